This design comes from an exercise in tuning for small area and a short achievable clock period on the open sky130 flow, not from production work. RTL that was checked went through simulation tests only; none was proved equivalent to the original. The runs stand in the order in which they began. Some may have run side by side, so a run need not build on the results above it, and the first need not be the original design. The series may have gaps, and a smaller design here may also do less where the tests do not look. Only the layout flow was run in run 12; the RTL was not checked for function there.

--- flow/run.sh ---
#!/bin/bash
# synth_recipe.tcl (not shown) runs the flow's synth.tcl, then flattens the netlist and writes it again
# the make line also repeats each setting of config.mk as NAME=value (left out here)
make -C /OpenROAD-flow-scripts/flow DESIGN_CONFIG=/design/flow/config.mk WORK_HOME=/design/flow/orfs CLKGATE_MAP_FILE= SYNTH_SCRIPT=/design/flow/synth_recipe.tcl finish
--- flow/config.mk ---
export PLATFORM = sky130hd
export DESIGN_NAME = CL_02
export DESIGN_NICKNAME = CL_02
export VERILOG_FILES = /design/flow/design.v
export SDC_FILE = /design/flow/constraint.sdc
export NUM_CORES = 4
export LEC_CHECK = 0
export CAP_MARGIN = 20
export CORE_MARGIN = 2
export CORE_UTILIZATION = 40
export SLEW_MARGIN = 20
--- flow/constraint.sdc ---
create_clock -name core_clock -period 11.0 [get_ports {clk}]
set_input_delay 2.2000 -clock core_clock [delete_from_list [all_inputs] [get_ports {clk}]]
set_output_delay 2.2000 -clock core_clock [all_outputs]
set_load 0.01 [all_outputs]
--- flow/design.v ---
module PC(PC_select, Jump_address, clk, rstn, instr_addr);
  input PC_select;  
  input rstn, clk;
  input [7:0] Jump_address;  
  output [7:0] instr_addr;  
  reg [7:0] instr_addr;
  always@(posedge clk or negedge rstn) 
  begin
    if (!rstn) 
      instr_addr <= 0;
    else   
    begin
      if(PC_select)       
        instr_addr <= Jump_address;
      else
        instr_addr <= instr_addr + 1;     
    end
  end
endmodule
module IR(in_instr, clk, rstn, out_instr);
  input [15:0] in_instr;  
  input clk, rstn;
  output [15:0] out_instr;  
  reg [15:0] out_instr;
  always @(posedge clk or negedge rstn)  
  begin
    if(!rstn)         
      out_instr <= 0;
    else
      out_instr <= in_instr;  
  end
endmodule
module Decode(instr, PC_select, source2_select, ALU_out_select, RegWrite_Flag, Rd_select, Mul_flag, jump_addr, immediate_addr, shift_amm, Rreg_sig1, Rreg_sig2, Wreg_sig, opcode);
  input [15:0] instr;  
  output PC_select;  
  output [1:0] source2_select;  
  output ALU_out_select;  
  output RegWrite_Flag;  
  output Rd_select;  
  output Mul_flag;  
  output [7:0] jump_addr;  
  output [5:0] immediate_addr;  
  output [2:0] shift_amm;  
  output [2:0] Rreg_sig1;  
  output [2:0] Rreg_sig2;  
  output [2:0] Wreg_sig;  
  output [3:0] opcode;  
  reg PC_select, ALU_out_select, RegWrite_Flag, Rd_select, Mul_flag;
  reg [1:0] source2_select;
  reg [7:0] jump_addr;
  reg [5:0] immediate_addr;
  always @(*)
  begin 
    jump_addr = instr[11:4];
    if(instr[3:0] == 4'b1001)  
      PC_select = 1;
    else
      PC_select = 0;
  end
  always @(*)
  begin 
    immediate_addr = instr[15:10];
    if(instr[3:0] >= 5 && instr[3:0] <= 8)  
      source2_select = 1;
    else if(instr[3:0] == 1 || instr[3:0] == 2)  
           source2_select = 2;
    else
      source2_select = 0;
  end
 always @(*)
  begin 
    if(instr[3:0] == 4'b0111)  
    begin
      ALU_out_select = 1;
    end
    else
      ALU_out_select = 0;
  end
 always @(*)
  begin 
    if(instr[3:0] == 4'b1000 || instr[3:0] == 4'b1001)  
    begin
      RegWrite_Flag = 0;
    end
    else
      RegWrite_Flag = 1;
  end
 always @(*)
  begin 
    if(instr[3:0] == 4'b0110)  
    begin
      Rd_select = 1;
    end
    else
      Rd_select = 0;
  end
 always @(*)
  begin 
    if(instr[3:0] == 4'b1010)  
      Mul_flag = 1;
    else
      Mul_flag = 0;
  end
  assign shift_amm = instr[15:13];  
  assign Rreg_sig1 = instr[9:7];  
  assign Rreg_sig2 = instr[12:10];  
  assign Wreg_sig = instr[6:4];  
  assign opcode = instr[3:0];  
endmodule
module ALU_CON(opcode, signal);
  input [3:0] opcode;  
  output [2:0] signal;  
  reg [2:0] signal;
  always @(*)
  begin
    if(opcode == 4'b0011)  
      signal = 3'b011;	
    else if(opcode == 4'b0100)  
      signal = 3'b010;	
    else if(opcode == 4'b1010)  
      signal = 3'b001;
    else if(opcode == 4'b0001)  
      signal = 3'b100;
    else if(opcode == 4'b0010)  
      signal = 3'b101;
    else   
      signal = 3'b000;	
  end
endmodule
module Control_logic_01(clk, rstn, imem_data, instr_addr, Instruction, PC_select, Source2_select, ALU_out_Select, RegWrite_Flag, Rd_select, Mul_flag, Jump_addr, Immediate_Addr, shift_amm, Rreg_Sig1, Rreg_Sig2, Wreg_Sig, OPCODE);
  input clk, rstn;  
  input [15:0] imem_data;  
  output [7:0] instr_addr;
  output [15:0] Instruction;
  output PC_select;
  output  [1:0] Source2_select;
  output ALU_out_Select, RegWrite_Flag, Rd_select, Mul_flag;
  output [7:0] Jump_addr;
  output [5:0] Immediate_Addr;
  output [2:0] shift_amm;
  output [2:0] Rreg_Sig1, Rreg_Sig2, Wreg_Sig;
  output [3:0] OPCODE;
  wire  pc_select;  
  wire [7:0] jump_addr;  
  wire [7:0] inst_address;  
  PC obj_PC(pc_select, jump_addr, clk, rstn, inst_address);
  wire [15:0] instruction;
  assign instruction = imem_data;  
  wire [15:0] instruction1;
  IR obj_IR(instruction, clk, rstn, instruction1);
  wire [1:0] source2_select;
  wire ALU_out_select, regwrite_flag, Rd_Select, mul_flag;
  wire [5:0] immediate_addr;
  wire [2:0] Shift_amm;
  wire [2:0] Rreg_sig1, Rreg_sig2, Wreg_sig;
  wire [3:0] opcode;
  Decode obj_Dec(instruction1, pc_select, source2_select, ALU_out_select, regwrite_flag, Rd_Select, mul_flag, jump_addr, immediate_addr, Shift_amm, Rreg_sig1, Rreg_sig2, Wreg_sig, opcode);
  assign instr_addr = inst_address;
  assign Instruction = instruction1;
  assign PC_select = pc_select;
  assign Source2_select = source2_select;
  assign ALU_out_Select = ALU_out_select;
  assign RegWrite_Flag = regwrite_flag;
  assign Rd_select = Rd_Select;
  assign Mul_flag = mul_flag;
  assign Jump_addr = jump_addr;
  assign Immediate_Addr = immediate_addr;
  assign shift_amm = Shift_amm;
  assign Rreg_Sig1 = Rreg_sig1;
  assign Rreg_Sig2 = Rreg_sig2;
  assign Wreg_Sig = Wreg_sig;
  assign OPCODE = opcode;
endmodule
module Bits_E(in, out);
  input [5:0] in;  
  output [15:0] out;  
  assign out = {10'd0 , in};  
endmodule
module RF(RegWrite_Flag, Rreg1, Rreg2, Wreg, Datain, clk, rstn, Dout1, Dout2, Dout3);
  input RegWrite_Flag;  
  input [2:0] Rreg1;  
  input [2:0] Rreg2;  
  input [2:0] Wreg;  
  input [15:0] Datain;  
  input clk, rstn;
  output [15:0] Dout1;  
  output [15:0] Dout2;  
  output [15:0] Dout3;  
  reg [15:0] RegMem[0:7];  
  integer i;
  always @(posedge clk or negedge rstn)
  begin
    if (!rstn)
      for(i = 0; i < 8; i = i + 1)
        RegMem[i] <= 0;
    else
      if(RegWrite_Flag)
        RegMem[Wreg] <= Datain;
  end
  assign Dout1 = RegMem[Rreg1];
  assign Dout2 = RegMem[Rreg2];
  assign Dout3 = RegMem[Wreg];
endmodule
module MUX_1(Source2_select, Dout2, Ext_Immed_Addr, shift_amm, out);
  input [1:0] Source2_select;  
  input [15:0] Dout2, Ext_Immed_Addr;
  input [2:0] shift_amm;  
  output [15:0] out;  
  reg [15:0] out;
  always @(*)
  begin
    case(Source2_select)
    2'b00: out = Dout2;  
    2'b01: out = Ext_Immed_Addr;  
    2'b10: out = shift_amm;  
    default: out = Dout2;
    endcase     
  end
endmodule
module ALU(in1, in2, con_sig, out);
  input [15:0] in1;
  input [15:0] in2;
  input [2:0] con_sig;  
  output [31:0] out;  
  reg [31:0] out;
  always @(*)
  begin
    case(con_sig)
    3'b000: out = in1 + in2;  
    3'b001: out = in1 * in2;  
    3'b010: out = in1 & in2;  
    3'b011: out = in1 | in2;  
    3'b100: out = in1 << in2;  
    3'b101: out = in1 >> in2;  
    default: out = in1 + in2;
    endcase
  end
endmodule
module SPR(clk, rstn, flag, ALU_res, SR, Lo, Hi);
  input clk, rstn;
  input flag;  
  input [31:0] ALU_res;  
  output [8:0] SR;
  output [15:0] Lo;
  output [15:0] Hi;
  reg [8:0] SR;
  reg [15:0] Lo;
  reg [15:0] Hi;
  always @(posedge clk or negedge rstn)
  begin
    if(!rstn)
    begin
       SR <= 0;
       Lo <= 0;
       Hi <= 0;
    end
    else if(flag)  
         begin
           Lo <= ALU_res[15:0];
           Hi <= ALU_res[31:16];
         end
  end
endmodule
module MUX_2(ALU_out_Select, ALU_res, Mem_Data, out);
  input ALU_out_Select;  
  input [15:0] ALU_res, Mem_Data;  
  output [15:0] out;  
  reg [15:0] out;
  always @(*)
  begin
    if(ALU_out_Select)   
      out = Mem_Data;  
    else
      out = ALU_res;  
  end
endmodule
module MUX_3(Rd_select, MUX_02_res, Ext_Immed_Addr, out);
  input Rd_select;  
  input [15:0] MUX_02_res, Ext_Immed_Addr;  
  output [15:0] out;  
  reg [15:0] out;
  always @(*)
  begin
    if(Rd_select)   
      out = Ext_Immed_Addr;  
    else
      out = MUX_02_res;  
  end
endmodule
module CL_02(clk, rstn, imem_addr, imem_data, dmem_addr, dmem_wdata, dmem_we, dmem_re, dmem_rdata, wb_en, wb_rd, wb_data);
  input clk, rstn;
  input [15:0] imem_data;    
  input [15:0] dmem_rdata;   
  output [7:0] imem_addr;    
  output [15:0] dmem_addr, dmem_wdata;
  output dmem_we, dmem_re;
  output wb_en;              
  output [2:0] wb_rd;
  output [15:0] wb_data;
  wire [7:0] instr_addr;
  wire [15:0] instruction;
  wire PC_select;
  wire [1:0] Source2_select;
  wire ALU_out_Select, RegWrite_Flag, Rd_Select, Mul_flag;
  wire [7:0] Jump_addr;
  wire [5:0] Immediate_Addr;
  wire [2:0] Shift_amm;
  wire [2:0] Rreg_Sig1, Rreg_Sig2, Wreg_Sig;
  wire [3:0] OPCODE;
  Control_logic_01 obj_CL_01(clk, rstn, imem_data, instr_addr, instruction, PC_select, Source2_select, ALU_out_Select, RegWrite_Flag, Rd_Select, Mul_flag, Jump_addr, Immediate_Addr, Shift_amm, Rreg_Sig1, Rreg_Sig2, Wreg_Sig, OPCODE);
  wire [2:0] ALU_signal; 
  ALU_CON obj_ALU_CON(OPCODE, ALU_signal);
  wire [15:0] Ext_Immed_Addr;
  Bits_E obj_BE(Immediate_Addr, Ext_Immed_Addr);
  wire [15:0] MUX_res3;
  wire [15:0] Dout1;
  wire [15:0] Dout2;
  wire [15:0] Dout3;   
  RF obj_RF(RegWrite_Flag, Rreg_Sig1, Rreg_Sig2, Wreg_Sig, MUX_res3, clk, rstn, Dout1, Dout2, Dout3);
  wire [15:0] res1;
  MUX_1 obj_M1(Source2_select, Dout2, Ext_Immed_Addr, Shift_amm, res1);
  wire [31:0] ALU_res;
  ALU obj_ALU(Dout1, res1, ALU_signal, ALU_res);
  wire [8:0] SR;
  wire [15:0] Lo;
  wire [15:0] Hi;
  SPR obj_SPR(clk, rstn, Mul_flag, ALU_res, SR, Lo, Hi);
  wire [15:0] Mem_Data;
  assign Mem_Data = dmem_rdata;
  wire [15:0] MUX_res2;
  MUX_2 obj_M2(ALU_out_Select, ALU_res[15:0], Mem_Data, MUX_res2);
  wire [15:0] MUX_res2b;
  assign MUX_res2b = (OPCODE == 4'b1011) ? Lo : (OPCODE == 4'b1100) ? Hi : MUX_res2;
  MUX_3 obj_M3(Rd_Select, MUX_res2b, Ext_Immed_Addr, MUX_res3);
  assign imem_addr = instr_addr;
  assign dmem_addr = ALU_res[15:0];
  assign dmem_wdata = Dout3;
  assign dmem_we = !RegWrite_Flag && !PC_select;
  assign dmem_re = ALU_out_Select;
  assign wb_en = RegWrite_Flag;
  assign wb_rd = Wreg_Sig;
  assign wb_data = MUX_res3;
endmodule
==> results.ini, run 1 <==
[setup_path]
regToRegSetupSlack_ps=2090
r2r-start=obj_CL_01.obj_IR.out_instr[8]
criticalPathCategory=flip-flop to output pin
crit_arrival_ps=8500
timing.rr.end=obj_SPR.Hi[15]
cp_top_family=adder cells
end_kind=output pin
cpMostUsedCell=fa_1
crit_buf_inv=6
cp_slowest_cell=dfrtp_4
reg2regPathDepth=24
required_ps=8800
cp_slowest_stage_delay_ps=570
start_kind=flip-flop
timing.critical_path.fanout_max=20

[hold_path]
min_to=obj_SPR.Lo[5]
hp-class=flip-flop to flip-flop
holdPathStages=1
hold_path_startpoint=obj_SPR.Lo[5]

[placed_design]
io_buffers=95
hpwl_um=71500
place.gp.congestion=1.08

[clocking]
cts.sinks=184
insertion_delay_ps=470
cts-buffers-inserted=17
postCtsHoldBufs=0
cts_max_path_buffers=2
tritoncts=built
cts-root-buf=clkbuf_16
htreeDepth=4
clkTransAtPathRegs_ps=70

[cells_and_area]
n_fill_cell=5463
area_growth_pct=12.9
multi_input_area_um2=15800
diodes=0
finalNetCount=3059
drive_gt1_share_pct=12.0
seqCellArea_um2=4620

[floorplan]
dieWidth_um=239
start_util_pct=40.3
io_pins=96
die_h_um=239
rows=86
die-area_um2=57200
core_area_um2=54900

[grt]
grt_remaining_overflow=0
grt_pass1_wl_um=137000
gr-usage-all-layers_pct=32.3
antenna_found_initial=1
grt_max_degree=71
first_global_vias=20719

[synthesis]
yosysSeqAreaShare_pct=20.8
yosysTopAreaCellShare_pct=20.8
synth_ff_type=dfrtp_1
ys_async_sr_fraction_pct=100
synth-seq-cells=184
yosys_warnings=11
avgSynthCellArea_um2=8.42
synth_area_leader_cell=dfrtp_1
synth_common_cells=inv_1 (295), nand2_1 (289), nor2_1 (277)
synth_most_common_cell=inv_1
syn_nets=2994
ys_types=91
yosys-top-cells-area=dfrtp_1 (21%), fa_1 (18%), ha_1 (7.7%)
synth-edff-count=0
synthCells=2628
syn_area_um2=22100

[sta]
skew_ps=11.4
final_max_slew_viol_count=0
fin_crit_sh_pct=97.3
fin_crit_ps=10700
fmax_mhz=93.4
tightest_slew_ps=1230
hold_viol=0
setup_tns_ps=0
finalSetupViolCount=0
rsz0062_at_grt=false
relSlewSlack_pct=18.0

[detailed_routing]
ant_nets=0
viasPerCell=6.26
drtPass1Iterations=6
num_vias=21356
wl_um=91000
wire_per_inst_um=26.7
drc_errors=0
drtIter0Drc=2572

[outcome]
status=complete, no violations

[job]
drv_cap=0

-- area by class of cell --
type,count,share of cell area [%]
clock inverter,14,0.536
inverter,308,4.69
timing repair buffer,228,7.92
multi-input combinational,1954,63.1
tap,704,3.52
clock buffer,18,1.72
sequential,184,18.5
-- how the worst max path moves through the flow --
| stage | start | to | slack, ps | cells past startpoint |
|---|---|---|---|---|
| after global placement | obj_CL_01.obj_IR.out_instr[3] | wb_data[9] | 230 | 30 |
| final | obj_CL_01.obj_IR.out_instr[8] | wb_data[15] | 300 | 25 |
| after detailed placement | obj_CL_01.obj_IR.out_instr[1] | wb_data[12] | 30 | 28 |
| after global routing | obj_CL_01.obj_IR.out_instr[1] | wb_data[9] | 50 | 30 |
| after CTS | obj_CL_01.obj_IR.out_instr[3] | wb_data[9] | 4 | 30 |
| after floorplan | obj_CL_01.obj_IR.out_instr[10] | wb_data[14] | 1060 | 29 |
-- stage by stage --
stage | setup slack, ps | utilization [%] | area [um2] | std cells | hold slack (ps)
after floorplan | 1060 | - | 22100 | 2628 | 441
after global placement | 228 | 44.0 | 24100 | 3365 | 456
after detailed placement | 32.4 | 44.0 | 24100 | 3365 | 464
after CTS | 3.73 | 45.1 | 24800 | 3397 | 485
after global routing | 46.9 | 45.5 | 25000 | 3410 | 507
final | 298 | 45.5 | 25000 | 3410 | 487
-- registers in the layout, indices dropped and copies added, names as in the netlist --
name,flops
obj_CL_01.obj_IR.out_instr,16
obj_CL_01.obj_PC.instr_addr,8
obj_RF.RegMem,128
obj_SPR.Hi,16
obj_SPR.Lo,16
-- per-layer routing --
layer	track usage [%]	vias up	part of all wire (%)
met2	46.8	1369	42
met3	7.41	210	11
li1	-	9167	-
met5	0	-	0.012
met1	47.1	10608	43
met4	11.5	2	4.1
-- what timing repair did --
item,4_1_cts,5_1_grt
buffers inserted,0,13
pin swaps,0,6
endpoints found under the setup margin,6,12
gates resized for setup,13,33
-- kinds of logic (layout without fill, tap and decap cells) --
family / count (synthesis) / count (layout) / synth area share, %
AO/OA/AOI/OAI: 654 / 654 / 20.1
AND/OR/NAND/NOR: 792 / 792 / 16.0
flip-flops: 184 / 184 / 20.8
XOR/XNOR: 41 / 41 / 1.62
multiplexers: 135 / 135 / 7.30
adder cells (fa/ha/maj): 332 / 332 / 25.4
buffers and inverters: 490 / 568 / 8.86
-- layout by cell type, fill, tap and decap left out, types with 25 or more instances in the layout --
master	synthesis	final
fa_1	195	195
a21o_1	26	26
ha_1	137	136
a31oi_1	45	45
mux2_2	56	56
buf_4	21	130
a211oi_1	38	37
nor2_1	277	271
nor2b_1	26	25
a221oi_1	26	25
a21oi_1	114	112
o22ai_1	26	26
nand3b_1	36	36
mux2i_1	58	58
nand3_1	49	49
dfrtp_1	184	178
o21ai_0	106	104
inv_1	295	292
o21ai_1	54	54
clkdlybuf4s50_1	0	92
o31ai_1	26	25
nand2b_1	31	31
xnor2_1	25	25
nand2_1	289	286
Power of run 1 is left out: the tool's default activity adds up to more than one toggle a clock period on the data nets, which glitch-free logic cannot reach.
==> run 2: changes to the inputs <==
==> flow/design.v (replaced) <==
module RF(clk, rstn, we, wa, wd, ra1, ra2, ra3, rd1, rd2, rd3);
  input clk, rstn;
  input we;
  input [2:0] wa;
  input [15:0] wd;
  input [2:0] ra1, ra2, ra3;
  output [15:0] rd1, rd2, rd3;
  reg [15:0] r [0:7];
  integer i;
  always @(posedge clk or negedge rstn) begin
    if (!rstn) begin
      for (i = 0; i < 8; i = i + 1)
        r[i] <= 16'd0;
    end else if (we) begin
      r[wa] <= wd;
    end
  end
  assign rd1 = r[ra1];
  assign rd2 = r[ra2];
  assign rd3 = r[ra3];
endmodule
module mul16(a, b, p);
  input [15:0] a, b;
  output [31:0] p;
  wire t1 = a[0] & b[0];
  wire t2 = a[0] & b[1];
  wire t3 = a[0] & b[2];
  wire t4 = a[0] & b[3];
  wire t5 = a[0] & b[4];
  wire t6 = a[0] & b[5];
  wire t7 = a[0] & b[6];
  wire t8 = a[0] & b[7];
  wire t9 = a[0] & b[8];
  wire t10 = a[0] & b[9];
  wire t11 = a[0] & b[10];
  wire t12 = a[0] & b[11];
  wire t13 = a[0] & b[12];
  wire t14 = a[0] & b[13];
  wire t15 = a[0] & b[14];
  wire t16 = a[0] & b[15];
  wire t17 = a[1] & b[0];
  wire t18 = a[1] & b[1];
  wire t19 = a[1] & b[2];
  wire t20 = a[1] & b[3];
  wire t21 = a[1] & b[4];
  wire t22 = a[1] & b[5];
  wire t23 = a[1] & b[6];
  wire t24 = a[1] & b[7];
  wire t25 = a[1] & b[8];
  wire t26 = a[1] & b[9];
  wire t27 = a[1] & b[10];
  wire t28 = a[1] & b[11];
  wire t29 = a[1] & b[12];
  wire t30 = a[1] & b[13];
  wire t31 = a[1] & b[14];
  wire t32 = a[1] & b[15];
  wire t33 = a[2] & b[0];
  wire t34 = a[2] & b[1];
  wire t35 = a[2] & b[2];
  wire t36 = a[2] & b[3];
  wire t37 = a[2] & b[4];
  wire t38 = a[2] & b[5];
  wire t39 = a[2] & b[6];
  wire t40 = a[2] & b[7];
  wire t41 = a[2] & b[8];
  wire t42 = a[2] & b[9];
  wire t43 = a[2] & b[10];
  wire t44 = a[2] & b[11];
  wire t45 = a[2] & b[12];
  wire t46 = a[2] & b[13];
  wire t47 = a[2] & b[14];
  wire t48 = a[2] & b[15];
  wire t49 = a[3] & b[0];
  wire t50 = a[3] & b[1];
  wire t51 = a[3] & b[2];
  wire t52 = a[3] & b[3];
  wire t53 = a[3] & b[4];
  wire t54 = a[3] & b[5];
  wire t55 = a[3] & b[6];
  wire t56 = a[3] & b[7];
  wire t57 = a[3] & b[8];
  wire t58 = a[3] & b[9];
  wire t59 = a[3] & b[10];
  wire t60 = a[3] & b[11];
  wire t61 = a[3] & b[12];
  wire t62 = a[3] & b[13];
  wire t63 = a[3] & b[14];
  wire t64 = a[3] & b[15];
  wire t65 = a[4] & b[0];
  wire t66 = a[4] & b[1];
  wire t67 = a[4] & b[2];
  wire t68 = a[4] & b[3];
  wire t69 = a[4] & b[4];
  wire t70 = a[4] & b[5];
  wire t71 = a[4] & b[6];
  wire t72 = a[4] & b[7];
  wire t73 = a[4] & b[8];
  wire t74 = a[4] & b[9];
  wire t75 = a[4] & b[10];
  wire t76 = a[4] & b[11];
  wire t77 = a[4] & b[12];
  wire t78 = a[4] & b[13];
  wire t79 = a[4] & b[14];
  wire t80 = a[4] & b[15];
  wire t81 = a[5] & b[0];
  wire t82 = a[5] & b[1];
  wire t83 = a[5] & b[2];
  wire t84 = a[5] & b[3];
  wire t85 = a[5] & b[4];
  wire t86 = a[5] & b[5];
  wire t87 = a[5] & b[6];
  wire t88 = a[5] & b[7];
  wire t89 = a[5] & b[8];
  wire t90 = a[5] & b[9];
  wire t91 = a[5] & b[10];
  wire t92 = a[5] & b[11];
  wire t93 = a[5] & b[12];
  wire t94 = a[5] & b[13];
  wire t95 = a[5] & b[14];
  wire t96 = a[5] & b[15];
  wire t97 = a[6] & b[0];
  wire t98 = a[6] & b[1];
  wire t99 = a[6] & b[2];
  wire t100 = a[6] & b[3];
  wire t101 = a[6] & b[4];
  wire t102 = a[6] & b[5];
  wire t103 = a[6] & b[6];
  wire t104 = a[6] & b[7];
  wire t105 = a[6] & b[8];
  wire t106 = a[6] & b[9];
  wire t107 = a[6] & b[10];
  wire t108 = a[6] & b[11];
  wire t109 = a[6] & b[12];
  wire t110 = a[6] & b[13];
  wire t111 = a[6] & b[14];
  wire t112 = a[6] & b[15];
  wire t113 = a[7] & b[0];
  wire t114 = a[7] & b[1];
  wire t115 = a[7] & b[2];
  wire t116 = a[7] & b[3];
  wire t117 = a[7] & b[4];
  wire t118 = a[7] & b[5];
  wire t119 = a[7] & b[6];
  wire t120 = a[7] & b[7];
  wire t121 = a[7] & b[8];
  wire t122 = a[7] & b[9];
  wire t123 = a[7] & b[10];
  wire t124 = a[7] & b[11];
  wire t125 = a[7] & b[12];
  wire t126 = a[7] & b[13];
  wire t127 = a[7] & b[14];
  wire t128 = a[7] & b[15];
  wire t129 = a[8] & b[0];
  wire t130 = a[8] & b[1];
  wire t131 = a[8] & b[2];
  wire t132 = a[8] & b[3];
  wire t133 = a[8] & b[4];
  wire t134 = a[8] & b[5];
  wire t135 = a[8] & b[6];
  wire t136 = a[8] & b[7];
  wire t137 = a[8] & b[8];
  wire t138 = a[8] & b[9];
  wire t139 = a[8] & b[10];
  wire t140 = a[8] & b[11];
  wire t141 = a[8] & b[12];
  wire t142 = a[8] & b[13];
  wire t143 = a[8] & b[14];
  wire t144 = a[8] & b[15];
  wire t145 = a[9] & b[0];
  wire t146 = a[9] & b[1];
  wire t147 = a[9] & b[2];
  wire t148 = a[9] & b[3];
  wire t149 = a[9] & b[4];
  wire t150 = a[9] & b[5];
  wire t151 = a[9] & b[6];
  wire t152 = a[9] & b[7];
  wire t153 = a[9] & b[8];
  wire t154 = a[9] & b[9];
  wire t155 = a[9] & b[10];
  wire t156 = a[9] & b[11];
  wire t157 = a[9] & b[12];
  wire t158 = a[9] & b[13];
  wire t159 = a[9] & b[14];
  wire t160 = a[9] & b[15];
  wire t161 = a[10] & b[0];
  wire t162 = a[10] & b[1];
  wire t163 = a[10] & b[2];
  wire t164 = a[10] & b[3];
  wire t165 = a[10] & b[4];
  wire t166 = a[10] & b[5];
  wire t167 = a[10] & b[6];
  wire t168 = a[10] & b[7];
  wire t169 = a[10] & b[8];
  wire t170 = a[10] & b[9];
  wire t171 = a[10] & b[10];
  wire t172 = a[10] & b[11];
  wire t173 = a[10] & b[12];
  wire t174 = a[10] & b[13];
  wire t175 = a[10] & b[14];
  wire t176 = a[10] & b[15];
  wire t177 = a[11] & b[0];
  wire t178 = a[11] & b[1];
  wire t179 = a[11] & b[2];
  wire t180 = a[11] & b[3];
  wire t181 = a[11] & b[4];
  wire t182 = a[11] & b[5];
  wire t183 = a[11] & b[6];
  wire t184 = a[11] & b[7];
  wire t185 = a[11] & b[8];
  wire t186 = a[11] & b[9];
  wire t187 = a[11] & b[10];
  wire t188 = a[11] & b[11];
  wire t189 = a[11] & b[12];
  wire t190 = a[11] & b[13];
  wire t191 = a[11] & b[14];
  wire t192 = a[11] & b[15];
  wire t193 = a[12] & b[0];
  wire t194 = a[12] & b[1];
  wire t195 = a[12] & b[2];
  wire t196 = a[12] & b[3];
  wire t197 = a[12] & b[4];
  wire t198 = a[12] & b[5];
  wire t199 = a[12] & b[6];
  wire t200 = a[12] & b[7];
  wire t201 = a[12] & b[8];
  wire t202 = a[12] & b[9];
  wire t203 = a[12] & b[10];
  wire t204 = a[12] & b[11];
  wire t205 = a[12] & b[12];
  wire t206 = a[12] & b[13];
  wire t207 = a[12] & b[14];
  wire t208 = a[12] & b[15];
  wire t209 = a[13] & b[0];
  wire t210 = a[13] & b[1];
  wire t211 = a[13] & b[2];
  wire t212 = a[13] & b[3];
  wire t213 = a[13] & b[4];
  wire t214 = a[13] & b[5];
  wire t215 = a[13] & b[6];
  wire t216 = a[13] & b[7];
  wire t217 = a[13] & b[8];
  wire t218 = a[13] & b[9];
  wire t219 = a[13] & b[10];
  wire t220 = a[13] & b[11];
  wire t221 = a[13] & b[12];
  wire t222 = a[13] & b[13];
  wire t223 = a[13] & b[14];
  wire t224 = a[13] & b[15];
  wire t225 = a[14] & b[0];
  wire t226 = a[14] & b[1];
  wire t227 = a[14] & b[2];
  wire t228 = a[14] & b[3];
  wire t229 = a[14] & b[4];
  wire t230 = a[14] & b[5];
  wire t231 = a[14] & b[6];
  wire t232 = a[14] & b[7];
  wire t233 = a[14] & b[8];
  wire t234 = a[14] & b[9];
  wire t235 = a[14] & b[10];
  wire t236 = a[14] & b[11];
  wire t237 = a[14] & b[12];
  wire t238 = a[14] & b[13];
  wire t239 = a[14] & b[14];
  wire t240 = a[14] & b[15];
  wire t241 = a[15] & b[0];
  wire t242 = a[15] & b[1];
  wire t243 = a[15] & b[2];
  wire t244 = a[15] & b[3];
  wire t245 = a[15] & b[4];
  wire t246 = a[15] & b[5];
  wire t247 = a[15] & b[6];
  wire t248 = a[15] & b[7];
  wire t249 = a[15] & b[8];
  wire t250 = a[15] & b[9];
  wire t251 = a[15] & b[10];
  wire t252 = a[15] & b[11];
  wire t253 = a[15] & b[12];
  wire t254 = a[15] & b[13];
  wire t255 = a[15] & b[14];
  wire t256 = a[15] & b[15];
  wire t257 = t14 ^ t29;
  wire t258 = t14 & t29;
  wire t259 = t15 ^ t30 ^ t45;
  wire t260 = (t15 & t30) | (t15 & t45) | (t30 & t45);
  wire t261 = t60 ^ t75;
  wire t262 = t60 & t75;
  wire t263 = t16 ^ t31 ^ t46;
  wire t264 = (t16 & t31) | (t16 & t46) | (t31 & t46);
  wire t265 = t61 ^ t76 ^ t91;
  wire t266 = (t61 & t76) | (t61 & t91) | (t76 & t91);
  wire t267 = t106 ^ t121;
  wire t268 = t106 & t121;
  wire t269 = t32 ^ t47 ^ t62;
  wire t270 = (t32 & t47) | (t32 & t62) | (t47 & t62);
  wire t271 = t77 ^ t92 ^ t107;
  wire t272 = (t77 & t92) | (t77 & t107) | (t92 & t107);
  wire t273 = t122 ^ t137;
  wire t274 = t122 & t137;
  wire t275 = t48 ^ t63 ^ t78;
  wire t276 = (t48 & t63) | (t48 & t78) | (t63 & t78);
  wire t277 = t93 ^ t108 ^ t123;
  wire t278 = (t93 & t108) | (t93 & t123) | (t108 & t123);
  wire t279 = t64 ^ t79 ^ t94;
  wire t280 = (t64 & t79) | (t64 & t94) | (t79 & t94);
  wire t281 = t10 ^ t25;
  wire t282 = t10 & t25;
  wire t283 = t11 ^ t26 ^ t41;
  wire t284 = (t11 & t26) | (t11 & t41) | (t26 & t41);
  wire t285 = t56 ^ t71;
  wire t286 = t56 & t71;
  wire t287 = t12 ^ t27 ^ t42;
  wire t288 = (t12 & t27) | (t12 & t42) | (t27 & t42);
  wire t289 = t57 ^ t72 ^ t87;
  wire t290 = (t57 & t72) | (t57 & t87) | (t72 & t87);
  wire t291 = t102 ^ t117;
  wire t292 = t102 & t117;
  wire t293 = t13 ^ t28 ^ t43;
  wire t294 = (t13 & t28) | (t13 & t43) | (t28 & t43);
  wire t295 = t58 ^ t73 ^ t88;
  wire t296 = (t58 & t73) | (t58 & t88) | (t73 & t88);
  wire t297 = t103 ^ t118 ^ t133;
  wire t298 = (t103 & t118) | (t103 & t133) | (t118 & t133);
  wire t299 = t148 ^ t163;
  wire t300 = t148 & t163;
  wire t301 = t257 ^ t44 ^ t59;
  wire t302 = (t257 & t44) | (t257 & t59) | (t44 & t59);
  wire t303 = t74 ^ t89 ^ t104;
  wire t304 = (t74 & t89) | (t74 & t104) | (t89 & t104);
  wire t305 = t119 ^ t134 ^ t149;
  wire t306 = (t119 & t134) | (t119 & t149) | (t134 & t149);
  wire t307 = t164 ^ t179 ^ t194;
  wire t308 = (t164 & t179) | (t164 & t194) | (t179 & t194);
  wire t309 = t258 ^ t259 ^ t261;
  wire t310 = (t258 & t259) | (t258 & t261) | (t259 & t261);
  wire t311 = t90 ^ t105 ^ t120;
  wire t312 = (t90 & t105) | (t90 & t120) | (t105 & t120);
  wire t313 = t135 ^ t150 ^ t165;
  wire t314 = (t135 & t150) | (t135 & t165) | (t150 & t165);
  wire t315 = t180 ^ t195 ^ t210;
  wire t316 = (t180 & t195) | (t180 & t210) | (t195 & t210);
  wire t317 = t260 ^ t262 ^ t263;
  wire t318 = (t260 & t262) | (t260 & t263) | (t262 & t263);
  wire t319 = t265 ^ t267 ^ t136;
  wire t320 = (t265 & t267) | (t265 & t136) | (t267 & t136);
  wire t321 = t151 ^ t166 ^ t181;
  wire t322 = (t151 & t166) | (t151 & t181) | (t166 & t181);
  wire t323 = t196 ^ t211 ^ t226;
  wire t324 = (t196 & t211) | (t196 & t226) | (t211 & t226);
  wire t325 = t264 ^ t266 ^ t268;
  wire t326 = (t264 & t266) | (t264 & t268) | (t266 & t268);
  wire t327 = t269 ^ t271 ^ t273;
  wire t328 = (t269 & t271) | (t269 & t273) | (t271 & t273);
  wire t329 = t152 ^ t167 ^ t182;
  wire t330 = (t152 & t167) | (t152 & t182) | (t167 & t182);
  wire t331 = t197 ^ t212 ^ t227;
  wire t332 = (t197 & t212) | (t197 & t227) | (t212 & t227);
  wire t333 = t270 ^ t272 ^ t274;
  wire t334 = (t270 & t272) | (t270 & t274) | (t272 & t274);
  wire t335 = t275 ^ t277 ^ t138;
  wire t336 = (t275 & t277) | (t275 & t138) | (t277 & t138);
  wire t337 = t153 ^ t168 ^ t183;
  wire t338 = (t153 & t168) | (t153 & t183) | (t168 & t183);
  wire t339 = t198 ^ t213 ^ t228;
  wire t340 = (t198 & t213) | (t198 & t228) | (t213 & t228);
  wire t341 = t276 ^ t278 ^ t279;
  wire t342 = (t276 & t278) | (t276 & t279) | (t278 & t279);
  wire t343 = t109 ^ t124 ^ t139;
  wire t344 = (t109 & t124) | (t109 & t139) | (t124 & t139);
  wire t345 = t154 ^ t169 ^ t184;
  wire t346 = (t154 & t169) | (t154 & t184) | (t169 & t184);
  wire t347 = t199 ^ t214 ^ t229;
  wire t348 = (t199 & t214) | (t199 & t229) | (t214 & t229);
  wire t349 = t280 ^ t80 ^ t95;
  wire t350 = (t280 & t80) | (t280 & t95) | (t80 & t95);
  wire t351 = t110 ^ t125 ^ t140;
  wire t352 = (t110 & t125) | (t110 & t140) | (t125 & t140);
  wire t353 = t155 ^ t170 ^ t185;
  wire t354 = (t155 & t170) | (t155 & t185) | (t170 & t185);
  wire t355 = t200 ^ t215 ^ t230;
  wire t356 = (t200 & t215) | (t200 & t230) | (t215 & t230);
  wire t357 = t96 ^ t111 ^ t126;
  wire t358 = (t96 & t111) | (t96 & t126) | (t111 & t126);
  wire t359 = t141 ^ t156 ^ t171;
  wire t360 = (t141 & t156) | (t141 & t171) | (t156 & t171);
  wire t361 = t186 ^ t201 ^ t216;
  wire t362 = (t186 & t201) | (t186 & t216) | (t201 & t216);
  wire t363 = t112 ^ t127 ^ t142;
  wire t364 = (t112 & t127) | (t112 & t142) | (t127 & t142);
  wire t365 = t157 ^ t172 ^ t187;
  wire t366 = (t157 & t172) | (t157 & t187) | (t172 & t187);
  wire t367 = t128 ^ t143 ^ t158;
  wire t368 = (t128 & t143) | (t128 & t158) | (t143 & t158);
  wire t369 = t7 ^ t22;
  wire t370 = t7 & t22;
  wire t371 = t8 ^ t23 ^ t38;
  wire t372 = (t8 & t23) | (t8 & t38) | (t23 & t38);
  wire t373 = t53 ^ t68;
  wire t374 = t53 & t68;
  wire t375 = t9 ^ t24 ^ t39;
  wire t376 = (t9 & t24) | (t9 & t39) | (t24 & t39);
  wire t377 = t54 ^ t69 ^ t84;
  wire t378 = (t54 & t69) | (t54 & t84) | (t69 & t84);
  wire t379 = t99 ^ t114;
  wire t380 = t99 & t114;
  wire t381 = t281 ^ t40 ^ t55;
  wire t382 = (t281 & t40) | (t281 & t55) | (t40 & t55);
  wire t383 = t70 ^ t85 ^ t100;
  wire t384 = (t70 & t85) | (t70 & t100) | (t85 & t100);
  wire t385 = t115 ^ t130 ^ t145;
  wire t386 = (t115 & t130) | (t115 & t145) | (t130 & t145);
  wire t387 = t282 ^ t283 ^ t285;
  wire t388 = (t282 & t283) | (t282 & t285) | (t283 & t285);
  wire t389 = t86 ^ t101 ^ t116;
  wire t390 = (t86 & t101) | (t86 & t116) | (t101 & t116);
  wire t391 = t131 ^ t146 ^ t161;
  wire t392 = (t131 & t146) | (t131 & t161) | (t146 & t161);
  wire t393 = t284 ^ t286 ^ t287;
  wire t394 = (t284 & t286) | (t284 & t287) | (t286 & t287);
  wire t395 = t289 ^ t291 ^ t132;
  wire t396 = (t289 & t291) | (t289 & t132) | (t291 & t132);
  wire t397 = t147 ^ t162 ^ t177;
  wire t398 = (t147 & t162) | (t147 & t177) | (t162 & t177);
  wire t399 = t288 ^ t290 ^ t292;
  wire t400 = (t288 & t290) | (t288 & t292) | (t290 & t292);
  wire t401 = t293 ^ t295 ^ t297;
  wire t402 = (t293 & t295) | (t293 & t297) | (t295 & t297);
  wire t403 = t299 ^ t178 ^ t193;
  wire t404 = (t299 & t178) | (t299 & t193) | (t178 & t193);
  wire t405 = t294 ^ t296 ^ t298;
  wire t406 = (t294 & t296) | (t294 & t298) | (t296 & t298);
  wire t407 = t300 ^ t301 ^ t303;
  wire t408 = (t300 & t301) | (t300 & t303) | (t301 & t303);
  wire t409 = t305 ^ t307 ^ t209;
  wire t410 = (t305 & t307) | (t305 & t209) | (t307 & t209);
  wire t411 = t302 ^ t304 ^ t306;
  wire t412 = (t302 & t304) | (t302 & t306) | (t304 & t306);
  wire t413 = t308 ^ t309 ^ t311;
  wire t414 = (t308 & t309) | (t308 & t311) | (t309 & t311);
  wire t415 = t313 ^ t315 ^ t225;
  wire t416 = (t313 & t315) | (t313 & t225) | (t315 & t225);
  wire t417 = t310 ^ t312 ^ t314;
  wire t418 = (t310 & t312) | (t310 & t314) | (t312 & t314);
  wire t419 = t316 ^ t317 ^ t319;
  wire t420 = (t316 & t317) | (t316 & t319) | (t317 & t319);
  wire t421 = t321 ^ t323 ^ t241;
  wire t422 = (t321 & t323) | (t321 & t241) | (t323 & t241);
  wire t423 = t318 ^ t320 ^ t322;
  wire t424 = (t318 & t320) | (t318 & t322) | (t320 & t322);
  wire t425 = t324 ^ t325 ^ t327;
  wire t426 = (t324 & t325) | (t324 & t327) | (t325 & t327);
  wire t427 = t329 ^ t331 ^ t242;
  wire t428 = (t329 & t331) | (t329 & t242) | (t331 & t242);
  wire t429 = t326 ^ t328 ^ t330;
  wire t430 = (t326 & t328) | (t326 & t330) | (t328 & t330);
  wire t431 = t332 ^ t333 ^ t335;
  wire t432 = (t332 & t333) | (t332 & t335) | (t333 & t335);
  wire t433 = t337 ^ t339 ^ t243;
  wire t434 = (t337 & t339) | (t337 & t243) | (t339 & t243);
  wire t435 = t334 ^ t336 ^ t338;
  wire t436 = (t334 & t336) | (t334 & t338) | (t336 & t338);
  wire t437 = t340 ^ t341 ^ t343;
  wire t438 = (t340 & t341) | (t340 & t343) | (t341 & t343);
  wire t439 = t345 ^ t347 ^ t244;
  wire t440 = (t345 & t347) | (t345 & t244) | (t347 & t244);
  wire t441 = t342 ^ t344 ^ t346;
  wire t442 = (t342 & t344) | (t342 & t346) | (t344 & t346);
  wire t443 = t348 ^ t349 ^ t351;
  wire t444 = (t348 & t349) | (t348 & t351) | (t349 & t351);
  wire t445 = t353 ^ t355 ^ t245;
  wire t446 = (t353 & t355) | (t353 & t245) | (t355 & t245);
  wire t447 = t350 ^ t352 ^ t354;
  wire t448 = (t350 & t352) | (t350 & t354) | (t352 & t354);
  wire t449 = t356 ^ t357 ^ t359;
  wire t450 = (t356 & t357) | (t356 & t359) | (t357 & t359);
  wire t451 = t361 ^ t231 ^ t246;
  wire t452 = (t361 & t231) | (t361 & t246) | (t231 & t246);
  wire t453 = t358 ^ t360 ^ t362;
  wire t454 = (t358 & t360) | (t358 & t362) | (t360 & t362);
  wire t455 = t363 ^ t365 ^ t202;
  wire t456 = (t363 & t365) | (t363 & t202) | (t365 & t202);
  wire t457 = t217 ^ t232 ^ t247;
  wire t458 = (t217 & t232) | (t217 & t247) | (t232 & t247);
  wire t459 = t364 ^ t366 ^ t367;
  wire t460 = (t364 & t366) | (t364 & t367) | (t366 & t367);
  wire t461 = t173 ^ t188 ^ t203;
  wire t462 = (t173 & t188) | (t173 & t203) | (t188 & t203);
  wire t463 = t218 ^ t233 ^ t248;
  wire t464 = (t218 & t233) | (t218 & t248) | (t233 & t248);
  wire t465 = t368 ^ t144 ^ t159;
  wire t466 = (t368 & t144) | (t368 & t159) | (t144 & t159);
  wire t467 = t174 ^ t189 ^ t204;
  wire t468 = (t174 & t189) | (t174 & t204) | (t189 & t204);
  wire t469 = t219 ^ t234 ^ t249;
  wire t470 = (t219 & t234) | (t219 & t249) | (t234 & t249);
  wire t471 = t160 ^ t175 ^ t190;
  wire t472 = (t160 & t175) | (t160 & t190) | (t175 & t190);
  wire t473 = t205 ^ t220 ^ t235;
  wire t474 = (t205 & t220) | (t205 & t235) | (t220 & t235);
  wire t475 = t176 ^ t191 ^ t206;
  wire t476 = (t176 & t191) | (t176 & t206) | (t191 & t206);
  wire t477 = t5 ^ t20;
  wire t478 = t5 & t20;
  wire t479 = t6 ^ t21 ^ t36;
  wire t480 = (t6 & t21) | (t6 & t36) | (t21 & t36);
  wire t481 = t51 ^ t66;
  wire t482 = t51 & t66;
  wire t483 = t369 ^ t37 ^ t52;
  wire t484 = (t369 & t37) | (t369 & t52) | (t37 & t52);
  wire t485 = t67 ^ t82 ^ t97;
  wire t486 = (t67 & t82) | (t67 & t97) | (t82 & t97);
  wire t487 = t370 ^ t371 ^ t373;
  wire t488 = (t370 & t371) | (t370 & t373) | (t371 & t373);
  wire t489 = t83 ^ t98 ^ t113;
  wire t490 = (t83 & t98) | (t83 & t113) | (t98 & t113);
  wire t491 = t372 ^ t374 ^ t375;
  wire t492 = (t372 & t374) | (t372 & t375) | (t374 & t375);
  wire t493 = t377 ^ t379 ^ t129;
  wire t494 = (t377 & t379) | (t377 & t129) | (t379 & t129);
  wire t495 = t376 ^ t378 ^ t380;
  wire t496 = (t376 & t378) | (t376 & t380) | (t378 & t380);
  wire t497 = t381 ^ t383 ^ t385;
  wire t498 = (t381 & t383) | (t381 & t385) | (t383 & t385);
  wire t499 = t382 ^ t384 ^ t386;
  wire t500 = (t382 & t384) | (t382 & t386) | (t384 & t386);
  wire t501 = t387 ^ t389 ^ t391;
  wire t502 = (t387 & t389) | (t387 & t391) | (t389 & t391);
  wire t503 = t388 ^ t390 ^ t392;
  wire t504 = (t388 & t390) | (t388 & t392) | (t390 & t392);
  wire t505 = t393 ^ t395 ^ t397;
  wire t506 = (t393 & t395) | (t393 & t397) | (t395 & t397);
  wire t507 = t394 ^ t396 ^ t398;
  wire t508 = (t394 & t396) | (t394 & t398) | (t396 & t398);
  wire t509 = t399 ^ t401 ^ t403;
  wire t510 = (t399 & t401) | (t399 & t403) | (t401 & t403);
  wire t511 = t400 ^ t402 ^ t404;
  wire t512 = (t400 & t402) | (t400 & t404) | (t402 & t404);
  wire t513 = t405 ^ t407 ^ t409;
  wire t514 = (t405 & t407) | (t405 & t409) | (t407 & t409);
  wire t515 = t406 ^ t408 ^ t410;
  wire t516 = (t406 & t408) | (t406 & t410) | (t408 & t410);
  wire t517 = t411 ^ t413 ^ t415;
  wire t518 = (t411 & t413) | (t411 & t415) | (t413 & t415);
  wire t519 = t412 ^ t414 ^ t416;
  wire t520 = (t412 & t414) | (t412 & t416) | (t414 & t416);
  wire t521 = t417 ^ t419 ^ t421;
  wire t522 = (t417 & t419) | (t417 & t421) | (t419 & t421);
  wire t523 = t418 ^ t420 ^ t422;
  wire t524 = (t418 & t420) | (t418 & t422) | (t420 & t422);
  wire t525 = t423 ^ t425 ^ t427;
  wire t526 = (t423 & t425) | (t423 & t427) | (t425 & t427);
  wire t527 = t424 ^ t426 ^ t428;
  wire t528 = (t424 & t426) | (t424 & t428) | (t426 & t428);
  wire t529 = t429 ^ t431 ^ t433;
  wire t530 = (t429 & t431) | (t429 & t433) | (t431 & t433);
  wire t531 = t430 ^ t432 ^ t434;
  wire t532 = (t430 & t432) | (t430 & t434) | (t432 & t434);
  wire t533 = t435 ^ t437 ^ t439;
  wire t534 = (t435 & t437) | (t435 & t439) | (t437 & t439);
  wire t535 = t436 ^ t438 ^ t440;
  wire t536 = (t436 & t438) | (t436 & t440) | (t438 & t440);
  wire t537 = t441 ^ t443 ^ t445;
  wire t538 = (t441 & t443) | (t441 & t445) | (t443 & t445);
  wire t539 = t442 ^ t444 ^ t446;
  wire t540 = (t442 & t444) | (t442 & t446) | (t444 & t446);
  wire t541 = t447 ^ t449 ^ t451;
  wire t542 = (t447 & t449) | (t447 & t451) | (t449 & t451);
  wire t543 = t448 ^ t450 ^ t452;
  wire t544 = (t448 & t450) | (t448 & t452) | (t450 & t452);
  wire t545 = t453 ^ t455 ^ t457;
  wire t546 = (t453 & t455) | (t453 & t457) | (t455 & t457);
  wire t547 = t454 ^ t456 ^ t458;
  wire t548 = (t454 & t456) | (t454 & t458) | (t456 & t458);
  wire t549 = t459 ^ t461 ^ t463;
  wire t550 = (t459 & t461) | (t459 & t463) | (t461 & t463);
  wire t551 = t460 ^ t462 ^ t464;
  wire t552 = (t460 & t462) | (t460 & t464) | (t462 & t464);
  wire t553 = t465 ^ t467 ^ t469;
  wire t554 = (t465 & t467) | (t465 & t469) | (t467 & t469);
  wire t555 = t466 ^ t468 ^ t470;
  wire t556 = (t466 & t468) | (t466 & t470) | (t468 & t470);
  wire t557 = t471 ^ t473 ^ t250;
  wire t558 = (t471 & t473) | (t471 & t250) | (t473 & t250);
  wire t559 = t472 ^ t474 ^ t475;
  wire t560 = (t472 & t474) | (t472 & t475) | (t474 & t475);
  wire t561 = t221 ^ t236 ^ t251;
  wire t562 = (t221 & t236) | (t221 & t251) | (t236 & t251);
  wire t563 = t476 ^ t192 ^ t207;
  wire t564 = (t476 & t192) | (t476 & t207) | (t192 & t207);
  wire t565 = t222 ^ t237 ^ t252;
  wire t566 = (t222 & t237) | (t222 & t252) | (t237 & t252);
  wire t567 = t208 ^ t223 ^ t238;
  wire t568 = (t208 & t223) | (t208 & t238) | (t223 & t238);
  wire t569 = t4 ^ t19;
  wire t570 = t4 & t19;
  wire t571 = t477 ^ t35 ^ t50;
  wire t572 = (t477 & t35) | (t477 & t50) | (t35 & t50);
  wire t573 = t478 ^ t479 ^ t481;
  wire t574 = (t478 & t479) | (t478 & t481) | (t479 & t481);
  wire t575 = t480 ^ t482 ^ t483;
  wire t576 = (t480 & t482) | (t480 & t483) | (t482 & t483);
  wire t577 = t484 ^ t486 ^ t487;
  wire t578 = (t484 & t486) | (t484 & t487) | (t486 & t487);
  wire t579 = t488 ^ t490 ^ t491;
  wire t580 = (t488 & t490) | (t488 & t491) | (t490 & t491);
  wire t581 = t492 ^ t494 ^ t495;
  wire t582 = (t492 & t494) | (t492 & t495) | (t494 & t495);
  wire t583 = t496 ^ t498 ^ t499;
  wire t584 = (t496 & t498) | (t496 & t499) | (t498 & t499);
  wire t585 = t500 ^ t502 ^ t503;
  wire t586 = (t500 & t502) | (t500 & t503) | (t502 & t503);
  wire t587 = t504 ^ t506 ^ t507;
  wire t588 = (t504 & t506) | (t504 & t507) | (t506 & t507);
  wire t589 = t508 ^ t510 ^ t511;
  wire t590 = (t508 & t510) | (t508 & t511) | (t510 & t511);
  wire t591 = t512 ^ t514 ^ t515;
  wire t592 = (t512 & t514) | (t512 & t515) | (t514 & t515);
  wire t593 = t516 ^ t518 ^ t519;
  wire t594 = (t516 & t518) | (t516 & t519) | (t518 & t519);
  wire t595 = t520 ^ t522 ^ t523;
  wire t596 = (t520 & t522) | (t520 & t523) | (t522 & t523);
  wire t597 = t524 ^ t526 ^ t527;
  wire t598 = (t524 & t526) | (t524 & t527) | (t526 & t527);
  wire t599 = t528 ^ t530 ^ t531;
  wire t600 = (t528 & t530) | (t528 & t531) | (t530 & t531);
  wire t601 = t532 ^ t534 ^ t535;
  wire t602 = (t532 & t534) | (t532 & t535) | (t534 & t535);
  wire t603 = t536 ^ t538 ^ t539;
  wire t604 = (t536 & t538) | (t536 & t539) | (t538 & t539);
  wire t605 = t540 ^ t542 ^ t543;
  wire t606 = (t540 & t542) | (t540 & t543) | (t542 & t543);
  wire t607 = t544 ^ t546 ^ t547;
  wire t608 = (t544 & t546) | (t544 & t547) | (t546 & t547);
  wire t609 = t548 ^ t550 ^ t551;
  wire t610 = (t548 & t550) | (t548 & t551) | (t550 & t551);
  wire t611 = t552 ^ t554 ^ t555;
  wire t612 = (t552 & t554) | (t552 & t555) | (t554 & t555);
  wire t613 = t556 ^ t558 ^ t559;
  wire t614 = (t556 & t558) | (t556 & t559) | (t558 & t559);
  wire t615 = t560 ^ t562 ^ t563;
  wire t616 = (t560 & t562) | (t560 & t563) | (t562 & t563);
  wire t617 = t564 ^ t566 ^ t567;
  wire t618 = (t564 & t566) | (t564 & t567) | (t566 & t567);
  wire t619 = t568 ^ t224 ^ t239;
  wire t620 = (t568 & t224) | (t568 & t239) | (t224 & t239);
  wire t621 = t3 ^ t18;
  wire t622 = t3 & t18;
  wire t623 = t569 ^ t34 ^ t49;
  wire t624 = (t569 & t34) | (t569 & t49) | (t34 & t49);
  wire t625 = t570 ^ t571 ^ t65;
  wire t626 = (t570 & t571) | (t570 & t65) | (t571 & t65);
  wire t627 = t572 ^ t573 ^ t81;
  wire t628 = (t572 & t573) | (t572 & t81) | (t573 & t81);
  wire t629 = t574 ^ t575 ^ t485;
  wire t630 = (t574 & t575) | (t574 & t485) | (t575 & t485);
  wire t631 = t576 ^ t577 ^ t489;
  wire t632 = (t576 & t577) | (t576 & t489) | (t577 & t489);
  wire t633 = t578 ^ t579 ^ t493;
  wire t634 = (t578 & t579) | (t578 & t493) | (t579 & t493);
  wire t635 = t580 ^ t581 ^ t497;
  wire t636 = (t580 & t581) | (t580 & t497) | (t581 & t497);
  wire t637 = t582 ^ t583 ^ t501;
  wire t638 = (t582 & t583) | (t582 & t501) | (t583 & t501);
  wire t639 = t584 ^ t585 ^ t505;
  wire t640 = (t584 & t585) | (t584 & t505) | (t585 & t505);
  wire t641 = t586 ^ t587 ^ t509;
  wire t642 = (t586 & t587) | (t586 & t509) | (t587 & t509);
  wire t643 = t588 ^ t589 ^ t513;
  wire t644 = (t588 & t589) | (t588 & t513) | (t589 & t513);
  wire t645 = t590 ^ t591 ^ t517;
  wire t646 = (t590 & t591) | (t590 & t517) | (t591 & t517);
  wire t647 = t592 ^ t593 ^ t521;
  wire t648 = (t592 & t593) | (t592 & t521) | (t593 & t521);
  wire t649 = t594 ^ t595 ^ t525;
  wire t650 = (t594 & t595) | (t594 & t525) | (t595 & t525);
  wire t651 = t596 ^ t597 ^ t529;
  wire t652 = (t596 & t597) | (t596 & t529) | (t597 & t529);
  wire t653 = t598 ^ t599 ^ t533;
  wire t654 = (t598 & t599) | (t598 & t533) | (t599 & t533);
  wire t655 = t600 ^ t601 ^ t537;
  wire t656 = (t600 & t601) | (t600 & t537) | (t601 & t537);
  wire t657 = t602 ^ t603 ^ t541;
  wire t658 = (t602 & t603) | (t602 & t541) | (t603 & t541);
  wire t659 = t604 ^ t605 ^ t545;
  wire t660 = (t604 & t605) | (t604 & t545) | (t605 & t545);
  wire t661 = t606 ^ t607 ^ t549;
  wire t662 = (t606 & t607) | (t606 & t549) | (t607 & t549);
  wire t663 = t608 ^ t609 ^ t553;
  wire t664 = (t608 & t609) | (t608 & t553) | (t609 & t553);
  wire t665 = t610 ^ t611 ^ t557;
  wire t666 = (t610 & t611) | (t610 & t557) | (t611 & t557);
  wire t667 = t612 ^ t613 ^ t561;
  wire t668 = (t612 & t613) | (t612 & t561) | (t613 & t561);
  wire t669 = t614 ^ t615 ^ t565;
  wire t670 = (t614 & t615) | (t614 & t565) | (t615 & t565);
  wire t671 = t616 ^ t617 ^ t253;
  wire t672 = (t616 & t617) | (t616 & t253) | (t617 & t253);
  wire t673 = t618 ^ t619 ^ t254;
  wire t674 = (t618 & t619) | (t618 & t254) | (t619 & t254);
  wire t675 = t620 ^ t240 ^ t255;
  wire t676 = (t620 & t240) | (t620 & t255) | (t240 & t255);
  wire [31:0] x = {1'b0, t676, t674, t672, t670, t668, t666, t664, t662, t660, t658, t656, t654, t652, t650, t648, t646, t644, t642, t640, t638, t636, t634, t632, t630, t628, t626, t624, t622, t621, t2, t1};
  wire [31:0] y = {1'b0, t256, t675, t673, t671, t669, t667, t665, t663, t661, t659, t657, t655, t653, t651, t649, t647, t645, t643, t641, t639, t637, t635, t633, t631, t629, t627, t625, t623, t33, t17, 1'b0};
  assign p = x + y;
endmodule
module CL_02(clk, rstn, imem_addr, imem_data, dmem_addr, dmem_wdata, dmem_we, dmem_re, dmem_rdata, wb_en, wb_rd, wb_data);
  input clk, rstn;
  input [15:0] imem_data;
  input [15:0] dmem_rdata;
  output [7:0] imem_addr;
  output [15:0] dmem_addr, dmem_wdata;
  output dmem_we, dmem_re;
  output wb_en;
  output [2:0] wb_rd;
  output [15:0] wb_data;
  reg [7:0]  pc;
  reg [15:0] ir;
  reg [15:0] opa, opb;    
  reg [15:0] lo, hi;
  wire [3:0] op = ir[3:0];
  wire [2:0] rd = ir[6:4];
  wire is_lw   = (op == 4'b0111);
  wire is_sw   = (op == 4'b1000);
  wire is_b    = (op == 4'b1001);
  wire is_mul  = (op == 4'b1010);
  wire [15:0] sum = opa + opb;
  wire [31:0] prod;
  mul16 u_mul(.a(opa), .b(opb), .p(prod));
  reg [15:0] res;
  always @(*) begin
    case (op)
      4'b0001: res = opa << opb[2:0];
      4'b0010: res = opa >> opb[2:0];
      4'b0011: res = opa | opb;
      4'b0100: res = opa & opb;
      4'b0110: res = {10'd0, ir[15:10]};
      4'b0111: res = dmem_rdata;
      4'b1010: res = prod[15:0];
      4'b1011: res = lo;
      4'b1100: res = hi;
      default: res = sum;
    endcase
  end
  assign wb_en      = !(is_sw || is_b);
  assign wb_rd      = rd;
  assign wb_data    = res;
  assign dmem_addr  = sum;
  assign dmem_we    = is_sw;
  assign dmem_re    = is_lw;
  assign imem_addr  = pc;
  wire [15:0] rf_d1, rf_d2, rf_d3;
  RF u_rf(.clk(clk), .rstn(rstn), .we(wb_en), .wa(rd), .wd(res),
          .ra1(imem_data[9:7]), .ra2(imem_data[12:10]), .ra3(rd),
          .rd1(rf_d1), .rd2(rf_d2), .rd3(rf_d3));
  assign dmem_wdata = rf_d3;
  wire [3:0] nop = imem_data[3:0];
  wire fwd1 = wb_en && (rd == imem_data[9:7]);
  wire fwd2 = wb_en && (rd == imem_data[12:10]);
  wire [15:0] a_next = fwd1 ? res : rf_d1;
  wire [15:0] r2     = fwd2 ? res : rf_d2;
  wire n_imm = (nop == 4'b0101) || (nop == 4'b0110) || (nop == 4'b0111) || (nop == 4'b1000);
  wire n_sh  = (nop == 4'b0001) || (nop == 4'b0010);
  wire [15:0] b_next = n_imm ? {10'd0, imem_data[15:10]} :
                       n_sh  ? {13'd0, imem_data[15:13]} : r2;
  always @(posedge clk or negedge rstn) begin
    if (!rstn) begin
      pc  <= 8'd0;
      ir  <= 16'd0;
      opa <= 16'd0;
      opb <= 16'd0;
    end else begin
      pc  <= is_b ? ir[11:4] : pc + 8'd1;
      ir  <= imem_data;
      opa <= a_next;
      opb <= b_next;
    end
  end
  always @(posedge clk or negedge rstn) begin
    if (!rstn) begin
      lo <= 16'd0;
      hi <= 16'd0;
    end else if (is_mul) begin
      lo <= prod[15:0];
      hi <= prod[31:16];
    end
  end
endmodule
==> run 2 against run 1 <==
Effect of this change: synthesized cell count decreased by 1.9%; non-clock buffer count decreased by 87; routed wire length decreased by 0.61%; register-to-register slack improved by 1600 ps; first-iteration DRC count decreased by 22%; core utilization decreased by 0.89 points.
==> results.ini, run 2 <==
[grt]
first_global_vias=20063
use_met1_pct=41.3
grt_max_degree=90
gr-usage-all-layers_pct=32.0
antenna_found_initial=0
grt_remaining_overflow=0
grt-busiest-layer=met2
grt_pass1_wl_um=134000
met3_usage_pct=3.26
grt.met2_usage_pct=53.5

[cells_and_area]
final_common_cell=nand2_1
largest_register_ffs=128
drive_gt1_share_pct=8.86
area_growth_pct=10.3
seqCellArea_um2=5410
finalNetCount=2881
regMostFlops=u_rf.r
mostFrequentLayoutCells=nand2_1 (366), inv_1 (301), nor2_1 (291)
final_area_um2=24100
n_fill_cell=5321
final_cells=3282
multi_input_area_um2=14500

[placed_design]
post_dp_cell_area_um2=23200
place.gp.congestion=0.995
hpwl_um=68600
io_buffers=95
placed_cells=3239

[clocking]
clkTransAtPathRegs_ps=60
postCtsHoldBufs=0
cts_setup_buffers=0
cts_resized=0
tritoncts=built
insertion_delay_ps=590
cts-root-buf=clkbuf_16
cts-buffers-inserted=26
cts.sinks=216
cts_max_path_buffers=3
htreeDepth=1

[floorplan]
rows=85
die_h_um=238
start_util_pct=40.5
io_pins=96
core_area_um2=53900
die-area_um2=56500
dieWidth_um=238

[synthesis]
yosysTopAreaCellShare_pct=24.8
synth-edff-count=0
synth_common_cells=nand2_1 (367), inv_1 (301), nor2_1 (292)
synth-seq-cells=216
synth_ff_type=dfrtp_1
yosys_warnings=3
synth_area_leader_cell=dfrtp_1
ys_types=93
syn_area_um2=21800
synthCells=2577
yosys-top-cells-area=dfrtp_1 (25%), fa_1 (18%), nand2_1 (6.3%)
syn_nets=2887
synth_most_common_cell=nand2_1
yosysSeqAreaShare_pct=24.8
ys_async_sr_fraction_pct=100
avgSynthCellArea_um2=8.47

[setup_path]
regToRegSetupSlack_ps=3690
timing.critical_path.fanout_max=15
crit_buf_inv=7
cpMostUsedCell=inv_1
crit_chain=clkinv_1 > nor2_1 > ha_1 > fa_1 > inv_1 > fa_1 > inv_1 > fa_1 > inv_1 > fa_1 > inv_1 > ha_1 > a21oi_1 > o21ai_0 > a21oi_2 > o21ai_1 > and2_1 > o31a_1 > a311oi_1 > nand2_1 > inv_1 > clkdlybuf4s50_1
start_kind=flip-flop
crit_arrival_ps=7090
cp_top_family=adder cells
required_ps=8800
end_kind=output pin
cp_slowest_stage_delay_ps=700
cp_slowest_cell=dfrtp_1
criticalPathCategory=flip-flop to output pin

[sta]
setup_tns_ps=0
rsz0062_at_grt=false
tightest_slew_ps=1220
fin_crit_sh_pct=84.4
skew_ps=32.1
fin_crit_ps=9290
finalSetupViolCount=0
final_max_slew_viol_count=0
hold_viol=0
relSlewSlack_pct=18.1
fmax_mhz=108
hold_ws_ps=459

[detailed_routing]
drtIter0Drc=2010
drtPass1Iterations=6
drc_errors=0
wl_um=90400
ant_nets=0
viasPerCell=6.07
num_vias=19916
wire_per_inst_um=27.6

[outcome]
status=complete, no violations

[job]
drv_cap=0

[hold_path]
hp-class=flip-flop to flip-flop

-- run 2: layout make-up --
cell class                      instances  area share, %
Multi-Input combinational cell       1869           60.1
Sequential cell                       216           22.5
Timing Repair Buffer                  141           5.30
Inverter                              317           4.94
Tap cell                              696           3.62
Clock buffer                           36           3.07
Clock inverter                          6          0.452
Antenna cell                            1         0.0104
-- run 2: worst paths after layout --
| path | depth (start not counted) | to | start |
|---|---|---|---|
| worst min register to register | 2 | pc[4] | ir[8] |
| max in group asynchronous | 2 | hi[7] | rstn |
| worst max-delay path | 22 | wb_data[14] | opa[4] |
| worst max register to register | 21 | hi[7] | opb[13] |
| worst min-delay path | 2 | pc[4] | ir[8] |
| min in group asynchronous | 1 | u_rf.r[2][12] | rstn |
-- run 2: routing by layer --
layer	vias up	part of all wire [%]
li1	8614	-
met1	9973	40
met2	1097	47
met3	232	7.1
met4	0	6.2
met5	-	0
-- run 2: logic make-up (layout without fill, tap and decap cells) --
family / Yosys count / after routing / synth area share [%]
and+or+nand+nor: 810 / 810 / 15.7
AOI/OAI and AO/OA: 599 / 599 / 18.1
buffers and inverters: 492 / 500 / 9.09
adders and majority gates: 276 / 276 / 22.6
DFF: 216 / 216 / 24.8
muxes: 139 / 139 / 8.03
xor gates and xnor gates: 45 / 45 / 1.81
other: 0 / 1 / 0
-- run 2: metrics by stage --
stage	utilization, %	setup WS, ps
after floorplan	-	3490
after global placement	43.1	2470
after detailed placement	43.1	2410
after CTS	44.6	1810
after global routing	44.6	1360
final	44.6	1710
-- run 2: worst reg2reg max path, cell delays in order, from the launching register on --
cell and delay [ps]:
dfrtp_1 600, clkinv_1 480, nor2_1 300, fa_1 470, fa_1 550, inv_1 50
fa_1 490, inv_1 50, fa_1 400, inv_1 90, fa_1 440, fa_1 520
inv_1 60, ha_1 410, a21oi_1 180, o21ai_0 130, a311oi_1 660, o21ai_1 340
a21o_1 260, a21oi_1 170, xor2_1 410, o21ai_1 100
Power of run 2 is left out for the same reason.
==> run 3: changes to the inputs <==
--- a/flow/config.mk
+++ b/flow/config.mk
@@ -10,2 +10,3 @@
 export CORE_UTILIZATION = 40
+export SETUP_SLACK_MARGIN = 3
 export SLEW_MARGIN = 20
==> run 3 against run 2 <==
Effect of this change: non-clock buffer count increased by 92; worst setup slack improved by 1300 ps; worst hold slack got worse by 0.97 ps; cell count increased by 2.8%; core utilization increased by 2.3 points; sequential cell count unchanged; clock skew increased by 3.9 ps; register-to-register slack improved by 360 ps; global-route usage increased by 0.77 points.
==> results.ini, run 3 <==
[outcome]
status=complete, no violations

[cells_and_area]
area_growth_pct=15.9
final_area_um2=25300
largest_register_ffs=128
final_cells=3374
finalNetCount=2973
final_common_cell=nand2_1
drive_gt1_share_pct=15.4
mostFrequentLayoutCells=nand2_1 (360), nor2_1 (286), inv_1 (284)
regMostFlops=u_rf.r
n_fill_cell=5251

[placed_design]
placed_cells=3239
post_dp_cell_area_um2=23200
io_buffers=95
place.gp.congestion=0.995
hpwl_um=68600

[setup_path]
timing.critical_path.fanout_max=6
end_kind=output pin
required_ps=8800
regToRegSetupSlack_ps=4050
crit_start=opa[1]
r2r-start=opa[5]
timing.rr.end=hi[7]
start_kind=flip-flop
criticalPathCategory=flip-flop to output pin
crit_arrival_ps=5750
crit_end=wb_data[15]
reg2regPathDepth=22

[synthesis]
yosysSeqAreaShare_pct=24.8
synth_ff_type=dfrtp_1
yosys-top-cells-area=dfrtp_1 (25%), fa_1 (18%), nand2_1 (6.3%)
synthCells=2577
synth-edff-count=0
ys_types=93
synth-seq-cells=216
ys_async_sr_fraction_pct=100
avgSynthCellArea_um2=8.47
syn_area_um2=21800
yosysTopAreaCellShare_pct=24.8
synth_common_cells=nand2_1 (367), inv_1 (301), nor2_1 (292)
syn_nets=2887
yosys_warnings=3
synth_most_common_cell=nand2_1
synth_area_leader_cell=dfrtp_1

[grt]
antenna_found_initial=1
grt_max_degree=90
met3_usage_pct=3.90
first_global_vias=20392
grt.met2_usage_pct=54.3
use_met1_pct=41.9
gr-usage-all-layers_pct=32.8
grt-busiest-layer=met2
grt_pass1_wl_um=137000
grt_remaining_overflow=0

[sta]
relSlewSlack_pct=16.3
hold_viol=0
finalSetupViolCount=0
fin_crit_sh_pct=72.3
rsz0062_at_grt=true
tightest_slew_ps=1250
fin_crit_ps=7950
final_max_slew_viol_count=0
fmax_mhz=126
setup_tns_ps=0
skew_ps=36.1

[detailed_routing]
ant_nets=0
wl_um=92600
drc_errors=0
drtPass1Iterations=5
num_vias=20464
viasPerCell=6.07
wire_per_inst_um=27.5
drtIter0Drc=2262

[hold_path]
hp-class=flip-flop to flip-flop

[floorplan]
core_area_um2=53900
die_h_um=238
die-area_um2=56500
start_util_pct=40.5
rows=85
dieWidth_um=238
io_pins=96

[clocking]
insertion_delay_ps=590
cts-root-buf=clkbuf_16
cts_max_path_buffers=3
postCtsHoldBufs=0
htreeDepth=1
cts-buffers-inserted=26
clkTransAtPathRegs_ps=60
tritoncts=built
cts.sinks=216

[job]
drv_cap=0

## run 3: cell types whose count changed in the layout (fill, tap and decap cells not counted), moves of 11 or more
| cell | before | now |
|---|---|---|
| inv_1 | 301 | 284 |
| dfrtp_2 | 3 | 24 |
| dfrtp_1 | 213 | 190 |
| ha_1 | 79 | 68 |
| clkinvlp_4 | 0 | 14 |
| buf_4 | 46 | 123 |
## run 3: per-stage QoR
stage,util [%],setup slack [ps],hold slack (ps)
final,46.9,3050,458
after floorplan,-,3490,426
after global placement,43.1,2470,436
after detailed placement,43.1,2410,444
after global routing,46.9,2840,479
after CTS,46.3,2890,460
## run 3: what timing repair did
| action | CTS | global route |
|---|---|---|
| gates resized for setup | 102 | 49 |
| pin swaps | 11 | 19 |
| endpoints found under the setup margin | 10 | 9 |
| gates cloned | 0 | 1 |
| setup buffers | 76 | 15 |
## run 3: worst min-delay path by stage
| stage | start | endpoint | slack [ps] | cells past startpoint |
|---|---|---|---|---|
| 4_1_cts | ir[8] | pc[4] | 460 | 2 |
| 3_5_place_dp | ir[8] | pc[4] | 440 | 2 |
| 3_3_place_gp | ir[7] | pc[3] | 440 | 2 |
| 2_1_floorplan | ir[7] | pc[3] | 430 | 2 |
| 6_report | ir[8] | pc[4] | 460 | 2 |
| 5_1_grt | ir[8] | pc[4] | 480 | 2 |
## run 3: cells by family (layout without fill, tap and decap cells)
family / Yosys count / after routing / share of synthesized area (%)
AO/OA/AOI/OAI: 599 / 599 / 18.1
XOR/XNOR: 45 / 45 / 1.81
adder cells (fa/ha/maj): 276 / 276 / 22.6
buffers and inverters: 492 / 592 / 9.09
flip-flops: 216 / 216 / 24.8
multiplexers: 139 / 139 / 8.03
other: 0 / 1 / 0
AND/OR/NAND/NOR: 810 / 810 / 15.7
## run 3: routing by layer
layer  wire length, um  vias up
li1                  -     8802
met1             35900    10195
met2             43800     1207
met3              7010      260
met4              5980        0
met5                 0        -
## run 3: cell type report
| type | count | area [um2] | area share, % |
|---|---|---|---|
| inverters | 317 | 1270 | 5.04 |
| clock buffers | 36 | 738 | 2.92 |
| well taps | 696 | 871 | 3.44 |
| repair buffers | 233 | 2090 | 8.25 |
| multi-input cells | 1869 | 14800 | 58.4 |
| diodes | 1 | 2.50 | 0.00989 |
| clock inverters | 6 | 109 | 0.430 |
| flip-flops and latches | 216 | 5440 | 21.5 |
## run 3: critical path, stage by stage, from the launching register on
cell and delay [ps]:
dfrtp_2 430, buf_4 140, buf_4 110, nand2_1 70, fa_1 620, inv_1 90, fa_1 520, fa_1 600
fa_1 450, ha_1 430, and4_1 240, nand2_1 90, nor3_4 200, buf_4 160, o211ai_1 120, buf_4 170
nor2_1 80, o21ai_1 80, a2bb2oi_2 170, buf_6 160, clkdlybuf4s15_2 230
Power of run 3 is left out for the same reason.
==> run 4: changes to the inputs <==
--- a/flow/design.v
+++ b/flow/design.v
@@ -1,2 +1,2 @@
-module RF(clk, rstn, we, wa, wd, ra1, ra2, ra3, rd1, rd2, rd3);
+module RF(clk, rstn, we, wa, wd, ra1, ra2, rd1, rd2);
   input clk, rstn;
@@ -5,17 +5,30 @@
   input [15:0] wd;
-  input [2:0] ra1, ra2, ra3;
-  output [15:0] rd1, rd2, rd3;
+  input [2:0] ra1, ra2;
+  output [15:0] rd1, rd2;
   reg [15:0] r [0:7];
-  integer i;
-  always @(posedge clk or negedge rstn) begin
-    if (!rstn) begin
-      for (i = 0; i < 8; i = i + 1)
-        r[i] <= 16'd0;
-    end else if (we) begin
+  reg [7:0] v;
+  always @(posedge clk) begin
+    if (we)
       r[wa] <= wd;
+  end
+  always @(posedge clk or negedge rstn) begin
+    if (!rstn)
+      v <= 8'd0;
+    else if (we)
+      v[wa] <= 1'b1;
+  end
+  wire [7:0] s1 = (8'd1 << ra1) & v;
+  wire [7:0] s2 = (8'd1 << ra2) & v;
+  reg [15:0] o1, o2;
+  integer i;
+  always @(*) begin
+    o1 = 16'd0;
+    o2 = 16'd0;
+    for (i = 0; i < 8; i = i + 1) begin
+      o1 = o1 | (r[i] & {16{s1[i]}});
+      o2 = o2 | (r[i] & {16{s2[i]}});
     end
   end
-  assign rd1 = r[ra1];
-  assign rd2 = r[ra2];
-  assign rd3 = r[ra3];
+  assign rd1 = o1;
+  assign rd2 = o2;
 endmodule
@@ -283,3 +296,3 @@
   wire t259 = t15 ^ t30 ^ t45;
-  wire t260 = (t15 & t30) | (t15 & t45) | (t30 & t45);
+  wire t260 = ((t15 ^ t30) ? t45 : t15);
   wire t261 = t60 ^ t75;
@@ -287,5 +300,5 @@
   wire t263 = t16 ^ t31 ^ t46;
-  wire t264 = (t16 & t31) | (t16 & t46) | (t31 & t46);
+  wire t264 = ((t16 ^ t31) ? t46 : t16);
   wire t265 = t61 ^ t76 ^ t91;
-  wire t266 = (t61 & t76) | (t61 & t91) | (t76 & t91);
+  wire t266 = ((t61 ^ t76) ? t91 : t61);
   wire t267 = t106 ^ t121;
@@ -307,3 +320,3 @@
   wire t283 = t11 ^ t26 ^ t41;
-  wire t284 = (t11 & t26) | (t11 & t41) | (t26 & t41);
+  wire t284 = ((t11 ^ t26) ? t41 : t11);
   wire t285 = t56 ^ t71;
@@ -311,5 +324,5 @@
   wire t287 = t12 ^ t27 ^ t42;
-  wire t288 = (t12 & t27) | (t12 & t42) | (t27 & t42);
+  wire t288 = ((t12 ^ t27) ? t42 : t12);
   wire t289 = t57 ^ t72 ^ t87;
-  wire t290 = (t57 & t72) | (t57 & t87) | (t72 & t87);
+  wire t290 = ((t57 ^ t72) ? t87 : t57);
   wire t291 = t102 ^ t117;
@@ -317,7 +330,7 @@
   wire t293 = t13 ^ t28 ^ t43;
-  wire t294 = (t13 & t28) | (t13 & t43) | (t28 & t43);
+  wire t294 = ((t13 ^ t28) ? t43 : t13);
   wire t295 = t58 ^ t73 ^ t88;
-  wire t296 = (t58 & t73) | (t58 & t88) | (t73 & t88);
+  wire t296 = ((t58 ^ t73) ? t88 : t58);
   wire t297 = t103 ^ t118 ^ t133;
-  wire t298 = (t103 & t118) | (t103 & t133) | (t118 & t133);
+  wire t298 = ((t103 ^ t118) ? t133 : t103);
   wire t299 = t148 ^ t163;
@@ -325,25 +338,25 @@
   wire t301 = t257 ^ t44 ^ t59;
-  wire t302 = (t257 & t44) | (t257 & t59) | (t44 & t59);
+  wire t302 = ((t257 ^ t44) ? t59 : t257);
   wire t303 = t74 ^ t89 ^ t104;
-  wire t304 = (t74 & t89) | (t74 & t104) | (t89 & t104);
+  wire t304 = ((t74 ^ t89) ? t104 : t74);
   wire t305 = t119 ^ t134 ^ t149;
-  wire t306 = (t119 & t134) | (t119 & t149) | (t134 & t149);
+  wire t306 = ((t119 ^ t134) ? t149 : t119);
   wire t307 = t164 ^ t179 ^ t194;
-  wire t308 = (t164 & t179) | (t164 & t194) | (t179 & t194);
+  wire t308 = ((t164 ^ t179) ? t194 : t164);
   wire t309 = t258 ^ t259 ^ t261;
-  wire t310 = (t258 & t259) | (t258 & t261) | (t259 & t261);
+  wire t310 = ((t258 ^ t259) ? t261 : t258);
   wire t311 = t90 ^ t105 ^ t120;
-  wire t312 = (t90 & t105) | (t90 & t120) | (t105 & t120);
+  wire t312 = ((t90 ^ t105) ? t120 : t90);
   wire t313 = t135 ^ t150 ^ t165;
-  wire t314 = (t135 & t150) | (t135 & t165) | (t150 & t165);
+  wire t314 = ((t135 ^ t150) ? t165 : t135);
   wire t315 = t180 ^ t195 ^ t210;
-  wire t316 = (t180 & t195) | (t180 & t210) | (t195 & t210);
+  wire t316 = ((t180 ^ t195) ? t210 : t180);
   wire t317 = t260 ^ t262 ^ t263;
-  wire t318 = (t260 & t262) | (t260 & t263) | (t262 & t263);
+  wire t318 = ((t260 ^ t262) ? t263 : t260);
   wire t319 = t265 ^ t267 ^ t136;
-  wire t320 = (t265 & t267) | (t265 & t136) | (t267 & t136);
+  wire t320 = ((t265 ^ t267) ? t136 : t265);
   wire t321 = t151 ^ t166 ^ t181;
-  wire t322 = (t151 & t166) | (t151 & t181) | (t166 & t181);
+  wire t322 = ((t151 ^ t166) ? t181 : t151);
   wire t323 = t196 ^ t211 ^ t226;
-  wire t324 = (t196 & t211) | (t196 & t226) | (t211 & t226);
+  wire t324 = ((t196 ^ t211) ? t226 : t196);
   wire t325 = t264 ^ t266 ^ t268;
@@ -395,3 +408,3 @@
   wire t371 = t8 ^ t23 ^ t38;
-  wire t372 = (t8 & t23) | (t8 & t38) | (t23 & t38);
+  wire t372 = ((t8 ^ t23) ? t38 : t8);
   wire t373 = t53 ^ t68;
@@ -399,5 +412,5 @@
   wire t375 = t9 ^ t24 ^ t39;
-  wire t376 = (t9 & t24) | (t9 & t39) | (t24 & t39);
+  wire t376 = ((t9 ^ t24) ? t39 : t9);
   wire t377 = t54 ^ t69 ^ t84;
-  wire t378 = (t54 & t69) | (t54 & t84) | (t69 & t84);
+  wire t378 = ((t54 ^ t69) ? t84 : t54);
   wire t379 = t99 ^ t114;
@@ -405,43 +418,43 @@
   wire t381 = t281 ^ t40 ^ t55;
-  wire t382 = (t281 & t40) | (t281 & t55) | (t40 & t55);
+  wire t382 = ((t281 ^ t40) ? t55 : t281);
   wire t383 = t70 ^ t85 ^ t100;
-  wire t384 = (t70 & t85) | (t70 & t100) | (t85 & t100);
+  wire t384 = ((t70 ^ t85) ? t100 : t70);
   wire t385 = t115 ^ t130 ^ t145;
-  wire t386 = (t115 & t130) | (t115 & t145) | (t130 & t145);
+  wire t386 = ((t115 ^ t130) ? t145 : t115);
   wire t387 = t282 ^ t283 ^ t285;
-  wire t388 = (t282 & t283) | (t282 & t285) | (t283 & t285);
+  wire t388 = ((t282 ^ t283) ? t285 : t282);
   wire t389 = t86 ^ t101 ^ t116;
-  wire t390 = (t86 & t101) | (t86 & t116) | (t101 & t116);
+  wire t390 = ((t86 ^ t101) ? t116 : t86);
   wire t391 = t131 ^ t146 ^ t161;
-  wire t392 = (t131 & t146) | (t131 & t161) | (t146 & t161);
+  wire t392 = ((t131 ^ t146) ? t161 : t131);
   wire t393 = t284 ^ t286 ^ t287;
-  wire t394 = (t284 & t286) | (t284 & t287) | (t286 & t287);
+  wire t394 = ((t284 ^ t286) ? t287 : t284);
   wire t395 = t289 ^ t291 ^ t132;
-  wire t396 = (t289 & t291) | (t289 & t132) | (t291 & t132);
+  wire t396 = ((t289 ^ t291) ? t132 : t289);
   wire t397 = t147 ^ t162 ^ t177;
-  wire t398 = (t147 & t162) | (t147 & t177) | (t162 & t177);
+  wire t398 = ((t147 ^ t162) ? t177 : t147);
   wire t399 = t288 ^ t290 ^ t292;
-  wire t400 = (t288 & t290) | (t288 & t292) | (t290 & t292);
+  wire t400 = ((t288 ^ t290) ? t292 : t288);
   wire t401 = t293 ^ t295 ^ t297;
-  wire t402 = (t293 & t295) | (t293 & t297) | (t295 & t297);
+  wire t402 = ((t293 ^ t295) ? t297 : t293);
   wire t403 = t299 ^ t178 ^ t193;
-  wire t404 = (t299 & t178) | (t299 & t193) | (t178 & t193);
+  wire t404 = ((t299 ^ t178) ? t193 : t299);
   wire t405 = t294 ^ t296 ^ t298;
-  wire t406 = (t294 & t296) | (t294 & t298) | (t296 & t298);
+  wire t406 = ((t294 ^ t296) ? t298 : t294);
   wire t407 = t300 ^ t301 ^ t303;
-  wire t408 = (t300 & t301) | (t300 & t303) | (t301 & t303);
+  wire t408 = ((t300 ^ t301) ? t303 : t300);
   wire t409 = t305 ^ t307 ^ t209;
-  wire t410 = (t305 & t307) | (t305 & t209) | (t307 & t209);
+  wire t410 = ((t305 ^ t307) ? t209 : t305);
   wire t411 = t302 ^ t304 ^ t306;
-  wire t412 = (t302 & t304) | (t302 & t306) | (t304 & t306);
+  wire t412 = ((t302 ^ t304) ? t306 : t302);
   wire t413 = t308 ^ t309 ^ t311;
-  wire t414 = (t308 & t309) | (t308 & t311) | (t309 & t311);
+  wire t414 = ((t308 ^ t309) ? t311 : t308);
   wire t415 = t313 ^ t315 ^ t225;
-  wire t416 = (t313 & t315) | (t313 & t225) | (t315 & t225);
+  wire t416 = ((t313 ^ t315) ? t225 : t313);
   wire t417 = t310 ^ t312 ^ t314;
-  wire t418 = (t310 & t312) | (t310 & t314) | (t312 & t314);
+  wire t418 = ((t310 ^ t312) ? t314 : t310);
   wire t419 = t316 ^ t317 ^ t319;
-  wire t420 = (t316 & t317) | (t316 & t319) | (t317 & t319);
+  wire t420 = ((t316 ^ t317) ? t319 : t316);
   wire t421 = t321 ^ t323 ^ t241;
-  wire t422 = (t321 & t323) | (t321 & t241) | (t323 & t241);
+  wire t422 = ((t321 ^ t323) ? t241 : t321);
   wire t423 = t318 ^ t320 ^ t322;
@@ -503,3 +516,3 @@
   wire t479 = t6 ^ t21 ^ t36;
-  wire t480 = (t6 & t21) | (t6 & t36) | (t21 & t36);
+  wire t480 = ((t6 ^ t21) ? t36 : t6);
   wire t481 = t51 ^ t66;
@@ -507,41 +520,41 @@
   wire t483 = t369 ^ t37 ^ t52;
-  wire t484 = (t369 & t37) | (t369 & t52) | (t37 & t52);
+  wire t484 = ((t369 ^ t37) ? t52 : t369);
   wire t485 = t67 ^ t82 ^ t97;
-  wire t486 = (t67 & t82) | (t67 & t97) | (t82 & t97);
+  wire t486 = ((t67 ^ t82) ? t97 : t67);
   wire t487 = t370 ^ t371 ^ t373;
-  wire t488 = (t370 & t371) | (t370 & t373) | (t371 & t373);
+  wire t488 = ((t370 ^ t371) ? t373 : t370);
   wire t489 = t83 ^ t98 ^ t113;
-  wire t490 = (t83 & t98) | (t83 & t113) | (t98 & t113);
+  wire t490 = ((t83 ^ t98) ? t113 : t83);
   wire t491 = t372 ^ t374 ^ t375;
-  wire t492 = (t372 & t374) | (t372 & t375) | (t374 & t375);
+  wire t492 = ((t372 ^ t374) ? t375 : t372);
   wire t493 = t377 ^ t379 ^ t129;
-  wire t494 = (t377 & t379) | (t377 & t129) | (t379 & t129);
+  wire t494 = ((t377 ^ t379) ? t129 : t377);
   wire t495 = t376 ^ t378 ^ t380;
-  wire t496 = (t376 & t378) | (t376 & t380) | (t378 & t380);
+  wire t496 = ((t376 ^ t378) ? t380 : t376);
   wire t497 = t381 ^ t383 ^ t385;
-  wire t498 = (t381 & t383) | (t381 & t385) | (t383 & t385);
+  wire t498 = ((t381 ^ t383) ? t385 : t381);
   wire t499 = t382 ^ t384 ^ t386;
-  wire t500 = (t382 & t384) | (t382 & t386) | (t384 & t386);
+  wire t500 = ((t382 ^ t384) ? t386 : t382);
   wire t501 = t387 ^ t389 ^ t391;
-  wire t502 = (t387 & t389) | (t387 & t391) | (t389 & t391);
+  wire t502 = ((t387 ^ t389) ? t391 : t387);
   wire t503 = t388 ^ t390 ^ t392;
-  wire t504 = (t388 & t390) | (t388 & t392) | (t390 & t392);
+  wire t504 = ((t388 ^ t390) ? t392 : t388);
   wire t505 = t393 ^ t395 ^ t397;
-  wire t506 = (t393 & t395) | (t393 & t397) | (t395 & t397);
+  wire t506 = ((t393 ^ t395) ? t397 : t393);
   wire t507 = t394 ^ t396 ^ t398;
-  wire t508 = (t394 & t396) | (t394 & t398) | (t396 & t398);
+  wire t508 = ((t394 ^ t396) ? t398 : t394);
   wire t509 = t399 ^ t401 ^ t403;
-  wire t510 = (t399 & t401) | (t399 & t403) | (t401 & t403);
+  wire t510 = ((t399 ^ t401) ? t403 : t399);
   wire t511 = t400 ^ t402 ^ t404;
-  wire t512 = (t400 & t402) | (t400 & t404) | (t402 & t404);
+  wire t512 = ((t400 ^ t402) ? t404 : t400);
   wire t513 = t405 ^ t407 ^ t409;
-  wire t514 = (t405 & t407) | (t405 & t409) | (t407 & t409);
+  wire t514 = ((t405 ^ t407) ? t409 : t405);
   wire t515 = t406 ^ t408 ^ t410;
-  wire t516 = (t406 & t408) | (t406 & t410) | (t408 & t410);
+  wire t516 = ((t406 ^ t408) ? t410 : t406);
   wire t517 = t411 ^ t413 ^ t415;
-  wire t518 = (t411 & t413) | (t411 & t415) | (t413 & t415);
+  wire t518 = ((t411 ^ t413) ? t415 : t411);
   wire t519 = t412 ^ t414 ^ t416;
-  wire t520 = (t412 & t414) | (t412 & t416) | (t414 & t416);
+  wire t520 = ((t412 ^ t414) ? t416 : t412);
   wire t521 = t417 ^ t419 ^ t421;
-  wire t522 = (t417 & t419) | (t417 & t421) | (t419 & t421);
+  wire t522 = ((t417 ^ t419) ? t421 : t417);
   wire t523 = t418 ^ t420 ^ t422;
@@ -595,25 +608,25 @@
   wire t571 = t477 ^ t35 ^ t50;
-  wire t572 = (t477 & t35) | (t477 & t50) | (t35 & t50);
+  wire t572 = ((t477 ^ t35) ? t50 : t477);
   wire t573 = t478 ^ t479 ^ t481;
-  wire t574 = (t478 & t479) | (t478 & t481) | (t479 & t481);
+  wire t574 = ((t478 ^ t479) ? t481 : t478);
   wire t575 = t480 ^ t482 ^ t483;
-  wire t576 = (t480 & t482) | (t480 & t483) | (t482 & t483);
+  wire t576 = ((t480 ^ t482) ? t483 : t480);
   wire t577 = t484 ^ t486 ^ t487;
-  wire t578 = (t484 & t486) | (t484 & t487) | (t486 & t487);
+  wire t578 = ((t484 ^ t486) ? t487 : t484);
   wire t579 = t488 ^ t490 ^ t491;
-  wire t580 = (t488 & t490) | (t488 & t491) | (t490 & t491);
+  wire t580 = ((t488 ^ t490) ? t491 : t488);
   wire t581 = t492 ^ t494 ^ t495;
-  wire t582 = (t492 & t494) | (t492 & t495) | (t494 & t495);
+  wire t582 = ((t492 ^ t494) ? t495 : t492);
   wire t583 = t496 ^ t498 ^ t499;
-  wire t584 = (t496 & t498) | (t496 & t499) | (t498 & t499);
+  wire t584 = ((t496 ^ t498) ? t499 : t496);
   wire t585 = t500 ^ t502 ^ t503;
-  wire t586 = (t500 & t502) | (t500 & t503) | (t502 & t503);
+  wire t586 = ((t500 ^ t502) ? t503 : t500);
   wire t587 = t504 ^ t506 ^ t507;
-  wire t588 = (t504 & t506) | (t504 & t507) | (t506 & t507);
+  wire t588 = ((t504 ^ t506) ? t507 : t504);
   wire t589 = t508 ^ t510 ^ t511;
-  wire t590 = (t508 & t510) | (t508 & t511) | (t510 & t511);
+  wire t590 = ((t508 ^ t510) ? t511 : t508);
   wire t591 = t512 ^ t514 ^ t515;
-  wire t592 = (t512 & t514) | (t512 & t515) | (t514 & t515);
+  wire t592 = ((t512 ^ t514) ? t515 : t512);
   wire t593 = t516 ^ t518 ^ t519;
-  wire t594 = (t516 & t518) | (t516 & t519) | (t518 & t519);
+  wire t594 = ((t516 ^ t518) ? t519 : t516);
   wire t595 = t520 ^ t522 ^ t523;
@@ -647,27 +660,27 @@
   wire t623 = t569 ^ t34 ^ t49;
-  wire t624 = (t569 & t34) | (t569 & t49) | (t34 & t49);
+  wire t624 = ((t569 ^ t34) ? t49 : t569);
   wire t625 = t570 ^ t571 ^ t65;
-  wire t626 = (t570 & t571) | (t570 & t65) | (t571 & t65);
+  wire t626 = ((t570 ^ t571) ? t65 : t570);
   wire t627 = t572 ^ t573 ^ t81;
-  wire t628 = (t572 & t573) | (t572 & t81) | (t573 & t81);
+  wire t628 = ((t572 ^ t573) ? t81 : t572);
   wire t629 = t574 ^ t575 ^ t485;
-  wire t630 = (t574 & t575) | (t574 & t485) | (t575 & t485);
+  wire t630 = ((t574 ^ t575) ? t485 : t574);
   wire t631 = t576 ^ t577 ^ t489;
-  wire t632 = (t576 & t577) | (t576 & t489) | (t577 & t489);
+  wire t632 = ((t576 ^ t577) ? t489 : t576);
   wire t633 = t578 ^ t579 ^ t493;
-  wire t634 = (t578 & t579) | (t578 & t493) | (t579 & t493);
+  wire t634 = ((t578 ^ t579) ? t493 : t578);
   wire t635 = t580 ^ t581 ^ t497;
-  wire t636 = (t580 & t581) | (t580 & t497) | (t581 & t497);
+  wire t636 = ((t580 ^ t581) ? t497 : t580);
   wire t637 = t582 ^ t583 ^ t501;
-  wire t638 = (t582 & t583) | (t582 & t501) | (t583 & t501);
+  wire t638 = ((t582 ^ t583) ? t501 : t582);
   wire t639 = t584 ^ t585 ^ t505;
-  wire t640 = (t584 & t585) | (t584 & t505) | (t585 & t505);
+  wire t640 = ((t584 ^ t585) ? t505 : t584);
   wire t641 = t586 ^ t587 ^ t509;
-  wire t642 = (t586 & t587) | (t586 & t509) | (t587 & t509);
+  wire t642 = ((t586 ^ t587) ? t509 : t586);
   wire t643 = t588 ^ t589 ^ t513;
-  wire t644 = (t588 & t589) | (t588 & t513) | (t589 & t513);
+  wire t644 = ((t588 ^ t589) ? t513 : t588);
   wire t645 = t590 ^ t591 ^ t517;
-  wire t646 = (t590 & t591) | (t590 & t517) | (t591 & t517);
+  wire t646 = ((t590 ^ t591) ? t517 : t590);
   wire t647 = t592 ^ t593 ^ t521;
-  wire t648 = (t592 & t593) | (t592 & t521) | (t593 & t521);
+  wire t648 = ((t592 ^ t593) ? t521 : t592);
   wire t649 = t594 ^ t595 ^ t525;
@@ -716,6 +729,9 @@
   reg [15:0] ir;
-  reg [15:0] opa, opb;    
+  reg [15:0] opa, opb;
   reg [15:0] lo, hi;
+  reg        hl_v;
   wire [3:0] op = ir[3:0];
   wire [2:0] rd = ir[6:4];
+  wire [5:0] imm = ir[15:10];
+  wire [2:0] sh = ir[15:13];
   wire is_lw   = (op == 4'b0111);
@@ -724,3 +740,5 @@
   wire is_mul  = (op == 4'b1010);
-  wire [15:0] sum = opa + opb;
+  wire use_imm = (op == 4'b0101) || is_lw || is_sw;
+  wire [15:0] addb = use_imm ? {10'd0, imm} : opb;
+  wire [15:0] sum = opa + addb;
   wire [31:0] prod;
@@ -730,11 +748,11 @@
     case (op)
-      4'b0001: res = opa << opb[2:0];
-      4'b0010: res = opa >> opb[2:0];
+      4'b0001: res = opa << sh;
+      4'b0010: res = opa >> sh;
       4'b0011: res = opa | opb;
       4'b0100: res = opa & opb;
-      4'b0110: res = {10'd0, ir[15:10]};
+      4'b0110: res = {10'd0, imm};
       4'b0111: res = dmem_rdata;
       4'b1010: res = prod[15:0];
-      4'b1011: res = lo;
-      4'b1100: res = hi;
+      4'b1011: res = lo & {16{hl_v}};
+      4'b1100: res = hi & {16{hl_v}};
       default: res = sum;
@@ -746,2 +764,3 @@
   assign dmem_addr  = sum;
+  assign dmem_wdata = opb;
   assign dmem_we    = is_sw;
@@ -749,34 +768,32 @@
   assign imem_addr  = pc;
-  wire [15:0] rf_d1, rf_d2, rf_d3;
+  wire n_sw = (imem_data[3:0] == 4'b1000);
+  wire [2:0] ra1 = imem_data[9:7];
+  wire [2:0] ra2 = n_sw ? imem_data[6:4] : imem_data[12:10];
+  wire [15:0] rf_d1, rf_d2;
   RF u_rf(.clk(clk), .rstn(rstn), .we(wb_en), .wa(rd), .wd(res),
-          .ra1(imem_data[9:7]), .ra2(imem_data[12:10]), .ra3(rd),
-          .rd1(rf_d1), .rd2(rf_d2), .rd3(rf_d3));
-  assign dmem_wdata = rf_d3;
-  wire [3:0] nop = imem_data[3:0];
-  wire fwd1 = wb_en && (rd == imem_data[9:7]);
-  wire fwd2 = wb_en && (rd == imem_data[12:10]);
+          .ra1(ra1), .ra2(ra2), .rd1(rf_d1), .rd2(rf_d2));
+  wire fwd1 = wb_en && (rd == ra1);
+  wire fwd2 = wb_en && (rd == ra2);
   wire [15:0] a_next = fwd1 ? res : rf_d1;
-  wire [15:0] r2     = fwd2 ? res : rf_d2;
-  wire n_imm = (nop == 4'b0101) || (nop == 4'b0110) || (nop == 4'b0111) || (nop == 4'b1000);
-  wire n_sh  = (nop == 4'b0001) || (nop == 4'b0010);
-  wire [15:0] b_next = n_imm ? {10'd0, imem_data[15:10]} :
-                       n_sh  ? {13'd0, imem_data[15:13]} : r2;
+  wire [15:0] b_next = fwd2 ? res : rf_d2;
   always @(posedge clk or negedge rstn) begin
     if (!rstn) begin
-      pc  <= 8'd0;
-      ir  <= 16'd0;
-      opa <= 16'd0;
-      opb <= 16'd0;
+      pc         <= 8'd0;
+      ir[3:0]    <= 4'b0110;
+      ir[6:4]    <= 3'd0;
+      ir[15:10]  <= 6'd0;
     end else begin
-      pc  <= is_b ? ir[11:4] : pc + 8'd1;
-      ir  <= imem_data;
-      opa <= a_next;
-      opb <= b_next;
+      pc         <= is_b ? ir[11:4] : pc + 8'd1;
+      ir[3:0]    <= imem_data[3:0];
+      ir[6:4]    <= imem_data[6:4];
+      ir[15:10]  <= imem_data[15:10];
     end
   end
-  always @(posedge clk or negedge rstn) begin
-    if (!rstn) begin
-      lo <= 16'd0;
-      hi <= 16'd0;
-    end else if (is_mul) begin
+  always @(posedge clk) begin
+    ir[9:7] <= imem_data[9:7];
+    opa     <= a_next;
+    opb     <= b_next;
+  end
+  always @(posedge clk) begin
+    if (is_mul) begin
       lo <= prod[15:0];
@@ -785,2 +802,8 @@
   end
+  always @(posedge clk or negedge rstn) begin
+    if (!rstn)
+      hl_v <= 1'b0;
+    else if (is_mul)
+      hl_v <= 1'b1;
+  end
 endmodule
--- a/flow/config.mk
+++ b/flow/config.mk
@@ -10,3 +10,3 @@
 export CORE_UTILIZATION = 40
-export SETUP_SLACK_MARGIN = 3
+export SETUP_SLACK_MARGIN = 4
 export SLEW_MARGIN = 20
==> run 4 against run 3 <==
Effect of this change: sequential share of layout area grew 5.0 points; register-to-register slack gained 760 ps; cell count shrank 15%; via count shrank 17%; first-iteration DRC count shrank 9.2%; global-route usage shrank 7.1 points; critical path type unchanged; worst setup slack gained 980 ps; core utilization grew 2.1 points; clock skew shrank 22 ps; sequential cell count grew 9; highest routed layer unchanged; maximum frequency grew 14%; routed wire length shrank 26%.
==> results.ini, run 4 <==
[synthesis]
synth-compound-area-share_pct=15.6
synth_area_leader_cell=edfxtp_1
yosys_warnings=2
synthAdderAreaFrac_pct=18.4
synth_most_common_cell=nand2_1
synth-seq-cells=225
muxShareOfSynthArea_pct=2.67
synth_common_cells=nand2_1 (263), edfxtp_1 (160), xnor2_1 (153)
synth-simple-area-share_pct=15.1
ys_async_sr_fraction_pct=13.3
yosys-top-cells-area=edfxtp_1 (24%), fa_1 (11%), xnor2_1 (6.8%)
syn_nets=2304
synth_top_family_by_area=adder cells
synth-edff-count=160
ys_types=82
synthXorXnorAreaFrac_pct=10.6
yosysTopAreaCellShare_pct=24.5
avgSynthCellArea_um2=9.34
yosysSeqAreaShare_pct=31.9
synth_ff_type=edfxtp_1
synthCells=2100
syn_area_um2=19600

[clocking]
cts-root-buf=clkbuf_16
postCtsHoldBufs=0
htreeDepth=1
cts.sinks=225
tritoncts=built
clkTransAtPathRegs_ps=60
cts_max_path_buffers=3
insertion_delay_ps=550
cts-buffers-inserted=25

[grt]
grt_pass1_wl_um=99500
grt_remaining_overflow=0
grt_max_degree=39
antenna_found_initial=3
first_global_vias=16617
gr-usage-all-layers_pct=25.7

[detailed_routing]
viasPerCell=5.92
drtIter0Drc=2055
ant_nets=0
drtPass1Iterations=6
wire_per_inst_um=24.0
drc_errors=0
wl_um=68300
num_vias=16894

[floorplan]
die_h_um=225
dieWidth_um=225
start_util_pct=40.3
die-area_um2=50800
rows=81
io_pins=96
core_area_um2=48600

[cells_and_area]
mostFrequentLayoutCells=nand2_1 (257), edfxtp_1 (160), inv_1 (134)
largest_register_ffs=128
n_fill_cell=4485
regMostFlops=u_rf.r
diodes=0
final_common_cell=nand2_1
area_growth_pct=21.6
finalNetCount=2416
drive_gt1_share_pct=16.1

[sta]
tightest_slew_ps=1200
skew_ps=14.2
finalSetupViolCount=0
rsz0062_at_grt=true
hold_viol=0
setup_tns_ps=0
final_max_slew_viol_count=0
fin_crit_sh_pct=63.4
relSlewSlack_pct=19.4
fmax_mhz=143
fin_crit_ps=6970

[setup_path]
required_ps=8800
timing.critical_path.fanout_max=11
crit_arrival_ps=4770
cpMostUsedCell=a21o_1
crit_chain=buf_12 > and2_1 > ha_4 > xnor2_2 > xnor2_1 > maj3_2 > maj3_1 > ha_1 > a21o_1 > a21o_1 > a21oi_2 > inv_1 > a211oi_2 > o211ai_1 > o41a_1 > o2111ai_2 > o21ai_2 > inv_2 > buf_6
start_kind=flip-flop
criticalPathCategory=flip-flop to output pin
end_kind=output pin
cp_slowest_stage_delay_ps=410
cp_slowest_cell=dfxtp_4

[placed_design]
io_buffers=95
place.gp.congestion=0.945
hpwl_um=45200

[job]
drv_cap=0

[hold_path]
hp-class=flip-flop to flip-flop

[outcome]
status=complete, no violations

==> run 4: cell types whose count changed in the layout (fill, tap and decap cells not counted), moves of 48 or more <==
cell      before  now
maj3_1         0   49
a22oi_1       19   83
edfxtp_1       0  160
nand2_1      360  257
inv_1        284  134
dfrtp_1      190   26
mux2_2        69   16
nor2_1       286   93
xor2_1        18   66
xnor2_1       27  122
and2_1         5  104
o21ai_0      173   55
fa_1         195  106
==> run 4: path summary, 6_finish.rpt <==
| kind | start | end | slack [ps] | depth (start not counted) |
|---|---|---|---|---|
| worst max register to register | opa[2] | hi[14] | 4810 | 23 |
| worst min register to register | ir[7] | pc[3] | 430 | 2 |
| max in group asynchronous | rstn | ir[2] | 8630 | 2 |
| min in group asynchronous | rstn | pc[0] | 2050 | 2 |
| worst min-delay path | ir[7] | pc[3] | 430 | 2 |
| worst max-delay path | opb[4] | wb_data[15] | 4030 | 19 |
==> run 4: cell type report <==
cell class	count	area, um2	area share [%]
Clock buffer	27	633	2.66
Inverter	147	552	2.31
Timing Repair Buffer	224	2370	9.92
Sequential cell	225	6310	26.5
Tap cell	622	778	3.26
Multi-Input combinational cell	1589	13000	54.5
Clock inverter	18	218	0.913
==> run 4: critical path, delay by kind of cell, from the launching register on <==
kind | cells | cell delay [ps]
AO/OA/AOI/OAI | 8 | 1570
XOR/XNOR | 2 | 310
adder cells (fa/ha/maj) | 4 | 1260
buffers and inverters | 4 | 500
flip-flops | 1 | 410
AND/OR/NAND/NOR | 1 | 170
==> run 4: repair_timing <==
item / CTS / global route
setup buffers: 17 / 36
setup endpoints to repair: 12 / 22
endpoints found under the hold margin: 0 / 0
resized for setup: 91 / 162
pin swaps: 14 / 44
cloned: 1 / 9
==> run 4: routing by layer <==
metal  track usage [%]  routed length (um)  up-vias
li1                  -                   -     7582
met1              32.7               26700     8286
met2              43.9               32800      840
met3              4.43                6260      186
met4              9.16                2550        0
met5                 0                   0        -
==> run 4: metrics by stage <==
| stage | instance area (um2) | util (%) | instances | hold WS (ps) | setup slack (ps) |
|---|---|---|---|---|---|
| after floorplan | 19600 | - | 2100 | 410 | 4400 |
| after global placement | 21400 | 43.9 | 2742 | 417 | 2950 |
| after detailed placement | 21400 | 44.0 | 2743 | 418 | 3260 |
| after CTS | 22700 | 46.6 | 2806 | 437 | 3820 |
| after global routing | 23800 | 49.0 | 2852 | 462 | 3890 |
| final | 23800 | 49.0 | 2852 | 434 | 4030 |
==> run 4: cells by family after synthesis <==
| logic type | after synthesis |
|---|---|
| simple gates | 619 |
| xor+xnor | 230 |
| mux | 49 |
| compound gates | 453 |
| fa+ha+maj | 238 |
| buf+inv | 286 |
| flops | 225 |
Power of run 4 is not shown: the default activity estimate is doubtful for this run.
==> run 5: changes to the inputs <==
--- a/flow/config.mk
+++ b/flow/config.mk
@@ -10,3 +10,3 @@
 export CORE_UTILIZATION = 40
-export SETUP_SLACK_MARGIN = 4
+export SETUP_SLACK_MARGIN = 5
 export SLEW_MARGIN = 20
==> run 5 against run 4 <==
Effect of this change: still clean; non-clock buffer count up 53; maximum frequency grew 2.2%; core utilization up 2.0 points; worst hold slack gained 7.5 ps; cell area is 4.1% higher; area after synthesis did not move; first-iteration DRC count fell by 6.5%; die area stayed put; sequential share of layout area shrank 0.97 points; critical path type unchanged; critical endpoint is now wb_data[13]; largest cell class unchanged.
==> results.ini, run 5 <==
[grt]
antenna_found_initial=2
grt_remaining_overflow=0
grt_max_degree=45
grt_pass1_wl_um=104000
gr-usage-all-layers_pct=26.9
first_global_vias=17413

[clocking]
htreeDepth=1
clkTransAtPathRegs_ps=70
postCtsHoldBufs=0
cts-buffers-inserted=25
cts_max_path_buffers=3
cts-root-buf=clkbuf_16
insertion_delay_ps=530
tritoncts=built
cts.sinks=225

[sta]
rsz0062_at_grt=true
relSlewSlack_pct=20.7
tightest_slew_ps=1180
skew_ps=13.9
finalSetupViolCount=0
setup_tns_ps=0
fin_crit_ps=6820
hold_viol=0
fin_crit_sh_pct=62.0
final_max_slew_viol_count=0
fmax_mhz=147

[setup_path]
reg2regPathDepth=23
crit_arrival_ps=4620
start_kind=flip-flop
criticalPathCategory=flip-flop to output pin
regToRegSetupSlack_ps=5060
r2r-start=opa[3]
timing.critical_path.fanout_max=5
end_kind=output pin
timing.rr.end=hi[12]
required_ps=8800

[placed_design]
place.gp.congestion=0.932
hpwl_um=44700
io_buffers=95

[cells_and_area]
area_growth_pct=26.6
final_common_cell=nand2_1
largest_register_ffs=128
mostFrequentLayoutCells=nand2_1 (258), edfxtp_1 (160), buf_4 (140)
regMostFlops=u_rf.r
finalNetCount=2469
multi_input_area_um2=13500
diodes=0
postLayoutCoreUtil_pct=51.0
seqCellArea_um2=6330
n_fill_cell=4378
drive_gt1_share_pct=21.9

[floorplan]
start_util_pct=40.3
rows=81
die-area_um2=50800
die_h_um=225
dieWidth_um=225
core_area_um2=48600
io_pins=96

[synthesis]
ys_types=82
synth_most_common_cell=nand2_1
syn_nets=2304
yosysTopAreaCellShare_pct=24.5
yosys_warnings=2
ys_async_sr_fraction_pct=13.3
synth-edff-count=160
avgSynthCellArea_um2=9.34
syn_area_um2=19600
synthCells=2100
synth-seq-cells=225
yosys-top-cells-area=edfxtp_1 (24%), fa_1 (11%), xnor2_1 (6.8%)
yosysSeqAreaShare_pct=31.9
synth_ff_type=edfxtp_1
synth_common_cells=nand2_1 (263), edfxtp_1 (160), xnor2_1 (153)
synth_area_leader_cell=edfxtp_1

[detailed_routing]
wl_um=70400
ant_nets=0
drtIter0Drc=1922
drtPass1Iterations=8
drc_errors=0
num_vias=17319
viasPerCell=5.96
wire_per_inst_um=24.2

[hold_path]
holdPathStages=2
min_to=pc[4]
hp-class=flip-flop to flip-flop
hold_path_startpoint=ir[8]

[job]
drv_cap=0

[outcome]
status=complete, no violations

-- run 5: changes by cell type in the layout (fill, tap and decap cells not counted), moves of 8 or more --
cell	delta
ha_1	-12
xnor2_2	+9
ha_4	+12
xnor2_1	-8
o21ai_0	-8
a21oi_1	-14
clkdlybuf4s50_1	-15
buf_6	+11
buf_4	+49
a21oi_2	+9
-- run 5: area by class of cell --
| cell class | count | share of cell area (%) |
|---|---|---|
| clock buffer | 32 | 2.84 |
| timing repair buffer | 277 | 11.5 |
| tap | 622 | 3.13 |
| multi-input combinational | 1589 | 54.4 |
| clock inverter | 13 | 0.413 |
| sequential | 225 | 25.5 |
| inverter | 147 | 2.26 |
-- run 5: worst max-delay path by stage --
stage                       start          end  slack [ps]
after floorplan            opa[1]  wb_data[15]        4980
after global placement     opb[5]  wb_data[13]        3400
final                      opa[1]  wb_data[13]        4180
after global routing       opb[5]  wb_data[15]        4030
after CTS                 opb[12]  wb_data[15]        4270
after detailed placement   opb[5]  wb_data[13]        3350
-- run 5: timing repair --
action / CTS / global route
buffers inserted: 77 / 35
endpoints found under the setup margin: 35 / 31
resized for setup: 318 / 94
cloned: 9 / 1
pin swaps: 80 / 60
-- run 5: critical path: stages (launching register included) --
cell and delay, ps:
dfxtp_4 390, buf_6 160, and2_4 160, ha_4 250, inv_2 40, maj3_2 370, maj3_2 370, nor2_4 120
nand2b_4 150, xnor2_4 90, maj3_1 420, ha_4 330, inv_1 90, o21ba_2 240, xnor2_2 220, a21o_1 170
o21ai_2 130, inv_2 130, clkdlybuf4s15_1 240
-- run 5: per-stage QoR --
stage	hold slack, ps	cells	instance area, um2	setup WS, ps
finish	442	2905	24800	4180
global route	463	2905	24800	4030
CTS	441	2869	24100	4270
detailed placement	426	2738	21400	3350
global placement	419	2738	21400	3400
floorplan	410	2100	19800	4980
-- run 5: cells by family (layout without fill, tap and decap cells) --
kind of cell | Yosys count | in the layout | synth area share, %
DFF | 225 | 225 | 31.9
xor gates and xnor gates | 230 | 230 | 10.6
and+or+nand+nor | 619 | 619 | 15.1
buffers and inverters | 286 | 469 | 5.72
muxes | 49 | 49 | 2.67
AOI/OAI and AO/OA | 453 | 453 | 15.6
adders and majority gates | 238 | 238 | 18.4
-- run 5: metal layers --
| layer | up-vias | global-route usage (%) | wire (um) |
|---|---|---|---|
| li1 | 7677 | - | - |
| met5 | - | 0 | 0 |
| met2 | 858 | 45.2 | 33100 |
| met4 | 0 | 11.9 | 3710 |
| met3 | 221 | 4.80 | 6150 |
| met1 | 8563 | 34.0 | 27500 |
Power of run 5 is not shown: the default activity estimate is doubtful for this run.
==> run 6: changes to the inputs <==
==> flow/flow/run.sh (new file) <==
#!/bin/bash
# The standard layout (standard.sh: ORFS synthesis through finish), with
# the input and output ports buffered by buf_1 cells instead of the default
# delay buffers.  The ORFS logs stay under orfs/logs; make's own output goes
# to standard.log.
set -o pipefail
bash standard.sh finish BUFFER_PORTS_ARGS="-buffer_cell sky130_fd_sc_hd__buf_1" > standard.log 2>&1
==> flow/standard.sh (new file) <==
#!/bin/bash
# synth_recipe.tcl (not shown) runs the flow's synth.tcl, then flattens the netlist and writes it again
# the make line also repeats each setting of config.mk as NAME=value (left out here)
make -C /OpenROAD-flow-scripts/flow DESIGN_CONFIG=/design/flow/config.mk WORK_HOME=/design/flow/orfs CLKGATE_MAP_FILE= SYNTH_SCRIPT=/design/flow/synth_recipe.tcl "${@:-finish}"
--- a/flow/config.mk
+++ b/flow/config.mk
@@ -10,3 +10,3 @@
 export CORE_UTILIZATION = 40
-export SETUP_SLACK_MARGIN = 5
+export SETUP_SLACK_MARGIN = 4
 export SLEW_MARGIN = 20
removed: flow/run.sh
==> run 6 against run 5 <==
Effect of this change: still clean on timing, DRC and antenna; critical endpoint is now wb_data[15]; global-route usage is 1.4 points lower; register-to-register slack worse by 440 ps; routed wire length is 6.4% lower.
==> results.ini, run 6 <==
[synthesis]
yosys_warnings=2
yosysSeqAreaShare_pct=31.9
syn_area_um2=19600
synth-seq-cells=225
avgSynthCellArea_um2=9.34
synth_most_common_cell=nand2_1
ys_types=82
synth_ff_type=edfxtp_1
yosysTopAreaCellShare_pct=24.5
ys_async_sr_fraction_pct=13.3
synthCells=2100
synth_common_cells=nand2_1 (263), edfxtp_1 (160), xnor2_1 (153)
yosys-top-cells-area=edfxtp_1 (24%), fa_1 (11%), xnor2_1 (6.8%)
synth_area_leader_cell=edfxtp_1
synth-edff-count=160
syn_nets=2304

[hold_path]
hp-class=flip-flop to flip-flop

[floorplan]
die-area_um2=50800
start_util_pct=40.3
core_area_um2=48600
rows=81
die_h_um=225
io_pins=96
dieWidth_um=225

[clocking]
tritoncts=built
insertion_delay_ps=550
cts-root-buf=clkbuf_16
cts_max_path_buffers=3
htreeDepth=1
clkTransAtPathRegs_ps=70
cts-buffers-inserted=25
postCtsHoldBufs=0
cts.sinks=225

[grt]
grt_remaining_overflow=0
grt_max_degree=39
first_global_vias=16942
antenna_found_initial=3
gr-usage-all-layers_pct=25.6
grt_pass1_wl_um=99400

[placed_design]
post_dp_cell_area_um2=20800
place.gp.congestion=0.935
hpwl_um=44900
io_buffers=95

[setup_path]
cp_top_family=adder cells
required_ps=8800
end_kind=output pin
cpMostUsedCell=inv_2
crit_chain=buf_12 > and2_1 > ha_1 > inv_1 > maj3_2 > maj3_1 > nor2_1 > nand2b_4 > xnor2_2 > xnor2_1 > ha_2 > nand4_1 > inv_2 > a211oi_2 > buf_4 > o41a_1 > o2111ai_4 > o21ai_4 > inv_2 > buf_2
timing.critical_path.fanout_max=11
cp_slowest_stage_delay_ps=400
criticalPathCategory=flip-flop to output pin
cp_slowest_cell=ha_2
regToRegSetupSlack_ps=4620
crit_arrival_ps=4880
crit_buf_inv=6
start_kind=flip-flop

[cells_and_area]
finalNetCount=2375
final_area_um2=22300
mostFrequentLayoutCells=nand2_1 (263), edfxtp_1 (160), xnor2_1 (138)
drive_gt1_share_pct=11.2
final_common_cell=nand2_1
largest_register_ffs=128
area_growth_pct=13.7
n_fill_cell=4599
regMostFlops=u_rf.r

[detailed_routing]
ant_nets=0
viasPerCell=5.97
drc_errors=0
drtIter0Drc=1722
wire_per_inst_um=23.5
drtPass1Iterations=8
num_vias=16765
wl_um=65900

[sta]
skew_ps=14.8
fmax_mhz=141
hold_viol=0
finalSetupViolCount=0
final_max_slew_viol_count=0
fin_crit_sh_pct=64.3
rsz0062_at_grt=true
relSlewSlack_pct=19.4
fin_crit_ps=7080
setup_tns_ps=0
tightest_slew_ps=1200

[outcome]
status=complete, no violations

[job]
drv_cap=0

## run 6: cell counts after synthesis
No cell type changed its count.
## run 6: logic make-up (layout without fill, tap and decap cells)
group	Yosys count	count (layout)	share of synthesized area, %
AO/OA/AOI/OAI	453	453	15.6
XOR/XNOR	230	230	10.6
adder cells (fa/ha/maj)	238	238	18.4
buffers and inverters	286	373	5.72
flip-flops	225	225	31.9
multiplexers	49	49	2.67
other	0	1	0
AND/OR/NAND/NOR	619	619	15.1
## run 6: final timing paths
check,endpoint,start,cells after the start
setup / recovery,wb_data[15],opa[1],20
hold / removal,pc[3],ir[7],2
min in group asynchronous,u_rf.v[7],rstn,1
setup reg to reg,hi[14],opb[14],24
hold reg to reg,pc[3],ir[7],2
max in group asynchronous,ir[3],rstn,1
## run 6: worst reg2reg max path: stages, from the launching register on
cell and delay (ps):
dfxtp_1 510, buf_4 340, nand2_1 130, fa_1 510, inv_1 50, fa_1 590
fa_1 190, inv_1 50, fa_1 500, inv_1 60, fa_1 530, inv_1 60
fa_1 500, inv_1 40, ha_1 380, nand2_1 140, o21ai_0 180, a21oi_1 90
o21ai_0 170, a21oi_1 90, nor2b_1 180, nor4_1 70, a21oi_1 420, a2111o_1 220
nand3_1 100
## run 6: stage by stage
step                      util [%]  setup slack, ps  hold slack [ps]  cells
after floorplan                  -             4400              410   2100
after global placement        42.7             3490              419   2740
after detailed placement      42.7             3460              424   2740
after CTS                     44.9             3860              442   2793
after global routing          45.9             3730              452   2809
final                         45.9             3920              441   2810
## run 6: repair_timing
action | 4_1_cts | 5_1_grt
cloned | 1 | 2
pin swaps | 2 | 22
resized for setup | 57 | 77
setup buffers | 9 | 14
endpoints found under the hold margin | 0 | 0
setup endpoints to repair | 13 | 12
## run 6: metal layers
layer / GRT usage [%] / up-vias / wire (um)
met2: 43.6 / 887 / 31400
met3: 4.04 / 206 / 5690
li1: - / 7492 / -
met4: 10.9 / 2 / 3010
met1: 32.2 / 8178 / 25700
met5: 0 / - / 13
## run 6: final cells by class
class / instances / area [um2] / share of cell area, %
sequential: 225 / 6280 / 28.2
clock buffer: 37 / 702 / 3.15
timing repair buffer: 183 / 1270 / 5.68
clock inverter: 6 / 68.8 / 0.308
inverter: 147 / 552 / 2.47
antenna: 1 / 2.50 / 0.0112
multi-input combinational: 1589 / 12700 / 56.7
tap: 622 / 778 / 3.49
Power of run 6 is not shown: the default activity estimate is doubtful for this run.
==> run 7: changes to the inputs <==
--- a/flow/design.v
+++ b/flow/design.v
@@ -34,5 +34,5 @@
 endmodule
-module mul16(a, b, p);
+module mul16(a, b, x, y);
   input [15:0] a, b;
-  output [31:0] p;
+  output [31:0] x, y;
   wire t1 = a[0] & b[0];
@@ -713,5 +713,4 @@
   wire t676 = (t620 & t240) | (t620 & t255) | (t240 & t255);
-  wire [31:0] x = {1'b0, t676, t674, t672, t670, t668, t666, t664, t662, t660, t658, t656, t654, t652, t650, t648, t646, t644, t642, t640, t638, t636, t634, t632, t630, t628, t626, t624, t622, t621, t2, t1};
-  wire [31:0] y = {1'b0, t256, t675, t673, t671, t669, t667, t665, t663, t661, t659, t657, t655, t653, t651, t649, t647, t645, t643, t641, t639, t637, t635, t633, t631, t629, t627, t625, t623, t33, t17, 1'b0};
-  assign p = x + y;
+  assign x = {1'b0, t676, t674, t672, t670, t668, t666, t664, t662, t660, t658, t656, t654, t652, t650, t648, t646, t644, t642, t640, t638, t636, t634, t632, t630, t628, t626, t624, t622, t621, t2, t1};
+  assign y = {1'b0, t256, t675, t673, t671, t669, t667, t665, t663, t661, t659, t657, t655, t653, t651, t649, t647, t645, t643, t641, t639, t637, t635, t633, t631, t629, t627, t625, t623, t33, t17, 1'b0};
 endmodule
@@ -741,6 +740,12 @@
   wire use_imm = (op == 4'b0101) || is_lw || is_sw;
+  wire use_mul = is_mul || (op == 4'b0001);
   wire [15:0] addb = use_imm ? {10'd0, imm} : opb;
-  wire [15:0] sum = opa + addb;
-  wire [31:0] prod;
-  mul16 u_mul(.a(opa), .b(opb), .p(prod));
+  wire [31:0] mx, my;
+  mul16 u_mul(.a(opa), .b(opb), .x(mx), .y(my));
+  wire [15:0] ca = use_mul ? mx[15:0] : opa;
+  wire [15:0] cb = use_mul ? my[15:0] : addb;
+  wire [16:0] cs = ca + cb;
+  wire [15:0] sum = cs[15:0];
+  wire [16:0] ph = {mx[31:16], 1'b1} + {my[31:16], cs[16]};
+  wire [15:0] prod_hi = ph[16:1];
   reg [15:0] res;
@@ -748,3 +753,2 @@
     case (op)
-      4'b0001: res = opa << sh;
       4'b0010: res = opa >> sh;
@@ -754,3 +758,2 @@
       4'b0111: res = dmem_rdata;
-      4'b1010: res = prod[15:0];
       4'b1011: res = lo & {16{hl_v}};
@@ -777,3 +780,4 @@
   wire [15:0] a_next = fwd1 ? res : rf_d1;
-  wire [15:0] b_next = fwd2 ? res : rf_d2;
+  wire n_sll = (imem_data[3:0] == 4'b0001);
+  wire [15:0] b_next = n_sll ? (16'd1 << imem_data[15:13]) : fwd2 ? res : rf_d2;
   always @(posedge clk or negedge rstn) begin
@@ -798,4 +802,4 @@
     if (is_mul) begin
-      lo <= prod[15:0];
-      hi <= prod[31:16];
+      lo <= sum;
+      hi <= prod_hi;
     end
==> flow/run.sh (new file) <==
#!/bin/bash
# synth_recipe.tcl (not shown) runs the flow's synth.tcl, then flattens the netlist and writes it again
# the make line also repeats each setting of config.mk as NAME=value (left out here)
make -C /OpenROAD-flow-scripts/flow DESIGN_CONFIG=/design/flow/config.mk WORK_HOME=/design/flow/orfs CLKGATE_MAP_FILE= SYNTH_SCRIPT=/design/flow/synth_recipe.tcl finish
removed: flow/flow/run.sh
removed: flow/standard.sh
==> run 7 against run 6 <==
Effect of this change: clock skew is 2.9 ps higher; cell count is 4.0% lower; largest cell class unchanged; still clean on timing, DRC and antenna; critical endpoint unchanged; highest routed layer unchanged; critical path type unchanged; synthesized cell count fell by 6.5%.
==> results.ini, run 7 <==
[outcome]
status=complete, no violations

[synthesis]
synth-edff-count=160
synth_area_leader_cell=edfxtp_1
yosys-top-cells-area=edfxtp_1 (25%), fa_1 (11%), xnor2_1 (6.5%)
yosys_warnings=2
synth_common_cells=nand2_1 (245), edfxtp_1 (160), xnor2_1 (140)
yosysTopAreaCellShare_pct=25.4
synth-seq-cells=225
synthCells=1964
ys_async_sr_fraction_pct=13.3
ys_types=80
syn_area_um2=18900
synth_ff_type=edfxtp_1
syn_nets=2154
yosysSeqAreaShare_pct=33.1
avgSynthCellArea_um2=9.63
synth_most_common_cell=nand2_1

[grt]
grt_max_degree=53
grt_pass1_wl_um=100000
antenna_found_initial=1
gr-usage-all-layers_pct=26.9
grt_remaining_overflow=0
first_global_vias=16137

[sta]
rsz0062_at_grt=true
final_max_slew_viol_count=0
setup_tns_ps=0
hold_viol=0
skew_ps=17.7
fin_crit_sh_pct=63.9
tightest_slew_ps=1140
hold_ws_ps=445
fmax_mhz=142
fin_crit_ps=7030
finalSetupViolCount=0
relSlewSlack_pct=24.0

[setup_path]
crit_buf_inv=6
reg2regPathDepth=23
crit_chain=buf_12 > and2_1 > ha_4 > xnor2_2 > xnor2_1 > inv_1 > maj3_1 > maj3_1 > o21ai_0 > ha_2 > o31ai_2 > o21bai_2 > buf_4 > o31ai_4 > mux2i_2 > buf_4 > nor2_2 > inv_2 > buf_2
timing.critical_path.fanout_max=10
required_ps=8800
end_kind=output pin
cp_top_family=adder cells
criticalPathCategory=flip-flop to output pin
crit_cells=19
crit_arrival_ps=4830
cp_slowest_cell=maj3_1
start_kind=flip-flop
regToRegSetupSlack_ps=4270
cp_slowest_stage_delay_ps=400

[hold_path]
hp-class=flip-flop to flip-flop
holdPathStages=2

[clocking]
clkTransAtPathRegs_ps=60
htreeDepth=1
cts-buffers-inserted=23
cts-root-buf=clkbuf_16
cts_max_path_buffers=3
insertion_delay_ps=540
cts.sinks=225
postCtsHoldBufs=0
tritoncts=built

[detailed_routing]
drtPass1Iterations=6
drc_errors=0
num_vias=16188
wl_um=67500
wire_per_inst_um=25.0
drtIter0Drc=1586
ant_nets=0
viasPerCell=6.00

[floorplan]
die_h_um=221
dieWidth_um=221
core_area_um2=46700
start_util_pct=40.5
rows=79
io_pins=96
die-area_um2=49000

[placed_design]
place.gp.congestion=0.945
io_buffers=95
hpwl_um=43300

[cells_and_area]
finalNetCount=2264
regMostFlops=u_rf.r
final_common_cell=nand2_1
area_growth_pct=21.3
drive_gt1_share_pct=16.9
largest_register_ffs=128
mostFrequentLayoutCells=nand2_1 (245), edfxtp_1 (160), inv_1 (133)
diodes=0
n_fill_cell=4282

[job]
drv_cap=0

==> run 7: cell count changes after synthesis, sizes merged, moves of 10 or more <==
| cell | delta |
|---|---|
| nand2 | -14 |
| a22oi | -26 |
| a22o | +11 |
| ha | -14 |
| xor2 | -16 |
| a21oi | -29 |
| o21ai | +15 |
| and2 | -15 |
| a31oi | +16 |
| mux2i | +10 |
| nand3 | -26 |
| nor3 | -20 |
==> run 7: timing repair <==
| item | 4_1_cts | 5_1_grt |
|---|---|---|
| gates cloned | 9 | 0 |
| endpoints found under the setup margin | 27 | 20 |
| resized for setup | 180 | 56 |
| pin swaps | 44 | 20 |
| setup buffers | 55 | 11 |
==> run 7: path summary, 6_finish.rpt <==
check	startpoint	end
setup / recovery	opb[4]	wb_data[15]
hold / removal	ir[9]	pc[5]
setup reg to reg	opa[2]	hi[15]
hold reg to reg	ir[9]	pc[5]
max in group asynchronous	rstn	ir[2]
min in group asynchronous	rstn	ir[6]
==> run 7: worst min-delay path: cells and delay by family (launching register included) <==
family | cells | cell delay, ps
DFF | 1 | 310
and+or+nand+nor | 1 | 40
AOI/OAI and AO/OA | 1 | 60
==> run 7: layout make-up <==
class                   count  area, um2  share of cell area [%]
clock buffers              29        608                    2.65
clock inverters            12        134                   0.583
inverters                 142        541                    2.36
multi-input cells        1454      12200                    53.2
flip-flops and latches    225       6330                    27.6
well taps                 607        759                    3.31
repair buffers            227       2370                    10.3
repair inverters            1       5.00                  0.0218
==> run 7: cell families after synthesis <==
| kind of cell | synth area share [%] |
|---|---|
| AND/OR/NAND/NOR | 13.4 |
| AO/OA/AOI/OAI | 15.7 |
| buffers and inverters | 6.05 |
| flip-flops | 33.1 |
| adder cells (fa/ha/maj) | 17.8 |
| XOR/XNOR | 10.7 |
| multiplexers | 3.35 |
==> run 7: routing by layer <==
layer,track usage [%],vias up,wire length [um]
li1,-,7072,-
met1,32.1,8097,25400
met2,46.3,813,32900
met3,3.53,204,4920
met4,16.6,2,4300
met5,0,-,13
==> run 7: stage by stage <==
step	cell area, um2	util, %	cells	setup WS (ps)
6_report	22900	49.2	2697	3970
5_1_grt	22900	49.2	2697	3810
3_3_place_gp	20500	44.0	2581	3080
2_1_floorplan	18900	-	1964	4440
3_5_place_dp	20600	44.1	2581	3020
4_1_cts	22600	48.5	2686	3920
Power of run 7 is not shown: the default activity estimate is doubtful for this run.
==> run 8: changes to the inputs <==
==> flow/flow/run.sh (new file) <==
#!/bin/bash
# The standard layout (standard.sh: ORFS synthesis through finish), with
# the input and output ports buffered by buf_1 cells instead of the default
# delay buffers.  The ORFS logs stay under orfs/logs; make's own output goes
# to standard.log.
set -o pipefail
bash standard.sh finish BUFFER_PORTS_ARGS="-buffer_cell sky130_fd_sc_hd__buf_1" > standard.log 2>&1
==> flow/standard.sh (new file) <==
#!/bin/bash
# synth_recipe.tcl (not shown) runs the flow's synth.tcl, then flattens the netlist and writes it again
# the make line also repeats each setting of config.mk as NAME=value (left out here)
make -C /OpenROAD-flow-scripts/flow DESIGN_CONFIG=/design/flow/config.mk WORK_HOME=/design/flow/orfs CLKGATE_MAP_FILE= SYNTH_SCRIPT=/design/flow/synth_recipe.tcl "${@:-finish}"
removed: flow/run.sh
==> run 8 against run 7 <==
Effect of this change: area after synthesis did not move; highest routed layer unchanged; critical path type unchanged; critical endpoint unchanged; sequential share of layout area up 1.2 points; routed wire length fell by 3.0%; cell area decreased by 4.1%; sequential cell count unchanged; synthesized cell count is the same; cell count down 1.6%; largest cell class unchanged; die area stayed put.
==> results.ini, run 8 <==
[floorplan]
core_area_um2=46700
io_pins=96
rows=79
die_h_um=221
dieWidth_um=221
die-area_um2=49000
start_util_pct=40.5

[cells_and_area]
diodes=0
largest_register_ffs=128
area_growth_pct=16.3
final_common_cell=nand2_1
mostFrequentLayoutCells=nand2_1 (243), edfxtp_1 (160), inv_1 (134)
drive_gt1_share_pct=15.2
finalNetCount=2224
n_fill_cell=4398
regMostFlops=u_rf.r

[synthesis]
synth_area_leader_cell=edfxtp_1
synthCells=1964
synth_common_cells=nand2_1 (245), edfxtp_1 (160), xnor2_1 (140)
yosysSeqAreaShare_pct=33.1
yosys_warnings=2
ys_async_sr_fraction_pct=13.3
ys_types=80
synth_most_common_cell=nand2_1
synth-edff-count=160
syn_area_um2=18900
synth-seq-cells=225
syn_nets=2154
yosysTopAreaCellShare_pct=25.4
yosys-top-cells-area=edfxtp_1 (25%), fa_1 (11%), xnor2_1 (6.5%)
avgSynthCellArea_um2=9.63
synth_ff_type=edfxtp_1

[grt]
grt-busiest-layer=met2
first_global_vias=15950
gr-usage-all-layers_pct=26.1
grt_pass1_wl_um=97700
antenna_found_initial=4
use_met1_pct=31.0
grt_remaining_overflow=0
met3_usage_pct=3.63
grt.met2_usage_pct=45.1
grt_max_degree=53

[setup_path]
reg2regPathDepth=23
regToRegSetupSlack_ps=4320
r2r-start=opa[3]
timing.rr.end=hi[15]
required_ps=8800
timing.critical_path.fanout_max=10
cp_slowest_cell=dfxtp_4
end_kind=output pin
crit_chain=buf_12 > and2_1 > ha_1 > xnor2_2 > xnor2_2 > inv_1 > maj3_1 > xnor3_1 > a21o_1 > ha_4 > and3_1 > a211oi_2 > o21bai_2 > buf_4 > o31ai_4 > mux2i_4 > nor2_2 > inv_2 > buf_2
cpMostUsedCell=xnor2_2
crit_buf_inv=5
start_kind=flip-flop
crit_arrival_ps=4760
crit_end=wb_data[15]
cp_top_family=compound AO/OA/AOI/OAI gates
crit_cells=19
criticalPathCategory=flip-flop to output pin
cp_slowest_stage_delay_ps=380
crit_start=opa[1]

[detailed_routing]
ant_nets=0
drc_errors=0
drtIter0Drc=1691
drtPass1Iterations=6
wl_um=65500
num_vias=15927
viasPerCell=6.00
wire_per_inst_um=24.7

[clocking]
cts-buffers-inserted=21
insertion_delay_ps=530
tritoncts=built
cts-root-buf=clkbuf_16
cts.sinks=225
htreeDepth=1
postCtsHoldBufs=0
cts_max_path_buffers=3
clkTransAtPathRegs_ps=70

[sta]
finalSetupViolCount=0
relSlewSlack_pct=27.9
fin_crit_ps=6960
final_max_slew_viol_count=0
hold_viol=0
tightest_slew_ps=1080
fin_crit_sh_pct=63.3
skew_ps=34.7
fmax_mhz=144
rsz0062_at_grt=true
setup_tns_ps=0

[job]
drv_cap=0

[outcome]
status=complete, no violations

[placed_design]
place.gp.congestion=0.950
hpwl_um=42300
io_buffers=95

[hold_path]
hp-class=flip-flop to flip-flop
hold_path_startpoint=ir[7]
holdPathStages=2

## run 8: cell counts after synthesis
Identical to the previous run, type by type.
## run 8: through the flow
step | instance area, um2 | util (%) | std cells | setup slack (ps) | hold WS, ps
3_5_place_dp | 19900 | 42.7 | 2578 | 3390 | 441
3_3_place_gp | 19900 | 42.7 | 2578 | 3460 | 419
6_report | 22000 | 47.2 | 2655 | 4040 | 447
2_1_floorplan | 18900 | - | 1964 | 4440 | 410
5_1_grt | 22000 | 47.2 | 2655 | 3920 | 482
4_1_cts | 21600 | 46.3 | 2646 | 3980 | 455
## run 8: final cells by class
| type | count | area, um2 | area share [%] |
|---|---|---|---|
| multi-input combinational | 1454 | 12200 | 55.2 |
| sequential | 225 | 6330 | 28.8 |
| timing repair buffer | 190 | 1570 | 7.15 |
| tap | 607 | 759 | 3.45 |
| clock buffer | 27 | 568 | 2.58 |
| inverter | 142 | 543 | 2.47 |
| clock inverter | 10 | 80.1 | 0.364 |
## run 8: timing repair
item                       in CTS  in global routing
buffers inserted               19                  9
cloned                         12                  0
pin swaps                      21                 28
resized for setup             134                 74
setup endpoints to repair      20                 14
## run 8: layer usage
layer	vias up	wire length (um)	part of all wire [%]
li1	7000	-	-
met1	7892	24300	37
met2	803	32000	49
met3	226	4880	7.5
met4	6	4230	6.5
met5	-	36	0.055
## run 8: kinds of logic (layout without fill, tap and decap cells)
family                     count (synthesis)  count (layout)  synth area share, %
AOI/OAI and AO/OA                        433             433                 15.7
xor gates and xnor gates                 212             212                 10.7
adders and majority gates                216             216                 17.8
buffers and inverters                    285             369                 6.05
DFF                                      225             225                 33.1
muxes                                     59              59                 3.35
and+or+nand+nor                          534             534                 13.4
## run 8: worst min-delay path by stage
stage | slack (ps) | to
floorplan | 410 | pc[3]
finish | 450 | pc[3]
detailed placement | 440 | pc[3]
global placement | 420 | pc[5]
global route | 480 | pc[5]
CTS | 450 | pc[3]
## run 8: worst register-to-register path: stages, from the launching register on
cell	delay (ps)
dfxtp_4	370
bufbuf_16	290
and2_1	180
fa_1	540
inv_1	50
fa_1	480
inv_1	60
fa_1	530
inv_1	50
fa_1	410
fa_1	510
inv_1	50
fa_1	540
ha_1	390
nor2b_1	150
o21ai_0	190
a21boi_0	150
o21ai_0	220
a21boi_0	160
o21ai_1	190
a21boi_0	170
o211a_1	280
o41ai_2	300
o21ai_0	170
Power of run 8 is not shown: the default activity estimate is doubtful for this run.
==> run 9: changes to the inputs <==
--- a/flow/config.mk
+++ b/flow/config.mk
@@ -10,2 +10,4 @@
 export CORE_UTILIZATION = 40
+export CTS_CLUSTER_DIAMETER = 100
+export CTS_CLUSTER_SIZE = 22
 export SETUP_SLACK_MARGIN = 4
==> run 9 against run 8 <==
Effect of this change: sequential share of layout area up 0.51 points; first-iteration DRC count shrank 3.2%; critical path depth shrank 1; maximum frequency is 0.24% lower; cell count fell by 0.53%; synthesized cell count unchanged; global-route usage shrank 0.16 points; critical endpoint unchanged; worst setup slack worse by 17 ps; non-clock buffer count decreased by 1; count of clock-buffer cells in the layout is 4 lower; sequential cell count stayed put; die area unchanged.
==> results.ini, run 9 <==
[outcome]
status=complete, no violations

[grt]
antenna_found_initial=5
grt_max_degree=53
gr-usage-all-layers_pct=25.9
first_global_vias=15868
grt_pass1_wl_um=97400
grt_remaining_overflow=0

[setup_path]
crit_arrival_ps=4780
required_ps=8800
criticalPathCategory=flip-flop to output pin
cp_slowest_cell=maj3_1
timing.critical_path.fanout_max=10
end_kind=output pin
start_kind=flip-flop
cp_slowest_stage_delay_ps=420
crit_chain=buf_12 > nand2_1 > xor2_1 > xnor2_1 > maj3_1 > xor2_1 > and2_1 > o31ai_1 > ha_1 > and3_1 > a211oi_2 > o21bai_2 > buf_4 > o31ai_4 > mux2i_4 > nor2_2 > inv_2 > buf_4

[sta]
rsz0062_at_grt=true
final_max_slew_viol_count=0
fmax_mhz=143
skew_ps=26.8
tightest_slew_ps=1100
hold_viol=0
fin_crit_ps=6980
fin_crit_sh_pct=63.4
relSlewSlack_pct=26.4
setup_tns_ps=0
finalSetupViolCount=0

[synthesis]
synthCells=1964
avgSynthCellArea_um2=9.63
synth_common_cells=nand2_1 (245), edfxtp_1 (160), xnor2_1 (140)
synth-edff-count=160
yosys_warnings=2
synth_ff_type=edfxtp_1
synth-seq-cells=225
yosysSeqAreaShare_pct=33.1
ys_types=80
ys_async_sr_fraction_pct=13.3
syn_nets=2154
synth_area_leader_cell=edfxtp_1
yosys-top-cells-area=edfxtp_1 (25%), fa_1 (11%), xnor2_1 (6.5%)
synth_most_common_cell=nand2_1
syn_area_um2=18900
yosysTopAreaCellShare_pct=25.4

[detailed_routing]
wire_per_inst_um=24.7
drtIter0Drc=1637
viasPerCell=6.05
drtPass1Iterations=8
drc_errors=0
num_vias=15967
ant_nets=0
wl_um=65200

[placed_design]
place.gp.congestion=0.950
hpwl_um=42300
io_buffers=95

[clocking]
clkTransAtPathRegs_ps=90
insertion_delay_ps=490
htreeDepth=1
cts_max_path_buffers=3
cts-root-buf=clkbuf_16
cts-buffers-inserted=14
postCtsHoldBufs=0
tritoncts=built
cts.sinks=225

[cells_and_area]
drive_gt1_share_pct=13.6
final_common_cell=nand2_1
n_fill_cell=4427
area_growth_pct=14.3
regMostFlops=u_rf.r
largest_register_ffs=128
finalNetCount=2216
diodes=0
mostFrequentLayoutCells=nand2_1 (245), edfxtp_1 (160), inv_1 (134)

[floorplan]
start_util_pct=40.5
rows=79
die_h_um=221
core_area_um2=46700
die-area_um2=49000
dieWidth_um=221
io_pins=96

[job]
drv_cap=0

[hold_path]
hp-class=flip-flop to flip-flop

run 9: cell counts after synthesis:
Identical to the previous run, type by type.
run 9: kinds of logic (layout without fill, tap and decap cells):
kind of cell	count (synthesis)	in the layout	share of synthesized area, %
simple gates	534	534	13.4
fa+ha+maj	216	216	17.8
mux	59	59	3.35
flops	225	225	33.1
compound gates	433	433	15.7
buf+inv	285	355	6.05
xor+xnor	212	212	10.7
run 9: final timing paths:
check                      startpoint  slack, ps  cells past startpoint     endpoint
min                             ir[7]        450                      2        pc[3]
max in group asynchronous        rstn       8610                      1        ir[0]
min in group asynchronous        rstn       1810                      1        ir[3]
min reg2reg                     ir[7]        450                      2        pc[3]
max reg2reg                    opa[3]       4330                     23       hi[15]
max                            opa[1]       4020                     18  wb_data[15]
run 9: layout make-up:
| cell class | instances | area [um2] | share of cell area (%) |
|---|---|---|---|
| Clock buffer | 23 | 405 | 1.87 |
| Tap cell | 607 | 759 | 3.51 |
| Timing Repair Buffer | 189 | 1570 | 7.27 |
| Multi-Input combinational cell | 1454 | 12000 | 55.5 |
| Sequential cell | 225 | 6330 | 29.3 |
| Clock inverter | 1 | 20.0 | 0.0926 |
| Inverter | 142 | 543 | 2.51 |
run 9: critical path, delay by kind of cell (launching register included):
family	cells	cell delay [ps]
xor+xnor	3	550
fa+ha+maj	2	800
flops	1	400
compound gates	4	1060
buf+inv	4	550
simple gates	4	560
mux	1	370
run 9: per-stage QoR:
| step | cells | setup slack (ps) | cell area (um2) | util [%] | hold slack (ps) |
|---|---|---|---|---|---|
| 2_1_floorplan | 1964 | 4440 | 18900 | - | 410 |
| 3_3_place_gp | 2578 | 3460 | 19900 | 42.7 | 419 |
| 3_5_place_dp | 2578 | 3390 | 19900 | 42.7 | 441 |
| 4_1_cts | 2630 | 4000 | 21300 | 45.7 | 458 |
| 5_1_grt | 2641 | 3860 | 21600 | 46.4 | 487 |
| 6_report | 2641 | 4020 | 21600 | 46.4 | 453 |
run 9: metal layers:
layer / share of wire (%) / global-route usage (%) / wire, um / up-vias
met3: 7.2 / 3.47 / 4710 / 222
met2: 49 / 44.9 / 31800 / 823
met4: 6.3 / 15.3 / 4100 / 6
met5: 0.057 / 0 / 37 / -
met1: 38 / 30.8 / 24500 / 7936
li1: - / - / - / 6980
run 9: repair_timing:
item	CTS	global route
gates cloned	12	0
pin swaps	20	21
buffers inserted	16	11
setup endpoints to repair	20	14
resized for setup	127	54
Power of run 9 is not shown: the default activity estimate is doubtful for this run.
==> run 10: changes to the inputs <==
--- a/flow/config.mk
+++ b/flow/config.mk
@@ -9,5 +9,6 @@
 export CORE_MARGIN = 2
-export CORE_UTILIZATION = 40
+export CORE_UTILIZATION = 55
 export CTS_CLUSTER_DIAMETER = 100
 export CTS_CLUSTER_SIZE = 22
+export PLACE_DENSITY = 0.75
 export SETUP_SLACK_MARGIN = 4
==> run 10 against run 9 <==
Effect of this change: cell count fell by 6.1%; area after synthesis unchanged; via count grew 0.41%; highest routed layer is now met4; cell area fell by 1.7%; register-to-register slack better by 60 ps; worst hold slack worse by 13 ps; global-route usage is 6.1 points higher; clock skew up 12 ps; critical endpoint is now wb_data[14]; count of clock-buffer cells in the layout did not move; core utilization up 17 points; critical path type unchanged; routed wire length fell by 7.8%; still clean; non-clock buffer count down 3.
==> results.ini, run 10 <==
[outcome]
status=complete, no violations

[floorplan]
start_util_pct=56.1
die-area_um2=35900
core_area_um2=33700
dieWidth_um=189
die_h_um=189
io_pins=96
rows=67

[cells_and_area]
area_growth_pct=12.4
mostFrequentLayoutCells=nand2_1 (244), edfxtp_1 (160), inv_1 (133)
diodes=0
postLayoutCoreUtil_pct=63.1
largest_register_ffs=128
final_common_cell=nand2_1
drive_gt1_share_pct=13.3
finalNetCount=2213
regMostFlops=u_rf.r

[clocking]
clkTransAtPathRegs_ps=100
insertion_delay_ps=490
cts.sinks=225
cts-buffers-inserted=14
tritoncts=built
cts-root-buf=clkbuf_16
cts_max_path_buffers=3
htreeDepth=1

[synthesis]
yosys_warnings=2
avgSynthCellArea_um2=9.63
synthCells=1964
synth-edff-count=160
yosysSeqAreaShare_pct=33.1
synth_most_common_cell=nand2_1
synth_ff_type=edfxtp_1
syn_nets=2154
yosys-top-cells-area=edfxtp_1 (25%), fa_1 (11%), xnor2_1 (6.5%)
ys_async_sr_fraction_pct=13.3
synth_common_cells=nand2_1 (245), edfxtp_1 (160), xnor2_1 (140)
synth_area_leader_cell=edfxtp_1
synthAdderAreaFrac_pct=17.8
muxShareOfSynthArea_pct=3.35
yosysTopAreaCellShare_pct=25.4
synth-compound-area-share_pct=15.7
synthXorXnorAreaFrac_pct=10.7
ys_types=80
synth_top_family_by_area=adder cells
syn_area_um2=18900
synth-simple-area-share_pct=13.4
synth-seq-cells=225

[grt]
antenna_found_initial=1
grt_max_degree=53
first_global_vias=15730
grt_pass1_wl_um=88700
grt_remaining_overflow=0
gr-usage-all-layers_pct=32.0

[setup_path]
r2r-start=opb[10]
crit_end=wb_data[14]
required_ps=8800
start_kind=flip-flop
timing.rr.end=hi[15]
timing.critical_path.fanout_max=11
end_kind=output pin
crit_arrival_ps=4820
crit_start=opb[9]
regToRegSetupSlack_ps=4390
criticalPathCategory=flip-flop to output pin
reg2regPathDepth=22

[placed_design]
hpwl_um=38600
io_buffers=95
place.gp.congestion=0.943
pre_cts_slack_ps=3540

[detailed_routing]
wire_per_inst_um=24.3
ant_nets=0
drc_errors=0
drtPass1Iterations=8
num_vias=16032
viasPerCell=6.47
wl_um=60100
drtIter0Drc=2008

[sta]
skew_ps=39.2
setup_tns_ps=0
relSlewSlack_pct=27.0
rsz0062_at_grt=false
hold_viol=0
fmax_mhz=142
finalSetupViolCount=0
fin_crit_sh_pct=63.8
fin_crit_ps=7020
final_max_slew_viol_count=0
tightest_slew_ps=1090
fin_ws_ps=3980

[hold_path]
hp-class=flip-flop to flip-flop

[job]
drv_cap=0

## run 10: worst max-delay path: stages (launching register included)
cell and delay (ps):
dfxtp_4 390, buf_12 160, and2_1 140, ha_1 310
xnor2_1 170, maj3_2 350, maj3_1 390, xnor2_1 150
xnor2_1 230, o21ai_0 110, ha_1 330, a21oi_1 300
nand3b_1 150, o221ai_2 260, o21ai_2 150, xnor2_2 160
buf_4 170, o21a_4 260, buf_1 140
## run 10: timing repair
item | 4_1_cts | 5_1_grt
pin swaps | 12 | 32
hold buffers | 0 | 0
buffers inserted | 14 | 21
setup endpoints to repair | 23 | 15
gates resized for setup | 74 | 105
gates cloned | 1 | 9
## run 10: how the worst min path moves through the flow
stage / startpoint / end / slack, ps / cells after the start
after global placement: ir[7] / pc[3] / 420 / 2
after detailed placement: ir[9] / pc[5] / 420 / 2
after CTS: ir[9] / pc[5] / 440 / 2
after global routing: ir[9] / pc[5] / 470 / 2
after floorplan: ir[7] / pc[3] / 410 / 2
final: ir[9] / pc[5] / 440 / 2
## run 10: cell families after synthesis
kind of cell,after synthesis
AO/OA/AOI/OAI,433
XOR/XNOR,212
adder cells (fa/ha/maj),216
buffers and inverters,285
flip-flops,225
multiplexers,59
AND/OR/NAND/NOR,534
## run 10: cell type report
type / instances / area [um2]
Clock buffer: 23 / 405
Timing Repair Buffer: 186 / 1430
Sequential cell: 225 / 6340
Fill cell: 2714 / 12400
Tap cell: 448 / 561
Multi-Input combinational cell: 1454 / 12000
Inverter: 142 / 538
Clock inverter: 1 / 16.3
## run 10: routing by layer
layer	global-route usage (%)	routed length, um	up-vias
li1	-	-	6977
met1	39.6	21300	7718
met2	55.2	28800	1073
met3	4.30	6400	264
met4	15.8	3620	0
met5	0	0	-
## run 10: stage by stage
stage / hold slack, ps / std cells / area, um2
after floorplan: 410 / 1964 / 18900
after global placement: 419 / 2410 / 19700
after detailed placement: 420 / 2410 / 19700
after CTS: 443 / 2449 / 20500
after global routing: 474 / 2479 / 21300
final: 440 / 2479 / 21300
Power of run 10 is not shown: the default activity estimate is doubtful for this run.
==> run 11: changes to the inputs <==
--- a/flow/config.mk
+++ b/flow/config.mk
@@ -13,3 +13,3 @@
 export PLACE_DENSITY = 0.75
-export SETUP_SLACK_MARGIN = 4
+export SETUP_SLACK_MARGIN = 4.5
 export SLEW_MARGIN = 20
==> run 11 against run 10 <==
Effect of this change: first-iteration DRC count grew 39%; cell area grew 7.3%; count of clock-buffer cells in the layout shrank 2; critical endpoint is now wb_data[15].
==> results.ini, run 11 <==
[outcome]
status=complete, no violations

[sta]
final_max_slew_viol_count=0
setup_tns_ps=0
finalSetupViolCount=0
fin_crit_sh_pct=62.6
relSlewSlack_pct=20.0
skew_ps=30.6
fin_crit_ps=6880
tightest_slew_ps=1200
fmax_mhz=145
rsz0062_at_grt=true
hold_viol=0

[clocking]
tritoncts=built
cts-buffers-inserted=14
cts.sinks=225
insertion_delay_ps=510
cts-root-buf=clkbuf_16
htreeDepth=1
postCtsHoldBufs=0
clkTransAtPathRegs_ps=100
cts_max_path_buffers=3

[floorplan]
die_h_um=189
dieWidth_um=189
core_area_um2=33700
rows=67
die-area_um2=35900
io_pins=96
start_util_pct=56.1

[synthesis]
synth-edff-count=160
yosys_warnings=2
synth_most_common_cell=nand2_1
synth_area_leader_cell=edfxtp_1
synth_ff_type=edfxtp_1
ys_async_sr_fraction_pct=13.3
yosysSeqAreaShare_pct=33.1
synth-seq-cells=225
yosys-top-cells-area=edfxtp_1 (25%), fa_1 (11%), xnor2_1 (6.5%)
ys_types=80
syn_nets=2154
syn_area_um2=18900
yosysTopAreaCellShare_pct=25.4
synth_common_cells=nand2_1 (245), edfxtp_1 (160), xnor2_1 (140)
avgSynthCellArea_um2=9.63
synthCells=1964

[detailed_routing]
drc_errors=0
drtPass1Iterations=9
viasPerCell=6.67
num_vias=17039
drtIter0Drc=2800
wire_per_inst_um=26.5
wl_um=67800
ant_nets=0

[setup_path]
required_ps=8800
start_kind=flip-flop
end_kind=output pin
crit_arrival_ps=4680
timing.critical_path.fanout_max=23
criticalPathCategory=flip-flop to output pin
reg2regPathDepth=24

[cells_and_area]
regMostFlops=u_rf.r
final_area_um2=22800
drive_gt1_share_pct=21.2
final_common_cell=nand2_1
largest_register_ffs=128
mostFrequentLayoutCells=nand2_1 (239), edfxtp_1 (160), inv_1 (131)
area_growth_pct=20.6
finalNetCount=2285

[placed_design]
place.gp.congestion=0.954
io_buffers=95
hpwl_um=41500
post_dp_cell_area_um2=19700

[grt]
grt_max_degree=53
grt_pass1_wl_um=98400
antenna_found_initial=4
grt_remaining_overflow=0
gr-usage-all-layers_pct=36.4
first_global_vias=16862

[hold_path]
hp-class=flip-flop to flip-flop
holdPathStages=2

[job]
drv_cap=0

## run 11: routing by layer
metal	vias up	part of all wire (%)	track usage, %
met5	-	0.037	0
met4	4	7.1	22.1
met3	390	13	9.42
met2	1297	45	58.2
met1	8219	35	44.4
li1	7129	-	-
## run 11: timing repair
item                       4_1_cts  5_1_grt
buffers inserted                65       32
cloned                          15        1
pin swaps                       61       69
setup endpoints to repair       31       24
resized for setup              232      106
## run 11: cell type report
| type | instances | area [um2] |
|---|---|---|
| multi-input combinational | 1454 | 12600 |
| sequential | 225 | 6330 |
| clock buffer | 21 | 398 |
| antenna | 2 | 5.00 |
| fill | 2454 | 10900 |
| clock inverter | 3 | 23.8 |
| inverter | 142 | 538 |
| tap | 448 | 561 |
| timing repair buffer | 258 | 2320 |
## run 11: worst max-delay path, cell delays in order, from the launching register on
cell and delay (ps):
dfxtp_1 380, buf_12 210, nand2_2 100, xor2_2 220
xnor2_2 140, xnor3_1 450, buf_4 150, buf_4 130
xnor2_1 290, xnor2_1 140, xnor2_1 280, o21ai_1 170
ha_1 390, o21ai_0 190, nand2b_1 90, o31ai_2 60
buf_4 170, mux2i_4 300, nor2_4 70, inv_2 100
buf_6 110
## run 11: worst paths after layout
kind | start | endpoint | slack (ps)
min in group asynchronous | rstn | pc[5] | 1780
max in group asynchronous | rstn | ir[3] | 8670
setup reg to reg | opa[1] | hi[15] | 4690
hold / removal | ir[8] | pc[4] | 460
setup / recovery | opb[11] | wb_data[15] | 4120
hold reg to reg | ir[8] | pc[4] | 460
## run 11: through the flow
step	util, %	instances	hold WS (ps)	setup slack [ps]
4_1_cts	65.3	2517	458	4300
5_1_grt	67.7	2551	485	4050
3_3_place_gp	58.4	2413	419	3680
6_report	67.7	2553	460	4120
3_5_place_dp	58.4	2413	439	3620
2_1_floorplan	-	1964	410	4550
## run 11: kinds of logic after synthesis
| group | synth area share, % |
|---|---|
| AO/OA/AOI/OAI | 15.7 |
| XOR/XNOR | 10.7 |
| adder cells (fa/ha/maj) | 17.8 |
| buffers and inverters | 6.05 |
| flip-flops | 33.1 |
| multiplexers | 3.35 |
| AND/OR/NAND/NOR | 13.4 |
Power of run 11 is not shown: the default activity estimate is doubtful for this run.
==> run 12: changes to the inputs <==
--- a/flow/design.v
+++ b/flow/design.v
@@ -740,3 +740,4 @@
   wire use_imm = (op == 4'b0101) || is_lw || is_sw;
-  wire use_mul = is_mul || (op == 4'b0001);
+  wire is_slr  = (op == 4'b0010);
+  wire use_mul = is_mul || (op == 4'b0001) || is_slr;
   wire [15:0] addb = use_imm ? {10'd0, imm} : opb;
@@ -750,2 +751,7 @@
   wire [15:0] prod_hi = ph[16:1];
+  function [15:0] rev16;
+    input [15:0] v;
+    integer k;
+    for (k = 0; k < 16; k = k + 1) rev16[k] = v[15 - k];
+  endfunction
   reg [15:0] res;
@@ -753,3 +759,3 @@
     case (op)
-      4'b0010: res = opa >> sh;
+      4'b0010: res = rev16(sum);    
       4'b0011: res = opa | opb;
@@ -779,4 +785,6 @@
   wire fwd2 = wb_en && (rd == ra2);
-  wire [15:0] a_next = fwd1 ? res : rf_d1;
-  wire n_sll = (imem_data[3:0] == 4'b0001);
+  wire [15:0] a_val  = fwd1 ? res : rf_d1;
+  wire n_slr = (imem_data[3:0] == 4'b0010);
+  wire [15:0] a_next = n_slr ? rev16(a_val) : a_val;
+  wire n_sll = (imem_data[3:0] == 4'b0001) || (imem_data[3:0] == 4'b0010);
   wire [15:0] b_next = n_sll ? (16'd1 << imem_data[15:13]) : fwd2 ? res : rf_d2;
--- a/flow/config.mk
+++ b/flow/config.mk
@@ -13,3 +13,3 @@
 export PLACE_DENSITY = 0.75
-export SETUP_SLACK_MARGIN = 4.5
+export SETUP_SLACK_MARGIN = 4
 export SLEW_MARGIN = 20
==> run 12 against run 11 <==
Effect of this change: first-iteration DRC count decreased by 27%; cell area decreased by 4.4%; die area decreased by 1.6%; critical path depth unchanged; via count decreased by 4.1%; sequential share of layout area increased by 1.3 points; still clean on timing, DRC and antenna; sequential cell count unchanged; count of clock-buffer cells in the layout increased by 2; cell count decreased by 2.3%; worst hold slack improved by 4.3 ps; area after synthesis decreased by 1.6%.
==> results.ini, run 12 <==
[clocking]
htreeDepth=1
clkTransAtPathRegs_ps=100
insertion_delay_ps=510
tritoncts=built
cts-buffers-inserted=14
cts_max_path_buffers=3
cts-root-buf=clkbuf_16
cts.sinks=225

[sta]
relSlewSlack_pct=32.0
finalSetupViolCount=0
hold_viol=0
skew_ps=50.1
tightest_slew_ps=1020
fin_crit_ps=7050
hold_ws_ps=464
final_max_slew_viol_count=0
fin_crit_sh_pct=64.1
fmax_mhz=142
rsz0062_at_grt=true
setup_tns_ps=0

[placed_design]
placed_cells=2369
hpwl_um=40900
post_dp_cell_area_um2=19400
io_buffers=95
place.gp.congestion=0.958

[setup_path]
regToRegSetupSlack_ps=4150
crit_chain=buf_12 > inv_1 > nor2_2 > ha_1 > xor2_2 > xnor2_2 > maj3_2 > xnor2_2 > xnor2_1 > xor2_1 > buf_4 > xnor2_4 > o21ai_2 > ha_4 > nor3b_2 > a31oi_1 > o21ai_1 > or3_4 > o21a_4 > buf_6
cp_slowest_cell=or3_4
end_kind=output pin
cp_slowest_stage_delay_ps=420
start_kind=flip-flop
timing.critical_path.fanout_max=7
required_ps=8800
r2r-start=opb[13]
reg2regPathDepth=24
crit_arrival_ps=4850
criticalPathCategory=flip-flop to output pin
cpMostUsedCell=xnor2_2
timing.rr.end=hi[15]

[synthesis]
synth-seq-cells=225
yosysSeqAreaShare_pct=33.6
yosysTopAreaCellShare_pct=25.8
syn_area_um2=18600
synth-edff-count=160
avgSynthCellArea_um2=9.71
synth_area_leader_cell=edfxtp_1
synth_ff_type=edfxtp_1
synth_most_common_cell=nand2_1
ys_async_sr_fraction_pct=13.3
yosys_warnings=2
synth_common_cells=nand2_1 (233), edfxtp_1 (160), inv_1 (142)
yosys-top-cells-area=edfxtp_1 (26%), fa_1 (11%), xnor2_1 (6.2%)
synthCells=1917
ys_types=82
syn_nets=2107

[cells_and_area]
final_area_um2=21800
final_common_cell=nand2_1
area_growth_pct=17.1
largest_register_ffs=128
drive_gt1_share_pct=18.9
regMostFlops=u_rf.r
final_cells=2494
diodes=0
finalNetCount=2228
mostFrequentLayoutCells=nand2_1 (229), edfxtp_1 (160), inv_1 (134)

[grt]
first_global_vias=15765
grt_max_degree=53
antenna_found_initial=1
grt_remaining_overflow=0
grt_pass1_wl_um=92400
gr-usage-all-layers_pct=34.3

[job]
drv_cap=0

[hold_path]
holdPathStages=2
hp-class=flip-flop to flip-flop
hold_path_startpoint=ir[8]
min_to=pc[4]

[floorplan]
io_pins=96
die-area_um2=35300
dieWidth_um=188
core_area_um2=33400
rows=67
start_util_pct=55.6
die_h_um=188

[detailed_routing]
ant_nets=0
num_vias=16346
drc_errors=0
wl_um=63400
viasPerCell=6.55
wire_per_inst_um=25.4
drtIter0Drc=2034
drtPass1Iterations=8

[outcome]
status=complete, no violations

==> run 12: cell families (layout without fill, tap and decap cells) <==
family | after synthesis | count (layout) | share of synthesized area [%]
buf+inv | 275 | 404 | 5.86
mux | 41 | 41 | 2.27
xor+xnor | 209 | 209 | 10.8
flops | 225 | 225 | 33.6
compound gates | 415 | 415 | 15.4
simple gates | 532 | 532 | 13.7
fa+ha+maj | 220 | 220 | 18.3
==> run 12: how the worst max path moves through the flow <==
stage,from,cells after the start,slack [ps],end
floorplan,ir[2],19,4050,wb_data[3]
global placement,opb[8],18,3320,wb_data[2]
detailed placement,opb[8],17,3170,wb_data[2]
CTS,opb[5],20,3960,wb_data[14]
global route,opb[10],20,3860,wb_data[15]
finish,opb[10],20,3950,wb_data[15]
==> run 12: through the flow <==
step	utilization, %	worst slack, ps
after detailed placement	57.9	3170
final	65.2	3950
after global routing	65.2	3860
after CTS	61.8	3960
after global placement	57.9	3320
after floorplan	-	4050
==> run 12: layout make-up <==
type                       count  area, um2
clock buffer                  23        415
clock inverter                 1       16.3
fill                        2552      11700
inverter                     144        556
multi-input combinational   1417      12200
sequential                   225       6340
tap                          448        561
timing repair buffer         236       1680
==> run 12: critical path, delay by kind of cell (launching register included) <==
family	cells	cell delay, ps
adders and majority gates	3	1010
AOI/OAI and AO/OA	4	600
and+or+nand+nor	3	730
xor gates and xnor gates	6	1040
DFF	1	380
buffers and inverters	4	570
==> run 12: what timing repair did <==
item,CTS,global route
gates resized for setup,137,128
cloned,1,3
buffers inserted,39,58
hold buffers,0,0
setup endpoints to repair,26,20
pin swaps,29,66
hold endpoints to repair,0,0
==> run 12: metal layers <==
metal	global-route usage [%]	part of all wire [%]	vias up
li1	-	-	6938
met1	43.1	36	7943
met2	57.5	47	1155
met3	4.30	9.9	310
met4	19.0	7.2	0
met5	0	0	-
Power of run 12 is not shown: the default activity estimate is doubtful for this run.
==> run 13: changes to the inputs <==
--- a/flow/design.v
+++ b/flow/design.v
@@ -740,4 +740,3 @@
   wire use_imm = (op == 4'b0101) || is_lw || is_sw;
-  wire is_slr  = (op == 4'b0010);
-  wire use_mul = is_mul || (op == 4'b0001) || is_slr;
+  wire use_mul = is_mul || (op == 4'b0001);
   wire [15:0] addb = use_imm ? {10'd0, imm} : opb;
@@ -751,7 +750,2 @@
   wire [15:0] prod_hi = ph[16:1];
-  function [15:0] rev16;
-    input [15:0] v;
-    integer k;
-    for (k = 0; k < 16; k = k + 1) rev16[k] = v[15 - k];
-  endfunction
   reg [15:0] res;
@@ -759,3 +753,3 @@
     case (op)
-      4'b0010: res = rev16(sum);    
+      4'b0010: res = opa >> sh;
       4'b0011: res = opa | opb;
@@ -785,6 +779,4 @@
   wire fwd2 = wb_en && (rd == ra2);
-  wire [15:0] a_val  = fwd1 ? res : rf_d1;
-  wire n_slr = (imem_data[3:0] == 4'b0010);
-  wire [15:0] a_next = n_slr ? rev16(a_val) : a_val;
-  wire n_sll = (imem_data[3:0] == 4'b0001) || (imem_data[3:0] == 4'b0010);
+  wire [15:0] a_next = fwd1 ? res : rf_d1;
+  wire n_sll = (imem_data[3:0] == 4'b0001);
   wire [15:0] b_next = n_sll ? (16'd1 << imem_data[15:13]) : fwd2 ? res : rf_d2;
--- a/flow/config.mk
+++ b/flow/config.mk
@@ -10,6 +10,4 @@
 export CORE_UTILIZATION = 55
-export CTS_CLUSTER_DIAMETER = 100
-export CTS_CLUSTER_SIZE = 22
 export PLACE_DENSITY = 0.75
-export SETUP_SLACK_MARGIN = 4
+export SETUP_SLACK_MARGIN = 3.5
 export SLEW_MARGIN = 20
==> run 13 against run 12 <==
Effect of this change: still clean on timing, DRC and antenna; core utilization is 3.9 points lower; clock skew is 27 ps lower; die area is 1.6% higher; global-route usage is 2.6 points lower; area after synthesis is 1.7% higher; critical path depth is 2 lower; worst setup slack worse by 290 ps; worst hold slack worse by 29 ps; register-to-register slack worse by 160 ps.
==> results.ini, run 13 <==
[cells_and_area]
regMostFlops=u_rf.r
final_area_um2=20600
drive_gt1_share_pct=9.32
final_common_cell=nand2_1
finalNetCount=2180
mostFrequentLayoutCells=nand2_1 (245), edfxtp_1 (160), inv_1 (135), xnor2_1 (135), fa_1 (106)
area_growth_pct=9.09
largest_register_ffs=128

[synthesis]
synthCells=1964
synth_most_common_cell=nand2_1
synth-edff-count=160
ys_types=80
synth-seq-cells=225
syn_area_um2=18900
syn_nets=2154
yosys_warnings=2
ys_async_sr_fraction_pct=13.3
synth_ff_type=edfxtp_1
avgSynthCellArea_um2=9.63
synth_common_cells=nand2_1 (245), edfxtp_1 (160), xnor2_1 (140)
yosysTopAreaCellShare_pct=25.4
synth_area_leader_cell=edfxtp_1
yosys-top-cells-area=edfxtp_1 (25%), fa_1 (11%), xnor2_1 (6.5%)
yosysSeqAreaShare_pct=33.1

[setup_path]
regToRegSetupSlack_ps=3990
timing.critical_path.fanout_max=18
required_ps=8800
start_kind=flip-flop
criticalPathCategory=flip-flop to output pin
crit_arrival_ps=5140
end_kind=output pin

[grt]
grt_max_degree=53
grt_remaining_overflow=0
first_global_vias=15713
gr-usage-all-layers_pct=31.6
grt_pass1_wl_um=87700
antenna_found_initial=1

[clocking]
tritoncts=built
cts.sinks=225
htreeDepth=1
clkTransAtPathRegs_ps=70
cts-buffers-inserted=23
insertion_delay_ps=540
cts-root-buf=clkbuf_16
cts_max_path_buffers=3

[placed_design]
place.gp.congestion=0.943
post_dp_cell_area_um2=19700
io_buffers=95
hpwl_um=38600

[floorplan]
rows=67
core_area_um2=33700
io_pins=96
die-area_um2=35900
die_h_um=189
start_util_pct=56.1
dieWidth_um=189

[detailed_routing]
wire_per_inst_um=23.1
num_vias=15610
viasPerCell=6.36
wl_um=56700
drtPass1Iterations=7
ant_nets=0
drc_errors=0
drtIter0Drc=1870

[sta]
setup_tns_ps=0
final_max_slew_viol_count=0
rsz0062_at_grt=true
relSlewSlack_pct=27.2
fin_crit_sh_pct=66.7
hold_viol=0
finalSetupViolCount=0
skew_ps=23.4
tightest_slew_ps=1090
fin_crit_ps=7340
fmax_mhz=136

[outcome]
status=complete, no violations

[job]
drv_cap=0

[hold_path]
hp-class=flip-flop to flip-flop

## run 13: cell count changes after synthesis, moves of 8 or more
cell | before | now
a221oi_1 | 26 | 40
nand2_1 | 233 | 245
a21o_1 | 24 | 33
clkbuf_1 | 95 | 111
xnor2_1 | 132 | 140
nand4_1 | 24 | 13
o21ai_0 | 69 | 79
a31oi_1 | 6 | 26
a22oi_1 | 86 | 57
mux2i_1 | 31 | 42
o21ai_1 | 22 | 12
a22o_1 | 27 | 39
## run 13: cell families (layout without fill, tap and decap cells)
group	after synthesis	in the layout	synth area share, %
adders and majority gates	216	216	17.8
DFF	225	225	33.1
AOI/OAI and AO/OA	433	433	15.7
other	0	1	0
buffers and inverters	285	327	6.05
muxes	59	59	3.35
xor gates and xnor gates	212	212	10.7
and+or+nand+nor	534	534	13.4
## run 13: what timing repair did
item,CTS,global route
endpoints found under the hold margin,0,0
buffers inserted,0,3
hold buffers,0,0
setup endpoints to repair,11,12
gates resized for setup,20,35
pin swaps,0,5
## run 13: worst paths after layout
kind,endpoint,depth (start not counted),start
min in group asynchronous,ir[14],1,rstn
worst max register to register,hi[13],22,opb[10]
worst min register to register,pc[5],2,ir[9]
max in group asynchronous,ir[0],1,rstn
worst min-delay path,pc[5],2,ir[9]
worst max-delay path,wb_data[11],18,ir[3]
## run 13: metrics by stage
step | hold slack (ps) | setup slack, ps | util, % | cells
2_1_floorplan | 410 | 4440 | - | 1964
3_3_place_gp | 419 | 3510 | 58.3 | 2410
3_5_place_dp | 420 | 3540 | 58.3 | 2410
4_1_cts | 437 | 3480 | 60.8 | 2451
5_1_grt | 470 | 3430 | 61.2 | 2454
6_report | 435 | 3660 | 61.2 | 2455
## run 13: area by class of cell
class | count | area, um2
antenna | 1 | 2.50
fill | 2818 | 13100
sequential | 225 | 6290
inverter | 142 | 537
timing repair buffer | 144 | 763
clock inverter | 15 | 166
clock buffer | 26 | 587
tap | 448 | 561
multi-input combinational | 1454 | 11700
## run 13: critical path, stage by stage, from the launching register on
cell and delay [ps]:
dfrtp_1 580, nand2b_1 120, nor3_1 390, a21oi_1 80, buf_4 230, mux2i_1 140
a21oi_1 320, ha_1 290, a21o_1 160, a21o_1 190, a21oi_1 230, o21ai_0 210
a211oi_1 400, o21bai_1 110, a21oi_1 230, xnor2_2 200, o21bai_1 330, inv_1 210
buf_1 180
## run 13: routing by layer
metal  part of all wire, %  global-route usage (%)  vias to the layer above
met5                     0                       0                        -
li1                      -                       -                     6921
met2                    48                    54.6                      871
met1                    37                    38.9                     7579
met3                   8.7                    4.10                      239
met4                   5.5                    16.5                        0
Power of run 13 is not shown: the default activity estimate is doubtful for this run.
==> run 14: changes to the inputs <==
--- a/flow/config.mk
+++ b/flow/config.mk
@@ -11,3 +11,3 @@
 export PLACE_DENSITY = 0.75
-export SETUP_SLACK_MARGIN = 3.5
+export SETUP_SLACK_MARGIN = 4
 export SLEW_MARGIN = 20
==> run 14 against run 13 <==
Effect of this change: global-route usage rose by 0.51 points; count of clock-buffer cells in the layout did not move; critical endpoint unchanged; clock skew rose by 5.2 ps; critical path depth did not move; register-to-register slack improved by 430 ps; area after synthesis did not move; cell count rose by 1.2%; first-iteration DRC count fell by 0.37%; sequential cell count did not move; via count rose by 1.8%; maximum frequency rose by 5.5%; worst setup slack improved by 380 ps.
==> results.ini, run 14 <==
[placed_design]
hpwl_um=38600
io_buffers=95
post_dp_cell_area_um2=19700
place.gp.congestion=0.943

[cells_and_area]
regMostFlops=u_rf.r
largest_register_ffs=128
final_area_um2=21400
n_fill_cell=2716
mostFrequentLayoutCells=nand2_1 (245), edfxtp_1 (160), inv_1 (133)
area_growth_pct=12.9
drive_gt1_share_pct=12.9
final_common_cell=nand2_1
finalNetCount=2210

[grt]
first_global_vias=15857
antenna_found_initial=1
grt_remaining_overflow=0
grt_max_degree=53
grt_pass1_wl_um=88900
gr-usage-all-layers_pct=32.1

[sta]
fin_crit_sh_pct=63.3
skew_ps=28.6
setup_tns_ps=0
hold_viol=0
relSlewSlack_pct=26.6
final_max_slew_viol_count=0
finalSetupViolCount=0
fin_crit_ps=6960
rsz0062_at_grt=true
tightest_slew_ps=1100
fmax_mhz=144

[synthesis]
yosys_warnings=2
syn_nets=2154
synthCells=1964
yosysTopAreaCellShare_pct=25.4
ys_types=80
syn_area_um2=18900
avgSynthCellArea_um2=9.63
synth-seq-cells=225
synth_common_cells=nand2_1 (245), edfxtp_1 (160), xnor2_1 (140)
yosys-top-cells-area=edfxtp_1 (25%), fa_1 (11%), xnor2_1 (6.5%)
synth_ff_type=edfxtp_1
yosysSeqAreaShare_pct=33.1
ys_async_sr_fraction_pct=13.3
synth_most_common_cell=nand2_1
synth_area_leader_cell=edfxtp_1
synth-edff-count=160

[setup_path]
required_ps=8800
crit_arrival_ps=4760
cp_top_family=compound AO/OA/AOI/OAI gates
crit_chain=buf_12 > and2_1 > ha_1 > a21oi_1 > o21ai_1 > inv_1 > maj3_1 > xnor3_1 > a21o_1 > ha_4 > and3_1 > a211oi_2 > o21bai_1 > a21oi_2 > xnor2_2 > o21bai_2 > inv_2 > buf_1
cp_slowest_stage_delay_ps=380
criticalPathCategory=flip-flop to output pin
start_kind=flip-flop
crit_buf_inv=4
end_kind=output pin
cp_slowest_cell=dfxtp_4
timing.critical_path.fanout_max=10

[hold_path]
hp-class=flip-flop to flip-flop

[clocking]
tritoncts=built
clkTransAtPathRegs_ps=70
cts-root-buf=clkbuf_16
cts-buffers-inserted=23
cts.sinks=225
postCtsHoldBufs=0
insertion_delay_ps=540
cts_max_path_buffers=3
htreeDepth=1

[floorplan]
die_h_um=189
die-area_um2=35900
core_area_um2=33700
rows=67
dieWidth_um=189
start_util_pct=56.1
io_pins=96

[detailed_routing]
ant_nets=0
wl_um=59300
viasPerCell=6.39
wire_per_inst_um=23.9
drtPass1Iterations=6
drtIter0Drc=1863
num_vias=15891
drc_errors=0

[job]
drv_cap=0

[outcome]
status=complete, no violations

-- run 14: logic make-up after synthesis --
| logic type | synth area share, % |
|---|---|
| AOI/OAI and AO/OA | 15.7 |
| xor gates and xnor gates | 10.7 |
| adders and majority gates | 17.8 |
| buffers and inverters | 6.05 |
| DFF | 33.1 |
| muxes | 3.35 |
| and+or+nand+nor | 13.4 |
-- run 14: per-stage QoR --
stage | setup WS (ps) | util, % | hold slack [ps] | std cells
after floorplan | 4440 | - | 410 | 1964
after CTS | 3950 | 61.9 | 437 | 2464
after global routing | 3890 | 63.3 | 470 | 2484
after detailed placement | 3540 | 58.3 | 420 | 2410
after global placement | 3510 | 58.3 | 419 | 2410
final | 4040 | 63.4 | 436 | 2485
-- run 14: per-layer routing --
layer	GRT usage (%)	up-vias	wire length [um]
met5	0	-	0
met4	17.0	0	3280
met3	4.47	248	5780
met2	55.7	983	28700
met1	38.9	7667	21500
li1	-	6993	-
-- run 14: tightest hold or removal path, stage by stage (launching register included) --
cell	delay (ps)
dfxtp_1	310
nand2_1	40
o21ai_0	60
-- run 14: worst paths after layout --
check	start	endpoint	slack, ps	cells past startpoint
setup / recovery	opb[5]	wb_data[11]	4040	18
hold / removal	ir[9]	pc[5]	440	2
setup reg to reg	opb[10]	hi[15]	4420	22
hold reg to reg	ir[9]	pc[5]	440	2
max in group asynchronous	rstn	ir[0]	8660	1
min in group asynchronous	rstn	hl_v	1750	1
-- run 14: cell type report --
class | instances | area (um2) | area share, %
repair buffers | 174 | 1220 | 5.73
inverters | 142 | 538 | 2.52
clock inverters | 15 | 166 | 0.779
diodes | 1 | 2.50 | 0.0117
flip-flops and latches | 225 | 6320 | 29.6
well taps | 448 | 561 | 2.63
multi-input cells | 1454 | 12000 | 56.0
clock buffers | 26 | 587 | 2.75
-- run 14: timing repair --
action,in CTS,in global routing
endpoints found under the setup margin,24,15
buffers inserted,12,15
gates resized for setup,88,67
gates cloned,1,5
hold endpoints to repair,0,0
pin swaps,13,29
Power of run 14 is not shown: the default activity estimate is doubtful for this run.
==> run 15: changes to the inputs <==
--- a/flow/design.v
+++ b/flow/design.v
@@ -731,2 +731,4 @@
   reg        hl_v;
+  reg        use_mul;    
+  reg        use_imm;    
   wire [3:0] op = ir[3:0];
@@ -739,4 +741,2 @@
   wire is_mul  = (op == 4'b1010);
-  wire use_imm = (op == 4'b0101) || is_lw || is_sw;
-  wire use_mul = is_mul || (op == 4'b0001);
   wire [15:0] addb = use_imm ? {10'd0, imm} : opb;
@@ -782,4 +782,7 @@
   wire [15:0] b_next = n_sll ? (16'd1 << imem_data[15:13]) : fwd2 ? res : rf_d2;
+  wire [3:0] nop = imem_data[3:0];
   always @(posedge clk or negedge rstn) begin
     if (!rstn) begin
+      use_mul    <= 1'b0;
+      use_imm    <= 1'b0;
       pc         <= 8'd0;
@@ -789,2 +792,4 @@
     end else begin
+      use_mul    <= (nop == 4'b1010) || (nop == 4'b0001);
+      use_imm    <= (nop == 4'b0101) || (nop == 4'b0111) || (nop == 4'b1000);
       pc         <= is_b ? ir[11:4] : pc + 8'd1;
--- a/flow/config.mk
+++ b/flow/config.mk
@@ -10,2 +10,4 @@
 export CORE_UTILIZATION = 55
+export CTS_CLUSTER_DIAMETER = 100
+export CTS_CLUSTER_SIZE = 22
 export PLACE_DENSITY = 0.75
==> run 15 against run 14 <==
Effect of this change: sequential cell count grew 2; routed wire length grew 4.4%; clock skew grew 10 ps; highest routed layer unchanged; sequential share of layout area grew 0.35 points; cell count shrank 0.89%; non-clock buffer count grew 2; maximum frequency shrank 0.54%; first-iteration DRC count grew 16%; still clean; critical endpoint is now wb_data[15]; core utilization shrank 1.7 points.
==> results.ini, run 15 <==
[clocking]
htreeDepth=1
cts-buffers-inserted=14
insertion_delay_ps=510
cts_max_path_buffers=3
clkTransAtPathRegs_ps=90
cts-root-buf=clkbuf_16
postCtsHoldBufs=0
tritoncts=built
cts.sinks=227

[hold_path]
hp-class=flip-flop to flip-flop
hold_path_startpoint=ir[9]

[sta]
fin_crit_sh_pct=63.6
fin_crit_ps=7000
fmax_mhz=143
skew_ps=38.7
relSlewSlack_pct=23.8
hold_viol=0
tightest_slew_ps=1140
rsz0062_at_grt=true
setup_tns_ps=0
hold_ws_ps=429
finalSetupViolCount=0
final_max_slew_viol_count=0

[synthesis]
avgSynthCellArea_um2=9.87
syn_area_um2=19200
synth_area_leader_cell=edfxtp_1
syn_nets=2135
yosys-top-cells-area=edfxtp_1 (25%), fa_1 (11%), xnor2_1 (6.0%)
yosysTopAreaCellShare_pct=25.0
yosysSeqAreaShare_pct=32.8
ys_types=83
synth_common_cells=nand2_1 (236), edfxtp_1 (160), inv_1 (141)
yosys_warnings=2
ys_async_sr_fraction_pct=14.1
synth_most_common_cell=nand2_1
synth_ff_type=edfxtp_1
synthCells=1945
synth-edff-count=160
synth-seq-cells=227

[grt]
grt_remaining_overflow=0
antenna_found_initial=0
first_global_vias=15691
gr-usage-all-layers_pct=32.8
grt.met2_usage_pct=55.1
met3_usage_pct=4.55
use_met1_pct=41.4
grt-busiest-layer=met2
grt_pass1_wl_um=90700
grt_max_degree=51

[setup_path]
cp_slowest_cell=dfxtp_4
crit_arrival_ps=4800
crit_buf_inv=3
required_ps=8800
cp_top_family=adder cells
cpMostUsedCell=xnor2_2
r2r-start=opa[2]
timing.critical_path.fanout_max=12
start_kind=flip-flop
criticalPathCategory=flip-flop to output pin
crit_start=opb[6]
cp_slowest_stage_delay_ps=410
crit_chain=buf_12 > nand2_1 > xor2_1 > xnor2_2 > maj3_2 > xnor2_2 > xnor2_1 > maj3_1 > mux2_2 > ha_4 > nand3_1 > or3_1 > a31o_2 > o211a_1 > a211o_4 > inv_2 > buf_2
end_kind=output pin

[detailed_routing]
drc_errors=0
drtIter0Drc=2165
wire_per_inst_um=25.1
wl_um=61900
ant_nets=0
viasPerCell=6.57
num_vias=16175
drtPass1Iterations=6

[job]
drv_cap=0

[cells_and_area]
finalNetCount=2190
diodes=0
mostFrequentLayoutCells=nand2_1 (236), edfxtp_1 (160), inv_1 (139)
largest_register_ffs=128
regMostFlops=u_rf.r
area_growth_pct=10.7
postLayoutCoreUtil_pct=61.7
drive_gt1_share_pct=12.3
final_common_cell=nand2_1

[outcome]
status=complete, no violations

[floorplan]
die-area_um2=36400
dieWidth_um=191
die_h_um=191
io_pins=96
rows=68
core_area_um2=34500
start_util_pct=55.7

[placed_design]
hpwl_um=40700
place.gp.congestion=0.944
io_buffers=95

==> run 15: kinds of logic (layout without fill, tap and decap cells) <==
group                      after synthesis  after routing  share of synthesized area [%]
AOI/OAI and AO/OA                      414            414                           15.0
xor gates and xnor gates               201            201                           11.0
adders and majority gates              217            217                           17.6
buffers and inverters                  278            341                           5.84
DFF                                    227            227                           32.8
muxes                                   67             67                           4.03
and+or+nand+nor                        541            541                           13.8
==> run 15: layout make-up <==
cell class	instances	area, um2
sequential	227	6370
clock inverter	2	20.0
fill	2768	13200
timing repair buffer	176	1190
clock buffer	22	402
tap	455	569
multi-input combinational	1440	12200
inverter	141	533
==> run 15: worst reg2reg max path, stage by stage, from the launching register on <==
cell and delay (ps):
dfxtp_4 440, buf_4 220, and2_1 170, fa_1 500
inv_1 50, fa_1 480, inv_1 60, fa_1 530
inv_1 50, fa_1 410, fa_1 530, inv_1 60
fa_1 500, ha_1 390, and3_1 180, nand3_1 140
nor2_1 100, a211oi_1 450, o211ai_1 160, o21a_1 250
a211o_1 300, a31o_2 240, a21oi_1 180, xnor2_1 90
==> run 15: stage by stage <==
stage	std cells	instance area [um2]	setup WS (ps)
floorplan	1945	19200	4230
global placement	2408	20000	3400
detailed placement	2408	20000	3270
CTS	2443	20700	3970
global route	2463	21300	3870
finish	2463	21300	4000
==> run 15: metal layers <==
| layer | up-vias | wire [um] |
|---|---|---|
| met1 | 7882 | 22500 |
| met5 | - | 0 |
| met2 | 1084 | 29300 |
| met3 | 274 | 6700 |
| li1 | 6935 | - |
| met4 | 0 | 3450 |
==> run 15: repair_timing <==
action                                  CTS  global route
buffers inserted                         11            16
resized for setup                        57            72
pin swaps                                 5             9
gates cloned                              0             4
endpoints found under the setup margin   21            15
==> run 15: path summary, 6_finish.rpt <==
| path | depth (start not counted) | endpoint | slack [ps] |
|---|---|---|---|
| max reg2reg | 23 | hi[14] | 4310 |
| min reg2reg | 2 | pc[5] | 430 |
| max in group asynchronous | 1 | use_imm | 8640 |
| min | 2 | pc[5] | 430 |
| max | 17 | wb_data[15] | 4000 |
| min in group asynchronous | 1 | u_rf.v[2] | 1790 |
Power of run 15 is not shown: the default activity estimate is doubtful for this run.
==> run 16: changes to the inputs <==
--- a/flow/config.mk
+++ b/flow/config.mk
@@ -9,6 +9,4 @@
 export CORE_MARGIN = 2
-export CORE_UTILIZATION = 55
-export CTS_CLUSTER_DIAMETER = 100
-export CTS_CLUSTER_SIZE = 22
-export PLACE_DENSITY = 0.75
+export CORE_UTILIZATION = 65
+export PLACE_DENSITY = 0.85
 export SETUP_SLACK_MARGIN = 4
==> run 16 against run 15 <==
Effect of this change: critical endpoint unchanged; synthesized cell count stayed put; worst setup slack better by 44 ps; via count up 2.0%; die area decreased by 15%; routed wire length grew 4.0%; register-to-register slack worse by 30 ps; sequential cell count unchanged; area after synthesis is the same; critical path depth up 3.
==> results.ini, run 16 <==
[outcome]
status=complete, no violations

[grt]
grt_max_degree=51
met3_usage_pct=7.88
grt_pass1_wl_um=94500
grt-busiest-layer=met2
first_global_vias=16553
grt.met2_usage_pct=66.7
use_met1_pct=50.4
antenna_found_initial=0
grt_remaining_overflow=0
gr-usage-all-layers_pct=40.4

[synthesis]
syn_area_um2=19200
yosysTopAreaCellShare_pct=25.0
synthXorXnorAreaFrac_pct=11.0
syn_nets=2135
synth-seq-cells=227
muxShareOfSynthArea_pct=4.03
synth_area_leader_cell=edfxtp_1
synth-compound-area-share_pct=15.0
ys_types=83
synth_top_family_by_area=adder cells
synth-simple-area-share_pct=13.8
synthAdderAreaFrac_pct=17.6
synth_most_common_cell=nand2_1
yosys_warnings=2
avgSynthCellArea_um2=9.87
synth_common_cells=nand2_1 (236), edfxtp_1 (160), inv_1 (141)
synth-edff-count=160
yosysSeqAreaShare_pct=32.8
synth_ff_type=edfxtp_1
synthCells=1945
yosys-top-cells-area=edfxtp_1 (25%), fa_1 (11%), xnor2_1 (6.0%)
ys_async_sr_fraction_pct=14.1

[clocking]
insertion_delay_ps=530
cts-root-buf=clkbuf_16
postCtsHoldBufs=0
cts-buffers-inserted=25
htreeDepth=1
tritoncts=built
cts_max_path_buffers=3
cts.sinks=227
clkTransAtPathRegs_ps=80

[detailed_routing]
viasPerCell=6.83
ant_nets=0
drtPass1Iterations=8
wire_per_inst_um=26.7
num_vias=16498
wl_um=64400
drc_errors=0
drtIter0Drc=2100

[setup_path]
crit_arrival_ps=4750
start_kind=flip-flop
reg2regPathDepth=23
end_kind=output pin
timing.critical_path.fanout_max=14
criticalPathCategory=flip-flop to output pin
required_ps=8800

[sta]
fmax_mhz=144
setup_tns_ps=0
fin_ws_ps=4050
rsz0062_at_grt=true
fin_crit_sh_pct=63.2
tightest_slew_ps=1230
final_max_slew_viol_count=0
finalSetupViolCount=0
hold_viol=0
relSlewSlack_pct=17.5
skew_ps=19.1
fin_crit_ps=6950

[job]
drv_cap=0

[placed_design]
io_buffers=95
post_dp_cell_area_um2=19900
place.gp.congestion=0.941
pre_cts_slack_ps=3480
hpwl_um=41400

[floorplan]
io_pins=96
die_h_um=176
rows=62
start_util_pct=66.4
core_area_um2=28900
dieWidth_um=176
die-area_um2=30900

[cells_and_area]
mostFrequentLayoutCells=nand2_1 (236), edfxtp_1 (160), inv_1 (139)
n_fill_cell=1946
postLayoutCoreUtil_pct=75.2
regMostFlops=u_rf.r
seqCellArea_um2=6360
final_common_cell=nand2_1
multi_input_area_um2=12200
final_area_um2=21800
finalNetCount=2203
area_growth_pct=13.3
drive_gt1_share_pct=13.5
diodes=0
largest_register_ffs=128

[hold_path]
holdPathStages=2
hp-class=flip-flop to flip-flop

run 16: changes by cell type in the layout (fill, tap and decap cells not counted), moves of 4 or more:
cell       delta
buf_4         -6
dfxtp_4       -4
o21ai_1       -4
clkbuf_16     +9
dfxtp_2       +4
bufinv_16     +5
o21ai_2       +4
buf_6         +4
run 16: cell families after synthesis:
group | after synthesis
adders and majority gates | 217
and+or+nand+nor | 541
DFF | 227
xor gates and xnor gates | 201
muxes | 67
buffers and inverters | 278
AOI/OAI and AO/OA | 414
run 16: cell type report:
| cell class | count | share of cell area [%] |
|---|---|---|
| inverter | 141 | 2.43 |
| sequential | 227 | 29.2 |
| multi-input combinational | 1440 | 56.1 |
| clock buffer | 30 | 3.01 |
| tap | 384 | 2.21 |
| timing repair buffer | 178 | 6.01 |
| clock inverter | 15 | 0.989 |
run 16: repair_timing:
item / 4_1_cts / 5_1_grt
gates cloned: 3 / 3
resized for setup: 62 / 83
endpoints found under the setup margin: 21 / 18
pin swaps: 12 / 11
buffers inserted: 13 / 10
run 16: layer usage:
layer  vias to the layer above  wire (um)
met5                         -          0
met4                         0       4440
met3                       349       7950
met2                      1259      29800
met1                      7933      22200
li1                       6957          -
run 16: worst max-delay path: stages, from the launching register on:
cell     delay (ps)
dfxtp_2         390
buf_12          170
and2_1          170
ha_4            220
xnor2_2         210
xnor2_2         110
maj3_2          360
xor2_2          200
xnor2_2         230
xnor2_1         150
xnor2_1         250
nand2_1          90
o21ai_1         110
ha_2            320
or3_1           340
o21ai_2          80
a31o_4          170
o21ai_2          90
a211o_4         380
inv_2            90
buf_6           100
run 16: path summary, 6_finish.rpt:
check / startpoint / to / slack, ps
min in group asynchronous: rstn / pc[6] / 1760
setup reg to reg: opa[3] / hi[14] / 4280
max in group asynchronous: rstn / use_imm / 8630
setup / recovery: opa[3] / wb_data[15] / 4050
hold reg to reg: ir[9] / pc[5] / 420
hold / removal: ir[9] / pc[5] / 420
run 16: metrics by stage:
step                      hold WS [ps]  std cells
after floorplan                    406       1945
after global placement             414       2341
after detailed placement           434       2341
after CTS                          423       2402
after global routing               454       2415
final                              421       2415
Power of run 16 is not shown: the default activity estimate is doubtful for this run.

-- re-timing with driven ports --
How much do the figures lean on ideal ports? The routed layouts below were timed once more, with nothing changed but the port constraints. Step 1 (the two cells are an assumption about what drives the block):
set clk [get_ports {clk}]
set_driving_cell -lib_cell sky130_fd_sc_hd__clkbuf_16 $clk
set_driving_cell -lib_cell sky130_fd_sc_hd__buf_2 [delete_from_list [all_inputs] $clk]
Step 2 times the ports against the registers' clock, not the clock port: input delays grow and output delays shrink by t, the midpoint of the rising clock arrivals with the driver on. a / b / c = no drivers / after step 1 / after step 2; a / b = the first two.
| run | shift t [ns] | setup WS [ns] | worst data-port slew with drivers (ns) | pins driven straight from the clock port |
|---|---|---|---|---|
| run 1 | 0.512 | 0.298 / 0.247 / 0.759 | 0.04 | 1 |
| run 2 | 0.631 | 1.711 / 1.653 / 2.283 | 0.09 | 1 |
| run 3 | 0.632 | 3.052 / 2.992 / 3.624 | 0.08 | 1 |
| run 4 | 0.599 | 4.029 / 3.977 / 4.193 | 0.05 | 1 |
| run 5 | 0.573 | 4.178 / 4.129 / 4.155 | 0.04 | 1 |
| run 6 | 0.591 | 3.922 / 3.872 / 4.463 | 0.04 | 1 |
| run 7 | 0.583 | 3.966 / 3.916 / 4.247 | 0.05 | 1 |
| run 8 | 0.564 | 4.037 / 3.988 / 4.323 | 0.08 | 1 |
| run 9 | 0.526 | 4.021 / 3.971 / 4.335 | 0.08 | 1 |
| run 10 | 0.520 | 3.978 / 3.926 / 4.388 | 0.06 | 1 |
| run 11 | 0.546 | 4.118 / 4.062 / 4.609 | 0.07 | 1 |
| run 12 | 0.534 | 3.951 / 3.901 / 4.153 | 0.08 | 1 |
| run 13 | 0.579 | 3.660 / 3.609 / 3.991 | 0.06 | 1 |
| run 14 | 0.579 | 4.042 / 3.992 / 4.421 | 0.06 | 1 |
| run 15 | 0.540 | 4.004 / 3.956 / 4.308 | 0.07 | 1 |
| run 16 | 0.575 | 4.048 / 3.999 / 4.279 | 0.07 | 1 |
After both steps every run listed still meets setup and hold. For run 5, which loses most, drivers alone change the setup slack by -0.049 ns; drivers and shift together by -0.023 ns.
